This design comes from an exercise in tuning for a short achievable clock period and few clock cycles on the open sky130 flow, not from production work.
Where RTL was checked, it was by simulation tests only, not by an equivalence proof against the original.
Runs are listed by start time; runs that overlapped did not see each other's results, and the first one shown may already differ from the original design.
The series may have gaps, and a smaller design here may also do less where the tests do not look.
The RTL of runs 5 to 9, 12, 13, 21 and 22 was laid out without a check of its function.
Power is estimated from default activity; no workload was simulated.

<file path="design/flow/run.sh">
#!/bin/bash
# synth_recipe.tcl (not shown) runs the flow's synth.tcl, then flattens the netlist and writes it again
# the make line also repeats each setting of config.mk as NAME=value (left out here)
make -C /OpenROAD-flow-scripts/flow DESIGN_CONFIG=/design/flow/config.mk WORK_HOME=/design/flow/orfs CLKGATE_MAP_FILE= SYNTH_SCRIPT=/design/flow/synth_recipe.tcl finish
</file>
<file path="design/flow/config.mk">
export PLATFORM = sky130hd
export DESIGN_NAME = TopLevel
export DESIGN_NICKNAME = TopLevel
export VERILOG_FILES = /design/flow/design.v
export SDC_FILE = /design/flow/constraint.sdc
export NUM_CORES = 4
export LEC_CHECK = 0
export CAP_MARGIN = 20
export CORE_MARGIN = 2
export CORE_UTILIZATION = 40
export SLEW_MARGIN = 20
</file>
<file path="design/flow/constraint.sdc">
create_clock -name core_clock -period 4.2 [get_ports {Clk}]
set_input_delay 0.8400 -clock core_clock [delete_from_list [all_inputs] [get_ports {Clk}]]
set_output_delay 0.8400 -clock core_clock [all_outputs]
set_load 0.01 [all_outputs]
</file>
<file path="design/flow/design.v">
package definitions;
localparam logic [2:0] _CMP     = 3'b000;
localparam logic [2:0] _BRANCH  = 3'b001;
localparam logic [2:0] _LOAD    = 3'b010;
localparam logic [2:0] _STORE   = 3'b011;
localparam logic [2:0] _XOR     = 3'b100;
localparam logic [2:0] _ADD     = 3'b101;
localparam logic [2:0] _SUB     = 3'b110;
localparam logic [2:0] _LSHIFT  = 3'b111;
endpackage
import definitions::*;
module ALU (
  input [7:0] InA, InB,
  input [2:0] Opcode,
  input RDX,
  input Shift,
  output logic [7:0] Out,
  output logic GE_FlagSet
);
  wire [7:0] LFSR_Out;
  LFSR_Acc lfsr_acc(InA, InB, LFSR_Out);
  wire [7:0] Sub = InA - InB;
  always_comb begin
    Out = 0;       
    GE_FlagSet = 0;
    case(Opcode)
      _CMP : begin
            GE_FlagSet = (Sub[7] == 0) ? 1 : 0;
            Out = InB + 1;  
        end
      _BRANCH: Out = Shift ? LFSR_Out : 0;
      _XOR : Out = InA ^ InB;
      _ADD : Out = InA + InB;
      _SUB : Out = InA - InB;
      _LSHIFT : Out = RDX ? ^(InB) : InA << InB;
    endcase
    if (Shift)
        Out = LFSR_Out;
  end
endmodule
module LFSR_Acc(
  input [6:0] Pattern,
  input [6:0] LFSR,
  output [7:0] Result
);
assign Result = {1'b0, LFSR[5:0], ^(Pattern&LFSR)};
endmodule
import definitions::*;
module Ctrl (
  input [8:0] Instruction,	    
  input IsLoadingReg,
  output logic 
    Immediate,
    RegSet,
    BranchEn,
    ConditionBranch,
    Halt,
    Shift,  
    RDX,
    MemToReg,
    RegWriteEn,
    MemWriteEn,
    Inc
);
wire [2:0] Opcode = Instruction[8:6];
assign Immediate = (Opcode == _LSHIFT) & ~(Instruction[5:3] == 3'b110);
assign RegSet = (Opcode == _LSHIFT) & (Instruction[5:3] == 3'b111) & !IsLoadingReg;
assign ConditionBranch = Instruction[5];
wire BranchOpSpecial;
assign BranchOpSpecial = ~|(Instruction[3:0]);
assign BranchEn = (Opcode == _BRANCH) & !BranchOpSpecial & !IsLoadingReg;
assign Halt = (Opcode == _BRANCH) & ConditionBranch & BranchOpSpecial & !IsLoadingReg;
assign Shift = (Opcode == _BRANCH) & !ConditionBranch & BranchOpSpecial &!IsLoadingReg;
assign RDX = (Opcode == _LSHIFT) & (Instruction[5:3] == 3'b110);
assign Inc = (Opcode == _CMP) & (Instruction[5:3] == 3'b111);
assign MemToReg = (Opcode == _LOAD) & !IsLoadingReg;
assign RegWriteEn = ((Opcode == _LOAD) | (Opcode == _XOR) | 
                    (Opcode == _ADD) | (Opcode == _SUB) | 
                    (Opcode == _LSHIFT) | Inc | Shift) & !IsLoadingReg;
assign MemWriteEn = (Opcode == _STORE) & !IsLoadingReg;
endmodule
module InstFetch(
    input              Reset,			    
                        Start,			    
                        Clk,			    
                        BranchEn,
                        ConditionBranch,
                        GE_Flag,         
    input        [4:0] BranchOffset,
    output logic [9:0] ProgCtr            
);
wire [9:0] ExtendedOffset = 10'(signed'(BranchOffset));
wire BranchTaken = BranchEn & (!ConditionBranch | GE_Flag);
always_ff @(posedge Clk)	            
	if(Reset)
	    ProgCtr <= 0;				        
	else if(Start)					    
	    ProgCtr <= ProgCtr;
    else if (BranchTaken)
        ProgCtr <= ProgCtr + ExtendedOffset;
    else
	    ProgCtr <= ProgCtr+'b1; 	        
endmodule
module RegFile #(parameter W=8, D=4)(
    input Clk,
          Reset,
          Start,
          RegSet,
          WriteEn,
          Shift,
          GE_FlagSet,
    input [D-1:0] RaddrA,
                  RaddrB,
                  Waddr,
    input [W-1:0] DataIn,
    output IsLoadingReg,
            GE_Flag,
    output [W-1:0] DataOutA,
    output [W-1:0] DataOutB
);
logic [W-1:0] Registers[2**D];
logic IsLoading, GE_FlagReg;
logic [D-1:0] LoadingReg;
wire [D-1:0] Waddr_final;
assign IsLoadingReg = IsLoading;
assign DataOutA = Shift ? Registers[6] : Registers[RaddrA];
assign DataOutB = Shift ? Registers[7] :Registers[RaddrB];
assign GE_Flag = GE_FlagReg;
assign Waddr_final = Shift ? 'b111 : IsLoading ? LoadingReg : Waddr;
always_ff @ (posedge Clk) begin
    if(RegSet & !Reset & !Start) begin
        IsLoading <= 1'b1;
        LoadingReg <= RaddrB;
    end
    if((IsLoading | WriteEn) & !Reset & !Start) begin
        if(Waddr_final == 'b111)
            Registers[Waddr_final][6:0] <= DataIn[6:0];
        else 
            Registers[Waddr_final]<= DataIn;
    end
    if(IsLoading | Reset) begin
        IsLoading <= 1'b0;
        GE_FlagReg <= 1'b0;
    end 
    if(Reset) begin
        for(int i=0;i<2**D;i++)
            Registers[i] <= 0;
    end
    if(GE_FlagSet) 
        GE_FlagReg <= 1'b1;
    else 
        GE_FlagReg <= 1'b0;
end
endmodule
module TopLevel(
	input Reset,    
          Clk,	    
	output logic Ack,	    
	output [9:0] InstAddr,
	input  [8:0] InstData,
	output [7:0] DataAddr,
	output [7:0] DataWrite,
	output       DataWriteEn,
	input  [7:0] DataRead
);
wire Start = 1'b0;
wire [9:0] PgmCtr, PCTarg;
wire [8:0] Instruction;
wire [7:0] ReadA, ReadB;     
wire [7:0] InA, InB, 	     
           InConstant,       
           ALU_out;          
wire [7:0] RegWriteValue,    
           MemWriteValue,    
           MemReadValue;     
wire [2:0] Waddr;
wire Immediate,
     RegSet,
     IsLoadingReg,
     Halt,
     Shift,
     RDX,
     MemToReg,
     MemWriteEn,
     RegWriteEn,
     Inc,
     BranchEn,
     ConditionBranch,
     GE_Flag,
     GE_FlagSet;
logic[15:0] CycleCt;
assign Ack = !Reset & Halt;
assign InstAddr = PgmCtr;
assign Instruction = InstData;
InstFetch IF (
    .Reset           (Reset),
    .Start           (Start),
    .Clk             (Clk),
    .BranchEn        (BranchEn),
    .ConditionBranch (ConditionBranch),
    .GE_Flag         (GE_Flag),              
    .BranchOffset    (Instruction[4:0]),
    .ProgCtr         (PgmCtr)
);					  
Ctrl Ctrl (
    .Instruction  (Instruction),
    .IsLoadingReg (IsLoadingReg),
    .Immediate    (Immediate),
    .RegSet       (RegSet),
    .BranchEn     (BranchEn),
    .ConditionBranch (ConditionBranch),
    .Halt		  (Halt),
    .Shift        (Shift),
    .RDX          (RDX),
    .MemToReg     (MemToReg),
    .RegWriteEn   (RegWriteEn),
    .MemWriteEn   (MemWriteEn),
    .Inc          (Inc)
);
assign Waddr = (RDX | RegSet | Inc) ? Instruction[2:0] : Instruction[5:3];
assign RegWriteValue = IsLoadingReg ? Instruction : 
                       MemToReg ? MemReadValue : ALU_out;
RegFile #(.W(8),.D(3)) RF (	 
    .Clk,
    .Reset        (Reset),
    .RegSet       (RegSet),
    .Start        (Start),
    .Shift        (Shift),
    .GE_FlagSet   (GE_FlagSet),
    .WriteEn      (RegWriteEn), 
    .RaddrA       (Instruction[5:3]),
    .RaddrB       (Instruction[2:0]), 
    .Waddr        (Waddr),
    .DataIn       (RegWriteValue), 
    .GE_Flag      (GE_Flag),
    .IsLoadingReg (IsLoadingReg),
    .DataOutA     (ReadA), 
    .DataOutB     (ReadB)
);
assign InA = ReadA;
assign InConstant = {5'b0, Instruction[2:0]};
assign InB = Immediate ? InConstant : ReadB;
ALU ALU  (
    .InA        (InA),
    .InB        (InB), 
    .Opcode     (Instruction[8:6]),
    .RDX        (RDX),
    .Shift      (Shift),
    .Out        (ALU_out),
    .GE_FlagSet (GE_FlagSet)
);
assign MemWriteValue = ReadA;
assign DataAddr    = InB;
assign DataWrite   = MemWriteValue;
assign DataWriteEn = MemWriteEn;
assign MemReadValue = DataRead;
always_ff @(posedge Clk)
  if (Reset == 1)	    
  	CycleCt <= 0;
  else if(Ack == 0)    
  	CycleCt <= CycleCt+16'b1;
endmodule
</file>
==> results of run 1 <==
## layer usage
| metal | vias up | share of wire [%] | wire (microns) |
|---|---|---|---|
| li1 | 3028 | - | - |
| met1 | 3240 | 41 | 9750 |
| met2 | 322 | 49 | 11500 |
| met3 | 55 | 6.9 | 1630 |
| met4 | 0 | 3.2 | 757 |
| met5 | - | 0 | 0 |
## final cells by class
type                            instances  area (sq um)
Clock inverter                          4          22.5
Sequential cell                        79          1610
Multi-Input combinational cell        548          4830
Fill cell                            1342          6200
Clock buffer                           12           246
Inverter                               27           104
Tap cell                              211           264
Timing Repair Buffer                  232          1980
## flip-flops by register name (all words and copies together), names as in the netlist
name / flops
RF.GE_FlagReg: 1
RF.LoadingReg: 3
RF.IsLoading: 1
RF.Registers: 64
IF.ProgCtr: 10
## synthesized netlist by cell type (5+ instances only)
cell       n
buf_4      9
o21ai_1   21
nand3_1   36
xor2_1     9
o211ai_1   6
o31ai_1    6
nand2_1   54
nor2b_1   12
clkbuf_1  21
mux2i_1   24
nand2b_1   7
inv_1     22
or3_1     11
buf_2      8
mux4_2    32
nor3_1    14
o21ai_2    6
o21ai_0   30
dfxtp_1   76
buf_1      5
and3_1    15
nor2_1    47
a21oi_1   49
a21o_1     7
xnor2_1   12
ha_1      32
a31oi_1   22
buf_6      5
a211oi_1   8
## final timing paths
check             slack, ns                  to               start  depth (start not counted)
setup / recovery       0.10  RF.Registers[1][3]         InstData[3]                         17
hold / removal         0.47  RF.Registers[5][0]  RF.Registers[5][0]                          2
setup reg to reg       0.27  RF.Registers[1][3]        RF.IsLoading                         17
hold reg to reg        0.47  RF.Registers[5][0]  RF.Registers[5][0]                          2
## power breakdown
part           internal [mW]  switching, mW
clock                  0.414          0.321
sequential             0.771         0.0133
combinational          0.297          0.325
total                   1.48          0.659
## through the flow
| stage | TNS, ns | worst slack, ns | cells | utilization, % |
|---|---|---|---|---|
| 2_1_floorplan | 0 | 0.000101 | 702 | - |
| 3_3_place_gp | -34.13 | -0.938 | 1064 | 52.3 |
| 4_1_cts | 0 | 0.00521 | 1095 | 56.4 |
| 6_report | 0 | 0.105 | 1113 | 59.4 |
| 5_1_grt | -0.0149 | -0.0149 | 1113 | 59.4 |
| 3_5_place_dp | -41.10 | -0.922 | 1064 | 52.3 |
## worst min-delay path, cell delays in order (launching register included)
cell     delay (ns)
dfxtp_1        0.32
nand2_1        0.05
mux2i_1        0.06
## cells by family after synthesis
logic type | count (synthesis) | share of synthesized area (%)
and+or+nand+nor | 227 | 18.9
AOI/OAI and AO/OA | 202 | 22.0
DFF | 79 | 25.7
buffers and inverters | 75 | 5.79
muxes | 62 | 17.0
adders and majority gates | 35 | 7.35
xor gates and xnor gates | 22 | 3.29
## repair_timing
item	CTS	global route
gates resized for setup	57	76
endpoints found under the setup margin	68	50
buffers inserted	16	18
pin swaps	23	44
==> summary.txt, run 1 <==
- Status: complete, no violations
- Slew @ Worst Pin: 0.844 ns
- Critical Path Sink Type: flop
- Post-synth EDFFs: 3
- Top FF cell, synth: dfxtp_1
- Die height: ~130 microns
- Number of antenna violations at the first check in global routing: 0
- Synth warn: 6
- Max_slew headroom: between 40 and 50%
- Fin crit period: a little over 4 ns
- GR met2 Demand/Resource: between 40% and 50%
- Number of global-route vias before repair: approximately 6500
- Top cells by area, synth: dfxtp_1 (24%), mux4_2 (12%), ha_1 (6.4%), a21oi_1 (3.9%), mux2i_1 (3.8%)
- Crit path launch type: primary input
- Async SR Flop Fraction: 0%
- Via-to-Cell Ratio: between 5 and 6
- Mapped cell area: 6270 sq um
- Clk root buf: clkbuf_16
- CTS tree: yes
- FF+latch count, synth: 79
- Static leakage power: 3.64 nW
- Antenna diodes: 0
- Total grt overflow: 0
- H-Tree Depth: 3
- Initial core utilization: about two fifths
- Register area share after synthesis: between 20% and 30%
- CP top delay family: buffers and inverters
- CORE AREA: 15300 sq um
- Clock Tree Buf Depth: 2
- Min-Delay Path Class: reg2reg
- Most common cell on crit path: buf_4
- CTS clk-pin slew, worst paths: roughly 0.06 ns
- Row cnt: 45
- Max Clk Rate: 244 MHz
- DR iter-0 viols: between 600 and 700
- Ports: between 40 and 50
- Dpl hpwl: 17.6 mm
- Share of layout cells above drive strength 1: about two fifths
- Pin count of the biggest net entering global routing: 36
- Area fraction of the dominant cell type after synthesis: between 20 and 25%
- Critical path class: in2reg
- Num CTS Buffers: 9
- Max Cap Violations: 0
- Clock Skews: 0.00775 ns
- PwrDens: ~240 nW/um^2
- DRC: 0
- Crit path max fanout: 8
- Detailed Routing Iterations Pass 1: 7
- IO Port Bufs: 46
- Drt wl/cell: between 20 and 25 microns
- Routed Wire Length: between 20 and 25 mm
- Leading cell type in the layout, fill and taps excluded: buf_4
- Antenna Nets Post-Route: 0
- Dpl cell area: approximately 8000 sq um
- Critical-path cell list: clkdlybuf4s15_1, buf_6, buf_4, mux4_2, o21ai_0, a21oi_2, buf_4, ha_1, o21ai_2, buf_4, buf_4, a311o_1, a21oi_2, a2111oi_1, or3_1, buf_12, mux2i_4
- Synthesized instance count: ~700
- Maximum VDD drop: around 0.22 mV
- Slowest-stage cell, CP: mux4_2
- Critical path buffer and inverter count: 7
- Hold_buf cts: 0
- Commonest non-fill, non-tap cells in the layout: buf_4 (166), dfxtp_1 (76), nand2_1 (54)
- GR peak layer: met2
- Slew Limit Fails: 0
- # setup viols final: 0
- Tcrit/Tclk final: approximately 98%
- All-Layer GR Usage: between 20% and 30%
- Fin Hold WS: 0.473 ns
- Die area: 16700 sq um
- Die X: 129 microns
- Routability Congestion: about 0.96
- Total power: between 2 and 2.5 mW
- Layout area overhead: 44.5%
- Syn nets: between 700 and 800
- Worst-Skew Late Latency: ~0.35 ns
- Mean Syn Cell Area: around 8.9 sq um
- Synth area leader: dfxtp_1
- GR Util met1: between 30% and 40%
- Vias post-DR: around 6600
- Layout Nets: ~950
- Netlist cell types: 85
- First-pass GRT wire length: roughly 36 mm
- Critical Path RT: ~4.5 ns
- Post-route cell area: roughly 9000 sq um
- Num Clock Sinks: between 70 and 80
- Critical path's largest stage delay: approximately 0.53 ns
- Met3 Resource Use GR: about 3.4%
- Final Hold Vio Count: 0
- Critical Path AT: roughly 4.4 ns
Testbench counts, summed over its fixed seeds: cycles 71,309.
==> run 2: changes to the inputs <==
==> design/flow/design.v (replaced) <==
package definitions;
localparam logic [2:0] _CMP     = 3'b000;
localparam logic [2:0] _BRANCH  = 3'b001;
localparam logic [2:0] _LOAD    = 3'b010;
localparam logic [2:0] _STORE   = 3'b011;
localparam logic [2:0] _XOR     = 3'b100;
localparam logic [2:0] _ADD     = 3'b101;
localparam logic [2:0] _SUB     = 3'b110;
localparam logic [2:0] _LSHIFT  = 3'b111;
endpackage
import definitions::*;
module TopLevel(
	input Reset,    
          Clk,	    
	output logic Ack,	    
	output [9:0] InstAddr,
	input  [8:0] InstData,
	output [7:0] DataAddr,
	output [7:0] DataWrite,
	output       DataWriteEn,
	input  [7:0] DataRead
);
logic [9:0] pc;
logic [7:0] rf [0:7];       
logic       isVal;          
logic       halted;
logic [7:0] valDest;        
logic [7:0] opA, opB, imm;
logic [7:0] shOH;           
logic       xAdd, xSub, xXor, xLsl, xRdx, xInc, xLd, xImm, xShift, xCmp, xSt;
logic [7:0] xWe;            
logic       xDest7;
wire [7:0] sumAB  = opA + opB;
wire [7:0] diffAB = opA - opB;
wire [7:0] incB   = opB + 8'd1;
logic [7:0] lsl;
always_comb begin
  lsl = 8'd0;
  for (int j = 0; j < 8; j++)
    for (int k = 0; k <= j; k++)
      lsl[j] = lsl[j] | (shOH[k] & opA[j-k]);
end
wire [7:0] lfsr = {1'b0, rf[7][5:0], ^(rf[6][6:0] & rf[7][6:0])};
wire [7:0] resRaw = ({8{xAdd}}   & sumAB)
                  | ({8{xSub}}   & diffAB)
                  | ({8{xXor}}   & (opA ^ opB))
                  | ({8{xLsl}}   & lsl)
                  | ({8{xRdx}}   & {7'b0, ^opB})
                  | ({8{xInc}}   & incB)
                  | ({8{xLd}}    & DataRead)
                  | ({8{xImm}}   & imm)
                  | ({8{xShift}} & lfsr);
wire [7:0] res = {resRaw[7] & ~xDest7, resRaw[6:0]};
wire       fEx = xCmp & ~diffAB[7];
always_ff @(posedge Clk)
  for (int i = 0; i < 8; i++)
    if (Reset)       rf[i] <= 8'd0;
    else if (xWe[i]) rf[i] <= res;
wire [8:0] w  = InstData;
wire [2:0] op = w[8:6];
wire [2:0] fa = w[5:3];
wire [2:0] fb = w[2:0];
wire       run = ~halted;
wire isBrGrp  = ~isVal & (op == _BRANCH);
wire isBr     = isBrGrp & (w[3:0] != 4'd0);
wire isHalt   = isBrGrp & (w[3:0] == 4'd0) & w[5];
wire isShift  = isBrGrp & (w[3:0] == 4'd0) & ~w[5];
wire taken    = isBr & (~w[5] | fEx);
wire isMov1   = ~isVal & (w[8:3] == 6'b111111);
wire isRdx    = ~isVal & (w[8:3] == 6'b111110);
wire isLslA   = ~isVal & (op == _LSHIFT) & (fa[2:1] != 2'b11);
wire isInc    = ~isVal & (op == _CMP) & (fa == 3'b111);
wire isLd     = ~isVal & (op == _LOAD);
wire isSt     = ~isVal & (op == _STORE);
wire isXor    = ~isVal & (op == _XOR);
wire isAdd    = ~isVal & (op == _ADD);
wire isSub    = ~isVal & (op == _SUB);
wire isCmpF   = (op == _CMP);        
wire [7:0] aOH = 8'd1 << fa;
wire [7:0] bOH = 8'd1 << fb;
wire [7:0] weD = isVal ? valDest
               : ({8{isLd | isXor | isAdd | isSub | isLslA}} & aOH)
               | ({8{isMov1 | isRdx | isInc}} & bOH)
               | {isShift, 7'b0};
wire [9:0] pcInc = pc + 10'd1;
wire [9:0] pcBr  = pc + {{5{w[4]}}, w[4:0]};
wire [7:0] rdA = xWe[fa] ? res : rf[fa];
wire [7:0] rdB = xWe[fb] ? res : rf[fb];
always_ff @(posedge Clk) begin
  if (Reset) begin
    pc      <= 10'd0;
    isVal   <= 1'b0;
    halted  <= 1'b0;
    valDest <= 8'd0;
    {xAdd, xSub, xXor, xLsl, xRdx, xInc, xLd, xImm, xShift, xCmp, xSt} <= '0;
    xWe     <= 8'd0;
    xDest7  <= 1'b0;
  end else begin
    pc      <= taken ? pcBr : pcInc;
    isVal   <= run & isMov1;
    halted  <= halted | isHalt;
    valDest <= bOH;
    xAdd    <= run & isAdd;
    xSub    <= run & isSub;
    xXor    <= run & isXor;
    xLsl    <= run & (isLslA | isMov1);
    xRdx    <= run & isRdx;
    xInc    <= run & isInc;
    xLd     <= run & isLd;
    xImm    <= run & isVal;
    xShift  <= run & isShift;
    xCmp    <= run & isCmpF;
    xSt     <= run & isSt;
    xWe     <= {8{run}} & weD;
    xDest7  <= weD[7];
  end
  opA  <= rdA;
  opB  <= rdB;
  imm  <= w[7:0];
  shOH <= bOH;
end
assign InstAddr    = pc;
assign DataAddr    = opB;
assign DataWrite   = opA;
assign DataWriteEn = xSt;
assign Ack         = halted;
endmodule
==> summary.txt, run 2 <==
- Dpl hpwl: roughly 16 mm
- Vias post-DR: 6648
- # setup viols final: 0
- Layout area overhead: 17.6%
- Maximum VDD drop: between 0.2 and 0.3 mV
- Die X: 139 microns
- Routed Wire Length: 23.0 mm
- Drt wl/cell: about 21 microns
- Total power: 3.39 mW
- CTS tree: yes
- Detailed Routing Iterations Pass 1: 5
- Slew @ Worst Pin: around 0.9 ns
- RSZ-0062 raised after global routing: no
- Largest regs: rf: 64 flops, pc: 10 flops
- Final Hold Vio Count: 0
- Clk root buf: clkbuf_16
- Number of global-route vias before repair: approximately 6300
- Post-synth EDFFs: 0
- DR iter-0 viols: 617
- Synth top cells by count: dfxtp_1 (136), nor2_1 (107), a211oi_1 (58), nand2_1 (56), clkbuf_1 (42)
- Area fraction of the dominant cell type after synthesis: between 30% and 40%
- CORE AREA: ~18000 sq um
- Max Cap Violations: 0
- Layout Nets: between 900 and 1000
- Mean Syn Cell Area: 8.74 sq um
- All-Layer GR Usage: 24.0%
- Pin count of the biggest net entering global routing: 81
- Critical path class: reg2reg
- Top reg by flops: rf
- Critical Path RT: roughly 4.5 ns
- Async SR Flop Fraction: 0%
- Setup Fix Bufs, Post-CTS: 0
- Tcrit/Tclk final: 90.0%
- Critical Path Sink Type: flop
- CTS clk-pin slew, worst paths: 0.06 ns
- H-Tree Depth: 4
- Post-route cell area: between 8000 and 9000 sq um
- Clock Skews: 0.0101 ns
- Critical path buffer and inverter count: 2
- PwrDens: just under 400 nW/um^2
- Static leakage power: 3.11 nW
- Slew Limit Fails: 0
- First-pass GRT wire length: 36.5 mm
- Synth warn: 2
- Clock Tree Buf Depth: 2
- Row cnt: 49
- Critical-path cell list: inv_1, ha_1, a31o_1, or3_4, a21bo_2, a21boi_2, nand2_1, ha_1, inv_1, fa_1, nor2b_1, o21ai_0, nand2b_1, a2111oi_2, o21a_1, nor3_1
- Dpl cell area: 7990 sq um
- Critical Path AT: 4.04 ns
- Total grt overflow: 0
- Final core utilization: 47.8%
- DRC: 0
- Share of layout cells above drive strength 1: between 10% and 20%
- Num Clock Sinks: ~140
- Max Clk Rate: ~260 MHz
- Ports: 47
- FF-to-FF setup slack: 0.42 ns
- TNS Setup: 0 ns
- Die height: 139 microns
- Leading cell type in the layout, fill and taps excluded: dfxtp_1
- Commonest non-fill, non-tap cells in the layout: dfxtp_1 (136), nor2_1 (107), a211oi_1 (58)
- Via-to-Cell Ratio: around 6.0
- Initial core utilization: between 40% and 50%
- Synthesized instance count: 832
- Register area share after synthesis: between 30% and 40%
- Number of antenna violations at the first check in global routing: 0
- Crit path launch type: flop
- Number of flip-flops in the largest register: 64
- FF+latch count, synth: 136
- Antenna Nets Post-Route: 0
- Worst-Skew Late Latency: around 0.42 ns
- Slowest-stage cell, CP: a2111oi_2
- Die area: a little under 20000 sq um
- Num CTS Buffers: 17
- Syn nets: 875
- Min-Delay Path Class: reg2reg
- Most frequent cell after synthesis: dfxtp_1
- Crit path max fanout: 8
- CP top delay family: compound AO/OA/AOI/OAI gates
- Top cells by area, synth: dfxtp_1 (37%), a211oi_1 (6.0%), nor2_1 (5.5%), mux2i_1 (3.9%), ha_1 (3.6%)
- Synth area leader: dfxtp_1
- Top FF cell, synth: dfxtp_1
- Mapped cell area: 7270 sq um
- Routability Congestion: around 0.9
- Max_slew headroom: between 30% and 40%
- Antenna diodes: 0
- Netlist cell types: 67
- Status: complete, no violations
- Layout fillers: about 1800
- Fin crit period: 3.78 ns
- IO Port Bufs: between 40 and 50
- Critical path's largest stage delay: approximately 0.44 ns
-- run 2: cell types whose count changed after synthesis, sizes merged, moves of 11 or more --
cell	previous run	this run
a211oi	12	59
a21oi	49	23
a22oi	0	31
a31oi	24	7
and3	15	2
clkbuf	21	44
dfxtp	76	136
ha	32	21
mux4	32	11
nand3	38	17
nor2	47	108
nor2b	12	24
o21ai	57	37
-- run 2: through the flow --
stage          instances  worst slack, ns  hold WS (ns)
3_5_place_dp        1072            0.209         0.442
5_1_grt             1102           0.0510         0.479
6_report            1102            0.421         0.454
3_3_place_gp        1072            0.294         0.442
2_1_floorplan        832            0.409         0.426
4_1_cts             1102            0.207         0.456
-- run 2: final timing paths --
path / from / endpoint / depth (start not counted)
min reg2reg: valDest[6] / xWe[6] / 2
max: opB[5] / pc[6] / 16
max reg2reg: opB[5] / pc[6] / 16
min: valDest[6] / xWe[6] / 2
-- run 2: layout make-up --
cell class | count | area [sq um] | area share [%]
Tap cell | 229 | 287 | 3.35
Inverter | 27 | 101 | 1.19
Clock buffer | 21 | 450 | 5.27
Multi-Input combinational cell | 602 | 4190 | 49.0
Sequential cell | 136 | 2720 | 31.8
Timing Repair Buffer | 78 | 696 | 8.13
Clock inverter | 9 | 103 | 1.20
-- run 2: worst min-delay path, cell delays in order, from the launching register on --
cell and delay [ns]:
dfxtp_1 0.30, nand2_1 0.05, a21oi_1 0.05
-- run 2: power by group --
| part | total (mW) | switching [mW] | internal, mW |
|---|---|---|---|
| Sequential | 1.40 | 0.0621 | 1.34 |
| Clock | 1.42 | 0.546 | 0.878 |
| Combinational | 0.564 | 0.328 | 0.236 |
-- run 2: timing repair --
| item | in CTS | in global routing |
|---|---|---|
| gates resized for setup | 0 | 4 |
| hold buffers | 0 | 0 |
| endpoints found under the hold margin | 0 | 0 |
| endpoints found under the setup margin | 0 | 5 |
-- run 2: routing by layer --
layer / GRT usage [%] / share of wire [%]
met5: 0 / 0
met4: 10.2 / 2.7
met3: 3.52 / 6.3
met2: 35.7 / 44
met1: 34.7 / 47
-- run 2: cell families after synthesis --
family,count (synthesis),synth area share [%]
adders and majority gates,24,4.44
and+or+nand+nor,265,17.0
muxes,47,8.50
AOI/OAI and AO/OA,242,24.7
DFF,136,37.4
buffers and inverters,94,5.07
xor gates and xnor gates,24,2.89
Testbench counts for the RTL of run 2, summed over its fixed seeds: cycles 71,357.
==> run 3: changes to the inputs <==
--- a/design/flow/config.mk
+++ b/design/flow/config.mk
@@ -5,7 +5,9 @@
 export SDC_FILE = /design/flow/constraint.sdc
 export NUM_CORES = 4
 export LEC_CHECK = 0
+export ABC_CLOCK_PERIOD_IN_PS = 1500
 export CAP_MARGIN = 20
 export CORE_MARGIN = 2
 export CORE_UTILIZATION = 40
+export SETUP_SLACK_MARGIN = 2.6
 export SLEW_MARGIN = 20
==> summary.txt, run 3 <==
- Async SR Flop Fraction: 0%
- PwrDens: approximately 360 nW/um^2
- Met3 Resource Use GR: roughly 5.2%
- Maximum VDD drop: roughly 0.27 mV
- Slew @ Worst Pin: 0.868 ns
- Layout area overhead: 46.3%
- GR met2 Demand/Resource: 44.1%
- Layout Nets: around 980
- Netlist cell types: 67
- Mapped cell area: ~7300 sq um
- Pin count of the biggest net entering global routing: between 80 and 90
- Clk root buf: clkbuf_16
- Row cnt: between 40 and 50
- Number of flip-flops in the largest register: 64
- Fin worst setup slack: 0.884 ns
- Post-synth EDFFs: 0
- Routed Wire Length: roughly 28 mm
- Sw frac: between 20% and 30%
- Initial core utilization: approximately two fifths
- Register area share after synthesis: 37.4%
- Synthesized instance count: around 830
- Num CTS Buffers: 17
- Synth warn: 2
- Drt wl/cell: roughly 24 microns
- Crit path max fanout: 5
- Slew Limit Fails: 0
- Vias post-DR: 7338
- Critical Path RT: approximately 4.5 ns
- Max Clk Rate: around 300 MHz
- Die area: 19300 sq um
- CORE AREA: about 18000 sq um
- Routability Congestion: around 0.9
- Clock Skews: roughly 0.011 ns
- FF+latch count, synth: 136
- H-Tree Depth: 4
- TNS Setup: 0 ns
- Dpl cell area: around 8200 sq um
- Min-Delay Path Class: reg2reg
- Die X: roughly 140 microns
- Number of global-route vias before repair: approximately 7100
- Area fraction of the dominant cell type after synthesis: 37.4%
- Top FF cell, synth: dfxtp_1
- Leading cell type in the layout, fill and taps excluded: dfxtp_1
- DR iter-0 viols: about 770
- Final Hold Vio Count: 0
- Syn nets: between 800 and 900
- Num Clock Sinks: 136
- Top reg by flops: rf
- Top cells by area, synth: dfxtp_1 (37%), a211oi_1 (6.0%), nor2_1 (5.5%), mux2i_1 (3.9%), ha_1 (3.6%)
- CTS tree: yes
- Share of layout cells above drive strength 1: roughly 35%
- Max Cap Violations: 0
- Commonest non-fill, non-tap cells in the layout: dfxtp_1 (111), nor2_1 (103), a211oi_1 (55), buf_6 (55), nand2_1 (51)
- Antenna diodes: 0
- Power Internal: approximately 2.7 mW
- Die height: around 140 microns
- Combinational share of power: 24.4%
- Max_slew headroom: a little over two fifths
- Detailed Routing Iterations Pass 1: 6
- DRC: 0
- Largest regs: rf: 64 flops, pc: 10 flops
- CTS clk-pin slew, worst paths: about 0.060 ns
- Clock Tree Buf Depth: 2
- GR peak layer: met2
- Antenna Nets Post-Route: 0
- Post-route cell area: around 11000 sq um
- Critical Path Sink Type: flop
- Critical path class: reg2reg
- Status: complete, no violations
- GR Util met1: a little under two fifths
- Most frequent cell after synthesis: dfxtp_1
- Tcrit/Tclk final: between 70% and 80%
- Mean Syn Cell Area: 8.74 sq um
- All-Layer GR Usage: between 20% and 30%
- IO Port Bufs: 46
- Static leakage power: ~4 nW
- Total power: approximately 3.8 mW
- Via-to-Cell Ratio: around 6.2
- Synth area leader: dfxtp_1
- Synth top cells by count: dfxtp_1 (136), nor2_1 (107), a211oi_1 (58), nand2_1 (56), clkbuf_1 (42)
- Dpl hpwl: 16.7 mm
- Switching pwr: 1.10 mW
- Number of antenna violations at the first check in global routing: 0
- Seq pwr share: a little under two fifths
- Critical Path AT: 3.66 ns
- RSZ-0062 raised after global routing: yes
- First-pass GRT wire length: between 40 and 50 mm
- Ports: 47
- Hold_buf cts: 0
- Crit path launch type: flop
- Worst-Skew Late Latency: between 0.4 and 0.5 ns
- Fin crit period: approximately 3.3 ns
- Pre-CTS WS: about 0.40 ns
- Placed insts: about 1100
- # setup viols final: 0
- Fin cells: roughly 1200
- Clock power frac: around two fifths
- Total grt overflow: 0
-- run 3: cell counts after synthesis --
No cell type changed its count.
-- run 3: cells by family after synthesis --
group | Yosys count | share of synthesized area (%)
XOR/XNOR | 24 | 2.89
adder cells (fa/ha/maj) | 24 | 4.44
flip-flops | 136 | 37.4
buffers and inverters | 94 | 5.07
AO/OA/AOI/OAI | 242 | 24.7
multiplexers | 47 | 8.50
AND/OR/NAND/NOR | 265 | 17.0
-- run 3: routing by layer --
metal | vias up | part of all wire (%)
met3 | 82 | 8.4
li1 | 3282 | -
met2 | 422 | 46
met4 | 0 | 3.9
met5 | - | 0
met1 | 3552 | 42
-- run 3: what timing repair did --
item | CTS | global route
cloned | 9 | 2
buffers inserted | 72 | 13
endpoints found under the setup margin | 151 | 133
resized for setup | 317 | 61
pin swaps | 48 | 31
-- run 3: worst paths after layout --
kind | startpoint | to | slack [ns] | depth (start not counted)
worst max register to register | opB[1] | pc[5] | 0.88 | 18
worst min-delay path | valDest[6] | xWe[6] | 0.48 | 2
worst max-delay path | opB[1] | pc[5] | 0.88 | 18
worst min register to register | valDest[6] | xWe[6] | 0.48 | 2
-- run 3: through the flow --
stage / hold slack (ns) / util, %
CTS: 0.462 / 57.3
global route: 0.494 / 59.4
detailed placement: 0.451 / 45.6
floorplan: 0.431 / -
global placement: 0.448 / 45.6
finish: 0.483 / 59.4
-- run 3: power groups by stage --
| stage | clock [mW] | sequential, mW | combinational [mW] |
|---|---|---|---|
| after floorplan | 0 | 1.42 | 0.406 |
| after global placement | 0 | 1.45 | 0.552 |
| after detailed placement | 0 | 1.45 | 0.557 |
| after CTS | 1.49 | 1.41 | 0.847 |
| after global routing | 1.55 | 1.42 | 0.978 |
| final | 1.48 | 1.41 | 0.931 |
-- run 3: critical path, cell delays in order, from the launching register on --
cell	delay [ns]
dfxtp_4	0.38
inv_4	0.05
ha_4	0.23
nand3b_1	0.21
a21oi_4	0.11
or3_4	0.38
a21bo_4	0.24
a21boi_4	0.15
buf_6	0.12
nand2_4	0.06
inv_4	0.06
ha_4	0.19
a21o_1	0.19
a21oi_4	0.17
o21bai_4	0.11
buf_4	0.16
a211oi_2	0.18
nor3_1	0.08
nor3_1	0.16
-- run 3: area by class of cell --
cell class,count,area (sq um)
sequential,136,2800
fill,1462,7260
multi-input combinational,604,5030
clock inverter,8,95.1
tap,229,287
timing repair buffer,155,1820
inverter,27,125
clock buffer,24,482
==> run 4: changes to the inputs <==
==> design/flow/config.mk (replaced) <==
export PLATFORM = sky130hd
export DESIGN_NAME = TopLevel
export DESIGN_NICKNAME = TopLevel
export VERILOG_FILES = /design/flow/design.v
export SDC_FILE = /design/flow/constraint.sdc
export NUM_CORES = 4
export LEC_CHECK = 0
export ABC_CLOCK_PERIOD_IN_PS = 2000
export CAP_MARGIN = 20
export CORE_MARGIN = 2
export CORE_UTILIZATION = 40
export SETUP_SLACK_MARGIN = 2.2
export SLEW_MARGIN = 20
==> summary.txt, run 4 <==
- Number of antenna violations at the first check in global routing: 0
- TNS Setup: 0 ns
- Die X: roughly 140 microns
- Mapped cell area: about 7300 sq um
- Max_slew headroom: 37.8%
- Leading cell type in the layout, fill and taps excluded: dfxtp_1
- Largest family of logic cells by synthesized area: compound AO/OA/AOI/OAI gates
- Commonest non-fill, non-tap cells in the layout: dfxtp_1 (112), nor2_1 (102), buf_4 (61)
- Final Hold Vio Count: 0
- Vias post-DR: roughly 7300
- WL met3: between 2 and 2.5 mm
- Met2 routed WL: between 10 and 15 mm
- Antenna diodes: 0
- Worst-Skew Late Latency: ~0.43 ns
- DRC: 0
- FF+latch count, synth: ~140
- Clock Tree Buf Depth: 2
- Synth area leader: dfxtp_1
- Crit path max fanout: 7
- Status: complete, no violations
- Max Cap Violations: 0
- Critical Path AT: about 3.6 ns
- Critical path class: reg2reg
- Number of flip-flops in the largest register: 64
- Via-to-Cell Ratio: 6.13
- Multiplexer share of the synthesized area: 8.50%
- Netlist cell types: between 60 and 70
- Top sig layer: met4
- Pre-CTS WS: ~0.32 ns
- Number of global-route vias before repair: ~7000
- Critical Path RT: 4.48 ns
- Top FF cell, synth: dfxtp_1
- Post-route cell area: around 11000 sq um
- Area fraction of the dominant cell type after synthesis: between 30% and 40%
- First-pass GRT wire length: 40.8 mm
- Syn nets: 875
- Adder-cell area share of the yosys netlist: 4.44%
- Critical Path Sink Type: flop
- Min-Delay Path Class: reg2reg
- PwrDens: about 370 nW/um^2
- Hold_buf cts: 0
- H-Tree Depth: 4
- Critical path buffer and inverter count: 3
- Top cells by area, synth: dfxtp_1 (37%), a211oi_1 (6.0%), nor2_1 (5.5%), mux2i_1 (3.9%), ha_1 (3.6%)
- Dpl hpwl: ~16 mm
- Routability Congestion: just over 0.9
- Register area share after synthesis: 37.4%
- IO Port Bufs: 46
- Static leakage power: between 4 and 5 nW
- Share of layout cells above drive strength 1: 35.2%
- Register area: between 2000 and 3000 sq um
- Die area: 19300 sq um
- Critical path's largest stage delay: around 0.37 ns
- Routed Wire Length: between 20 and 30 mm
- CTS tree: yes
- RSZ-0062 raised after global routing: yes
- Most frequent cell after synthesis: dfxtp_1
- Row cnt: between 40 and 50
- Simple-gate share of the synthesized area: around 17%
- # setup viols final: 0
- Layout area overhead: 46.9%
- Layout Nets: ~1000
- CTS clk-pin slew, worst paths: ~0.06 ns
- Maximum VDD drop: ~0.27 mV
- DR iter-0 viols: 791
- Dpl cell area: slightly above 8000 sq um
- Top reg by flops: rf
- Fin worst setup slack: between 0.8 and 0.9 ns
- Clock Skews: 0.00897 ns
- Layout fillers: about 1500
- Slowest-stage cell, CP: dfxtp_4
- Largest regs: rf: 64 flops, pc: 10 flops
- Total grt overflow: 0
- Detailed Routing Iterations Pass 1: 6
- Num Clock Sinks: between 100 and 150
- Clk root buf: clkbuf_16
- WL met1: 12.1 mm
- Crit path launch type: flop
- Initial core utilization: 40.6%
- Slew Limit Fails: 0
- Die height: about 140 microns
- Synth top cells by count: dfxtp_1 (136), nor2_1 (107), a211oi_1 (58), nand2_1 (56), clkbuf_1 (42)
- XOR/XNOR Fraction of Synth Area: roughly 2.9%
- Tcrit/Tclk final: about four fifths
- Drt wl/cell: 23.2 microns
- Post-synthesis compound-gate area fraction: between 20% and 30%
- Synth warn: 2
- CORE AREA: 17900 sq um
- Synthesized instance count: 832
- All-Layer GR Usage: between 20% and 30%
- Mean Syn Cell Area: just under 9 sq um
- Fin crit period: 3.33 ns
- Ports: 47
- Footprint of the multi-input gates: roughly 5000 sq um
- Post-synth EDFFs: 0
- Pin count of the biggest net entering global routing: slightly above 80
- Num CTS Buffers: 17
- Max Clk Rate: about 300 MHz
- Critical-path cell list: ha_4, a21o_1, a31o_1, buf_4, o21ai_2, a21bo_4, a21boi_4, buf_6, nand2_4, ha_4, inv_2, fa_2, nor2b_2, o21ai_2, nand2b_4, nand3_2, nor3_2, o21a_1, nor3_1
- Async SR Flop Fraction: 0%
- Fin Hold WS: ~0.45 ns
- Slew @ Worst Pin: ~0.93 ns
- Antenna Nets Post-Route: 0
- CP top delay family: compound AO/OA/AOI/OAI gates
## run 4: cell counts after synthesis
Identical to the previous run, type by type.
## run 4: final timing paths
kind / start / slack, ns / depth (start not counted) / endpoint
setup / recovery: opA[4] / 0.87 / 19 / pc[6]
hold / removal: valDest[6] / 0.45 / 2 / xWe[6]
setup reg to reg: opA[4] / 0.87 / 19 / pc[6]
hold reg to reg: valDest[6] / 0.45 / 2 / xWe[6]
## run 4: kinds of logic (layout without fill, tap and decap cells)
| group | count (synthesis) | after routing |
|---|---|---|
| xor+xnor | 24 | 24 |
| flops | 136 | 136 |
| simple gates | 265 | 265 |
| buf+inv | 94 | 225 |
| compound gates | 242 | 243 |
| mux | 47 | 47 |
| fa+ha+maj | 24 | 24 |
## run 4: per-stage QoR
stage / util, % / cells / power, mW
floorplan: - / 832 / 1.82
global placement: 45.5 / 1061 / 2.00
detailed placement: 45.5 / 1061 / 2.00
CTS: 56.8 / 1161 / 3.88
global route: 59.7 / 1193 / 4.12
finish: 59.7 / 1193 / 3.99
## run 4: timing repair
action                                  4_1_cts  5_1_grt
pin swaps                                    47       32
resized for setup                           229       74
cloned                                        9        2
setup buffers                                59       30
endpoints found under the setup margin      136      112
## run 4: worst reg2reg max path, stage by stage (launching register included)
cell	delay, ns
dfxtp_4	0.37
ha_4	0.24
a21o_1	0.19
a31o_1	0.25
buf_4	0.14
o21ai_2	0.21
a21bo_4	0.18
a21boi_4	0.06
buf_6	0.14
nand2_4	0.06
ha_4	0.12
inv_2	0.04
fa_2	0.36
nor2b_2	0.16
o21ai_2	0.09
nand2b_4	0.15
nand3_2	0.10
nor3_2	0.14
o21a_1	0.15
nor3_1	0.04
## run 4: cell type report
class	instances	share of cell area, %
Inverter	27	1.03
Clock buffer	21	4.31
Multi-Input combinational cell	603	47.0
Sequential cell	136	26.1
Timing Repair Buffer	166	17.3
Clock inverter	11	1.60
Tap cell	229	2.68
## run 4: per-layer routing
metal	vias up	track usage (%)
met2	406	41.9
met4	0	10.8
li1	3309	-
met1	3532	38.3
met3	67	4.94
met5	-	0
## run 4: where the power goes
group / leakage (nW) / total, mW / internal (mW) / switching [mW]
sequential: 1.12 / 1.41 / 1.34 / 0.0678
clock: 0.300 / 1.61 / 1.03 / 0.585
combinational: 2.61 / 0.965 / 0.482 / 0.483
==> run 5: changes to the inputs <==
--- a/design/flow/design.v
+++ b/design/flow/design.v
@@ -20,6 +20,29 @@
 	output       DataWriteEn,
 	input  [7:0] DataRead
 );
+function automatic logic [8:0] padd8(input logic [7:0] a, input logic [7:0] b, input logic cin);
+  logic [7:0] g, p, gg, pp, gn, pn;
+  logic [8:0] c;
+  g = a & b;
+  p = a ^ b;
+  gg = g; pp = p;
+  for (int d = 1; d < 8; d = d * 2) begin
+    gn = gg; pn = pp;
+    for (int i = d; i < 8; i++) begin
+      gn[i] = gg[i] | (pp[i] & gg[i-d]);
+      pn[i] = pp[i] & pp[i-d];
+    end
+    gg = gn; pp = pn;
+  end
+  c[0] = cin;
+  for (int i = 0; i < 8; i++) c[i+1] = gg[i] | (pp[i] & cin);
+  padd8 = {c[8], p ^ c[7:0]};
+endfunction
+function automatic logic [9:0] pinc10(input logic [9:0] a);
+  logic [9:0] r;
+  for (int i = 0; i < 10; i++) r[i] = a[i] ^ (&(a | ~((10'd1 << i) - 10'd1)));
+  pinc10 = r;
+endfunction
 logic [9:0] pc;
 logic [7:0] rf [0:7];       
 logic       isVal;          
@@ -30,9 +53,12 @@
 logic       xAdd, xSub, xXor, xLsl, xRdx, xInc, xLd, xImm, xShift, xCmp, xSt;
 logic [7:0] xWe;            
 logic       xDest7;
-wire [7:0] sumAB  = opA + opB;
-wire [7:0] diffAB = opA - opB;
-wire [7:0] incB   = opB + 8'd1;
+wire [8:0] sumC   = padd8(opA, opB, 1'b0);
+wire [8:0] diffC  = padd8(opA, ~opB, 1'b1);
+wire [8:0] incC   = padd8(opB, 8'd0, 1'b1);
+wire [7:0] sumAB  = sumC[7:0];
+wire [7:0] diffAB = diffC[7:0];
+wire [7:0] incB   = incC[7:0];
 logic [7:0] lsl;
 always_comb begin
   lsl = 8'd0;
@@ -82,8 +108,12 @@
                : ({8{isLd | isXor | isAdd | isSub | isLslA}} & aOH)
                | ({8{isMov1 | isRdx | isInc}} & bOH)
                | {isShift, 7'b0};
-wire [9:0] pcInc = pc + 10'd1;
-wire [9:0] pcBr  = pc + {{5{w[4]}}, w[4:0]};
+wire [9:0] pcInc = pinc10(pc);
+wire [8:0] loSum = padd8({3'b0, pc[4:0]}, {3'b0, w[4:0]}, 1'b0);
+wire [4:0] hiP   = pinc10({5'b0, pc[9:5]});
+wire [4:0] hiM   = ~pinc10({5'b0, ~pc[9:5]});
+wire [4:0] hiBr  = (loSum[5] ^ w[4]) ? (w[4] ? hiM : hiP) : pc[9:5];
+wire [9:0] pcBr  = {hiBr, loSum[4:0]};
 wire [7:0] rdA = xWe[fa] ? res : rf[fa];
 wire [7:0] rdB = xWe[fb] ? res : rf[fb];
 always_ff @(posedge Clk) begin
==> design/flow/config.mk (replaced) <==
export PLATFORM = sky130hd
export DESIGN_NAME = TopLevel
export DESIGN_NICKNAME = TopLevel
export VERILOG_FILES = /design/flow/design.v
export SDC_FILE = /design/flow/constraint.sdc
export NUM_CORES = 4
export LEC_CHECK = 0
export ABC_CLOCK_PERIOD_IN_PS = 1500
export CAP_MARGIN = 20
export CORE_MARGIN = 2
export CORE_UTILIZATION = 40
export SETUP_SLACK_MARGIN = 2.6
export SLEW_MARGIN = 20
==> summary.txt, run 5 <==
- Static leakage power: approximately 4 nW
- Register area share after synthesis: approximately 36%
- Status: complete, no violations
- Mapped cell area: 7470 sq um
- Clk root buf: clkbuf_16
- H-Tree Depth: 4
- Detailed Routing Iterations Pass 1: 6
- Critical Path Sink Type: flop
- Ports: 47
- Min-Delay Path Class: reg2reg
- Leading cell type in the layout, fill and taps excluded: dfxtp_1
- Max Clk Rate: roughly 410 MHz
- Post-synth EDFFs: 0
- Pin count of the biggest net entering global routing: 39
- Netlist cell types: roughly 70
- Share of layout cells above drive strength 1: slightly above 40%
- Crit path max fanout: 5
- Crit path from: opB[3]
- Commonest non-fill, non-tap cells in the layout: dfxtp_1 (109), nor2_1 (107), buf_4 (64)
- First-pass GRT wire length: slightly above 40 mm
- Syn nets: between 800 and 900
- Vias post-DR: between 7000 and 8000
- Top cells by area, synth: dfxtp_1 (36%), a211oi_1 (6.2%), nor2_1 (5.9%), ha_1 (5.2%), mux4_2 (4.8%)
- Die height: roughly 140 microns
- Most frequent cell after synthesis: dfxtp_1
- PwrDens: 342 nW/um^2
- CORE AREA: between 15000 and 20000 sq um
- Mean Syn Cell Area: just under 9 sq um
- Routed Wire Length: roughly 27 mm
- Number of antenna violations at the first check in global routing: 0
- Synth top cells by count: dfxtp_1 (136), nor2_1 (118), a211oi_1 (62), nand2_1 (46), clkbuf_1 (45)
- Max Cap Violations: 0
- Async SR Flop Fraction: 0%
- Routability Congestion: ~0.84
- Die area: approximately 20000 sq um
- Layout area overhead: 46.1%
- Layout Nets: a little over 1000
- Tcrit/Tclk final: 58.5%
- Largest regs: rf: 64 flops, pc: 10 flops
- Clock Skews: 0.0128 ns
- Max_slew headroom: 35.5%
- Synthesized instance count: around 840
- Antenna Nets Post-Route: 0
- Antenna diodes: 0
- Worst Hold Launch: pc[0]
- Synth area leader: dfxtp_1
- Adder-cell area share of the yosys netlist: 5.72%
- Top reg by flops: rf
- Slew Limit Fails: 0
- RSZ-0062 raised after global routing: yes
- Total power: between 3 and 4 mW
- Multiplexer share of the synthesized area: roughly a tenth
- Maximum VDD drop: 0.325 mV
- Top FF cell, synth: dfxtp_1
- Total grt overflow: 0
- TNS Setup: 0 ns
- Pre-CTS WS: 0.728 ns
- Fin Hold WS: just under 0.5 ns
- Num CTS Buffers: 17
- Slew @ Worst Pin: approximately 0.97 ns
- Fin crit period: ~2.5 ns
- Dpl hpwl: around 16 mm
- Number of flip-flops in the largest register: between 60 and 70
- Synth warn: 2
- IO Port Bufs: between 40 and 50
- Initial core utilization: 41.2%
- Clock Tree Buf Depth: 2
- XOR/XNOR Fraction of Synth Area: under 10%
- Die X: roughly 140 microns
- CTS clk-pin slew, worst paths: around 0.06 ns
- # setup viols final: 0
- Crit path launch type: flop
- DRC: 0
- FF+latch count, synth: between 100 and 150
- Via-to-Cell Ratio: roughly 6.1
- Reg-to-reg startpoint: opB[3]
- CTS tree: yes
- Area fraction of the dominant cell type after synthesis: a little over a third
- All-Layer GR Usage: 26.3%
- Drt wl/cell: about 22 microns
- Row cnt: 49
- Num Clock Sinks: ~140
- Largest family of logic cells by synthesized area: compound AO/OA/AOI/OAI gates
- Critical Path AT: between 2 and 3 ns
- Fin worst setup slack: about 1.7 ns
- Simple-gate share of the synthesized area: roughly 16%
- Final Hold Vio Count: 0
- Post-synthesis compound-gate area fraction: 22.8%
- DR iter-0 viols: between 700 and 800
- Critical Path RT: 4.57 ns
- Number of global-route vias before repair: about 7000
- Worst-Skew Late Latency: 0.43 ns
- Critical path class: reg2reg
run 5: cell types whose count changed after synthesis, moves of 6 or more:
cell | before | now
nor2b_1 | 24 | 5
a22oi_1 | 31 | 25
nor2_1 | 107 | 118
a21oi_1 | 23 | 40
and3_1 | 2 | 9
o21ai_0 | 37 | 31
ha_1 | 21 | 31
o211ai_1 | 12 | 4
inv_1 | 27 | 38
a22o_1 | 8 | 1
nand2_1 | 56 | 46
run 5: kinds of logic after synthesis:
kind of cell	Yosys count
adders and majority gates	33
DFF	136
buffers and inverters	106
xor gates and xnor gates	27
muxes	51
and+or+nand+nor	253
AOI/OAI and AO/OA	238
run 5: report_power, final:
part	internal [mW]	switching, mW	leakage, nW
registers	1.34	0.0762	1.12
logic	0.474	0.482	2.71
clock network	0.759	0.606	0.263
total	2.57	1.16	4.10
run 5: worst max-delay path, stage by stage (launching register included):
cell,delay (ns)
dfxtp_4,0.37
inv_2,0.05
ha_4,0.28
o21ai_2,0.06
a221o_2,0.41
buf_6,0.15
o21ai_2,0.12
mux2_4,0.33
a41oi_4,0.16
buf_6,0.16
buf_16,0.13
mux2i_1,0.07
nor2_1,0.10
run 5: layer usage:
layer	part of all wire (%)	up-vias	global-route usage, %
met5	0	-	0
met4	3.0	0	10.2
met3	7.7	58	4.45
met2	47	351	41.9
met1	43	3594	35.7
li1	-	3360	-
run 5: layout make-up:
| type | instances | area (sq um) |
|---|---|---|
| Fill cell | 1487 | 7230 |
| Multi-Input combinational cell | 605 | 5300 |
| Sequential cell | 136 | 2810 |
| Timing Repair Buffer | 162 | 1810 |
| Clock buffer | 19 | 433 |
| Tap cell | 229 | 287 |
| Inverter | 40 | 185 |
| Clock inverter | 13 | 95.1 |
run 5: through the flow:
step	util [%]	cell area, sq um	cells
2_1_floorplan	-	8080	844
3_3_place_gp	46.6	8450	1065
3_5_place_dp	46.6	8450	1065
4_1_cts	57.6	10400	1187
5_1_grt	60.2	10900	1204
6_report	60.2	10900	1204
run 5: worst paths after layout:
path | end | slack, ns | cells after the start
setup / recovery | rf[0][7] | 1.74 | 12
hold / removal | pc[0] | 0.48 | 1
setup reg to reg | rf[0][7] | 1.74 | 12
hold reg to reg | pc[0] | 0.48 | 1
run 5: repair_timing:
| action | CTS | global route |
|---|---|---|
| resized for setup | 326 | 78 |
| pin swaps | 54 | 43 |
| setup endpoints to repair | 153 | 131 |
| buffers inserted | 82 | 15 |
| cloned | 8 | 2 |
| hold buffers | 0 | 0 |
==> run 6: changes to the inputs <==
==> design/flow/config.mk (replaced) <==
export PLATFORM = sky130hd
export DESIGN_NAME = TopLevel
export DESIGN_NICKNAME = TopLevel
export VERILOG_FILES = /design/flow/design.v
export SDC_FILE = /design/flow/constraint.sdc
export NUM_CORES = 4
export LEC_CHECK = 0
export ABC_CLOCK_PERIOD_IN_PS = 1000
export CAP_MARGIN = 20
export CORE_MARGIN = 2
export CORE_UTILIZATION = 40
export SETUP_SLACK_MARGIN = 3.0
export SLEW_MARGIN = 20
==> summary.txt, run 6 <==
- Number of global-route vias before repair: ~7700
- Layout area overhead: 56.6%
- Critical Path RT: roughly 4.5 ns
- Num CTS Buffers: 17
- Clock Tree Buf Depth: 2
- Vias post-DR: approximately 7900
- H-Tree Depth: 4
- Crit path launch type: flop
- Worst-Skew Late Latency: between 0.4 and 0.5 ns
- Area fraction of the dominant cell type after synthesis: 36.4%
- Critical Path AT: 2.78 ns
- IO Port Bufs: 46
- CTS clk-pin slew, worst paths: 0.06 ns
- All-Layer GR Usage: between 20% and 30%
- TNS Setup: 0 ns
- Fin worst setup slack: 1.72 ns
- Pin count of the biggest net entering global routing: 54
- Clock Skews: between 0.008 and 0.009 ns
- Final Hold Vio Count: 0
- Register area share after synthesis: 36.4%
- Max Clk Rate: approximately 400 MHz
- Mean Syn Cell Area: 8.86 sq um
- Hold Path Cell Cnt: 2
- RSZ-0062 raised after global routing: yes
- Footprint of the multi-input gates: around 5600 sq um
- Static leakage power: between 4 and 5 nW
- Leading cell type in the layout, fill and taps excluded: dfxtp_1
- Worst Reg-to-Reg Cells: 11
- Antenna diodes: 0
- Total grt overflow: 0
- Detailed Routing Iterations Pass 1: 6
- Slew Limit Fails: 0
- Die height: around 140 microns
- FF+latch count, synth: ~140
- Synthesized instance count: approximately 840
- Hold_buf cts: 0
- Crit path max fanout: 8
- Mapped cell area: between 7000 and 8000 sq um
- DR iter-0 viols: 974
- CORE AREA: 18100 sq um
- Register area: about 2800 sq um
- Ports: 47
- Status: complete, no violations
- Synth top cells by count: dfxtp_1 (136), nor2_1 (118), a211oi_1 (62), nand2_1 (46), clkbuf_1 (45)
- Via-to-Cell Ratio: about 6.4
- Number of antenna violations at the first check in global routing: 0
- Maximum VDD drop: ~0.34 mV
- Share of layout cells above drive strength 1: between 40 and 50%
- # setup viols final: 0
- Number of flip-flops in the largest register: 64
- Largest regs: rf: 64 flops, pc: 10 flops
- Min-Delay Path Class: reg2reg
- Synth area leader: dfxtp_1
- Post-synth EDFFs: 0
- Pre-CTS WS: 0.715 ns
- Critical path class: reg2reg
- First-pass GRT wire length: 44.4 mm
- PwrDens: between 300 and 400 nW/um^2
- Top reg by flops: rf
- Routed Wire Length: roughly 30 mm
- Top cells by area, synth: dfxtp_1 (36%), a211oi_1 (6.2%), nor2_1 (5.9%), ha_1 (5.2%), mux4_2 (4.8%)
- Fin crit period: around 2.5 ns
- Layout Nets: ~1000
- Tcrit/Tclk final: between 50% and 60%
- Row cnt: 49
- Initial core utilization: 41.2%
- Commonest non-fill, non-tap cells in the layout: dfxtp_1 (104), nor2_1 (99), buf_4 (80)
- Syn nets: 896
- Die X: roughly 140 microns
- CTS tree: yes
- Synth warn: 2
- Critical Path Sink Type: flop
- Netlist cell types: approximately 70
- Dpl hpwl: 17.2 mm
- Most frequent cell after synthesis: dfxtp_1
- Die area: 19800 sq um
- Async SR Flop Fraction: 0%
- Max Cap Violations: 0
- Antenna Nets Post-Route: 0
- Slew @ Worst Pin: 0.807 ns
- Layout fillers: between 1000 and 1500
- Top FF cell, synth: dfxtp_1
- Max_slew headroom: 46.1%
- Clk root buf: clkbuf_16
- DRC: 0
- Drt wl/cell: 24.6 microns
- Num Clock Sinks: between 100 and 150
- Routability Congestion: just under 0.9
[run 6: cell counts after synthesis]
Identical to the previous run, type by type.
[run 6: per-stage QoR]
step / total power [mW] / utilization [%] / hold slack (ns) / cells / cell area (sq um)
floorplan: 1.92 / - / 0.438 / 844 / 8370
global placement: 2.05 / 47.4 / 0.446 / 1067 / 8610
detailed placement: 2.07 / 47.4 / 0.455 / 1067 / 8610
CTS: 3.85 / 61.0 / 0.482 / 1206 / 11100
global route: 4.12 / 64.5 / 0.508 / 1237 / 11700
finish: 4.02 / 64.5 / 0.468 / 1237 / 11700
[run 6: cell families (layout without fill, tap and decap cells)]
group	after synthesis	count (layout)	synth area share, %
adders and majority gates	33	33	5.72
xor gates and xnor gates	27	27	3.16
DFF	136	136	36.4
AOI/OAI and AO/OA	238	239	22.8
muxes	51	51	9.57
and+or+nand+nor	253	255	15.9
buffers and inverters	106	267	6.43
[run 6: critical path, cell delays in order, from the launching register on]
cell and delay [ns]:
dfxtp_4 0.38, inv_2 0.05, ha_4 0.28, o21ai_4 0.07, a221o_2 0.43, buf_6 0.16
or2_4 0.23, a21oi_2 0.14, buf_6 0.17, and2_4 0.20, o31a_2 0.15, o311ai_1 0.09
[run 6: metal layers]
metal,wire length (microns),up-vias,global-route usage (%)
li1,-,3428,-
met1,12200,3874,37.6
met2,14400,475,47.1
met3,2500,105,5.06
met4,1320,0,14.6
met5,0,-,0
[run 6: report_power, final]
group | internal, mW | leakage [nW] | switching [mW] | total (mW)
logic | 0.541 | 3.03 | 0.555 | 1.10
registers | 1.34 | 1.13 | 0.0706 | 1.41
clock network | 0.904 | 0.302 | 0.608 | 1.51
total | 2.78 | 4.45 | 1.23 | 4.02
[run 6: path summary, 6_finish.rpt]
| check | slack, ns | startpoint | end |
|---|---|---|---|
| max | 1.72 | opB[1] | pc[6] |
| min | 0.47 | valDest[0] | xWe[0] |
| max reg2reg | 1.72 | opB[1] | pc[6] |
| min reg2reg | 0.47 | valDest[0] | xWe[0] |
[run 6: area by class of cell]
type / count / area share [%]
clock inverter: 12 / 0.898
tap: 229 / 2.45
timing repair buffer: 195 / 19.2
multi-input combinational: 605 / 47.5
inverter: 40 / 1.76
sequential: 136 / 24.0
clock buffer: 20 / 4.18
[run 6: what timing repair did]
item,CTS,global route
gates resized for setup,343,86
pin swaps,45,58
endpoints found under the setup margin,161,143
gates cloned,10,2
buffers inserted,97,29
==> run 7: changes to the inputs <==
--- a/design/flow/design.v
+++ b/design/flow/design.v
@@ -52,7 +52,7 @@
 logic [7:0] shOH;           
 logic       xAdd, xSub, xXor, xLsl, xRdx, xInc, xLd, xImm, xShift, xCmp, xSt;
 logic [7:0] xWe;            
-logic       xDest7;
+logic [7:0] daReg, dwReg;   
 wire [8:0] sumC   = padd8(opA, opB, 1'b0);
 wire [8:0] diffC  = padd8(opA, ~opB, 1'b1);
 wire [8:0] incC   = padd8(opB, 8'd0, 1'b1);
@@ -76,12 +76,12 @@
                   | ({8{xLd}}    & DataRead)
                   | ({8{xImm}}   & imm)
                   | ({8{xShift}} & lfsr);
-wire [7:0] res = {resRaw[7] & ~xDest7, resRaw[6:0]};
+wire [7:0] res = resRaw;    
 wire       fEx = xCmp & ~diffAB[7];
 always_ff @(posedge Clk)
   for (int i = 0; i < 8; i++)
     if (Reset)       rf[i] <= 8'd0;
-    else if (xWe[i]) rf[i] <= res;
+    else if (xWe[i]) rf[i] <= (i == 7) ? {1'b0, res[6:0]} : res;
 wire [8:0] w  = InstData;
 wire [2:0] op = w[8:6];
 wire [2:0] fa = w[5:3];
@@ -114,8 +114,14 @@
 wire [4:0] hiM   = ~pinc10({5'b0, ~pc[9:5]});
 wire [4:0] hiBr  = (loSum[5] ^ w[4]) ? (w[4] ? hiM : hiP) : pc[9:5];
 wire [9:0] pcBr  = {hiBr, loSum[4:0]};
-wire [7:0] rdA = xWe[fa] ? res : rf[fa];
-wire [7:0] rdB = xWe[fb] ? res : rf[fb];
+wire fwdA  = xWe[fa];
+wire fwdB  = xWe[fb];
+wire fwdA7 = xWe[fa] & (fa != 3'd7);
+wire fwdB7 = xWe[fb] & (fb != 3'd7);
+wire [7:0] rfA = rf[fa];
+wire [7:0] rfB = rf[fb];
+wire [7:0] rdA = {fwdA7 ? res[7] : rfA[7], fwdA ? res[6:0] : rfA[6:0]};
+wire [7:0] rdB = {fwdB7 ? res[7] : rfB[7], fwdB ? res[6:0] : rfB[6:0]};
 always_ff @(posedge Clk) begin
   if (Reset) begin
     pc      <= 10'd0;
@@ -124,7 +130,6 @@
     valDest <= 8'd0;
     {xAdd, xSub, xXor, xLsl, xRdx, xInc, xLd, xImm, xShift, xCmp, xSt} <= '0;
     xWe     <= 8'd0;
-    xDest7  <= 1'b0;
   end else begin
     pc      <= taken ? pcBr : pcInc;
     isVal   <= run & isMov1;
@@ -142,16 +147,17 @@
     xCmp    <= run & isCmpF;
     xSt     <= run & isSt;
     xWe     <= {8{run}} & weD;
-    xDest7  <= weD[7];
   end
+  if (isLd | isSt) daReg <= rdB;
+  if (isSt)         dwReg <= rdA;
   opA  <= rdA;
   opB  <= rdB;
   imm  <= w[7:0];
   shOH <= bOH;
 end
 assign InstAddr    = pc;
-assign DataAddr    = opB;
-assign DataWrite   = opA;
+assign DataAddr    = daReg;
+assign DataWrite   = dwReg;
 assign DataWriteEn = xSt;
 assign Ack         = halted;
 endmodule
==> design/flow/config.mk (replaced) <==
export PLATFORM = sky130hd
export DESIGN_NAME = TopLevel
export DESIGN_NICKNAME = TopLevel
export VERILOG_FILES = /design/flow/design.v
export SDC_FILE = /design/flow/constraint.sdc
export NUM_CORES = 4
export LEC_CHECK = 0
export ABC_CLOCK_PERIOD_IN_PS = 1500
export CAP_MARGIN = 20
export CORE_MARGIN = 2
export CORE_UTILIZATION = 40
export SETUP_SLACK_MARGIN = 2.6
export SLEW_MARGIN = 20
==> summary.txt, run 7 <==
- Drt wl/cell: 22.0 microns
- Status: complete, no violations
- GR peak layer: met2
- Crit path max fanout: 7
- Leading cell type in the layout, fill and taps excluded: nor2_1
- Die area: roughly 21000 sq um
- Commonest non-fill, non-tap cells in the layout: nor2_1 (109), dfxtp_1 (102), buf_4 (55)
- Tcrit/Tclk final: 58.9%
- Crit path launch type: flop
- Via-to-Cell Ratio: between 5 and 6
- Static leakage power: roughly 3.9 nW
- Die height: 144 microns
- Slew @ Worst Pin: 0.577 ns
- Synthesized instance count: between 800 and 900
- H-Tree Depth: 4
- Max Clk Rate: 404 MHz
- Initial core utilization: between 40 and 50%
- Share of layout cells above drive strength 1: between 30 and 40%
- Slowest-stage cell, CP: dfxtp_4
- Critical Path AT: roughly 2.8 ns
- Met3 Resource Use GR: 4.83%
- Ports: 47
- FF+latch count, synth: 150
- IO Port Bufs: 46
- Top reg by flops: rf
- Slew Limit Fails: 0
- All-Layer GR Usage: 25.4%
- Layout area overhead: 39.3%
- Area fraction of the dominant cell type after synthesis: about 34%
- Clock Skews: around 0.011 ns
- Async SR Flop Fraction: 0%
- Total grt overflow: 0
- Critical Path Sink Type: flop
- DR iter-0 viols: 758
- # setup viols final: 0
- GR met2 Demand/Resource: 41.0%
- Vias post-DR: approximately 7300
- Final Hold Vio Count: 0
- Layout fillers: between 1500 and 2000
- Synth warn: 2
- Num Clock Sinks: 150
- RSZ-0062 raised after global routing: yes
- Critical-path cell list: buf_6, buf_6, inv_2, ha_4, o211a_4, or2_4, a21o_1, a221oi_2, a21oi_2, nor2_4, buf_6, a211oi_1
- Antenna Nets Post-Route: 0
- Synth area leader: dfxtp_1
- GR Util met1: between 30% and 40%
- Post-synth EDFFs: 16
- TNS Setup: 0 ns
- Routed Wire Length: 27.0 mm
- Worst-Skew Late Latency: between 0.4 and 0.5 ns
- Pin count of the biggest net entering global routing: 43
- Detailed Routing Iterations Pass 1: 7
- Dpl hpwl: between 15 and 20 mm
- CORE AREA: a little under 20000 sq um
- Number of antenna violations at the first check in global routing: 0
- Synth top cells by count: dfxtp_1 (134), nor2_1 (116), a211oi_1 (63), clkbuf_1 (45), nand2_1 (40)
- Routability Congestion: 0.919
- Total power: around 3.9 mW
- Layout Nets: ~1000
- Max Cap Violations: 0
- Most frequent cell after synthesis: dfxtp_1
- Fin crit period: between 2 and 2.5 ns
- Critical path class: reg2reg
- Maximum VDD drop: between 0.2 and 0.3 mV
- First-pass GRT wire length: between 30 and 40 mm
- Mean Syn Cell Area: 9.17 sq um
- Num CTS Buffers: 17
- Mapped cell area: 7860 sq um
- Clk root buf: clkbuf_16
- Most common cell on crit path: buf_6
- CTS clk-pin slew, worst paths: 0.06 ns
- Number of flip-flops in the largest register: 63
- CTS tree: yes
- Die X: around 140 microns
- Number of global-route vias before repair: about 7000
- Row cnt: 51
- Top cells by area, synth: dfxtp_1 (34%), edfxtp_1 (6.1%), a211oi_1 (6.0%), nor2_1 (5.5%), ha_1 (4.9%)
- Clock Tree Buf Depth: 2
- Netlist cell types: 75
- DRC: 0
- Register area share after synthesis: around two fifths
- Min-Delay Path Class: reg2reg
- Critical path's largest stage delay: about 0.37 ns
- Largest regs: rf: 63 flops, pc: 10 flops
- Max_slew headroom: 61.5%
- Antenna diodes: 0
- Critical Path RT: about 4.5 ns
- Syn nets: a little over 900
- PwrDens: about 360 nW/um^2
- Top FF cell, synth: dfxtp_1
-- run 7: final timing paths --
path / from / endpoint / slack (ns) / depth (start not counted)
min: valDest[7] / xWe[7] / 0.46 / 2
max: opB[0] / rf[5][4] / 1.72 / 12
max reg2reg: opB[0] / rf[5][4] / 1.72 / 12
min reg2reg: valDest[7] / xWe[7] / 0.46 / 2
-- run 7: metrics by stage --
step / util, % / hold slack [ns] / setup slack (ns) / std cells / instance area, sq um
floorplan: - / 0.431 / 1.85 / 857 / 8420
global placement: 45.4 / 0.436 / 0.782 / 1113 / 8810
detailed placement: 45.4 / 0.445 / 0.722 / 1113 / 8810
CTS: 53.2 / 0.461 / 1.67 / 1199 / 10300
global route: 56.4 / 0.465 / 1.63 / 1228 / 10900
finish: 56.4 / 0.458 / 1.72 / 1228 / 10900
-- run 7: per-layer routing --
layer	vias up	share of wire (%)
met5	-	0
met4	0	3.4
met2	338	47
met3	66	7.1
met1	3535	43
li1	3385	-
-- run 7: logic make-up after synthesis --
| family | Yosys count | synth area share (%) |
|---|---|---|
| and+or+nand+nor | 245 | 14.5 |
| adders and majority gates | 33 | 5.44 |
| xor gates and xnor gates | 30 | 3.34 |
| buffers and inverters | 106 | 5.70 |
| muxes | 38 | 6.58 |
| DFF | 150 | 40.2 |
| AOI/OAI and AO/OA | 255 | 24.2 |
-- run 7: repair_timing --
item / CTS / global route
setup buffers: 49 / 25
hold buffers: 0 / 0
gates resized for setup: 298 / 78
pin swaps: 37 / 46
endpoints found under the setup margin: 185 / 147
cloned: 5 / 4
-- run 7: critical path: cells and delay by family, from the launching register on --
family,cells,cell delay [ns]
and+or+nand+nor,2,0.47
adders and majority gates,1,0.16
buffers and inverters,4,0.43
DFF,1,0.37
AOI/OAI and AO/OA,5,0.89
-- run 7: area by class of cell --
type                    count  area (sq um)  area share (%)
multi-input cells         603          5130            46.9
flip-flops and latches    150          3240            29.6
repair buffers            143          1530            14.0
clock buffers              18           439            4.01
well taps                 265           332            3.03
inverters                  35           153            1.39
clock inverters            14           113            1.03
-- run 7: report_power, final --
group	switching (mW)	internal (mW)
Sequential	0.0849	1.51
Combinational	0.451	0.412
Clock	0.653	0.785
Total	1.19	2.70
==> run 8: changes to the inputs <==
==> design/flow/config.mk (replaced) <==
export PLATFORM = sky130hd
export DESIGN_NAME = TopLevel
export DESIGN_NICKNAME = TopLevel
export VERILOG_FILES = /design/flow/design.v
export SDC_FILE = /design/flow/constraint.sdc
export NUM_CORES = 4
export LEC_CHECK = 0
export ABC_CLOCK_PERIOD_IN_PS = 2000
export CAP_MARGIN = 20
export CORE_MARGIN = 2
export CORE_UTILIZATION = 40
export SETUP_SLACK_MARGIN = 2.3
export SLEW_MARGIN = 20
export TNS_END_PERCENT = 100
==> summary.txt, run 8 <==
- Commonest non-fill, non-tap cells in the layout: nor2_1 (108), dfxtp_1 (104), a211oi_2 (60)
- Register area share after synthesis: between 40 and 50%
- Post-synth EDFFs: 16
- Sw frac: approximately 28%
- Layout area overhead: 39.6%
- Crit path launch type: flop
- CORE AREA: 19400 sq um
- Clock Tree Buf Depth: 2
- Critical Path AT: around 2.8 ns
- Pin count of the biggest net entering global routing: 94
- Num CTS Buffers: 17
- TNS Setup: 0 ns
- Clock Skews: between 0.007 and 0.008 ns
- Power Internal: around 2.9 mW
- Initial core utilization: roughly two fifths
- Via-to-Cell Ratio: around 6.0
- Netlist cell types: between 70 and 80
- FF+latch count, synth: 150
- CTS tree: yes
- Worst-Skew Late Latency: between 0.4 and 0.5 ns
- Hold Path Cell Cnt: 2
- Synthesized instance count: roughly 860
- DR iter-0 viols: between 700 and 800
- FF-to-FF setup slack: between 1.5 and 2 ns
- All-Layer GR Usage: around 25%
- Critical Path Sink Type: flop
- Top reg by flops: rf
- Fin crit period: ~2.5 ns
- First-pass GRT wire length: about 40 mm
- Layout fillers: approximately 1700
- Register area: approximately 3200 sq um
- Vias post-DR: between 7000 and 8000
- Routed Wire Length: approximately 27 mm
- Number of global-route vias before repair: between 6000 and 7000
- Adder-cell area share of the yosys netlist: 5.44%
- Total power: roughly 4.1 mW
- Dpl hpwl: 16.9 mm
- Ports: 47
- Simple-gate share of the synthesized area: 14.5%
- Layout Nets: around 1000
- Final core utilization: 56.6%
- RSZ-0062 raised after global routing: yes
- Post-synthesis compound-gate area fraction: 24.2%
- Row cnt: between 50 and 60
- CTS clk-pin slew, worst paths: 0.06 ns
- Total grt overflow: 0
- Combinational share of power: 22.4%
- Footprint of the multi-input gates: between 5000 and 6000 sq um
- Area fraction of the dominant cell type after synthesis: about a third
- Most frequent cell after synthesis: dfxtp_1
- Top FF cell, synth: dfxtp_1
- Maximum VDD drop: ~0.28 mV
- Die area: just over 20000 sq um
- Drt wl/cell: ~22 microns
- Clk root buf: clkbuf_16
- Crit path max fanout: 6
- Multiplexer share of the synthesized area: 6.58%
- Seq pwr share: about two fifths
- Mapped cell area: approximately 8000 sq um
- # setup viols final: 0
- Max_slew headroom: 45.7%
- Antenna Nets Post-Route: 0
- Clock power frac: roughly two fifths
- Slew @ Worst Pin: around 0.8 ns
- DRC: 0
- PwrDens: about 370 nW/um^2
- Number of antenna violations at the first check in global routing: 0
- Leading cell type in the layout, fill and taps excluded: nor2_1
- Switching pwr: between 1 and 1.5 mW
- Static leakage power: between 3 and 4 nW
- Mean Syn Cell Area: between 9 and 10 sq um
- Synth area leader: dfxtp_1
- Die height: approximately 140 microns
- Worst Reg-to-Reg Cells: 11
- Synth top cells by count: dfxtp_1 (134), nor2_1 (116), a211oi_1 (63), clkbuf_1 (45), nand2_1 (40)
- Async SR Flop Fraction: 0%
- Largest family of logic cells by synthesized area: compound AO/OA/AOI/OAI gates
- Syn nets: between 900 and 1000
- Detailed Routing Iterations Pass 1: 8
- Number of flip-flops in the largest register: between 60 and 70
- Status: complete, no violations
- Min-Delay Path Class: reg2reg
- Slew Limit Fails: 0
- Antenna diodes: 0
- Largest regs: rf: 63 flops, pc: 10 flops
- Routability Congestion: slightly above 0.9
- Max Clk Rate: approximately 410 MHz
- Die X: about 140 microns
- Hold_buf cts: 0
- IO Port Bufs: 46
- Top cells by area, synth: dfxtp_1 (34%), edfxtp_1 (6.1%), a211oi_1 (6.0%), nor2_1 (5.5%), ha_1 (4.9%)
- Num Clock Sinks: 150
- Tcrit/Tclk final: 58.4%
- Max Cap Violations: 0
- Final Hold Vio Count: 0
- Share of layout cells above drive strength 1: ~40%
- Synth warn: 2
- Critical Path RT: 4.56 ns
- XOR/XNOR Fraction of Synth Area: under 10%
- Critical path class: reg2reg
- H-Tree Depth: 4
[run 8: changes by cell type in the layout (fill, tap and decap cells not counted), moves of 4 or more]
cell,previous run,this run
buf_2,18,5
clkdlybuf4s15_1,0,6
inv_1,25,21
inv_6,6,1
buf_6,36,24
a211oi_2,41,60
clkbuf_2,0,17
clkdlybuf4s15_2,0,6
buf_8,6,2
a211oi_1,30,10
[run 8: stage by stage]
| step | hold WS [ns] | cell area, sq um | setup WS, ns | std cells |
|---|---|---|---|---|
| CTS | 0.476 | 10400 | 1.65 | 1193 |
| global route | 0.497 | 11000 | 1.67 | 1219 |
| finish | 0.481 | 11000 | 1.75 | 1219 |
| global placement | 0.439 | 8680 | 0.762 | 1110 |
| detailed placement | 0.462 | 8680 | 0.720 | 1110 |
| floorplan | 0.431 | 8230 | 1.85 | 857 |
[run 8: power by group through the flow]
stage | combinational (mW) | sequential (mW) | clock, mW
after floorplan | 0.444 | 1.58 | 0
after global placement | 0.577 | 1.62 | 0
after detailed placement | 0.579 | 1.62 | 0
after CTS | 0.793 | 1.59 | 1.59
after global routing | 0.973 | 1.59 | 1.66
final | 0.916 | 1.59 | 1.58
[run 8: path summary, 6_finish.rpt]
path	start	endpoint
max reg2reg	opB[0]	pc[6]
max	opB[0]	pc[6]
min	valDest[6]	xWe[6]
min reg2reg	valDest[6]	xWe[6]
[run 8: cells by family (layout without fill, tap and decap cells)]
group | count (synthesis) | count (layout)
xor gates and xnor gates | 30 | 30
AOI/OAI and AO/OA | 255 | 255
DFF | 150 | 150
buffers and inverters | 106 | 203
and+or+nand+nor | 245 | 245
muxes | 38 | 38
adders and majority gates | 33 | 33
[run 8: timing repair]
| action | in CTS | in global routing |
|---|---|---|
| endpoints found under the setup margin | 184 | 135 |
| setup buffers | 51 | 25 |
| resized for setup | 232 | 124 |
| gates cloned | 2 | 1 |
| pin swaps | 35 | 67 |
[run 8: cell type report]
class / count / share of cell area, %
flip-flops and latches: 150 / 29.5
clock buffers: 23 / 4.46
repair buffers: 138 / 12.4
multi-input cells: 601 / 48.0
clock inverters: 7 / 1.08
inverters: 35 / 1.46
well taps: 265 / 3.02
[run 8: worst max-delay path: stages (launching register included)]
cell	delay (ns)
dfxtp_4	0.38
buf_4	0.15
inv_2	0.06
ha_4	0.16
o211a_4	0.27
o21ai_4	0.19
a31oi_4	0.13
o21ai_4	0.23
a21oi_4	0.13
buf_6	0.15
or4b_1	0.46
nand4_1	0.08
[run 8: routing by layer]
metal  wire length (microns)  vias to the layer above  share of wire, %  GRT usage [%]
li1                        -                     3348                 -              -
met1                   11100                     3545                42           34.2
met2                   13000                      333                48           41.0
met3                    1860                       65               7.0           4.44
met4                     793                        0               3.0           9.91
met5                       0                        -                 0              0
==> run 9: changes to the inputs <==
--- a/design/flow/design.v
+++ b/design/flow/design.v
@@ -43,6 +43,20 @@
   for (int i = 0; i < 10; i++) r[i] = a[i] ^ (&(a | ~((10'd1 << i) - 10'd1)));
   pinc10 = r;
 endfunction
+function automatic logic ge7(input logic [6:0] a, input logic [6:0] b);
+  logic [7:0] gt, eq, gt2, eq2;
+  for (int i = 0; i < 7; i++) begin
+    gt[i] = a[i] & ~b[i];
+    eq[i] = ~(a[i] ^ b[i]);
+  end
+  gt[7] = 1'b0; eq[7] = 1'b1;
+  for (int d = 1; d < 8; d = d * 2)
+    for (int i = 0; i < 8; i += 2 * d) begin
+      gt[i + 2*d - 1] = gt[i + 2*d - 1] | (eq[i + 2*d - 1] & gt[i + d - 1]);
+      eq[i + 2*d - 1] = eq[i + 2*d - 1] & eq[i + d - 1];
+    end
+  ge7 = gt[7] | eq[7];
+endfunction
 logic [9:0] pc;
 logic [7:0] rf [0:7];       
 logic       isVal;          
@@ -53,12 +67,21 @@
 logic       xAdd, xSub, xXor, xLsl, xRdx, xInc, xLd, xImm, xShift, xCmp, xSt;
 logic [7:0] xWe;            
 logic [7:0] daReg, dwReg;   
-wire [8:0] sumC   = padd8(opA, opB, 1'b0);
-wire [8:0] diffC  = padd8(opA, ~opB, 1'b1);
-wire [8:0] incC   = padd8(opB, 8'd0, 1'b1);
-wire [7:0] sumAB  = sumC[7:0];
-wire [7:0] diffAB = diffC[7:0];
-wire [7:0] incB   = incC[7:0];
+logic [7:0] resReg;
+logic [7:0] rWe;
+logic [7:0] curRf [0:7];
+always_comb
+  for (int i = 0; i < 8; i++) begin
+    curRf[i] = rWe[i] ? resReg : rf[i];
+    if (i == 7) curRf[i][7] = 1'b0;
+  end
+always_ff @(posedge Clk)
+  for (int i = 0; i < 8; i++)
+    if (Reset) rf[i] <= 8'd0;
+    else       rf[i] <= curRf[i];
+wire [7:0] sumAB  = padd8(opA, opB, 1'b0);
+wire [7:0] diffAB = padd8(opA, ~opB, 1'b1);
+wire [7:0] incB   = padd8(opB, 8'd0, 1'b1);
 logic [7:0] lsl;
 always_comb begin
   lsl = 8'd0;
@@ -66,22 +89,18 @@
     for (int k = 0; k <= j; k++)
       lsl[j] = lsl[j] | (shOH[k] & opA[j-k]);
 end
-wire [7:0] lfsr = {1'b0, rf[7][5:0], ^(rf[6][6:0] & rf[7][6:0])};
-wire [7:0] resRaw = ({8{xAdd}}   & sumAB)
-                  | ({8{xSub}}   & diffAB)
-                  | ({8{xXor}}   & (opA ^ opB))
-                  | ({8{xLsl}}   & lsl)
-                  | ({8{xRdx}}   & {7'b0, ^opB})
-                  | ({8{xInc}}   & incB)
-                  | ({8{xLd}}    & DataRead)
-                  | ({8{xImm}}   & imm)
-                  | ({8{xShift}} & lfsr);
-wire [7:0] res = resRaw;    
-wire       fEx = xCmp & ~diffAB[7];
-always_ff @(posedge Clk)
-  for (int i = 0; i < 8; i++)
-    if (Reset)       rf[i] <= 8'd0;
-    else if (xWe[i]) rf[i] <= (i == 7) ? {1'b0, res[6:0]} : res;
+wire [7:0] lfsr = {1'b0, curRf[7][5:0], ^(curRf[6][6:0] & curRf[7][6:0])};
+wire [7:0] misc = ({8{xXor}}   & (opA ^ opB))
+                | ({8{xLsl}}   & lsl)
+                | ({8{xRdx}}   & {7'b0, ^opB})
+                | ({8{xLd}}    & DataRead)
+                | ({8{xImm}}   & imm)
+                | ({8{xShift}} & lfsr);
+wire [7:0] res  = ({8{xAdd}} & sumAB)
+                | ({8{xSub}} & diffAB)
+                | ({8{xInc}} & incB)
+                | misc;
+wire       fEx  = xCmp & (opA[7] ^ opB[7] ^ ge7(opA[6:0], opB[6:0]));
 wire [8:0] w  = InstData;
 wire [2:0] op = w[8:6];
 wire [2:0] fa = w[5:3];
@@ -91,7 +110,6 @@
 wire isBr     = isBrGrp & (w[3:0] != 4'd0);
 wire isHalt   = isBrGrp & (w[3:0] == 4'd0) & w[5];
 wire isShift  = isBrGrp & (w[3:0] == 4'd0) & ~w[5];
-wire taken    = isBr & (~w[5] | fEx);
 wire isMov1   = ~isVal & (w[8:3] == 6'b111111);
 wire isRdx    = ~isVal & (w[8:3] == 6'b111110);
 wire isLslA   = ~isVal & (op == _LSHIFT) & (fa[2:1] != 2'b11);
@@ -114,12 +132,15 @@
 wire [4:0] hiM   = ~pinc10({5'b0, ~pc[9:5]});
 wire [4:0] hiBr  = (loSum[5] ^ w[4]) ? (w[4] ? hiM : hiP) : pc[9:5];
 wire [9:0] pcBr  = {hiBr, loSum[4:0]};
+wire [9:0] nextF0 = (isBr & ~w[5]) ? pcBr : pcInc;
+wire [9:0] nextF1 = isBr ? pcBr : pcInc;
+wire [9:0] pcNext = fEx ? nextF1 : nextF0;
 wire fwdA  = xWe[fa];
 wire fwdB  = xWe[fb];
 wire fwdA7 = xWe[fa] & (fa != 3'd7);
 wire fwdB7 = xWe[fb] & (fb != 3'd7);
-wire [7:0] rfA = rf[fa];
-wire [7:0] rfB = rf[fb];
+wire [7:0] rfA = curRf[fa];
+wire [7:0] rfB = curRf[fb];
 wire [7:0] rdA = {fwdA7 ? res[7] : rfA[7], fwdA ? res[6:0] : rfA[6:0]};
 wire [7:0] rdB = {fwdB7 ? res[7] : rfB[7], fwdB ? res[6:0] : rfB[6:0]};
 always_ff @(posedge Clk) begin
@@ -130,8 +151,9 @@
     valDest <= 8'd0;
     {xAdd, xSub, xXor, xLsl, xRdx, xInc, xLd, xImm, xShift, xCmp, xSt} <= '0;
     xWe     <= 8'd0;
+    rWe     <= 8'd0;
   end else begin
-    pc      <= taken ? pcBr : pcInc;
+    pc      <= pcNext;
     isVal   <= run & isMov1;
     halted  <= halted | isHalt;
     valDest <= bOH;
@@ -147,13 +169,15 @@
     xCmp    <= run & isCmpF;
     xSt     <= run & isSt;
     xWe     <= {8{run}} & weD;
+    rWe     <= xWe;
   end
   if (isLd | isSt) daReg <= rdB;
   if (isSt)         dwReg <= rdA;
-  opA  <= rdA;
-  opB  <= rdB;
-  imm  <= w[7:0];
-  shOH <= bOH;
+  opA    <= rdA;
+  opB    <= rdB;
+  imm    <= w[7:0];
+  shOH   <= bOH;
+  resReg <= res;
 end
 assign InstAddr    = pc;
 assign DataAddr    = daReg;
==> summary.txt, run 9 <==
- Status: complete, no violations
- Pin count of the biggest net entering global routing: between 60 and 70
- RSZ-0062 raised after global routing: yes
- DR iter-0 viols: 641
- Area fraction of the dominant cell type after synthesis: about a third
- Number of flip-flops in the largest register: 63
- CTS tree: yes
- First-pass GRT wire length: roughly 42 mm
- Footprint of the multi-input gates: around 5400 sq um
- PwrDens: ~360 nW/um^2
- All-Layer GR Usage: about 24%
- Number of antenna violations at the first check in global routing: 0
- Die X: 151 microns
- Total grt overflow: 0
- IO Port Bufs: 46
- Post-route cell area: around 11000 sq um
- Max Cap Violations: 0
- Mean Syn Cell Area: approximately 9 sq um
- Row cnt: 53
- Antenna Nets Post-Route: 0
- Synth area leader: dfxtp_1
- Largest regs: rf: 63 flops, pc: 10 flops
- Hold_buf cts: 0
- Async SR Flop Fraction: 0%
- Total power: between 4 and 5 mW
- Synth warn: 3
- Detailed Routing Iterations Pass 1: 5
- Antenna diodes: 0
- Number of global-route vias before repair: ~7100
- Dpl hpwl: roughly 19 mm
- Most frequent cell after synthesis: dfxtp_1
- Commonest non-fill, non-tap cells in the layout: nor2_1 (119), dfxtp_1 (115), buf_4 (77)
- Maximum VDD drop: roughly 0.23 mV
- DRC: 0
- Layout fillers: 1834
- Fin crit period: around 2.5 ns
- Synth top cells by count: dfxtp_1 (150), nor2_1 (124), mux2i_1 (83), clkbuf_1 (48), nand2_1 (45)
- Slew Limit Fails: 0
- Initial core utilization: about two fifths
- Syn nets: just under 1000
- Routability Congestion: between 0.9 and 1
- Register area: 3580 sq um
- Static leakage power: about 4.4 nW
- Slew @ Worst Pin: ~0.8 ns
- Max_slew headroom: ~45%
- Final Hold Vio Count: 0
- Clock Tree Buf Depth: 2
- FF+latch count, synth: between 150 and 200
- Num Clock Sinks: around 170
- Critical path class: reg2reg
- Max Clk Rate: 407 MHz
- Mapped cell area: between 8000 and 9000 sq um
- Top cells by area, synth: dfxtp_1 (35%), mux2i_1 (9.6%), edfxtp_1 (5.6%), nor2_1 (5.4%), ha_1 (4.5%)
- Top FF cell, synth: dfxtp_1
- H-Tree Depth: 4
- Routed Wire Length: between 20 and 30 mm
- Worst-Skew Late Latency: 0.44 ns
- Tcrit/Tclk final: approximately three fifths
- Layout area overhead: 31.9%
- CTS clk-pin slew, worst paths: approximately 0.070 ns
- Die height: about 150 microns
- Crit path max fanout: 6
- Top reg by flops: rf
- Fin Hold WS: around 0.45 ns
- Ports: 47
- Vias post-DR: a little under 8000
- Synthesized instance count: roughly 940
- Num CTS Buffers: 17
- Critical Path AT: about 2.8 ns
- Die area: 22800 sq um
- Share of layout cells above drive strength 1: between 30% and 40%
- Via-to-Cell Ratio: about 5.8
- Critical Path RT: between 4 and 5 ns
- Placed insts: ~1200
- Clk root buf: clkbuf_16
- Layout Nets: 1089
- # setup viols final: 0
- Clock Skews: about 0.013 ns
- Crit path launch type: flop
- Critical Path Sink Type: flop
- CORE AREA: between 20000 and 25000 sq um
- TNS Setup: 0 ns
- Post-synth EDFFs: 16
- Min-Delay Path Class: reg2reg
- Leading cell type in the layout, fill and taps excluded: nor2_1
- Drt wl/cell: 21.0 microns
- Dpl cell area: 9370 sq um
- Netlist cell types: 75
- Register area share after synthesis: between 40% and 50%
- Fin cells: approximately 1300
run 9: cells by family after synthesis:
logic type / count (synthesis) / share of synthesized area (%)
adder cells (fa/ha/maj): 33 / 4.95
AO/OA/AOI/OAI: 218 / 18.0
buffers and inverters: 113 / 5.29
flip-flops: 166 / 40.3
multiplexers: 101 / 12.6
XOR/XNOR: 25 / 2.85
AND/OR/NAND/NOR: 287 / 16.0
run 9: path summary, 6_finish.rpt:
kind / start / endpoint / slack [ns] / cells past startpoint
worst max-delay path: opB[6] / pc[9] / 1.74 / 11
worst min-delay path: valDest[0] / xWe[0] / 0.45 / 2
worst max register to register: opB[6] / pc[9] / 1.74 / 11
worst min register to register: valDest[0] / xWe[0] / 0.45 / 2
run 9: layout make-up:
cell class / count / area share, %
multi-input combinational: 665 / 47.4
tap: 275 / 3.02
clock buffer: 17 / 3.73
inverter: 41 / 1.50
sequential: 166 / 31.4
timing repair buffer: 146 / 11.5
clock inverter: 15 / 1.41
run 9: worst max-delay path, stage by stage, from the launching register on:
cell and delay (ns):
dfxtp_4 0.35, inv_2 0.04, ha_4 0.26, buf_4 0.14, buf_6 0.10, a21o_1 0.15
a31o_4 0.25, nor4_4 0.24, nor3_4 0.08, buf_12 0.14, or4_4 0.51, o211ai_1 0.10
run 9: power breakdown:
part           internal [mW]  leakage, nW  total [mW]  switching [mW]
registers               1.65         1.39        1.75          0.0992
clock network          0.843        0.284        1.56           0.718
logic                  0.372         2.74       0.782           0.410
run 9: what timing repair did:
| action | CTS | global route |
|---|---|---|
| setup buffers | 52 | 34 |
| pin swaps | 38 | 34 |
| endpoints found under the setup margin | 123 | 79 |
| gates resized for setup | 272 | 91 |
| gates cloned | 2 | 1 |
run 9: per-layer routing:
metal	track usage [%]	part of all wire (%)	vias up
li1	-	-	3618
met1	33.8	45	3718
met4	10.7	3.6	0
met5	0	0	-
met3	3.83	6.1	60
met2	37.5	45	313
run 9: stage by stage:
step	worst slack, ns	util, %
floorplan	1.71	-
global placement	0.727	44.3
detailed placement	0.670	44.3
CTS	1.74	51.8
global route	1.66	53.9
finish	1.74	53.9
==> run 10: changes to the inputs <==
--- a/design/flow/design.v
+++ b/design/flow/design.v
@@ -66,7 +66,6 @@
 logic [7:0] shOH;           
 logic       xAdd, xSub, xXor, xLsl, xRdx, xInc, xLd, xImm, xShift, xCmp, xSt;
 logic [7:0] xWe;            
-logic [7:0] daReg, dwReg;   
 logic [7:0] resReg;
 logic [7:0] rWe;
 logic [7:0] curRf [0:7];
@@ -171,8 +170,6 @@
     xWe     <= {8{run}} & weD;
     rWe     <= xWe;
   end
-  if (isLd | isSt) daReg <= rdB;
-  if (isSt)         dwReg <= rdA;
   opA    <= rdA;
   opB    <= rdB;
   imm    <= w[7:0];
@@ -180,8 +177,8 @@
   resReg <= res;
 end
 assign InstAddr    = pc;
-assign DataAddr    = daReg;
-assign DataWrite   = dwReg;
+assign DataAddr    = opB;
+assign DataWrite   = opA;
 assign DataWriteEn = xSt;
 assign Ack         = halted;
 endmodule
==> summary.txt, run 10 <==
- CTS tree: yes
- Top cells by area, synth: dfxtp_1 (36%), mux2i_1 (9.1%), nor2_1 (5.9%), ha_1 (4.7%), nand2_1 (2.6%)
- Syn nets: 1000
- Slew @ Worst Pin: 0.663 ns
- Slew Limit Fails: 0
- Drt wl/cell: about 21 microns
- Routed Wire Length: about 29 mm
- Fin crit period: around 2.3 ns
- CTS clk-pin slew, worst paths: 0.06 ns
- Min-Delay Path Class: reg2reg
- Most frequent cell after synthesis: dfxtp_1
- Top reg by flops: rf
- Synthesized instance count: roughly 950
- Share of layout cells above drive strength 1: between 30% and 40%
- Num Clock Sinks: 150
- Crit path max fanout: 8
- Hold_buf cts: 0
- RSZ-0062 raised after global routing: yes
- H-Tree Depth: 4
- Register area share after synthesis: around 36%
- Pin count of the biggest net entering global routing: 99
- Post-synth EDFFs: 0
- First-pass GRT wire length: roughly 45 mm
- Commonest non-fill, non-tap cells in the layout: nor2_1 (123), dfxtp_1 (113), buf_4 (78)
- Max Cap Violations: 0
- Hold Path Cell Cnt: 1
- Status: complete, no violations
- Total power: ~3.9 mW
- Die area: between 20000 and 25000 sq um
- Critical path class: reg2reg
- Number of global-route vias before repair: between 7000 and 8000
- DRC: 0
- Max Clk Rate: between 400 and 500 MHz
- Largest regs: rf: 63 flops, pc: 10 flops
- All-Layer GR Usage: a little over a quarter
- Synth warn: 3
- Worst-Skew Late Latency: around 0.43 ns
- TNS Setup: 0 ns
- Number of flip-flops in the largest register: 63
- # setup viols final: 0
- Netlist cell types: 81
- Max_slew headroom: between 50% and 60%
- Async SR Flop Fraction: 0%
- Final Hold Vio Count: 0
- Antenna diodes: 0
- Antenna Nets Post-Route: 0
- Synth top cells by count: dfxtp_1 (150), nor2_1 (130), mux2i_1 (76), nand2_1 (58), inv_1 (42)
- Worst Reg-to-Reg Cells: 9
- Vias post-DR: slightly below 8000
- Total grt overflow: 0
- DR iter-0 viols: approximately 750
- Die X: about 150 microns
- Static leakage power: 4.42 nW
- Synth area leader: dfxtp_1
- Maximum VDD drop: 0.302 mV
- PwrDens: between 300 and 400 nW/um^2
- IO Port Bufs: 46
- Top FF cell, synth: dfxtp_1
- Initial core utilization: around 41%
- Number of antenna violations at the first check in global routing: 0
- Layout area overhead: 35.4%
- Critical Path Sink Type: flop
- Leading cell type in the layout, fill and taps excluded: nor2_1
- Placed insts: approximately 1200
- Mean Syn Cell Area: 8.78 sq um
- Critical Path RT: 4.55 ns
- Area fraction of the dominant cell type after synthesis: around 36%
- Clk root buf: clkbuf_16
- Ports: between 40 and 50
- Routability Congestion: 0.898
- Critical Path AT: 2.67 ns
- Detailed Routing Iterations Pass 1: 5
- Crit path launch type: flop
- Via-to-Cell Ratio: slightly below 6
- Tcrit/Tclk final: about 55%
- Clock Skews: approximately 0.0064 ns
- Dpl hpwl: 18.6 mm
- Die height: ~150 microns
- Mapped cell area: roughly 8300 sq um
- Num CTS Buffers: 17
- Fin cells: around 1300
- Clock Tree Buf Depth: 2
- FF+latch count, synth: 150
- Row cnt: 52
- CORE AREA: ~20000 sq um
- Layout Nets: between 1000 and 1500
[run 10: changes by cell type after synthesis, sizes merged, moves of 7 or more]
cell    before  now
edfxtp      16    0
nand2       46   58
buf         23   34
clkbuf      49   38
a22oi       21   11
a221oi       8   15
[run 10: path summary, 6_finish.rpt]
check / startpoint / to / slack [ns]
setup / recovery: opB[4] / pc[5] / 1.88
setup reg to reg: opB[4] / pc[5] / 1.88
hold / removal: xWe[4] / rWe[4] / 0.49
hold reg to reg: xWe[4] / rWe[4] / 0.49
[run 10: critical path, cell delays in order (launching register included)]
cell	delay, ns
dfxtp_4	0.38
inv_2	0.05
ha_4	0.23
a21o_4	0.22
a31o_4	0.27
nor4_4	0.34
nor3_4	0.08
buf_6	0.15
or4_4	0.41
o211ai_1	0.10
[run 10: timing repair]
action,4_1_cts,5_1_grt
endpoints found under the hold margin,0,0
gates resized for setup,292,61
setup endpoints to repair,91,53
setup buffers,74,21
cloned,4,0
pin swaps,59,43
[run 10: area by class of cell]
cell class,count,area (sq um)
inverters,43,181
flip-flops and latches,150,3110
multi-input cells,683,5510
well taps,270,338
clock inverters,15,119
clock buffers,17,425
repair buffers,163,1590
fillers,1823,9090
[run 10: layer usage]
layer | track usage [%] | vias up | share of wire, %
li1 | - | 3670 | -
met1 | 36.0 | 3809 | 44
met2 | 40.8 | 372 | 45
met3 | 4.23 | 82 | 6.9
met4 | 12.1 | 0 | 4.1
met5 | 0 | - | 0
[run 10: cell families after synthesis]
family | Yosys count | share of synthesized area [%]
buffers and inverters | 115 | 5.83
AOI/OAI and AO/OA | 217 | 18.9
adders and majority gates | 33 | 5.14
DFF | 150 | 36.1
and+or+nand+nor | 307 | 17.5
muxes | 100 | 13.5
xor gates and xnor gates | 26 | 3.06
[run 10: power breakdown]
group | switching [mW] | internal (mW) | total (mW)
Clock | 0.656 | 0.765 | 1.42
Sequential | 0.106 | 1.47 | 1.58
Combinational | 0.431 | 0.423 | 0.854
[run 10: stage by stage]
stage	utilization, %	worst slack [ns]	cell area (sq um)	hold slack (ns)
3_3_place_gp	44.7	0.841	9110	0.464
2_1_floorplan	-	1.77	8570	0.433
3_5_place_dp	44.7	0.844	9110	0.462
5_1_grt	55.4	1.83	11300	0.497
4_1_cts	53.9	1.93	11000	0.478
6_report	55.4	1.88	11300	0.487
Testbench counts for the RTL of run 10, summed over its fixed seeds: cycles 71,357.
==> run 11: changes to the inputs <==
==> design/flow/flow/run.sh (new file) <==
#!/bin/bash
# Standard layout, run through standard.sh; output logged here.
bash standard.sh > standard.log 2>&1
==> design/flow/standard.sh (new file) <==
#!/bin/bash
# synth_recipe.tcl (not shown) runs the flow's synth.tcl, then flattens the netlist and writes it again
# the make line also repeats each setting of config.mk as NAME=value (left out here)
make -C /OpenROAD-flow-scripts/flow DESIGN_CONFIG=/design/flow/config.mk WORK_HOME=/design/flow/orfs CLKGATE_MAP_FILE= SYNTH_SCRIPT=/design/flow/synth_recipe.tcl "${@:-finish}"
removed: design/flow/run.sh
==> summary.txt, run 11 <==
- Status: complete, no violations
- Number of antenna violations at the first check in global routing: 0
- Synth area leader: dfxtp_1
- Critical-path cell list: inv_2, ha_4, a21o_4, a31o_4, nor4_4, nor3_4, buf_6, or4_4, o211ai_1
- Post-synth EDFFs: 0
- Slew @ Worst Pin: approximately 0.66 ns
- Ports: 47
- Number of global-route vias before repair: 7650
- Static leakage power: around 4.4 nW
- Total grt overflow: 0
- Share of layout cells above drive strength 1: between 30% and 40%
- IO Port Bufs: 46
- Clk root buf: clkbuf_16
- Row cnt: 52
- Critical path's largest stage delay: 0.41 ns
- Die X: around 150 microns
- Antenna Nets Post-Route: 0
- Top reg by flops: rf
- Leading cell type in the layout, fill and taps excluded: nor2_1
- First-pass GRT wire length: between 40 and 50 mm
- Mapped cell area: 8330 sq um
- Largest regs: rf: 63 flops, pc: 10 flops
- Pre-CTS WS: 0.844 ns
- Clock Tree Buf Depth: 2
- DRC: 0
- Routability Congestion: ~0.9
- All-Layer GR Usage: 26.3%
- PwrDens: ~340 nW/um^2
- Fin crit period: about 2.3 ns
- Fin cells: 1341
- Critical Path RT: 4.55 ns
- Num CTS Buffers: 17
- TNS Setup: 0 ns
- Routed Wire Length: approximately 29 mm
- Max Clk Rate: between 400 and 500 MHz
- Antenna diodes: 0
- Fin worst setup slack: around 1.9 ns
- # setup viols final: 0
- Synth warn: 3
- Slowest-stage cell, CP: or4_4
- Max_slew headroom: roughly 56%
- Syn nets: 1000
- Crit path launch type: flop
- DR iter-0 viols: between 700 and 800
- RSZ-0062 raised after global routing: yes
- Layout Nets: between 1000 and 1500
- Maximum VDD drop: 0.302 mV
- Dpl hpwl: approximately 19 mm
- Synth top cells by count: dfxtp_1 (150), nor2_1 (130), mux2i_1 (76), nand2_1 (58), inv_1 (42)
- Area fraction of the dominant cell type after synthesis: 36.1%
- Async SR Flop Fraction: 0%
- H-Tree Depth: 4
- Top FF cell, synth: dfxtp_1
- CTS clk-pin slew, worst paths: 0.06 ns
- Critical Path Sink Type: flop
- CP top delay family: simple AND/OR/NAND/NOR gates
- Detailed Routing Iterations Pass 1: 5
- Slew Limit Fails: 0
- Initial core utilization: slightly above 40%
- Critical Path AT: 2.67 ns
- Netlist cell types: between 80 and 90
- Most frequent cell after synthesis: dfxtp_1
- Vias post-DR: a little under 8000
- Top cells by area, synth: dfxtp_1 (36%), mux2i_1 (9.1%), nor2_1 (5.9%), ha_1 (4.7%), nand2_1 (2.6%)
- Number of flip-flops in the largest register: 63
- Placed insts: between 1000 and 1500
- Via-to-Cell Ratio: ~5.9
- Final Hold Vio Count: 0
- Layout area overhead: 35.4%
- Die area: approximately 22000 sq um
- Pin count of the biggest net entering global routing: between 90 and 100
- Synthesized instance count: approximately 950
- Die height: between 100 and 150 microns
- Min-Delay Path Class: reg2reg
- Tcrit/Tclk final: a little under three fifths
- Clock Skews: around 0.0064 ns
- FF+latch count, synth: 150
- Final core utilization: between 50% and 60%
- Max Cap Violations: 0
- Commonest non-fill, non-tap cells in the layout: nor2_1 (123), dfxtp_1 (113), buf_4 (78)
- CORE AREA: roughly 20000 sq um
- Critical path class: reg2reg
- CTS tree: yes
- Worst-Skew Late Latency: 0.43 ns
- Crit path max fanout: 8
- Num Clock Sinks: 150
- Critical path buffer and inverter count: 2
- Register area share after synthesis: a little over a third
- Mean Syn Cell Area: 8.78 sq um
- Hold_buf cts: 0
- Drt wl/cell: between 20 and 25 microns
[run 11: cell counts after synthesis]
No cell type changed its count.
[run 11: logic make-up after synthesis]
group                      share of synthesized area, %
AOI/OAI and AO/OA                                  18.9
xor gates and xnor gates                           3.06
adders and majority gates                          5.14
buffers and inverters                              5.83
DFF                                                36.1
muxes                                              13.5
and+or+nand+nor                                    17.5
[run 11: metrics by stage]
stage	power, mW	area, sq um	hold WS [ns]
2_1_floorplan	1.99	8570	0.433
6_report	3.85	11300	0.487
5_1_grt	3.98	11300	0.497
3_5_place_dp	2.19	9110	0.462
3_3_place_gp	2.20	9110	0.464
4_1_cts	3.78	11000	0.478
[run 11: repair_timing]
action / CTS / global route
endpoints found under the hold margin: 0 / 0
gates resized for setup: 292 / 61
endpoints found under the setup margin: 91 / 53
pin swaps: 59 / 43
setup buffers: 74 / 21
gates cloned: 4 / 0
[run 11: final cells by class]
| cell class | count | area, sq um |
|---|---|---|
| clock inverter | 15 | 119 |
| fill | 1823 | 9090 |
| timing repair buffer | 163 | 1590 |
| inverter | 43 | 181 |
| tap | 270 | 338 |
| sequential | 150 | 3110 |
| clock buffer | 17 | 425 |
| multi-input combinational | 683 | 5510 |
[run 11: worst paths after layout]
path	end	startpoint	cells past startpoint	slack, ns
setup / recovery	pc[5]	opB[4]	9	1.88
hold / removal	rWe[4]	xWe[4]	1	0.49
hold reg to reg	rWe[4]	xWe[4]	1	0.49
setup reg to reg	pc[5]	opB[4]	9	1.88
[run 11: where the power goes]
part	switching, mW	total, mW	leakage, nW	internal (mW)
sequential	0.106	1.58	1.24	1.47
combinational	0.431	0.854	2.93	0.423
clock	0.656	1.42	0.254	0.765
total	1.19	3.85	4.42	2.66
[run 11: worst register-to-register path: stages (launching register included)]
cell,delay [ns]
dfxtp_4,0.38
inv_2,0.05
ha_4,0.23
a21o_4,0.22
a31o_4,0.27
nor4_4,0.34
nor3_4,0.08
buf_6,0.15
or4_4,0.41
o211ai_1,0.10
[run 11: routing by layer]
layer / vias to the layer above / routed length, microns / track usage, %
met5: - / 0 / 0
met2: 372 / 12800 / 40.8
met3: 82 / 1990 / 4.23
met1: 3809 / 12800 / 36.0
li1: 3670 / - / -
met4: 0 / 1180 / 12.1
==> run 12: changes to the inputs <==
--- a/design/flow/design.v
+++ b/design/flow/design.v
@@ -65,6 +65,7 @@
 logic [7:0] opA, opB, imm;
 logic [7:0] shOH;           
 logic       xAdd, xSub, xXor, xLsl, xRdx, xInc, xLd, xImm, xShift, xCmp, xSt;
+logic       xFc;            
 logic [7:0] xWe;            
 logic [7:0] resReg;
 logic [7:0] rWe;
@@ -99,16 +100,23 @@
                 | ({8{xSub}} & diffAB)
                 | ({8{xInc}} & incB)
                 | misc;
-wire       fEx  = xCmp & (opA[7] ^ opB[7] ^ ge7(opA[6:0], opB[6:0]));
+wire       fEx  = (xCmp & (opA[7] ^ opB[7] ^ ge7(opA[6:0], opB[6:0]))) | xFc;
 wire [8:0] w  = InstData;
 wire [2:0] op = w[8:6];
 wire [2:0] fa = w[5:3];
 wire [2:0] fb = w[2:0];
 wire       run = ~halted;
+logic       pendBge, predReg, foldedReg;
+logic [9:0] altPc;
+logic [4:0] pendIx;
+wire        squash = pendBge & (fEx ^ predReg);
+wire        go     = run & ~squash;
+wire        fUse   = fEx & ~foldedReg;
 wire isBrGrp  = ~isVal & (op == _BRANCH);
 wire isBr     = isBrGrp & (w[3:0] != 4'd0);
 wire isHalt   = isBrGrp & (w[3:0] == 4'd0) & w[5];
 wire isShift  = isBrGrp & (w[3:0] == 4'd0) & ~w[5];
+wire taken    = isBr & (~w[5] | fUse);
 wire isMov1   = ~isVal & (w[8:3] == 6'b111111);
 wire isRdx    = ~isVal & (w[8:3] == 6'b111110);
 wire isLslA   = ~isVal & (op == _LSHIFT) & (fa[2:1] != 2'b11);
@@ -119,21 +127,55 @@
 wire isAdd    = ~isVal & (op == _ADD);
 wire isSub    = ~isVal & (op == _SUB);
 wire isCmpF   = (op == _CMP);        
+wire pNormal  = isVal | ~((op == _BRANCH) | (w[8:3] == 6'b111111));
+localparam int NT = 32;
+logic       tValid [NT];
+logic       tCtx   [NT];      
+logic [4:0] tTag   [NT];
+logic       tIsB   [NT];      
+logic       tIsBge [NT];      
+logic       tFus   [NT];      
+logic       tFval  [NT];      
+logic [7:0] tV     [NT];      
+logic [9:0] tT     [NT];      
+logic [1:0] tCtr   [NT];      
+wire [4:0] ix    = pc[4:0];
+wire       hit   = tValid[ix] & (tTag[ix] == pc[9:5]);
+wire       seqHit = hit & ~tCtx[ix];
+wire       tgtHit = hit &  tCtx[ix];
+wire [9:0] eT    = tT[ix];
+wire       pred  = tCtr[ix][1];
+wire foldB   = seqHit & pNormal & tIsB[ix];
+wire foldBge = seqHit & pNormal & tIsBge[ix];
+wire fuse    = seqHit & isMov1 & tFus[ix];
+wire tgtFold = tgtHit & tIsB[ix];           
+wire [9:0] pcInc  = pinc10(pc);
+wire [9:0] pcInc2 = {pinc10({1'b0, pc[9:1]}) , pc[0]};
+wire [8:0] loSum = padd8({3'b0, pc[4:0]}, {3'b0, w[4:0]}, 1'b0);
+wire [4:0] hiP   = pinc10({5'b0, pc[9:5]});
+wire [4:0] hiM   = ~pinc10({5'b0, ~pc[9:5]});
+wire [4:0] hiBr  = (loSum[5] ^ w[4]) ? (w[4] ? hiM : hiP) : pc[9:5];
+wire [9:0] pcBr  = {hiBr, loSum[4:0]};
+wire [9:0] pcTk  = tgtFold ? eT : pcBr;
+wire [9:0] pcNt  = (foldB | (foldBge & pred)) ? eT
+                 : ((foldBge & ~pred) | fuse) ? pcInc2 : pcInc;
+wire [9:0] pcNext = squash ? altPc : (taken ? pcTk : pcNt);
+logic       seqReg, tkReg;
+logic [9:0] prevPc;
+wire        wIsBPat   = (op == _BRANCH) & (w[3:0] != 4'd0) & ~w[5];
+wire        wIsBgePat = (op == _BRANCH) & (w[3:0] != 4'd0) &  w[5];
+wire        wFus      = (op != _CMP) | (fa == fb);
+wire        wFval     = (op == _CMP);
+wire [4:0]  lx        = prevPc[4:0];
+wire        lSame     = tValid[lx] & (tTag[lx] == prevPc[9:5]) & (tCtx[lx] == tkReg);
+wire        learn     = ~lSame & ((seqReg & (wIsBPat | wIsBgePat | (isVal & wFus)))
+                                | (tkReg & wIsBPat));
 wire [7:0] aOH = 8'd1 << fa;
 wire [7:0] bOH = 8'd1 << fb;
 wire [7:0] weD = isVal ? valDest
                : ({8{isLd | isXor | isAdd | isSub | isLslA}} & aOH)
                | ({8{isMov1 | isRdx | isInc}} & bOH)
                | {isShift, 7'b0};
-wire [9:0] pcInc = pinc10(pc);
-wire [8:0] loSum = padd8({3'b0, pc[4:0]}, {3'b0, w[4:0]}, 1'b0);
-wire [4:0] hiP   = pinc10({5'b0, pc[9:5]});
-wire [4:0] hiM   = ~pinc10({5'b0, ~pc[9:5]});
-wire [4:0] hiBr  = (loSum[5] ^ w[4]) ? (w[4] ? hiM : hiP) : pc[9:5];
-wire [9:0] pcBr  = {hiBr, loSum[4:0]};
-wire [9:0] nextF0 = (isBr & ~w[5]) ? pcBr : pcInc;
-wire [9:0] nextF1 = isBr ? pcBr : pcInc;
-wire [9:0] pcNext = fEx ? nextF1 : nextF0;
 wire fwdA  = xWe[fa];
 wire fwdB  = xWe[fb];
 wire fwdA7 = xWe[fa] & (fa != 3'd7);
@@ -144,37 +186,70 @@
 wire [7:0] rdB = {fwdB7 ? res[7] : rfB[7], fwdB ? res[6:0] : rfB[6:0]};
 always_ff @(posedge Clk) begin
   if (Reset) begin
-    pc      <= 10'd0;
-    isVal   <= 1'b0;
-    halted  <= 1'b0;
-    valDest <= 8'd0;
-    {xAdd, xSub, xXor, xLsl, xRdx, xInc, xLd, xImm, xShift, xCmp, xSt} <= '0;
-    xWe     <= 8'd0;
-    rWe     <= 8'd0;
+    pc        <= 10'd0;
+    isVal     <= 1'b0;
+    halted    <= 1'b0;
+    valDest   <= 8'd0;
+    {xAdd, xSub, xXor, xLsl, xRdx, xInc, xLd, xImm, xShift, xCmp, xSt, xFc} <= '0;
+    xWe       <= 8'd0;
+    rWe       <= 8'd0;
+    pendBge   <= 1'b0;
+    foldedReg <= 1'b0;
+    seqReg    <= 1'b0;
+    tkReg     <= 1'b0;
   end else begin
-    pc      <= pcNext;
-    isVal   <= run & isMov1;
-    halted  <= halted | isHalt;
-    valDest <= bOH;
-    xAdd    <= run & isAdd;
-    xSub    <= run & isSub;
-    xXor    <= run & isXor;
-    xLsl    <= run & (isLslA | isMov1);
-    xRdx    <= run & isRdx;
-    xInc    <= run & isInc;
-    xLd     <= run & isLd;
-    xImm    <= run & isVal;
-    xShift  <= run & isShift;
-    xCmp    <= run & isCmpF;
-    xSt     <= run & isSt;
-    xWe     <= {8{run}} & weD;
-    rWe     <= xWe;
-  end
+    pc        <= pcNext;
+    isVal     <= go & isMov1 & ~fuse;
+    halted    <= halted | (go & isHalt);
+    valDest   <= bOH;
+    xAdd      <= go & isAdd;
+    xSub      <= go & isSub;
+    xXor      <= go & isXor;
+    xLsl      <= go & (isLslA | (isMov1 & ~fuse));
+    xRdx      <= go & isRdx;
+    xInc      <= go & isInc;
+    xLd       <= go & isLd;
+    xImm      <= go & (isVal | fuse);
+    xShift    <= go & isShift;
+    xCmp      <= go & isCmpF;
+    xSt       <= go & isSt;
+    xFc       <= go & fuse & tFval[ix];
+    xWe       <= {8{go}} & weD;
+    rWe       <= xWe;
+    pendBge   <= go & ~taken & foldBge;
+    foldedReg <= go & (taken ? tgtFold : (foldB | foldBge));
+    seqReg    <= go & ~taken & ~foldB & ~foldBge & ~fuse;
+    tkReg     <= go & taken & ~tgtFold;
+  end
+  predReg <= pred;
+  altPc   <= pred ? pcInc2 : eT;
+  pendIx  <= ix;
+  prevPc  <= pc;
   opA    <= rdA;
   opB    <= rdB;
-  imm    <= w[7:0];
+  imm    <= fuse ? tV[ix] : w[7:0];
   shOH   <= bOH;
   resReg <= res;
+end
+always_ff @(posedge Clk) begin
+  for (int i = 0; i < NT; i++) begin
+    if (Reset) tValid[i] <= 1'b0;
+    else if (learn && lx == i) begin
+      tValid[i] <= 1'b1;
+      tCtx[i]   <= tkReg;
+      tTag[i]   <= prevPc[9:5];
+      tIsB[i]   <= wIsBPat;
+      tIsBge[i] <= wIsBgePat;
+      tFus[i]   <= wFus;
+      tFval[i]  <= wFval;
+      tV[i]     <= w[7:0];
+      tT[i]     <= pcBr;
+      tCtr[i]   <= w[4] ? 2'd2 : 2'd1;    
+    end else if (pendBge && pendIx == i) begin
+      if (fEx) tCtr[i] <= (tCtr[i] == 2'd3) ? 2'd3 : tCtr[i] + 2'd1;
+      else     tCtr[i] <= (tCtr[i] == 2'd0) ? 2'd0 : tCtr[i] - 2'd1;
+    end
+  end
 end
 assign InstAddr    = pc;
 assign DataAddr    = opB;
==> design/flow/run.sh (new file) <==
#!/bin/bash
# synth_recipe.tcl (not shown) runs the flow's synth.tcl, then flattens the netlist and writes it again
# the make line also repeats each setting of config.mk as NAME=value (left out here)
make -C /OpenROAD-flow-scripts/flow DESIGN_CONFIG=/design/flow/config.mk WORK_HOME=/design/flow/orfs CLKGATE_MAP_FILE= SYNTH_SCRIPT=/design/flow/synth_recipe.tcl finish
removed: design/flow/flow/run.sh
removed: design/flow/standard.sh
==> summary.txt, run 12 <==
- Async SR Flop Fraction: 0%
- Synth area leader: edfxtp_1
- Hold_buf cts: 0
- # setup viols final: 0
- PwrDens: 398 nW/um^2
- Dpl hpwl: 142 mm
- Total grt overflow: 0
- Routability Congestion: around 1.1
- Final Hold Vio Count: 0
- Pin count of the biggest net entering global routing: about 80
- IO Port Bufs: 46
- Power Internal: between 20 and 25 mW
- Die area: 127000 sq um
- Top FF cell, synth: edfxtp_1
- First-pass GRT wire length: approximately 300 mm
- CTS clk-pin slew, worst paths: 0.06 ns
- Number of flip-flops in the largest register: 320
- Commonest non-fill, non-tap cells in the layout: edfxtp_1 (960), buf_4 (405), a22oi_1 (200)
- All-Layer GR Usage: 33.5%
- Clock power frac: 39.5%
- Critical Path RT: approximately 4.6 ns
- Status: complete, no violations
- Top cells by area, synth: edfxtp_1 (58%), dfxtp_1 (8.4%), a22oi_1 (3.2%), mux2i_1 (3.2%), nor2_1 (2.3%)
- CTS tree: yes
- Leading cell type in the layout, fill and taps excluded: edfxtp_1
- Combinational share of power: between 10% and 20%
- Register area: between 30000 and 40000 sq um
- Netlist cell types: 85
- Fin Hold WS: 0.471 ns
- RSZ-0062 raised after global routing: yes
- Critical Path Sink Type: flop
- CORE AREA: approximately 120000 sq um
- Slew @ Worst Pin: between 0.8 and 0.9 ns
- Fin crit period: 4.04 ns
- Layout Nets: 4410
- Slowest-stage cell, CP: dfxtp_4
- Clock Skews: roughly 0.035 ns
- Register area share after synthesis: 66.7%
- Routed Wire Length: roughly 230 mm
- Num Clock Sinks: between 1000 and 1500
- Slew Limit Fails: 0
- Switching pwr: around 6.9 mW
- Mean Syn Cell Area: about 14 sq um
- DRC: 0
- TNS Setup: 0 ns
- Initial core utilization: 40.1%
- Antenna Nets Post-Route: 0
- Ports: 47
- Footprint of the multi-input gates: between 15000 and 20000 sq um
- Synthesized instance count: 3644
- Max Cap Violations: 0
- Row cnt: approximately 130
- Crit path launch type: flop
- Clk root buf: clkbuf_16
- Critical path class: reg2reg
- Tcrit/Tclk final: ~96%
- Share of layout cells above drive strength 1: between 30% and 40%
- Number of global-route vias before repair: about 37000
- Static leakage power: between 20 and 25 nW
- Detailed Routing Iterations Pass 1: 9
- Number of antenna violations at the first check in global routing: 10
- Layout fillers: between 9000 and 10000
- Max_slew headroom: 43.4%
- Most frequent cell after synthesis: edfxtp_1
- Critical-path cell list: buf_6, nand3b_1, buf_4, nor2_4, a22o_1, nor3_1, a31oi_1, xor2_2, a2111oi_4, buf_4, a41oi_4, nand2b_4, buf_6, buf_16, buf_12, buf_12, buf_4, nor2_4, buf_12
- Largest regs: tT: 320 flops, tV: 256 flops, tTag: 160 flops
- Synth warn: 13
- Via-to-Cell Ratio: ~6.6
- Min-Delay Path Class: reg2reg
- Syn nets: 3703
- Seq pwr share: roughly 47%
- Num CTS Buffers: 119
- Mapped cell area: 49500 sq um
- Worst-Skew Late Latency: 0.75 ns
- Layout area overhead: 37.6%
- Max Clk Rate: about 250 MHz
- Maximum VDD drop: approximately 0.39 mV
- FF+latch count, synth: roughly 1200
- Critical path's largest stage delay: 0.42 ns
- Crit path max fanout: 17
- Area fraction of the dominant cell type after synthesis: 58.2%
- Sw frac: between 20% and 30%
- Top reg by flops: tT
- Die height: 356 microns
- Final core utilization: a little under three fifths
- Critical path buffer and inverter count: 9
- Synth top cells by count: edfxtp_1 (960), nor2_1 (300), a22oi_1 (211), dfxtp_1 (208), clkbuf_1 (182)
- H-Tree Depth: 3
- Critical Path AT: about 4.5 ns
- Post-synth EDFFs: 960
- CP top delay family: buffers and inverters
- DR iter-0 viols: ~7200
- Clock Tree Buf Depth: 3
- Drt wl/cell: 37.7 microns
- Die X: between 300 and 400 microns
- Vias post-DR: between 40000 and 50000
run 12: what timing repair did:
item / CTS / global route
gates resized for setup: 254 / 782
pin swaps: 112 / 137
gates cloned: 25 / 47
buffers inserted: 130 / 146
setup endpoints to repair: 1611 / 1581
run 12: worst reg2reg max path, cell delays in order (launching register included):
cell and delay, ns:
dfxtp_4 0.42, buf_6 0.14, nand3b_1 0.17, buf_4 0.23, nor2_4 0.18, a22o_1 0.19
nor3_1 0.05, a31oi_1 0.28, xor2_2 0.36, a2111oi_4 0.08, buf_4 0.17, a41oi_4 0.25
nand2b_4 0.09, buf_6 0.15, buf_16 0.13, buf_12 0.13, buf_12 0.12, buf_4 0.15
nor2_4 0.15, buf_12 0.22
run 12: worst paths after layout:
kind / startpoint / end / slack (ns) / cells past startpoint
setup reg to reg: prevPc[3] / tT[29][8] / 0.16 / 19
hold reg to reg: xWe[3] / rWe[3] / 0.47 / 1
setup / recovery: prevPc[3] / tT[29][8] / 0.16 / 19
hold / removal: xWe[3] / rWe[3] / 0.47 / 1
run 12: power groups by stage:
stage	Sequential, mW	Clock, mW	Combinational, mW
3_3_place_gp	13.1	0	2.47
6_report	12.8	10.7	3.56
5_1_grt	12.8	11.2	3.64
4_1_cts	12.8	10.7	2.74
3_5_place_dp	13.1	0	2.47
2_1_floorplan	13.0	0	1.30
run 12: per-stage QoR:
step	instances	power, mW	cell area, sq um	setup WS [ns]
final	6100	27.1	68100	0.164
after global routing	6095	27.6	68100	0.144
after CTS	5901	26.3	62800	0.348
after detailed placement	5519	15.5	56100	-0.391
after global placement	5519	15.6	56100	-0.398
after floorplan	3644	14.3	50400	0.457
run 12: cells by family after synthesis:
| kind of cell | Yosys count | synth area share (%) |
|---|---|---|
| flip-flops | 1168 | 66.7 |
| AO/OA/AOI/OAI | 880 | 13.4 |
| AND/OR/NAND/NOR | 875 | 8.82 |
| buffers and inverters | 341 | 2.85 |
| multiplexers | 233 | 5.13 |
| adder cells (fa/ha/maj) | 104 | 2.34 |
| XOR/XNOR | 43 | 0.761 |
run 12: final cells by class:
type,count,share of cell area (%)
inverter,95,0.551
timing repair buffer,828,14.9
multi-input combinational,2138,27.1
antenna,6,0.0220
clock inverter,64,0.856
tap,1637,3.01
clock buffer,163,4.90
timing repair inverter,1,0.0110
sequential,1168,48.6
run 12: per-layer routing:
layer	vias up	part of all wire (%)	global-route usage, %
met5	-	0.048	0
met4	10	7.2	16.4
met3	852	14	9.57
met2	3389	43	50.2
met1	20229	36	44.6
li1	15938	-	-
==> run 13: changes to the inputs <==
--- a/design/flow/design.v
+++ b/design/flow/design.v
@@ -66,6 +66,7 @@
 logic [7:0] shOH;           
 logic       xAdd, xSub, xXor, xLsl, xRdx, xInc, xLd, xImm, xShift, xCmp, xSt;
 logic       xFc;            
+logic       kill;           
 logic [7:0] xWe;            
 logic [7:0] resReg;
 logic [7:0] rWe;
@@ -107,16 +108,19 @@
 wire [2:0] fb = w[2:0];
 wire       run = ~halted;
 logic       pendBge, predReg, foldedReg;
-logic [9:0] altPc;
-logic [4:0] pendIx;
-wire        squash = pendBge & (fEx ^ predReg);
-wire        go     = run & ~squash;
-wire        fUse   = fEx & ~foldedReg;
+logic [9:0] altF, killPc;
+wire        go   = run & ~kill;
+wire        fUse = fEx & ~foldedReg;
+wire        misF = pendBge & ~kill & (fEx ^ predReg);
 wire isBrGrp  = ~isVal & (op == _BRANCH);
 wire isBr     = isBrGrp & (w[3:0] != 4'd0);
 wire isHalt   = isBrGrp & (w[3:0] == 4'd0) & w[5];
 wire isShift  = isBrGrp & (w[3:0] == 4'd0) & ~w[5];
-wire taken    = isBr & (~w[5] | fUse);
+wire isBgeU   = isBr & w[5];
+wire predU    = w[4];
+wire taken    = isBr & (~w[5] | predU);
+wire misU     = go & ~misF & isBgeU & (fUse ^ predU);
+wire mis      = misF | misU;
 wire isMov1   = ~isVal & (w[8:3] == 6'b111111);
 wire isRdx    = ~isVal & (w[8:3] == 6'b111110);
 wire isLslA   = ~isVal & (op == _LSHIFT) & (fa[2:1] != 2'b11);
@@ -128,10 +132,10 @@
 wire isSub    = ~isVal & (op == _SUB);
 wire isCmpF   = (op == _CMP);        
 wire pNormal  = isVal | ~((op == _BRANCH) | (w[8:3] == 6'b111111));
-localparam int NT = 32;
+localparam int NT = 8;
 logic       tValid [NT];
 logic       tCtx   [NT];      
-logic [4:0] tTag   [NT];
+logic [9:0] tTag   [NT];      
 logic       tIsB   [NT];      
 logic       tIsBge [NT];      
 logic       tFus   [NT];      
@@ -139,47 +143,78 @@
 logic [7:0] tV     [NT];      
 logic [9:0] tT     [NT];      
 logic [1:0] tCtr   [NT];      
-wire [4:0] ix    = pc[4:0];
-wire       hit   = tValid[ix] & (tTag[ix] == pc[9:5]);
-wire       seqHit = hit & ~tCtx[ix];
-wire       tgtHit = hit &  tCtx[ix];
-wire [9:0] eT    = tT[ix];
-wire       pred  = tCtr[ix][1];
-wire foldB   = seqHit & pNormal & tIsB[ix];
-wire foldBge = seqHit & pNormal & tIsBge[ix];
-wire fuse    = seqHit & isMov1 & tFus[ix];
-wire tgtFold = tgtHit & tIsB[ix];           
+logic [2:0] tNext;            
+logic [NT-1:0] hitV;
+always_comb
+  for (int i = 0; i < NT; i++) hitV[i] = tValid[i] & (tTag[i] == pc);
+logic       lCtx, lIsB, lIsBge, lFus, lFval, lPred;
+logic [7:0] lV;
+logic [9:0] lT;
+always_comb begin
+  {lCtx, lIsB, lIsBge, lFus, lFval, lPred} = '0;
+  lV = '0; lT = '0;
+  for (int i = 0; i < NT; i++) begin
+    lCtx   |= hitV[i] & tCtx[i];
+    lIsB   |= hitV[i] & tIsB[i];
+    lIsBge |= hitV[i] & tIsBge[i];
+    lFus   |= hitV[i] & tFus[i];
+    lFval  |= hitV[i] & tFval[i];
+    lPred  |= hitV[i] & tCtr[i][1];
+    lV     |= {8{hitV[i]}} & tV[i];
+    lT     |= {10{hitV[i]}} & tT[i];
+  end
+end
+logic          fiHit, fiCtx, fiIsB, fiIsBge, fiFus, fiFval, fiPred;
+logic [7:0]    fiV;
+logic [9:0]    fiT;
+logic [NT-1:0] fiHitV, pendHitV, ctrV;
+logic          ctrUpd, ctrUp;
+logic          seqReg, tkReg, seq1Reg, prevNormal, prevMov1;
+logic [9:0]    prevPc, prevPrevPc;
+wire seqE    = fiHit & seqReg & ~fiCtx;
+wire tgtE    = fiHit & seqReg &  fiCtx;
+wire foldB   = seqE & pNormal & fiIsB;
+wire foldBge = seqE & pNormal & fiIsBge;
+wire fuse    = seqE & isMov1 & fiFus;
+wire tgtFold = tgtE & fiIsB;           
 wire [9:0] pcInc  = pinc10(pc);
-wire [9:0] pcInc2 = {pinc10({1'b0, pc[9:1]}) , pc[0]};
+wire [9:0] pcInc2 = {pinc10({1'b0, pc[9:1]}), pc[0]};
 wire [8:0] loSum = padd8({3'b0, pc[4:0]}, {3'b0, w[4:0]}, 1'b0);
 wire [4:0] hiP   = pinc10({5'b0, pc[9:5]});
 wire [4:0] hiM   = ~pinc10({5'b0, ~pc[9:5]});
 wire [4:0] hiBr  = (loSum[5] ^ w[4]) ? (w[4] ? hiM : hiP) : pc[9:5];
 wire [9:0] pcBr  = {hiBr, loSum[4:0]};
-wire [9:0] pcTk  = tgtFold ? eT : pcBr;
-wire [9:0] pcNt  = (foldB | (foldBge & pred)) ? eT
-                 : ((foldBge & ~pred) | fuse) ? pcInc2 : pcInc;
-wire [9:0] pcNext = squash ? altPc : (taken ? pcTk : pcNt);
-logic       seqReg, tkReg;
-logic [9:0] prevPc;
+wire [9:0] pcTk  = tgtFold ? fiT : pcBr;
+wire [9:0] pcNt  = (foldB | (foldBge & fiPred)) ? fiT
+                 : ((foldBge & ~fiPred) | fuse) ? pcInc2 : pcInc;
+wire [9:0] pcNext = kill ? killPc : (taken ? pcTk : pcNt);
+wire [9:0] altU   = predU ? pcInc : pcTk;
 wire        wIsBPat   = (op == _BRANCH) & (w[3:0] != 4'd0) & ~w[5];
 wire        wIsBgePat = (op == _BRANCH) & (w[3:0] != 4'd0) &  w[5];
 wire        wFus      = (op != _CMP) | (fa == fb);
 wire        wFval     = (op == _CMP);
-wire [4:0]  lx        = prevPc[4:0];
-wire        lSame     = tValid[lx] & (tTag[lx] == prevPc[9:5]) & (tCtx[lx] == tkReg);
-wire        learn     = ~lSame & ((seqReg & (wIsBPat | wIsBgePat | (isVal & wFus)))
-                                | (tkReg & wIsBPat));
+logic       lHit;
+always_comb begin
+  lHit = 1'b0;
+  for (int i = 0; i < NT; i++) lHit |= tValid[i] & (tTag[i] == prevPrevPc);
+end
+logic       lrn, lrnCtx, lrnIsB, lrnIsBge, lrnFus, lrnFval, lrnCtr1;
+logic [9:0] lrnTag, lrnT;
+logic [7:0] lrnV;
+wire        learn = seq1Reg & ~lHit & ~(lrn & (lrnTag == prevPrevPc)) & ((seqReg & prevNormal & (wIsBPat | wIsBgePat))
+                                     | (seqReg & prevMov1 & isVal & wFus)
+                                     | (tkReg & wIsBPat));
 wire [7:0] aOH = 8'd1 << fa;
 wire [7:0] bOH = 8'd1 << fb;
 wire [7:0] weD = isVal ? valDest
                : ({8{isLd | isXor | isAdd | isSub | isLslA}} & aOH)
                | ({8{isMov1 | isRdx | isInc}} & bOH)
                | {isShift, 7'b0};
-wire fwdA  = xWe[fa];
-wire fwdB  = xWe[fb];
-wire fwdA7 = xWe[fa] & (fa != 3'd7);
-wire fwdB7 = xWe[fb] & (fb != 3'd7);
+wire [7:0] xWeK = xWe & {8{~kill}};
+wire fwdA  = xWeK[fa];
+wire fwdB  = xWeK[fb];
+wire fwdA7 = xWeK[fa] & (fa != 3'd7);
+wire fwdB7 = xWeK[fb] & (fb != 3'd7);
 wire [7:0] rfA = curRf[fa];
 wire [7:0] rfB = curRf[fb];
 wire [7:0] rdA = {fwdA7 ? res[7] : rfA[7], fwdA ? res[6:0] : rfA[6:0]};
@@ -193,14 +228,19 @@
     {xAdd, xSub, xXor, xLsl, xRdx, xInc, xLd, xImm, xShift, xCmp, xSt, xFc} <= '0;
     xWe       <= 8'd0;
     rWe       <= 8'd0;
+    kill      <= 1'b0;
     pendBge   <= 1'b0;
     foldedReg <= 1'b0;
     seqReg    <= 1'b0;
     tkReg     <= 1'b0;
+    seq1Reg   <= 1'b0;
+    fiHit     <= 1'b0;
+    tNext     <= 3'd0;
+    lrn       <= 1'b0;
   end else begin
     pc        <= pcNext;
     isVal     <= go & isMov1 & ~fuse;
-    halted    <= halted | (go & isHalt);
+    halted    <= halted | (go & ~mis & isHalt);
     valDest   <= bOH;
     xAdd      <= go & isAdd;
     xSub      <= go & isSub;
@@ -212,41 +252,66 @@
     xImm      <= go & (isVal | fuse);
     xShift    <= go & isShift;
     xCmp      <= go & isCmpF;
-    xSt       <= go & isSt;
-    xFc       <= go & fuse & tFval[ix];
+    xSt       <= go & ~mis & isSt;
+    xFc       <= go & fuse & fiFval;
     xWe       <= {8{go}} & weD;
-    rWe       <= xWe;
-    pendBge   <= go & ~taken & foldBge;
+    rWe       <= xWeK;
+    kill      <= mis;
+    pendBge   <= go & foldBge;
     foldedReg <= go & (taken ? tgtFold : (foldB | foldBge));
     seqReg    <= go & ~taken & ~foldB & ~foldBge & ~fuse;
     tkReg     <= go & taken & ~tgtFold;
-  end
-  predReg <= pred;
-  altPc   <= pred ? pcInc2 : eT;
-  pendIx  <= ix;
-  prevPc  <= pc;
+    seq1Reg   <= seqReg;
+    fiHit     <= |hitV;
+    tNext     <= lrn ? tNext + 3'd1 : tNext;
+    lrn       <= learn;
+  end
+  lrnCtx     <= tkReg;
+  lrnTag     <= prevPrevPc;
+  lrnIsB     <= wIsBPat;
+  lrnIsBge   <= wIsBgePat;
+  lrnFus     <= wFus;
+  lrnFval    <= wFval;
+  lrnV       <= w[7:0];
+  lrnT       <= pcBr;
+  lrnCtr1    <= w[4];
+  predReg    <= fiPred;
+  if (foldBge) altF <= fiPred ? pcInc2 : fiT;
+  killPc     <= misF ? altF : altU;
+  ctrUpd     <= pendBge & ~kill;
+  ctrUp      <= fEx;
+  ctrV       <= pendHitV;
+  pendHitV   <= fiHitV;
+  {fiCtx, fiIsB, fiIsBge, fiFus, fiFval, fiPred} <= {lCtx, lIsB, lIsBge, lFus, lFval, lPred};
+  fiV        <= lV;
+  fiT        <= lT;
+  fiHitV     <= hitV;
+  prevPc     <= pc;
+  prevPrevPc <= prevPc;
+  prevNormal <= pNormal;
+  prevMov1   <= isMov1;
   opA    <= rdA;
   opB    <= rdB;
-  imm    <= fuse ? tV[ix] : w[7:0];
+  imm    <= fuse ? fiV : w[7:0];
   shOH   <= bOH;
   resReg <= res;
 end
 always_ff @(posedge Clk) begin
   for (int i = 0; i < NT; i++) begin
     if (Reset) tValid[i] <= 1'b0;
-    else if (learn && lx == i) begin
+    else if (lrn && tNext == i) begin
       tValid[i] <= 1'b1;
-      tCtx[i]   <= tkReg;
-      tTag[i]   <= prevPc[9:5];
-      tIsB[i]   <= wIsBPat;
-      tIsBge[i] <= wIsBgePat;
-      tFus[i]   <= wFus;
-      tFval[i]  <= wFval;
-      tV[i]     <= w[7:0];
-      tT[i]     <= pcBr;
-      tCtr[i]   <= w[4] ? 2'd2 : 2'd1;    
-    end else if (pendBge && pendIx == i) begin
-      if (fEx) tCtr[i] <= (tCtr[i] == 2'd3) ? 2'd3 : tCtr[i] + 2'd1;
+      tCtx[i]   <= lrnCtx;
+      tTag[i]   <= lrnTag;
+      tIsB[i]   <= lrnIsB;
+      tIsBge[i] <= lrnIsBge;
+      tFus[i]   <= lrnFus;
+      tFval[i]  <= lrnFval;
+      tV[i]     <= lrnV;
+      tT[i]     <= lrnT;
+      tCtr[i]   <= lrnCtr1 ? 2'd2 : 2'd1;    
+    end else if (ctrUpd && ctrV[i]) begin
+      if (ctrUp) tCtr[i] <= (tCtr[i] == 2'd3) ? 2'd3 : tCtr[i] + 2'd1;
       else     tCtr[i] <= (tCtr[i] == 2'd0) ? 2'd0 : tCtr[i] - 2'd1;
     end
   end
==> summary.txt, run 13 <==
- Crit path from: opB[0]
- DR iter-0 viols: 2084
- Synth top cells by count: edfxtp_1 (290), dfxtp_1 (286), xnor2_1 (160), nor2_1 (156), nand2_1 (107)
- Die area: 63300 sq um
- Total power: approximately 13 mW
- Number of global-route vias before repair: about 17000
- Routability Congestion: 0.915
- H-Tree Depth: 2
- All-Layer GR Usage: a little under a quarter
- Slew @ Worst Pin: 0.942 ns
- # setup viols final: 0
- Final core utilization: 52.6%
- Synth warn: 13
- Total grt overflow: 0
- Clock Skews: 0.0321 ns
- Share of layout cells above drive strength 1: a little under a third
- Clk root buf: clkbuf_16
- Dpl cell area: 26200 sq um
- Most frequent cell after synthesis: edfxtp_1
- Status: complete, no violations
- Initial core utilization: 40.5%
- Via-to-Cell Ratio: roughly 5.8
- CORE AREA: between 60000 and 70000 sq um
- Pin count of the biggest net entering global routing: 63
- TNS Setup: 0 ns
- Top FF cell, synth: edfxtp_1
- Max_slew headroom: a little under two fifths
- RSZ-0062 raised after global routing: yes
- Synth area leader: edfxtp_1
- Min-Delay Path Class: reg2reg
- Post-synth EDFFs: 290
- Synthesized instance count: ~2100
- Fin Hold WS: about 0.32 ns
- PwrDens: roughly 400 nW/um^2
- Simple-gate share of the synthesized area: 9.81%
- XOR/XNOR Fraction of Synth Area: 7.79%
- Hold_buf cts: 0
- Reg-to-reg startpoint: opB[0]
- FF+latch count, synth: ~580
- Worst-Skew Late Latency: around 0.64 ns
- Largest family of logic cells by synthesized area: compound AO/OA/AOI/OAI gates
- Num Clock Sinks: 576
- Leading cell type in the layout, fill and taps excluded: edfxtp_1
- Die X: 252 microns
- Register area share after synthesis: slightly below 60%
- Dpl hpwl: ~44 mm
- Netlist cell types: between 80 and 90
- Die height: between 200 and 300 microns
- Maximum VDD drop: 0.334 mV
- Top cells by area, synth: edfxtp_1 (36%), dfxtp_1 (23%), xnor2_1 (5.7%), mux2i_1 (3.6%), nor2_1 (2.4%)
- Critical Path RT: 4.77 ns
- DRC: 0
- Mean Syn Cell Area: roughly 12 sq um
- Vias post-DR: 18192
- Max Cap Violations: 0
- Worst Hold Launch: pendHitV[6]
- Fin crit period: between 2 and 2.5 ns
- Critical path class: reg2reg
- Mapped cell area: between 20000 and 25000 sq um
- Async SR Flop Fraction: 0%
- Static leakage power: around 11 nW
- Final Hold Vio Count: 0
- IO Port Bufs: 46
- Crit path launch type: flop
- Drt wl/cell: 25.6 microns
- Num CTS Buffers: 58
- Row cnt: 90
- Routed Wire Length: 79.7 mm
- Clock Tree Buf Depth: 3
- Max Clk Rate: 406 MHz
- CTS tree: yes
- Critical Path AT: about 3 ns
- Antenna Nets Post-Route: 0
- Adder-cell area share of the yosys netlist: 2.78%
- Detailed Routing Iterations Pass 1: 7
- Syn nets: about 2100
- Ports: 47
- Critical Path Sink Type: flop
- Multiplexer share of the synthesized area: around 6.0%
- Number of antenna violations at the first check in global routing: 0
- Layout Nets: 2344
- Tcrit/Tclk final: 58.6%
- Post-synthesis compound-gate area fraction: between 10% and 20%
- Layout area overhead: 29.8%
- Post-route cell area: 31800 sq um
- Commonest non-fill, non-tap cells in the layout: edfxtp_1 (290), dfxtp_1 (238), xnor2_1 (144)
- Area fraction of the dominant cell type after synthesis: a little over a third
- Slew Limit Fails: 0
- First-pass GRT wire length: around 110 mm
- Largest regs: tT: 80 flops, tTag: 80 flops, tV: 64 flops
- Crit path max fanout: 3
- CTS clk-pin slew, worst paths: about 0.060 ns
==> run 13: worst paths after layout <==
path	to	slack, ns	depth (start not counted)
worst min register to register	ctrV[6]	0.32	0
worst min-delay path	ctrV[6]	0.32	0
worst max register to register	xSt	1.74	11
worst max-delay path	xSt	1.74	11
==> run 13: routing by layer <==
layer / GRT usage, % / wire [microns]
met5: 0 / 0
met4: 8.50 / 3380
met3: 3.69 / 6260
met2: 38.9 / 37300
met1: 32.5 / 32800
==> run 13: kinds of logic after synthesis <==
family | after synthesis
buf+inv | 191
fa+ha+maj | 56
mux | 131
simple gates | 486
flops | 576
xor+xnor | 218
compound gates | 400
==> run 13: layout make-up <==
class / instances / area [sq um]
diodes: 1 / 2.50
inverters: 61 / 235
well taps: 782 / 978
repair buffers: 291 / 3300
clock inverters: 26 / 229
clock buffers: 82 / 1680
flip-flops and latches: 576 / 14600
fillers: 5056 / 28600
multi-input cells: 1295 / 10800
==> run 13: report_power, final <==
group,switching (mW),total [mW],internal (mW)
clock network,2.23,5.10,2.87
logic,0.690,1.37,0.682
registers,0.227,6.27,6.04
total,3.15,12.7,9.59
==> run 13: what timing repair did <==
item	4_1_cts	5_1_grt
hold endpoints to repair	0	0
gates cloned	12	3
buffers inserted	136	53
endpoints found under the setup margin	426	307
pin swaps	94	90
gates resized for setup	435	162
==> run 13: per-stage QoR <==
stage	setup slack, ns	instances
3_5_place_dp	0.680	2801
3_3_place_gp	0.731	2800
4_1_cts	1.76	3057
6_report	1.74	3114
5_1_grt	1.65	3113
2_1_floorplan	1.68	2058
==> run 13: critical path: stages (launching register included) <==
cell and delay, ns:
dfxtp_4 0.40, inv_4 0.05, ha_4 0.26, o211ai_1 0.09, buf_4 0.15, a21oi_4 0.19, o2111ai_4 0.19, buf_6 0.16
a2111oi_4 0.30, a311o_1 0.20, mux2i_1 0.23, and3_1 0.18
==> run 14: changes to the inputs <==
--- a/design/flow/design.v
+++ b/design/flow/design.v
@@ -108,7 +108,8 @@
 wire [2:0] fb = w[2:0];
 wire       run = ~halted;
 logic       pendBge, predReg, foldedReg;
-logic [9:0] altF, killPc;
+logic [9:0] altF, altFk, altUk;
+logic       killF;
 wire        go   = run & ~kill;
 wire        fUse = fEx & ~foldedReg;
 wire        misF = pendBge & ~kill & (fEx ^ predReg);
@@ -140,7 +141,6 @@
 logic       tIsBge [NT];      
 logic       tFus   [NT];      
 logic       tFval  [NT];      
-logic [7:0] tV     [NT];      
 logic [9:0] tT     [NT];      
 logic [1:0] tCtr   [NT];      
 logic [2:0] tNext;            
@@ -148,11 +148,10 @@
 always_comb
   for (int i = 0; i < NT; i++) hitV[i] = tValid[i] & (tTag[i] == pc);
 logic       lCtx, lIsB, lIsBge, lFus, lFval, lPred;
-logic [7:0] lV;
 logic [9:0] lT;
 always_comb begin
   {lCtx, lIsB, lIsBge, lFus, lFval, lPred} = '0;
-  lV = '0; lT = '0;
+  lT = '0;
   for (int i = 0; i < NT; i++) begin
     lCtx   |= hitV[i] & tCtx[i];
     lIsB   |= hitV[i] & tIsB[i];
@@ -160,12 +159,10 @@
     lFus   |= hitV[i] & tFus[i];
     lFval  |= hitV[i] & tFval[i];
     lPred  |= hitV[i] & tCtr[i][1];
-    lV     |= {8{hitV[i]}} & tV[i];
     lT     |= {10{hitV[i]}} & tT[i];
   end
 end
 logic          fiHit, fiCtx, fiIsB, fiIsBge, fiFus, fiFval, fiPred;
-logic [7:0]    fiV;
 logic [9:0]    fiT;
 logic [NT-1:0] fiHitV, pendHitV, ctrV;
 logic          ctrUpd, ctrUp;
@@ -187,7 +184,7 @@
 wire [9:0] pcTk  = tgtFold ? fiT : pcBr;
 wire [9:0] pcNt  = (foldB | (foldBge & fiPred)) ? fiT
                  : ((foldBge & ~fiPred) | fuse) ? pcInc2 : pcInc;
-wire [9:0] pcNext = kill ? killPc : (taken ? pcTk : pcNt);
+wire [9:0] pcNext = kill ? (killF ? altFk : altUk) : (taken ? pcTk : pcNt);
 wire [9:0] altU   = predU ? pcInc : pcTk;
 wire        wIsBPat   = (op == _BRANCH) & (w[3:0] != 4'd0) & ~w[5];
 wire        wIsBgePat = (op == _BRANCH) & (w[3:0] != 4'd0) &  w[5];
@@ -200,10 +197,9 @@
 end
 logic       lrn, lrnCtx, lrnIsB, lrnIsBge, lrnFus, lrnFval, lrnCtr1;
 logic [9:0] lrnTag, lrnT;
-logic [7:0] lrnV;
-wire        learn = seq1Reg & ~lHit & ~(lrn & (lrnTag == prevPrevPc)) & ((seqReg & prevNormal & (wIsBPat | wIsBgePat))
-                                     | (seqReg & prevMov1 & isVal & wFus)
-                                     | (tkReg & wIsBPat));
+wire        asVal = seqReg & prevMov1 & isVal & wFus;
+wire        asBr  = (seqReg & prevNormal & (wIsBPat | wIsBgePat)) | (tkReg & wIsBPat);
+wire        learn = seq1Reg & ~lHit & ~(lrn & (lrnTag == prevPrevPc)) & (asVal | asBr);
 wire [7:0] aOH = 8'd1 << fa;
 wire [7:0] bOH = 8'd1 << fb;
 wire [7:0] weD = isVal ? valDest
@@ -229,6 +225,7 @@
     xWe       <= 8'd0;
     rWe       <= 8'd0;
     kill      <= 1'b0;
+    killF     <= 1'b0;
     pendBge   <= 1'b0;
     foldedReg <= 1'b0;
     seqReg    <= 1'b0;
@@ -257,6 +254,7 @@
     xWe       <= {8{go}} & weD;
     rWe       <= xWeK;
     kill      <= mis;
+    killF     <= misF;
     pendBge   <= go & foldBge;
     foldedReg <= go & (taken ? tgtFold : (foldB | foldBge));
     seqReg    <= go & ~taken & ~foldB & ~foldBge & ~fuse;
@@ -268,22 +266,21 @@
   end
   lrnCtx     <= tkReg;
   lrnTag     <= prevPrevPc;
-  lrnIsB     <= wIsBPat;
-  lrnIsBge   <= wIsBgePat;
-  lrnFus     <= wFus;
+  lrnIsB     <= asBr & wIsBPat;
+  lrnIsBge   <= asBr & wIsBgePat;
+  lrnFus     <= asVal;
   lrnFval    <= wFval;
-  lrnV       <= w[7:0];
-  lrnT       <= pcBr;
+  lrnT       <= asVal ? {2'b0, w[7:0]} : pcBr;
   lrnCtr1    <= w[4];
   predReg    <= fiPred;
   if (foldBge) altF <= fiPred ? pcInc2 : fiT;
-  killPc     <= misF ? altF : altU;
+  altFk      <= altF;
+  altUk      <= altU;
   ctrUpd     <= pendBge & ~kill;
   ctrUp      <= fEx;
   ctrV       <= pendHitV;
   pendHitV   <= fiHitV;
   {fiCtx, fiIsB, fiIsBge, fiFus, fiFval, fiPred} <= {lCtx, lIsB, lIsBge, lFus, lFval, lPred};
-  fiV        <= lV;
   fiT        <= lT;
   fiHitV     <= hitV;
   prevPc     <= pc;
@@ -292,7 +289,7 @@
   prevMov1   <= isMov1;
   opA    <= rdA;
   opB    <= rdB;
-  imm    <= fuse ? fiV : w[7:0];
+  imm    <= fuse ? fiT[7:0] : w[7:0];
   shOH   <= bOH;
   resReg <= res;
 end
@@ -307,7 +304,6 @@
       tIsBge[i] <= lrnIsBge;
       tFus[i]   <= lrnFus;
       tFval[i]  <= lrnFval;
-      tV[i]     <= lrnV;
       tT[i]     <= lrnT;
       tCtr[i]   <= lrnCtr1 ? 2'd2 : 2'd1;    
     end else if (ctrUpd && ctrV[i]) begin
==> summary.txt, run 14 <==
- Maximum VDD drop: ~0.35 mV
- Number of global-route vias before repair: 16960
- Hold_buf cts: 0
- Critical Path Sink Type: flop
- CTS clk-pin slew, worst paths: about 0.060 ns
- Critical path's largest stage delay: 0.37 ns
- Ports: 47
- Slowest-stage cell, CP: dfxtp_4
- IO Port Bufs: 46
- Detailed Routing Iterations Pass 1: 7
- Share of layout cells above drive strength 1: 31.4%
- Met3 Resource Use GR: 3.23%
- CP top delay family: compound AO/OA/AOI/OAI gates
- Top FF cell, synth: dfxtp_1
- Worst hold endpoint: ctrV[5]
- Register area share after synthesis: a little over half
- All-Layer GR Usage: around 25%
- Worst-Skew Late Latency: 0.64 ns
- First-pass GRT wire length: around 110 mm
- Die area: about 59000 sq um
- Worst Hold Launch: pendHitV[5]
- Tcrit/Tclk final: a little under three fifths
- Final Hold Vio Count: 0
- Antenna Nets Post-Route: 0
- Via-to-Cell Ratio: approximately 5.7
- WP depth: 8
- Max_slew headroom: 41.3%
- Dpl hpwl: roughly 45 mm
- Commonest non-fill, non-tap cells in the layout: dfxtp_1 (229), edfxtp_1 (226), buf_4 (158)
- DRC: 0
- Initial core utilization: around two fifths
- Worst reg2reg endpoint: xSt
- GR peak layer: met2
- FF-to-FF setup slack: 1.85 ns
- Max Clk Rate: 425 MHz
- Synth warn: 12
- Hold Path Cell Cnt: 0
- RSZ-0062 raised after global routing: yes
- Async SR Flop Fraction: 0%
- Worst Reg-to-Reg Cells: 8
- Fin crit period: about 2.4 ns
- Mean Syn Cell Area: around 11 sq um
- Routability Congestion: ~0.9
- Syn nets: just over 2000
- Synthesized instance count: 2010
- Reg-to-reg startpoint: opB[2]
- Clk root buf: clkbuf_16
- Mapped cell area: 22800 sq um
- Status: complete, no violations
- Area fraction of the dominant cell type after synthesis: 29.8%
- Crit path launch type: flop
- Total grt overflow: 0
- CTS tree: yes
- Post-route cell area: between 20000 and 30000 sq um
- Die X: 243 microns
- Slew Limit Fails: 0
- GR Util met1: roughly a third
- Synth top cells by count: dfxtp_1 (282), edfxtp_1 (226), nor2_1 (160), xnor2_1 (145), nand2_1 (104)
- Number of antenna violations at the first check in global routing: 2
- CORE AREA: between 50000 and 60000 sq um
- Static leakage power: 11.0 nW
- Most frequent cell after synthesis: dfxtp_1
- Critical path buffer and inverter count: 1
- Max Cap Violations: 0
- Pin count of the biggest net entering global routing: about 50
- Layout area overhead: 31.6%
- GR met2 Demand/Resource: around 40%
- Post-synth EDFFs: 226
- Top cells by area, synth: edfxtp_1 (30%), dfxtp_1 (25%), xnor2_1 (5.6%), mux2i_1 (4.1%), nor2_1 (2.6%)
- Dpl cell area: roughly 24000 sq um
- Clock Skews: around 0.045 ns
- Die height: between 200 and 250 microns
- Largest regs: tT: 80 flops, tTag: 80 flops, rf: 63 flops
- Layout Nets: about 2300
- Placed insts: between 2000 and 3000
- Row cnt: 87
- Synth area leader: edfxtp_1
- TNS Setup: 0 ns
- Crit path max fanout: 5
- # setup viols final: 0
- Vias post-DR: 17499
- H-Tree Depth: 2
- DR iter-0 viols: 1831
- Slew @ Worst Pin: about 0.88 ns
- Clock Tree Buf Depth: 3
- PwrDens: roughly 400 nW/um^2
- FF+latch count, synth: around 510
- Critical path class: reg2reg
- Critical-path cell list: inv_2, ha_4, or3_4, o221a_4, a311o_1, a31oi_1, mux2_4, and3_4
- Fin cells: roughly 3000
- Netlist cell types: 95
- Num Clock Sinks: 508
- Drt wl/cell: roughly 25 microns
- Leading cell type in the layout, fill and taps excluded: dfxtp_1
- Min-Delay Path Class: reg2reg
- Routed Wire Length: ~76 mm
- Critical Path RT: approximately 4.7 ns
- Critical Path AT: ~2.9 ns
- Num CTS Buffers: between 50 and 60
==> run 14: changes by cell type in the layout (fill, tap and decap cells not counted), sizes merged, moves of 14 or more <==
cell,previous run,this run
a22oi,65,51
edfxtp,290,226
xnor2,160,145
mux2,32,48
==> run 14: kinds of logic after synthesis <==
kind of cell,Yosys count,share of synthesized area [%]
muxes,150,7.30
buffers and inverters,200,3.71
AOI/OAI and AO/OA,388,12.2
and+or+nand+nor,499,11.0
xor gates and xnor gates,209,8.22
DFF,508,54.6
adders and majority gates,56,2.99
==> run 14: worst max-delay path by stage <==
stage | from | end | slack [ns]
2_1_floorplan | InstData[1] | pc[8] | 1.73
3_3_place_gp | InstData[6] | pc[8] | 0.58
3_5_place_dp | InstData[6] | pc[7] | 0.61
4_1_cts | opB[2] | xSt | 1.81
5_1_grt | pc[0] | altUk[5] | 1.80
6_report | opB[2] | xSt | 1.85
==> run 14: layout make-up <==
| cell class | count | area, sq um |
|---|---|---|
| clock inverter | 20 | 196 |
| fill | 4850 | 26400 |
| timing repair buffer | 306 | 3470 |
| antenna | 1 | 2.50 |
| inverter | 67 | 264 |
| tap | 756 | 946 |
| clock buffer | 80 | 1530 |
| sequential | 508 | 12600 |
| multi-input combinational | 1310 | 11000 |
==> run 14: metrics by stage <==
stage / worst slack (ns) / power, mW / hold slack (ns) / util, %
floorplan: 1.73 / 6.28 / 0.310 / -
detailed placement: 0.607 / 6.63 / 0.312 / 43.2
global placement: 0.580 / 6.61 / 0.310 / 43.2
CTS: 1.81 / 11.5 / 0.326 / 51.1
finish: 1.85 / 11.7 / 0.325 / 53.2
global route: 1.80 / 12.0 / 0.328 / 53.2
==> run 14: power breakdown <==
group          switching, mW  internal [mW]
combinational          0.735          0.728
clock                   1.99           2.66
sequential             0.236           5.31
total                   2.96           8.69
==> run 14: worst register-to-register path: cells and delay by family, from the launching register on <==
kind,cells,cell delay [ns]
AO/OA/AOI/OAI,3,0.80
AND/OR/NAND/NOR,2,0.54
adder cells (fa/ha/maj),1,0.16
buffers and inverters,1,0.05
multiplexers,1,0.34
flip-flops,1,0.37
==> run 14: timing repair <==
| action | CTS | global route |
|---|---|---|
| buffers inserted | 147 | 57 |
| resized for setup | 496 | 100 |
| gates cloned | 14 | 8 |
| endpoints found under the setup margin | 361 | 221 |
| pin swaps | 101 | 76 |
==> run 14: layer usage <==
layer	up-vias	routed length (microns)
met4	0	3280
met2	760	36400
met1	8718	31600
li1	7852	-
met3	169	4860
met5	-	0
Testbench counts for the RTL of run 14, summed over its fixed seeds: cycles 65,439.
==> run 15: changes to the inputs <==
--- a/design/flow/design.v
+++ b/design/flow/design.v
@@ -21,22 +21,22 @@
 	input  [7:0] DataRead
 );
 function automatic logic [8:0] padd8(input logic [7:0] a, input logic [7:0] b, input logic cin);
-  logic [7:0] g, p, gg, pp, gn, pn;
+  logic [7:0] g, t, gg, tt, gn, tn;
   logic [8:0] c;
   g = a & b;
-  p = a ^ b;
-  gg = g; pp = p;
+  t = a | b;            
+  gg = g; tt = t;
   for (int d = 1; d < 8; d = d * 2) begin
-    gn = gg; pn = pp;
+    gn = gg; tn = tt;
     for (int i = d; i < 8; i++) begin
-      gn[i] = gg[i] | (pp[i] & gg[i-d]);
-      pn[i] = pp[i] & pp[i-d];
+      gn[i] = gg[i] | (tt[i] & gg[i-d]);
+      tn[i] = tt[i] & tt[i-d];
     end
-    gg = gn; pp = pn;
+    gg = gn; tt = tn;
   end
   c[0] = cin;
-  for (int i = 0; i < 8; i++) c[i+1] = gg[i] | (pp[i] & cin);
-  padd8 = {c[8], p ^ c[7:0]};
+  for (int i = 0; i < 8; i++) c[i+1] = gg[i] | (tt[i] & cin);
+  padd8 = {c[8], (a ^ b) ^ c[7:0]};
 endfunction
 function automatic logic [9:0] pinc10(input logic [9:0] a);
   logic [9:0] r;
@@ -44,18 +44,18 @@
   pinc10 = r;
 endfunction
 function automatic logic ge7(input logic [6:0] a, input logic [6:0] b);
-  logic [7:0] gt, eq, gt2, eq2;
+  logic [7:0] g, t;
   for (int i = 0; i < 7; i++) begin
-    gt[i] = a[i] & ~b[i];
-    eq[i] = ~(a[i] ^ b[i]);
+    g[i] = a[i] & ~b[i];
+    t[i] = a[i] | ~b[i];
   end
-  gt[7] = 1'b0; eq[7] = 1'b1;
+  g[7] = 1'b0; t[7] = 1'b1;
   for (int d = 1; d < 8; d = d * 2)
     for (int i = 0; i < 8; i += 2 * d) begin
-      gt[i + 2*d - 1] = gt[i + 2*d - 1] | (eq[i + 2*d - 1] & gt[i + d - 1]);
-      eq[i + 2*d - 1] = eq[i + 2*d - 1] & eq[i + d - 1];
+      g[i + 2*d - 1] = g[i + 2*d - 1] | (t[i + 2*d - 1] & g[i + d - 1]);
+      t[i + 2*d - 1] = t[i + 2*d - 1] & t[i + d - 1];
     end
-  ge7 = gt[7] | eq[7];
+  ge7 = g[7] | t[7];
 endfunction
 logic [9:0] pc;
 logic [7:0] rf [0:7];       
@@ -249,7 +249,7 @@
     xImm      <= go & (isVal | fuse);
     xShift    <= go & isShift;
     xCmp      <= go & isCmpF;
-    xSt       <= go & ~mis & isSt;
+    xSt       <= go & isSt;
     xFc       <= go & fuse & fiFval;
     xWe       <= {8{go}} & weD;
     rWe       <= xWeK;
@@ -315,6 +315,6 @@
 assign InstAddr    = pc;
 assign DataAddr    = opB;
 assign DataWrite   = opA;
-assign DataWriteEn = xSt;
+assign DataWriteEn = xSt & ~kill;    
 assign Ack         = halted;
 endmodule
==> summary.txt, run 15 <==
- Num Clock Sinks: about 510
- DRC: 0
- DR iter-0 viols: about 2000
- Register area: 12600 sq um
- Number of antenna violations at the first check in global routing: 3
- CTS clk-pin slew, worst paths: 0.06 ns
- CTS tree: yes
- Critical path class: reg2reg
- Synth area leader: edfxtp_1
- Hold_buf cts: 0
- Critical-path cell list: buf_12, ha_4, nand2b_4, a2111o_1, nand3_2, nand4_1, buf_4, nand3_4, mux2i_4, a21oi_2
- Top FF cell, synth: dfxtp_1
- Top cells by area, synth: edfxtp_1 (30%), dfxtp_1 (25%), xnor2_1 (5.7%), mux2i_1 (4.2%), ha_1 (3.1%)
- Clk root buf: clkbuf_16
- IO Port Bufs: 46
- Mapped cell area: 22800 sq um
- Worst-Skew Late Latency: around 0.63 ns
- Fin crit period: 2.30 ns
- Critical path's largest stage delay: ~0.41 ns
- Synthesized instance count: between 2000 and 2500
- Status: complete, no violations
- Crit path launch type: flop
- Layout fillers: 4826
- Share of layout cells above drive strength 1: between 30 and 40%
- Placed insts: 2754
- FF+latch count, synth: slightly above 500
- Max Cap Violations: 0
- Switching pwr: roughly 3 mW
- Synth top cells by count: dfxtp_1 (282), edfxtp_1 (226), nor2_1 (174), xnor2_1 (148), nand2_1 (109)
- Tcrit/Tclk final: 54.7%
- Leading cell type in the layout, fill and taps excluded: dfxtp_1
- Clock power frac: about two fifths
- Largest regs: tT: 80 flops, tTag: 80 flops, rf: 63 flops
- Num CTS Buffers: 53
- Pin count of the biggest net entering global routing: 65
- Critical Path AT: between 2 and 3 ns
- Sw frac: approximately 25%
- Post-synth EDFFs: between 200 and 250
- Number of global-route vias before repair: ~17000
- Row cnt: 87
- Vias post-DR: 17901
- Synth warn: 12
- Final Hold Vio Count: 0
- Clock Tree Buf Depth: 3
- Max_slew headroom: 31.3%
- Slew Limit Fails: 0
- Die X: 243 microns
- Critical Path Sink Type: flop
- Total grt overflow: 0
- Slowest-stage cell, CP: a2111o_1
- Die area: ~59000 sq um
- Most frequent cell after synthesis: dfxtp_1
- Commonest non-fill, non-tap cells in the layout: dfxtp_1 (239), edfxtp_1 (226), nor2_1 (153)
- RSZ-0062 raised after global routing: yes
- Detailed Routing Iterations Pass 1: 8
- Layout area overhead: 33.3%
- # setup viols final: 0
- Area fraction of the dominant cell type after synthesis: 29.8%
- Routed Wire Length: 76.5 mm
- Static leakage power: approximately 11 nW
- Slew @ Worst Pin: just over 1 ns
- Dpl hpwl: between 40 and 50 mm
- Min-Delay Path Class: reg2reg
- CORE AREA: around 56000 sq um
- Mean Syn Cell Area: 11.2 sq um
- Async SR Flop Fraction: 0%
- Footprint of the multi-input gates: around 11000 sq um
- Netlist cell types: 85
- All-Layer GR Usage: between 20% and 30%
- Fin Hold WS: approximately 0.32 ns
- Antenna Nets Post-Route: 0
- Register area share after synthesis: between 50% and 60%
- Ports: 47
- Critical Path RT: 4.66 ns
- Power Internal: 8.97 mW
- H-Tree Depth: 2
- First-pass GRT wire length: around 110 mm
- Clock Skews: 0.0485 ns
- Initial core utilization: approximately two fifths
- Drt wl/cell: around 25 microns
- Die height: approximately 240 microns
- TNS Setup: 0 ns
- Layout Nets: around 2400
- Fin cells: a little over 3000
- Routability Congestion: 0.906
- Maximum VDD drop: 0.429 mV
- Seq pwr share: a little under half
- Combinational share of power: between 10% and 20%
- Crit path max fanout: 4
- Antenna diodes: 0
- Max Clk Rate: approximately 440 MHz
- Via-to-Cell Ratio: just under 6
- Syn nets: between 2000 and 2500
- PwrDens: around 390 nW/um^2
==> run 15: cell types whose count changed after synthesis, moves of 9 or more <==
cell and change:
and2_1 -10, mux2_2 -12, o21ai_0 -12, nor2b_1 +11
xor2_1 +9, ha_1 +16, nor2_1 +14
==> run 15: cell families after synthesis <==
kind of cell | Yosys count | synth area share [%]
XOR/XNOR | 218 | 8.38
flip-flops | 508 | 54.6
buffers and inverters | 201 | 3.64
AO/OA/AOI/OAI | 385 | 12.2
AND/OR/NAND/NOR | 505 | 10.9
adder cells (fa/ha/maj) | 73 | 3.91
multiplexers | 137 | 6.40
==> run 15: per-stage QoR <==
stage	worst slack (ns)	instance area (sq um)	total power, mW	util, %
after detailed placement	0.668	24400	6.63	43.3
after CTS	1.91	29300	11.9	52.0
after global placement	0.705	24400	6.62	43.3
final	1.90	30300	12.0	53.8
after floorplan	1.45	23400	6.26	-
after global routing	1.80	30300	12.3	53.8
==> run 15: power by group through the flow <==
stage               logic (mW)  clock network (mW)  registers, mW
finish                    1.45                4.96           5.54
global route              1.54                5.23           5.55
CTS                       1.30                5.03           5.53
detailed placement       0.940                   0           5.69
global placement         0.935                   0           5.68
floorplan                0.738                   0           5.52
==> run 15: final cells by class <==
type / instances / area share (%)
clock buffers: 68 / 4.90
repair buffers: 327 / 12.4
inverters: 73 / 0.998
clock inverters: 30 / 1.19
flip-flops and latches: 508 / 41.4
well taps: 756 / 3.12
multi-input cells: 1328 / 36.1
==> run 15: routing by layer <==
metal,vias up,global-route usage (%),share of wire (%)
met3,184,4.66,8.2
met2,905,40.8,46
met1,8893,33.2,42
met5,-,0,0.035
li1,7915,-,-
met4,4,9.33,3.8
==> run 15: critical path, delay by kind of cell, from the launching register on <==
kind / cells / cell delay [ns]
AND/OR/NAND/NOR: 4 / 0.53
buffers and inverters: 2 / 0.35
multiplexers: 1 / 0.27
adder cells (fa/ha/maj): 1 / 0.14
AO/OA/AOI/OAI: 2 / 0.49
flip-flops: 1 / 0.35
==> run 15: worst paths after layout <==
kind	start	to	slack, ns	cells past startpoint
setup / recovery	opA[0]	kill	1.90	10
hold / removal	prevPc[1]	prevPrevPc[1]	0.32	0
setup reg to reg	opA[0]	kill	1.90	10
hold reg to reg	prevPc[1]	prevPrevPc[1]	0.32	0
==> run 15: repair_timing <==
item,4_1_cts,5_1_grt
setup buffers,167,51
resized for setup,434,141
cloned,20,0
endpoints found under the setup margin,363,201
pin swaps,109,81
Testbench counts for the RTL of run 15, summed over its fixed seeds: cycles 65,439.
==> run 16: changes to the inputs <==
--- a/design/flow/design.v
+++ b/design/flow/design.v
@@ -133,10 +133,12 @@
 wire isSub    = ~isVal & (op == _SUB);
 wire isCmpF   = (op == _CMP);        
 wire pNormal  = isVal | ~((op == _BRANCH) | (w[8:3] == 6'b111111));
+wire [9:0] pcInc  = pinc10(pc);
 localparam int NT = 8;
 logic       tValid [NT];
 logic       tCtx   [NT];      
 logic [9:0] tTag   [NT];      
+logic [9:0] tTagM  [NT];      
 logic       tIsB   [NT];      
 logic       tIsBge [NT];      
 logic       tFus   [NT];      
@@ -144,29 +146,33 @@
 logic [9:0] tT     [NT];      
 logic [1:0] tCtr   [NT];      
 logic [2:0] tNext;            
-logic [NT-1:0] hitV;
+logic [NT-1:0] hitV0, hitV1, hitV;
 always_comb
-  for (int i = 0; i < NT; i++) hitV[i] = tValid[i] & (tTag[i] == pc);
-logic       lCtx, lIsB, lIsBge, lFus, lFval, lPred;
-logic [9:0] lT;
+  for (int i = 0; i < NT; i++) begin
+    hitV0[i] = tValid[i] & (tTag[i] == pc);
+    hitV1[i] = tValid[i] & (tTagM[i] == pc);
+  end
+logic [5:0] lF0, lF1;    
+logic [9:0] lT0, lT1;
 always_comb begin
-  {lCtx, lIsB, lIsBge, lFus, lFval, lPred} = '0;
-  lT = '0;
+  lF0 = '0; lF1 = '0; lT0 = '0; lT1 = '0;
   for (int i = 0; i < NT; i++) begin
-    lCtx   |= hitV[i] & tCtx[i];
-    lIsB   |= hitV[i] & tIsB[i];
-    lIsBge |= hitV[i] & tIsBge[i];
-    lFus   |= hitV[i] & tFus[i];
-    lFval  |= hitV[i] & tFval[i];
-    lPred  |= hitV[i] & tCtr[i][1];
-    lT     |= {10{hitV[i]}} & tT[i];
+    lF0 |= {6{hitV0[i]}} & {tCtx[i], tIsB[i], tIsBge[i], tFus[i], tFval[i], tCtr[i][1]};
+    lF1 |= {6{hitV1[i]}} & {tCtx[i], tIsB[i], tIsBge[i], tFus[i], tFval[i], tCtr[i][1]};
+    lT0 |= {10{hitV0[i]}} & tT[i];
+    lT1 |= {10{hitV1[i]}} & tT[i];
   end
 end
+assign hitV = fuse ? hitV1 : hitV0;
+wire [5:0] lF = fuse ? lF1 : lF0;
+wire [9:0] lT = fuse ? lT1 : lT0;
 logic          fiHit, fiCtx, fiIsB, fiIsBge, fiFus, fiFval, fiPred;
 logic [9:0]    fiT;
 logic [NT-1:0] fiHitV, pendHitV, ctrV;
 logic          ctrUpd, ctrUp;
-logic          seqReg, tkReg, seq1Reg, prevNormal, prevMov1;
+logic          seqReg, tkReg, seq1Reg, prevNormal, prevMov1, tkFold, chainR;
+logic [9:0]    chainT;
+logic [NT-1:0] chainV;
 logic [9:0]    prevPc, prevPrevPc;
 wire seqE    = fiHit & seqReg & ~fiCtx;
 wire tgtE    = fiHit & seqReg &  fiCtx;
@@ -174,7 +180,6 @@
 wire foldBge = seqE & pNormal & fiIsBge;
 wire fuse    = seqE & isMov1 & fiFus;
 wire tgtFold = tgtE & fiIsB;           
-wire [9:0] pcInc  = pinc10(pc);
 wire [9:0] pcInc2 = {pinc10({1'b0, pc[9:1]}), pc[0]};
 wire [8:0] loSum = padd8({3'b0, pc[4:0]}, {3'b0, w[4:0]}, 1'b0);
 wire [4:0] hiP   = pinc10({5'b0, pc[9:5]});
@@ -196,9 +201,10 @@
   for (int i = 0; i < NT; i++) lHit |= tValid[i] & (tTag[i] == prevPrevPc);
 end
 logic       lrn, lrnCtx, lrnIsB, lrnIsBge, lrnFus, lrnFval, lrnCtr1;
-logic [9:0] lrnTag, lrnT;
+logic [9:0] lrnTag, lrnTagM, lrnT;
 wire        asVal = seqReg & prevMov1 & isVal & wFus;
 wire        asBr  = (seqReg & prevNormal & (wIsBPat | wIsBgePat)) | (tkReg & wIsBPat);
+wire        chain = tkFold & go & isBr & ~w[5];
 wire        learn = seq1Reg & ~lHit & ~(lrn & (lrnTag == prevPrevPc)) & (asVal | asBr);
 wire [7:0] aOH = 8'd1 << fa;
 wire [7:0] bOH = 8'd1 << fb;
@@ -231,6 +237,8 @@
     seqReg    <= 1'b0;
     tkReg     <= 1'b0;
     seq1Reg   <= 1'b0;
+    tkFold    <= 1'b0;
+    chainR    <= 1'b0;
     fiHit     <= 1'b0;
     tNext     <= 3'd0;
     lrn       <= 1'b0;
@@ -257,15 +265,18 @@
     killF     <= misF;
     pendBge   <= go & foldBge;
     foldedReg <= go & (taken ? tgtFold : (foldB | foldBge));
-    seqReg    <= go & ~taken & ~foldB & ~foldBge & ~fuse;
+    seqReg    <= go & ~taken & ~foldB & ~foldBge;
+    tkFold    <= go & (foldB | (foldBge & fiPred));
+    chainR    <= chain;
     tkReg     <= go & taken & ~tgtFold;
-    seq1Reg   <= seqReg;
+    seq1Reg   <= fuse | seqReg;
     fiHit     <= |hitV;
     tNext     <= lrn ? tNext + 3'd1 : tNext;
     lrn       <= learn;
   end
   lrnCtx     <= tkReg;
   lrnTag     <= prevPrevPc;
+  lrnTagM    <= ~pinc10(~prevPrevPc);
   lrnIsB     <= asBr & wIsBPat;
   lrnIsBge   <= asBr & wIsBgePat;
   lrnFus     <= asVal;
@@ -279,14 +290,16 @@
   ctrUpd     <= pendBge & ~kill;
   ctrUp      <= fEx;
   ctrV       <= pendHitV;
+  chainV     <= pendHitV;
+  chainT     <= pcBr;
   pendHitV   <= fiHitV;
-  {fiCtx, fiIsB, fiIsBge, fiFus, fiFval, fiPred} <= {lCtx, lIsB, lIsBge, lFus, lFval, lPred};
+  {fiCtx, fiIsB, fiIsBge, fiFus, fiFval, fiPred} <= lF;
   fiT        <= lT;
   fiHitV     <= hitV;
-  prevPc     <= pc;
-  prevPrevPc <= prevPc;
-  prevNormal <= pNormal;
-  prevMov1   <= isMov1;
+  prevPc     <= fuse ? pcInc : pc;
+  prevPrevPc <= fuse ? pc : prevPc;
+  prevNormal <= fuse | pNormal;        
+  prevMov1   <= isMov1 & ~fuse;
   opA    <= rdA;
   opB    <= rdB;
   imm    <= fuse ? fiT[7:0] : w[7:0];
@@ -300,12 +313,15 @@
       tValid[i] <= 1'b1;
       tCtx[i]   <= lrnCtx;
       tTag[i]   <= lrnTag;
+      tTagM[i]  <= lrnTagM;
       tIsB[i]   <= lrnIsB;
       tIsBge[i] <= lrnIsBge;
       tFus[i]   <= lrnFus;
       tFval[i]  <= lrnFval;
       tT[i]     <= lrnT;
       tCtr[i]   <= lrnCtr1 ? 2'd2 : 2'd1;    
+    end else if (chainR && chainV[i]) begin
+      tT[i]     <= chainT;
     end else if (ctrUpd && ctrV[i]) begin
       if (ctrUp) tCtr[i] <= (tCtr[i] == 2'd3) ? 2'd3 : tCtr[i] + 2'd1;
       else     tCtr[i] <= (tCtr[i] == 2'd0) ? 2'd0 : tCtr[i] - 2'd1;
==> summary.txt, run 16 <==
- FF-to-FF setup slack: around 1.7 ns
- Post-route cell area: between 40000 and 50000 sq um
- Critical-path cell list: buf_4, inv_4, ha_4, nand2b_4, a2111oi_4, buf_4, o31ai_2, a21oi_1, mux2i_1, a311o_1, mux2_4
- Die X: roughly 270 microns
- Critical Path AT: approximately 3 ns
- Mean Syn Cell Area: around 11 sq um
- Antenna Nets Post-Route: 0
- Fin Hold WS: 0.317 ns
- Top FF cell, synth: edfxtp_1
- RSZ-0062 raised after global routing: yes
- Max_slew headroom: 42.9%
- CP top delay family: compound AO/OA/AOI/OAI gates
- Crit path max fanout: 4
- Fin crit period: ~2.5 ns
- Worst-Skew Late Latency: between 0.6 and 0.7 ns
- Dpl hpwl: 61.7 mm
- Num Clock Sinks: approximately 600
- Slew Limit Fails: 0
- Slowest-stage cell, CP: dfxtp_4
- Max Cap Violations: 0
- Die area: ~74000 sq um
- Mapped cell area: approximately 29000 sq um
- Dpl cell area: about 31000 sq um
- FF+latch count, synth: 610
- Clk root buf: clkbuf_16
- CORE AREA: 71400 sq um
- IO Port Bufs: 46
- Async SR Flop Fraction: 0%
- Leading cell type in the layout, fill and taps excluded: edfxtp_1
- Number of antenna violations at the first check in global routing: 1
- Critical path class: reg2reg
- DR iter-0 viols: between 3000 and 4000
- Multiplexer share of the synthesized area: between 8 and 9%
- Netlist cell types: 79
- Ports: 47
- Pre-CTS WS: about 0.46 ns
- Critical path buffer and inverter count: 3
- DRC: 0
- Fin worst setup slack: 1.69 ns
- Most common cell on crit path: buf_4
- Commonest non-fill, non-tap cells in the layout: edfxtp_1 (306), dfxtp_1 (250), buf_4 (250)
- All-Layer GR Usage: between 20 and 30%
- Critical path's largest stage delay: between 0.3 and 0.4 ns
- Area fraction of the dominant cell type after synthesis: 31.9%
- Adder-cell area share of the yosys netlist: roughly 2.8%
- Static leakage power: about 15 nW
- First-pass GRT wire length: between 150 and 200 mm
- Layout fillers: between 5000 and 6000
- Status: complete, no violations
- Hold_buf cts: 0
- Drt wl/cell: about 28 microns
- Synth warn: 13
- Number of global-route vias before repair: roughly 23000
- Layout area overhead: 39.8%
- Register area share after synthesis: between 50 and 60%
- Slew @ Worst Pin: 0.851 ns
- Detailed Routing Iterations Pass 1: 10
- Total grt overflow: 0
- Synth area leader: edfxtp_1
- H-Tree Depth: 3
- Critical Path RT: between 4 and 5 ns
- Largest family of logic cells by synthesized area: compound AO/OA/AOI/OAI gates
- Largest regs: tT: 80 flops, tTagM: 80 flops, tTag: 80 flops
- Final core utilization: a little under three fifths
- Critical Path Sink Type: flop
- Syn nets: ~2700
- TNS Setup: 0 ns
- Num CTS Buffers: 68
- Tcrit/Tclk final: between 50 and 60%
- XOR/XNOR Fraction of Synth Area: a little under a tenth
- Crit path launch type: flop
- Initial core utilization: about two fifths
- PwrDens: approximately 370 nW/um^2
- Pin count of the biggest net entering global routing: 60
- Clock Tree Buf Depth: 3
- Share of layout cells above drive strength 1: between 30% and 40%
- Die height: ~270 microns
- Via-to-Cell Ratio: between 6 and 7
- CTS clk-pin slew, worst paths: ~0.060 ns
- Final Hold Vio Count: 0
- Routability Congestion: between 0.9 and 1
- Layout Nets: 3090
- Routed Wire Length: 111 mm
- Simple-gate share of the synthesized area: 10.4%
- CTS tree: yes
- Post-synth EDFFs: between 300 and 400
- Max Clk Rate: approximately 400 MHz
- Vias post-DR: 24351
- Min-Delay Path Class: reg2reg
- # setup viols final: 0
- Row cnt: 98
- Maximum VDD drop: approximately 0.27 mV
- Clock Skews: around 0.035 ns
- Top cells by area, synth: edfxtp_1 (32%), dfxtp_1 (21%), xnor2_1 (8.3%), mux2_2 (4.6%), mux2i_1 (3.5%)
- Synthesized instance count: 2578
- Post-synthesis compound-gate area fraction: between 10% and 20%
- Synth top cells by count: edfxtp_1 (306), dfxtp_1 (304), xnor2_1 (272), nand2_1 (196), nor2_1 (192)
- Most frequent cell after synthesis: edfxtp_1
run 16: changes by cell type after synthesis, sizes merged, moves of 16 or more:
cell	change
xnor2	+124
clkbuf	+28
nand2	+86
o21ai	+21
nor2	+18
edfxtp	+80
a21oi	+37
dfxtp	+22
a211oi	+16
a222oi	+18
mux2	+78
xor2	-33
run 16: what timing repair did:
item	in CTS	in global routing
pin swaps	144	158
setup buffers	258	127
endpoints found under the setup margin	533	300
cloned	18	8
resized for setup	578	261
run 16: through the flow:
| step | std cells | power (mW) |
|---|---|---|
| 2_1_floorplan | 2578 | 7.78 |
| 3_3_place_gp | 3478 | 8.24 |
| 4_1_cts | 3876 | 14.7 |
| 5_1_grt | 4011 | 15.3 |
| 6_report | 4012 | 15.0 |
| 3_5_place_dp | 3478 | 8.27 |
run 16: cell type report:
| type | count | area, sq um | share of cell area, % |
|---|---|---|---|
| sequential | 610 | 15500 | 38.4 |
| multi-input combinational | 1731 | 14900 | 37.0 |
| timing repair buffer | 522 | 6140 | 15.2 |
| clock buffer | 104 | 2070 | 5.15 |
| tap | 950 | 1190 | 2.95 |
| inverter | 75 | 322 | 0.799 |
| clock inverter | 18 | 180 | 0.447 |
| timing repair inverter | 1 | 5.00 | 0.0124 |
| antenna | 1 | 2.50 | 0.00621 |
run 16: logic make-up after synthesis:
| logic type | count (synthesis) |
|---|---|
| buffers and inverters | 243 |
| AND/OR/NAND/NOR | 631 |
| flip-flops | 610 |
| AO/OA/AOI/OAI | 496 |
| XOR/XNOR | 310 |
| multiplexers | 224 |
| adder cells (fa/ha/maj) | 64 |
run 16: routing by layer:
layer	GRT usage (%)	routed length [microns]	vias to the layer above	share of wire, %
met3	5.85	10500	483	9.4
met1	34.7	41500	11978	37
met5	0	13	-	0.012
met2	45.5	51600	1583	46
li1	-	-	10305	-
met4	17.1	7720	2	6.9
run 16: path summary, 6_finish.rpt:
check / from / endpoint / depth (start not counted)
hold reg to reg: pendHitV[7] / ctrV[7] / 0
setup / recovery: opB[0] / opB[6] / 11
hold / removal: pendHitV[7] / ctrV[7] / 0
setup reg to reg: opB[0] / opB[6] / 11
run 16: power by group:
group          internal, mW  switching [mW]
Clock                  3.59            2.47
Combinational          1.06           0.975
Sequential             6.48           0.382
Testbench counts for the RTL of run 16, summed over its fixed seeds: cycles 62,196.
==> run 17: changes to the inputs <==
--- a/design/flow/design.v
+++ b/design/flow/design.v
@@ -60,7 +60,7 @@
 logic [9:0] pc;
 logic [7:0] rf [0:7];       
 logic       isVal;          
-logic       halted;
+logic       halted, haltP;
 logic [7:0] valDest;        
 logic [7:0] opA, opB, imm;
 logic [7:0] shOH;           
@@ -142,6 +142,7 @@
 logic       tIsB   [NT];      
 logic       tIsBge [NT];      
 logic       tFus   [NT];      
+logic       tFcmp  [NT];      
 logic       tFval  [NT];      
 logic [9:0] tT     [NT];      
 logic [1:0] tCtr   [NT];      
@@ -152,21 +153,21 @@
     hitV0[i] = tValid[i] & (tTag[i] == pc);
     hitV1[i] = tValid[i] & (tTagM[i] == pc);
   end
-logic [5:0] lF0, lF1;    
+logic [6:0] lF0, lF1;    
 logic [9:0] lT0, lT1;
 always_comb begin
   lF0 = '0; lF1 = '0; lT0 = '0; lT1 = '0;
   for (int i = 0; i < NT; i++) begin
-    lF0 |= {6{hitV0[i]}} & {tCtx[i], tIsB[i], tIsBge[i], tFus[i], tFval[i], tCtr[i][1]};
-    lF1 |= {6{hitV1[i]}} & {tCtx[i], tIsB[i], tIsBge[i], tFus[i], tFval[i], tCtr[i][1]};
+    lF0 |= {7{hitV0[i]}} & {tCtx[i], tIsB[i], tIsBge[i], tFus[i], tFval[i], tCtr[i][1], tFcmp[i]};
+    lF1 |= {7{hitV1[i]}} & {tCtx[i], tIsB[i], tIsBge[i], tFus[i], tFval[i], tCtr[i][1], tFcmp[i]};
     lT0 |= {10{hitV0[i]}} & tT[i];
     lT1 |= {10{hitV1[i]}} & tT[i];
   end
 end
 assign hitV = fuse ? hitV1 : hitV0;
-wire [5:0] lF = fuse ? lF1 : lF0;
+wire [6:0] lF = fuse ? lF1 : lF0;
 wire [9:0] lT = fuse ? lT1 : lT0;
-logic          fiHit, fiCtx, fiIsB, fiIsBge, fiFus, fiFval, fiPred;
+logic          fiHit, fiCtx, fiIsB, fiIsBge, fiFus, fiFval, fiPred, fiFcmp;
 logic [9:0]    fiT;
 logic [NT-1:0] fiHitV, pendHitV, ctrV;
 logic          ctrUpd, ctrUp;
@@ -178,7 +179,8 @@
 wire tgtE    = fiHit & seqReg &  fiCtx;
 wire foldB   = seqE & pNormal & fiIsB;
 wire foldBge = seqE & pNormal & fiIsBge;
-wire fuse    = seqE & isMov1 & fiFus;
+wire fuseCmp = seqE & isMov1 & fiFus & fiFcmp & (fiT[5:3] != fb) & (fiT[2:0] != fb);
+wire fuse    = (seqE & isMov1 & fiFus & ~fiFcmp) | fuseCmp;
 wire tgtFold = tgtE & fiIsB;           
 wire [9:0] pcInc2 = {pinc10({1'b0, pc[9:1]}), pc[0]};
 wire [8:0] loSum = padd8({3'b0, pc[4:0]}, {3'b0, w[4:0]}, 1'b0);
@@ -193,16 +195,16 @@
 wire [9:0] altU   = predU ? pcInc : pcTk;
 wire        wIsBPat   = (op == _BRANCH) & (w[3:0] != 4'd0) & ~w[5];
 wire        wIsBgePat = (op == _BRANCH) & (w[3:0] != 4'd0) &  w[5];
-wire        wFus      = (op != _CMP) | (fa == fb);
+wire        wFcmp     = (op == _CMP) & (fa != fb);
 wire        wFval     = (op == _CMP);
 logic       lHit;
 always_comb begin
   lHit = 1'b0;
   for (int i = 0; i < NT; i++) lHit |= tValid[i] & (tTag[i] == prevPrevPc);
 end
-logic       lrn, lrnCtx, lrnIsB, lrnIsBge, lrnFus, lrnFval, lrnCtr1;
+logic       lrn, lrnCtx, lrnIsB, lrnIsBge, lrnFus, lrnFval, lrnCtr1, lrnFcmp;
 logic [9:0] lrnTag, lrnTagM, lrnT;
-wire        asVal = seqReg & prevMov1 & isVal & wFus;
+wire        asVal = seqReg & prevMov1 & isVal;
 wire        asBr  = (seqReg & prevNormal & (wIsBPat | wIsBgePat)) | (tkReg & wIsBPat);
 wire        chain = tkFold & go & isBr & ~w[5];
 wire        learn = seq1Reg & ~lHit & ~(lrn & (lrnTag == prevPrevPc)) & (asVal | asBr);
@@ -213,19 +215,28 @@
                | ({8{isMov1 | isRdx | isInc}} & bOH)
                | {isShift, 7'b0};
 wire [7:0] xWeK = xWe & {8{~kill}};
-wire fwdA  = xWeK[fa];
-wire fwdB  = xWeK[fb];
-wire fwdA7 = xWeK[fa] & (fa != 3'd7);
-wire fwdB7 = xWeK[fb] & (fb != 3'd7);
-wire [7:0] rfA = curRf[fa];
-wire [7:0] rfB = curRf[fb];
-wire [7:0] rdA = {fwdA7 ? res[7] : rfA[7], fwdA ? res[6:0] : rfA[6:0]};
-wire [7:0] rdB = {fwdB7 ? res[7] : rfB[7], fwdB ? res[6:0] : rfB[6:0]};
+function automatic logic [7:0] rdReg(input logic [2:0] r, input logic [7:0] k,
+                                     input logic [7:0] x, input logic [63:0] cur);
+  logic f, f7;
+  logic [7:0] c;
+  f  = k[r];
+  f7 = k[r] & (r != 3'd7);
+  c  = cur[r*8 +: 8];
+  rdReg = {f7 ? x[7] : c[7], f ? x[6:0] : c[6:0]};
+endfunction
+wire [63:0] curRfP = {curRf[7], curRf[6], curRf[5], curRf[4], curRf[3], curRf[2], curRf[1], curRf[0]};
+wire [7:0] rdAw = rdReg(fa, xWeK, res, curRfP);
+wire [7:0] rdBw = rdReg(fb, xWeK, res, curRfP);
+wire [7:0] rdAv = rdReg(fiT[5:3], xWeK, res, curRfP);
+wire [7:0] rdBv = rdReg(fiT[2:0], xWeK, res, curRfP);
+wire [7:0] rdA = fuseCmp ? rdAv : rdAw;
+wire [7:0] rdB = fuseCmp ? rdBv : rdBw;
 always_ff @(posedge Clk) begin
   if (Reset) begin
     pc        <= 10'd0;
     isVal     <= 1'b0;
     halted    <= 1'b0;
+    haltP     <= 1'b0;
     valDest   <= 8'd0;
     {xAdd, xSub, xXor, xLsl, xRdx, xInc, xLd, xImm, xShift, xCmp, xSt, xFc} <= '0;
     xWe       <= 8'd0;
@@ -245,7 +256,8 @@
   end else begin
     pc        <= pcNext;
     isVal     <= go & isMov1 & ~fuse;
-    halted    <= halted | (go & ~mis & isHalt);
+    haltP     <= go & isHalt;
+    halted    <= halted | (haltP & ~kill);
     valDest   <= bOH;
     xAdd      <= go & isAdd;
     xSub      <= go & isSub;
@@ -256,9 +268,9 @@
     xLd       <= go & isLd;
     xImm      <= go & (isVal | fuse);
     xShift    <= go & isShift;
-    xCmp      <= go & isCmpF;
+    xCmp      <= go & (isCmpF | fuseCmp);
     xSt       <= go & isSt;
-    xFc       <= go & fuse & fiFval;
+    xFc       <= go & fuse & ~fuseCmp & fiFval;
     xWe       <= {8{go}} & weD;
     rWe       <= xWeK;
     kill      <= mis;
@@ -281,6 +293,7 @@
   lrnIsBge   <= asBr & wIsBgePat;
   lrnFus     <= asVal;
   lrnFval    <= wFval;
+  lrnFcmp    <= wFcmp;
   lrnT       <= asVal ? {2'b0, w[7:0]} : pcBr;
   lrnCtr1    <= w[4];
   predReg    <= fiPred;
@@ -293,7 +306,7 @@
   chainV     <= pendHitV;
   chainT     <= pcBr;
   pendHitV   <= fiHitV;
-  {fiCtx, fiIsB, fiIsBge, fiFus, fiFval, fiPred} <= lF;
+  {fiCtx, fiIsB, fiIsBge, fiFus, fiFval, fiPred, fiFcmp} <= lF;
   fiT        <= lT;
   fiHitV     <= hitV;
   prevPc     <= fuse ? pcInc : pc;
@@ -318,6 +331,7 @@
       tIsBge[i] <= lrnIsBge;
       tFus[i]   <= lrnFus;
       tFval[i]  <= lrnFval;
+      tFcmp[i]  <= lrnFcmp;
       tT[i]     <= lrnT;
       tCtr[i]   <= lrnCtr1 ? 2'd2 : 2'd1;    
     end else if (chainR && chainV[i]) begin
@@ -332,5 +346,5 @@
 assign DataAddr    = opB;
 assign DataWrite   = opA;
 assign DataWriteEn = xSt & ~kill;    
-assign Ack         = halted;
+assign Ack         = haltP & ~kill;
 endmodule
==> summary.txt, run 17 <==
- Number of antenna violations at the first check in global routing: 4
- Critical Path RT: between 4 and 5 ns
- Slew Limit Fails: 0
- Async SR Flop Fraction: 0%
- Status: complete, no violations
- Die X: roughly 280 microns
- Slew @ Worst Pin: ~0.79 ns
- DRC: 0
- Slowest-stage cell, CP: dfxtp_4
- Top cells by area, synth: edfxtp_1 (31%), dfxtp_1 (20%), xnor2_1 (7.6%), mux4_2 (4.6%), mux2_2 (4.3%)
- Syn nets: ~2800
- Row cnt: 101
- Crit path launch type: flop
- Final Hold Vio Count: 0
- Synth area leader: edfxtp_1
- Routability Congestion: ~0.9
- DR iter-0 viols: between 3000 and 4000
- First-pass GRT wire length: about 170 mm
- Synth top cells by count: edfxtp_1 (314), dfxtp_1 (307), xnor2_1 (268), nand2_1 (190), nor2_1 (162)
- Vias post-DR: ~26000
- Critical path class: reg2reg
- CORE AREA: between 70000 and 80000 sq um
- Register area: roughly 16000 sq um
- H-Tree Depth: 3
- Critical Path AT: between 3 and 4 ns
- Antenna Nets Post-Route: 0
- TNS Setup: 0 ns
- Max Cap Violations: 0
- Clock Tree Buf Depth: 3
- Leading cell type in the layout, fill and taps excluded: edfxtp_1
- Post-synth EDFFs: around 310
- Antenna diodes: 0
- Critical-path cell list: buf_12, ha_4, or2_4, o211a_4, buf_6, o21ai_4, and2_4, a21oi_4, mux2_4, mux2_4
- CTS clk-pin slew, worst paths: around 0.060 ns
- Synth warn: 14
- Largest regs: tT: 80 flops, tTagM: 80 flops, tTag: 80 flops
- Die area: 79400 sq um
- Register area share after synthesis: roughly half
- Synthesized instance count: ~2700
- Drt wl/cell: approximately 29 microns
- Simple-gate share of the synthesized area: a little under an eighth
- FF+latch count, synth: just over 600
- Commonest non-fill, non-tap cells in the layout: edfxtp_1 (314), buf_4 (297), dfxtp_1 (248)
- Critical path's largest stage delay: 0.36 ns
- Via-to-Cell Ratio: between 6 and 7
- Die height: approximately 280 microns
- CTS tree: yes
- Worst-Skew Late Latency: about 0.64 ns
- Share of layout cells above drive strength 1: a little over two fifths
- Dpl cell area: approximately 33000 sq um
- # setup viols final: 0
- Critical Path Sink Type: flop
- Fin crit period: roughly 2.5 ns
- Dpl hpwl: 66.2 mm
- Multiplexer share of the synthesized area: roughly an eighth
- Mean Syn Cell Area: between 10 and 15 sq um
- Initial core utilization: roughly 41%
- XOR/XNOR Fraction of Synth Area: under 10%
- All-Layer GR Usage: approximately 29%
- Netlist cell types: 99
- Footprint of the multi-input gates: 17000 sq um
- RSZ-0062 raised after global routing: yes
- Mapped cell area: between 30000 and 40000 sq um
- Pin count of the biggest net entering global routing: 52
- Ports: between 40 and 50
- PwrDens: 348 nW/um^2
- Total grt overflow: 0
- Max Clk Rate: approximately 400 MHz
- Most common cell on crit path: mux2_4
- Layout Nets: ~3300
- Crit path max fanout: 6
- Detailed Routing Iterations Pass 1: 9
- IO Port Bufs: between 40 and 50
- Num CTS Buffers: between 60 and 70
- Largest family of logic cells by synthesized area: multiplexers
- Number of global-route vias before repair: between 20000 and 30000
- Layout area overhead: 41.0%
- Clk root buf: clkbuf_16
- Area fraction of the dominant cell type after synthesis: between 30% and 40%
- Static leakage power: 15.8 nW
- Adder-cell area share of the yosys netlist: under 10%
- Post-route cell area: between 40000 and 50000 sq um
- Routed Wire Length: between 100 and 150 mm
- Num Clock Sinks: between 600 and 700
- Max_slew headroom: a little under half
- Min-Delay Path Class: reg2reg
- Top FF cell, synth: edfxtp_1
- Layout fillers: 5798
- Tcrit/Tclk final: 59.4%
- Most frequent cell after synthesis: edfxtp_1
- Clock Skews: ~0.03 ns
- Post-synthesis compound-gate area fraction: 11.3%
- Maximum VDD drop: 0.279 mV
run 17: cell types whose count changed after synthesis, sizes merged, moves of 10 or more:
cell / delta
a211oi: -21
a21oi: -12
nor3: +31
mux4: +57
nor2b: +13
nand4: +19
clkbuf: -23
a41oi: +10
nor2: -27
buf: +33
mux2i: -15
a22oi: +61
a222oi: -22
run 17: timing repair:
| item | CTS | global route |
|---|---|---|
| pin swaps | 194 | 178 |
| setup buffers | 342 | 95 |
| gates resized for setup | 746 | 251 |
| hold buffers | 0 | 0 |
| gates cloned | 24 | 6 |
| setup endpoints to repair | 526 | 254 |
run 17: cell type report:
type,count,share of cell area (%)
Clock buffer,106,4.68
Clock inverter,20,0.454
Inverter,74,0.718
Multi-Input combinational cell,1830,39.0
Sequential cell,621,36.2
Tap cell,1030,2.96
Timing Repair Buffer,592,16.0
run 17: path summary, 6_finish.rpt:
check                           startpoint     endpoint  slack [ns]  cells past startpoint
worst max-delay path                 pc[2]      lrnT[6]        1.70                     10
worst min-delay path             fiHitV[4]  pendHitV[4]        0.33                      0
worst max register to register       pc[2]      lrnT[6]        1.70                     10
worst min register to register   fiHitV[4]  pendHitV[4]        0.33                      0
run 17: where the power goes:
group          switching, mW  internal, mW
Combinational           1.02          1.10
Clock                   2.56          3.54
Sequential             0.368          6.59
run 17: critical path, delay by kind of cell, from the launching register on:
family	cells	cell delay, ns
mux	2	0.56
flops	1	0.36
simple gates	2	0.48
fa+ha+maj	1	0.16
buf+inv	2	0.27
compound gates	3	0.57
run 17: per-stage QoR:
stage	worst slack, ns	hold WS [ns]	cells	power (mW)	utilization, %
6_report	1.70	0.326	4273	15.2	57.2
3_3_place_gp	0.672	0.310	3680	8.34	43.3
5_1_grt	1.68	0.331	4273	15.6	57.2
4_1_cts	1.77	0.327	4172	14.9	54.5
3_5_place_dp	0.674	0.315	3680	8.36	43.3
2_1_floorplan	1.28	0.310	2698	7.86	-
run 17: cells by family after synthesis:
| family | Yosys count |
|---|---|
| DFF | 621 |
| buffers and inverters | 252 |
| adders and majority gates | 64 |
| and+or+nand+nor | 692 |
| AOI/OAI and AO/OA | 491 |
| muxes | 266 |
| xor gates and xnor gates | 312 |
run 17: layer usage:
layer	share of wire (%)	GRT usage (%)	wire (microns)
met5	0.034	0	41
met4	6.9	16.8	8380
met3	11	6.30	13100
met2	46	46.8	55800
met1	37	36.8	44700
Testbench counts for the RTL of run 17, summed over its fixed seeds: cycles 61,019.
==> run 18: changes to the inputs <==
--- a/design/flow/config.mk
+++ b/design/flow/config.mk
@@ -8,7 +8,8 @@
 export ABC_CLOCK_PERIOD_IN_PS = 2000
 export CAP_MARGIN = 20
 export CORE_MARGIN = 2
-export CORE_UTILIZATION = 40
+export CORE_UTILIZATION = 60
+export PLACE_DENSITY = 0.75
 export SETUP_SLACK_MARGIN = 2.3
 export SLEW_MARGIN = 20
 export TNS_END_PERCENT = 100
==> summary.txt, run 18 <==
- Die area: between 50000 and 60000 sq um
- Synth top cells by count: edfxtp_1 (314), dfxtp_1 (307), xnor2_1 (268), nand2_1 (190), nor2_1 (162)
- Crit path max fanout: 5
- Slowest-stage cell, CP: dfxtp_4
- Max_slew headroom: around 48%
- Critical Path Sink Type: flop
- Max Cap Violations: 0
- Hold_buf cts: 0
- Max Clk Rate: between 300 and 400 MHz
- Routed Wire Length: 124 mm
- Status: complete, no violations
- Worst-Skew Late Latency: 0.61 ns
- Layout Nets: 3172
- Number of antenna violations at the first check in global routing: 6
- FF+latch count, synth: approximately 620
- Register area share after synthesis: about half
- Layout fillers: roughly 2600
- CORE AREA: about 50000 sq um
- Fin worst setup slack: approximately 1.6 ns
- Most common cell on crit path: buf_12
- Final core utilization: around four fifths
- Num CTS Buffers: 66
- H-Tree Depth: 3
- Fin crit period: between 2 and 3 ns
- # setup viols final: 0
- Crit path launch type: flop
- Leading cell type in the layout, fill and taps excluded: edfxtp_1
- Initial core utilization: 60.4%
- Pin count of the biggest net entering global routing: 61
- First-pass GRT wire length: roughly 170 mm
- Register area: 15800 sq um
- Clk root buf: clkbuf_16
- Critical path's largest stage delay: about 0.38 ns
- DR iter-0 viols: approximately 5300
- DRC: 0
- Static leakage power: roughly 15 nW
- Die X: 231 microns
- Syn nets: around 2800
- CTS clk-pin slew, worst paths: roughly 0.060 ns
- Commonest non-fill, non-tap cells in the layout: edfxtp_1 (314), buf_4 (246), dfxtp_1 (244)
- Synthesized instance count: ~2700
- Share of layout cells above drive strength 1: about 40%
- TNS Setup: 0 ns
- Slew @ Worst Pin: 0.775 ns
- Critical Path RT: approximately 4.7 ns
- Dpl hpwl: between 60 and 70 mm
- Total grt overflow: 0
- Final Hold Vio Count: 0
- Detailed Routing Iterations Pass 1: 11
- Num Clock Sinks: between 600 and 700
- Post-synth EDFFs: 314
- Netlist cell types: 99
- Die height: approximately 230 microns
- Largest regs: tT: 80 flops, tTagM: 80 flops, tTag: 80 flops
- Maximum VDD drop: about 0.37 mV
- Mapped cell area: 30900 sq um
- All-Layer GR Usage: between 40% and 50%
- RSZ-0062 raised after global routing: yes
- Min-Delay Path Class: reg2reg
- Number of global-route vias before repair: between 20000 and 30000
- Area fraction of the dominant cell type after synthesis: between 30% and 40%
- Mean Syn Cell Area: between 10 and 15 sq um
- Ports: 47
- Async SR Flop Fraction: 0%
- Vias post-DR: 27387
- Clock Tree Buf Depth: 3
- IO Port Bufs: 46
- Top cells by area, synth: edfxtp_1 (31%), dfxtp_1 (20%), xnor2_1 (7.6%), mux4_2 (4.6%), mux2_2 (4.3%)
- CTS tree: yes
- Row cnt: 83
- Fin Hold WS: 0.329 ns
- PwrDens: approximately 360 nW/um^2
- Synth warn: 14
- Most frequent cell after synthesis: edfxtp_1
- Routability Congestion: ~0.94
- Layout area overhead: 34.7%
- Critical path class: reg2reg
- Critical-path cell list: buf_6, buf_12, buf_12, xnor2_2, nand4_1, nor3_4, buf_6, buf_12, buf_16, a22oi_1, nand2_2, nor3_4, a41oi_2
- Clock Skews: roughly 0.033 ns
- Synth area leader: edfxtp_1
- Top FF cell, synth: edfxtp_1
- Tcrit/Tclk final: approximately three fifths
- Via-to-Cell Ratio: between 7 and 8
- Drt wl/cell: ~32 microns
- Footprint of the multi-input gates: 16900 sq um
- Slew Limit Fails: 0
- Critical Path AT: between 3 and 4 ns
- Antenna Nets Post-Route: 0
- Pre-CTS WS: ~0.67 ns
[run 18: cell counts after synthesis]
No cell type changed its count.
[run 18: cells by family (layout without fill, tap and decap cells)]
logic type                 count (synthesis)  after routing  synth area share, %
buffers and inverters                    252            689                 3.74
other                                      0              1                    0
AOI/OAI and AO/OA                        491            491                 11.3
DFF                                      621            621                 50.4
adders and majority gates                 64             64                 2.63
xor gates and xnor gates                 312            312                 8.85
and+or+nand+nor                          692            696                 11.4
muxes                                    266            266                 11.6
[run 18: where the power goes]
group	total (mW)	internal [mW]	switching [mW]
logic	2.03	1.01	1.02
registers	6.99	6.59	0.392
clock network	5.92	3.36	2.55
[run 18: cell type report]
cell class,count,share of cell area [%]
Timing Repair Buffer,499,13.5
Clock buffer,94,4.49
Antenna cell,1,0.00601
Inverter,74,0.845
Sequential cell,621,37.9
Tap cell,680,2.04
Multi-Input combinational cell,1829,40.6
Clock inverter,22,0.583
[run 18: stage by stage]
step / total power [mW] / cell area (sq um) / std cells
global placement: 8.31 / 32700 / 3339
global route: 15.2 / 41600 / 3820
detailed placement: 8.35 / 32700 / 3339
floorplan: 7.86 / 31900 / 2698
finish: 14.9 / 41600 / 3820
CTS: 14.5 / 39700 / 3726
[run 18: path summary, 6_finish.rpt]
check,from,endpoint,slack [ns],cells after the start
max,pc[1],fiPred,1.65,13
min,pendHitV[6],ctrV[6],0.33,0
max reg2reg,pc[1],fiPred,1.65,13
min reg2reg,pendHitV[6],ctrV[6],0.33,0
[run 18: critical path, delay by kind of cell (launching register included)]
family / cells / cell delay [ns]
buf+inv: 6 / 0.84
simple gates: 4 / 0.73
flops: 1 / 0.38
compound gates: 2 / 0.31
xor+xnor: 1 / 0.13
[run 18: timing repair]
item | 4_1_cts | 5_1_grt
cloned | 20 | 3
buffers inserted | 251 | 90
resized for setup | 705 | 231
setup endpoints to repair | 538 | 361
pin swaps | 179 | 145
[run 18: metal layers]
layer  part of all wire (%)  wire length (microns)  vias up  global-route usage [%]
li1                       -                      -    10797                       -
met1                     35                  42800    13046                    57.5
met2                     43                  52800     2810                    61.8
met3                     16                  20000      730                    12.1
met4                    6.8                   8390        4                    21.1
met5                  0.014                     17        -                       0
==> run 19: changes to the inputs <==
==> design/flow/design.v: back to that of run 15 <==
--- a/design/flow/config.mk
+++ b/design/flow/config.mk
@@ -8,8 +8,7 @@
 export ABC_CLOCK_PERIOD_IN_PS = 2000
 export CAP_MARGIN = 20
 export CORE_MARGIN = 2
-export CORE_UTILIZATION = 60
-export PLACE_DENSITY = 0.75
-export SETUP_SLACK_MARGIN = 2.3
+export CORE_UTILIZATION = 40
+export SETUP_SLACK_MARGIN = 2.0
 export SLEW_MARGIN = 20
 export TNS_END_PERCENT = 100
==> summary.txt, run 19 <==
- Max Clk Rate: approximately 420 MHz
- Mean Syn Cell Area: roughly 11 sq um
- Detailed Routing Iterations Pass 1: 5
- Max Cap Violations: 0
- Static leakage power: 10.4 nW
- Critical Path AT: 2.89 ns
- FF-to-FF setup slack: between 1.5 and 2 ns
- Drt wl/cell: about 25 microns
- Die X: 243 microns
- Leading cell type in the layout, fill and taps excluded: dfxtp_1
- Fin Hold WS: around 0.32 ns
- Synth warn: 12
- Number of global-route vias before repair: about 16000
- Num CTS Buffers: a little over 50
- Layout area overhead: 24.4%
- Row cnt: 87
- Ports: 47
- First-pass GRT wire length: 108 mm
- PwrDens: ~400 nW/um^2
- Top cells by area, synth: edfxtp_1 (30%), dfxtp_1 (25%), xnor2_1 (5.7%), mux2i_1 (4.2%), ha_1 (3.1%)
- Area fraction of the dominant cell type after synthesis: a little under 30%
- Synth area leader: edfxtp_1
- Clock Skews: between 0.06 and 0.07 ns
- Syn nets: between 2000 and 2500
- Status: complete, no violations
- Most frequent cell after synthesis: dfxtp_1
- Mapped cell area: ~23000 sq um
- Worst reg2reg endpoint: pc[9]
- Min-Delay Path Class: reg2reg
- # setup viols final: 0
- IO Port Bufs: 46
- Commonest non-fill, non-tap cells in the layout: dfxtp_1 (242), edfxtp_1 (226), nor2_1 (161)
- Worst-Skew Late Latency: roughly 0.63 ns
- Initial core utilization: between 40% and 50%
- Pin count of the biggest net entering global routing: 64
- Slew @ Worst Pin: 0.961 ns
- Via-to-Cell Ratio: 5.71
- Register area share after synthesis: between 50% and 60%
- Clock Tree Buf Depth: 3
- Dpl hpwl: between 40 and 50 mm
- CORE AREA: roughly 56000 sq um
- Critical Path RT: between 4 and 5 ns
- CTS tree: yes
- Total grt overflow: 0
- Worst Hold Launch: prevPc[2]
- Routed Wire Length: 73.7 mm
- FF+latch count, synth: about 510
- DR iter-0 viols: 1536
- Hold Path Cell Cnt: 0
- Maximum VDD drop: approximately 0.30 mV
- Crit path launch type: flop
- Async SR Flop Fraction: 0%
- Synth top cells by count: dfxtp_1 (282), edfxtp_1 (226), nor2_1 (174), xnor2_1 (148), nand2_1 (109)
- Netlist cell types: 85
- Largest regs: tT: 80 flops, tTag: 80 flops, rf: 63 flops
- Slew Limit Fails: 0
- All-Layer GR Usage: 24.2%
- Critical path class: reg2reg
- Post-synth EDFFs: ~230
- Die height: between 200 and 250 microns
- Share of layout cells above drive strength 1: between 20% and 30%
- Antenna Nets Post-Route: 0
- DRC: 0
- Top FF cell, synth: dfxtp_1
- Worst Reg-to-Reg Cells: 12
- Reg-to-reg startpoint: pc[1]
- H-Tree Depth: 2
- Routability Congestion: just under 1
- TNS Setup: 0 ns
- Synthesized instance count: just over 2000
- RSZ-0062 raised after global routing: yes
- Worst hold endpoint: prevPrevPc[2]
- Final Hold Vio Count: 0
- Max_slew headroom: between 30% and 40%
- Number of antenna violations at the first check in global routing: 1
- Num Clock Sinks: slightly above 500
- Critical Path Sink Type: flop
- Tcrit/Tclk final: between 50% and 60%
- Layout Nets: 2279
- Hold_buf cts: 0
- Crit path max fanout: 6
- Fin crit period: 2.36 ns
- Vias post-DR: roughly 17000
- CTS clk-pin slew, worst paths: ~0.070 ns
- Die area: about 59000 sq um
- Clk root buf: clkbuf_16
-- run 19: cell types whose count changed in the layout (fill, tap and decap cells not counted), moves of 41 or more --
cell      change
buf_4       -108
edfxtp_1     -88
buf_6        -87
mux2_2       -80
xnor2_1      -80
mux4_2       -60
nand2_1      -56
buf_12       -48
a22oi_1      -41
-- run 19: worst max-delay path by stage --
stage           startpoint      to  slack [ns]
3_3_place_gp   InstData[1]   pc[7]        0.50
4_1_cts             opA[1]  opA[4]        1.85
6_report             pc[1]   pc[9]        1.84
5_1_grt              pc[1]   pc[9]        1.77
2_1_floorplan  InstData[4]   pc[6]        1.45
3_5_place_dp   InstData[1]   pc[7]        0.53
-- run 19: critical path, stage by stage, from the launching register on --
cell,delay [ns]
dfxtp_2,0.33
buf_12,0.13
buf_8,0.12
inv_4,0.05
ha_4,0.12
nor2b_4,0.03
o21a_1,0.19
a211o_4,0.40
buf_6,0.15
mux2i_4,0.18
xnor2_2,0.23
o221ai_2,0.12
o22ai_1,0.21
-- run 19: layout make-up --
class | instances | area [sq um]
Fill cell | 5016 | 28100
Timing Repair Buffer | 250 | 2410
Sequential cell | 508 | 12600
Multi-Input combinational cell | 1318 | 10400
Inverter | 73 | 297
Clock inverter | 25 | 243
Antenna cell | 1 | 2.50
Tap cell | 756 | 946
Clock buffer | 71 | 1460
-- run 19: through the flow --
stage          power [mW]  utilization, %  cells  setup slack, ns  instance area, sq um
3_3_place_gp         6.62            42.9   2765            0.503                 24200
5_1_grt              11.8            50.2   3001             1.77                 28300
4_1_cts              11.4            48.5   2951             1.85                 27300
2_1_floorplan        6.21               -   2027             1.45                 23000
6_report             11.5            50.3   3002             1.84                 28300
3_5_place_dp         6.63            42.9   2765            0.532                 24200
-- run 19: layer usage --
metal	track usage [%]	vias up	share of wire (%)
li1	-	7714	-
met4	8.82	2	3.8
met5	0	-	0.020
met1	34.8	8426	44
met2	36.8	841	44
met3	3.69	159	7.9
-- run 19: what timing repair did --
action                     in CTS  in global routing
gates resized for setup       249                135
buffers inserted               89                 48
gates cloned                    1                  2
pin swaps                      45                 83
setup endpoints to repair     182                118
-- run 19: logic make-up (layout without fill, tap and decap cells) --
kind of cell | after synthesis | in the layout | share of synthesized area [%]
xor+xnor | 218 | 218 | 8.38
mux | 137 | 137 | 6.40
flops | 508 | 508 | 54.6
fa+ha+maj | 73 | 73 | 3.91
other cells | 0 | 1 | 0
compound gates | 385 | 385 | 12.2
buf+inv | 201 | 419 | 3.64
simple gates | 505 | 505 | 10.9
-- run 19: power by group --
part / internal (mW) / total [mW] / switching, mW
clock network: 2.63 / 4.60 / 1.97
logic: 0.615 / 1.34 / 0.726
registers: 5.31 / 5.54 / 0.233
Testbench counts for the RTL of run 19, summed over its fixed seeds: cycles 65,439.
==> run 20: changes to the inputs <==
==> design/flow/design.v: back to that of run 17 <==
==> summary.txt, run 20 <==
- Fin worst setup slack: around 1.8 ns
- Area fraction of the dominant cell type after synthesis: between 30% and 40%
- Max_slew headroom: between 30% and 40%
- Antenna Nets Post-Route: 0
- Number of antenna violations at the first check in global routing: 0
- Commonest non-fill, non-tap cells in the layout: edfxtp_1 (314), dfxtp_1 (257), xnor2_1 (245)
- Fin crit period: roughly 2.4 ns
- Critical path class: reg2reg
- Vias post-DR: approximately 24000
- Clk root buf: clkbuf_16
- Mean Syn Cell Area: around 11 sq um
- Routed Wire Length: 110 mm
- Synthesized instance count: 2698
- Static leakage power: 13.8 nW
- Worst-Skew Late Latency: 0.62 ns
- Synth area leader: edfxtp_1
- Slew @ Worst Pin: roughly 0.93 ns
- Total grt overflow: 0
- DRC: 0
- Clock Tree Buf Depth: 3
- Leading cell type in the layout, fill and taps excluded: edfxtp_1
- Min-Delay Path Class: reg2reg
- Pre-CTS WS: approximately 0.58 ns
- Maximum VDD drop: between 0.3 and 0.4 mV
- Most frequent cell after synthesis: edfxtp_1
- Critical-path cell list: buf_12, clkinv_8, ha_4, nor2b_4, o311ai_4, a211oi_4, o21bai_1, xnor2_2, a21oi_1, o31ai_1
- Layout fillers: around 6500
- Pin count of the biggest net entering global routing: 73
- Register area share after synthesis: between 50% and 60%
- TNS Setup: 0 ns
- Antenna diodes: 0
- All-Layer GR Usage: 26.6%
- PwrDens: between 300 and 400 nW/um^2
- RSZ-0062 raised after global routing: yes
- Syn nets: 2779
- First-pass GRT wire length: ~160 mm
- Fin cells: approximately 4000
- CTS tree: yes
- Number of global-route vias before repair: approximately 24000
- Via-to-Cell Ratio: around 6
- Die height: about 280 microns
- FF+latch count, synth: roughly 620
- Fin Hold WS: 0.323 ns
- Async SR Flop Fraction: 0%
- Slowest-stage cell, CP: dfxtp_4
- Drt wl/cell: 27.3 microns
- DR iter-0 viols: between 2000 and 3000
- Top FF cell, synth: edfxtp_1
- Netlist cell types: 99
- Top cells by area, synth: edfxtp_1 (31%), dfxtp_1 (20%), xnor2_1 (7.6%), mux4_2 (4.6%), mux2_2 (4.3%)
- Critical Path AT: 2.90 ns
- Ports: 47
- Share of layout cells above drive strength 1: a little under a third
- Layout Nets: 3025
- Detailed Routing Iterations Pass 1: 6
- Num CTS Buffers: 69
- Post-route cell area: between 30000 and 40000 sq um
- Total power: between 10 and 15 mW
- Die area: 79400 sq um
- Hold_buf cts: 0
- Die X: around 280 microns
- Row cnt: a little over 100
- CORE AREA: ~76000 sq um
- Critical Path Sink Type: flop
- Max Clk Rate: about 420 MHz
- Max Cap Violations: 0
- Placed insts: about 3700
- Dpl cell area: about 33000 sq um
- Status: complete, no violations
- Final Hold Vio Count: 0
- IO Port Bufs: 46
- Dpl hpwl: 66.9 mm
- Crit path max fanout: 4
- Layout area overhead: 27.2%
- CTS clk-pin slew, worst paths: 0.06 ns
- Critical Path RT: roughly 4.7 ns
- Synth warn: 14
- H-Tree Depth: 3
- Largest regs: tT: 80 flops, tTagM: 80 flops, tTag: 80 flops
- Synth top cells by count: edfxtp_1 (314), dfxtp_1 (307), xnor2_1 (268), nand2_1 (190), nor2_1 (162)
- Mapped cell area: 30900 sq um
- Post-synth EDFFs: approximately 310
- Critical path's largest stage delay: approximately 0.42 ns
- Routability Congestion: 0.925
- Crit path launch type: flop
- Tcrit/Tclk final: about 57%
- Num Clock Sinks: roughly 620
- Final core utilization: about half
- Clock Skews: 0.0263 ns
- Initial core utilization: approximately two fifths
- # setup viols final: 0
- Slew Limit Fails: 0
run 20: power by group:
part           switching (mW)  total (mW)  internal (mW)
Combinational           0.828        1.64          0.814
Sequential              0.380        6.98           6.60
Clock                    2.46        5.85           3.39
run 20: what timing repair did:
action	in CTS	in global routing
pin swaps	82	126
endpoints found under the setup margin	397	173
resized for setup	414	202
endpoints found under the hold margin	0	0
setup buffers	130	72
cloned	10	6
run 20: area by class of cell:
cell class	instances	area [sq um]	area share (%)
multi-input cells	1827	15900	40.5
well taps	1030	1290	3.28
flip-flops and latches	621	15700	40.1
inverters	74	323	0.822
repair buffers	351	3870	9.87
clock inverters	20	151	0.386
clock buffers	101	1980	5.04
run 20: kinds of logic (layout without fill, tap and decap cells):
group | count (synthesis) | in the layout | share of synthesized area (%)
buffers and inverters | 252 | 546 | 3.74
flip-flops | 621 | 621 | 50.4
AND/OR/NAND/NOR | 692 | 694 | 11.4
adder cells (fa/ha/maj) | 64 | 64 | 2.63
multiplexers | 266 | 266 | 11.6
XOR/XNOR | 312 | 312 | 8.85
AO/OA/AOI/OAI | 491 | 491 | 11.3
run 20: worst paths after layout:
path	startpoint	endpoint	slack (ns)	cells past startpoint
hold / removal	pendHitV[5]	ctrV[5]	0.32	0
hold reg to reg	pendHitV[5]	ctrV[5]	0.32	0
setup / recovery	opB[0]	opB[7]	1.80	10
setup reg to reg	opB[0]	opB[7]	1.80	10
run 20: critical path, delay by kind of cell, from the launching register on:
kind	cells	cell delay, ns
buffers and inverters	2	0.18
AO/OA/AOI/OAI	5	1.14
adder cells (fa/ha/maj)	1	0.16
XOR/XNOR	1	0.23
AND/OR/NAND/NOR	1	0.16
flip-flops	1	0.42
run 20: metal layers:
metal,wire length [microns],part of all wire (%),track usage (%),vias up
li1,-,-,-,10487
met1,41800,38,33.3,12060
met2,51400,47,43.7,1393
met3,10000,9.1,5.57,348
met4,6480,5.9,13.1,0
met5,0,0,0,-
Testbench counts for the RTL of run 20, summed over its fixed seeds: cycles 61,019.
==> run 21: changes to the inputs <==
--- a/design/flow/design.v
+++ b/design/flow/design.v
@@ -110,9 +110,11 @@
 logic       pendBge, predReg, foldedReg;
 logic [9:0] altF, altFk, altUk;
 logic       killF;
-wire        go   = run & ~kill;
+logic       eValidR, eFR;
+wire        misE = pendBge & ~kill & eValidR & (eFR ^ predReg);
+wire        go   = run & ~kill & ~misE;
 wire        fUse = fEx & ~foldedReg;
-wire        misF = pendBge & ~kill & (fEx ^ predReg);
+wire        misF = pendBge & ~kill & ~eValidR & (fEx ^ predReg);
 wire isBrGrp  = ~isVal & (op == _BRANCH);
 wire isBr     = isBrGrp & (w[3:0] != 4'd0);
 wire isHalt   = isBrGrp & (w[3:0] == 4'd0) & w[5];
@@ -130,7 +132,8 @@
 wire isSt     = ~isVal & (op == _STORE);
 wire isXor    = ~isVal & (op == _XOR);
 wire isAdd    = ~isVal & (op == _ADD);
-wire isSub    = ~isVal & (op == _SUB);
+wire isSub    = ~isVal & (op == _SUB) & (fa != fb);
+wire isZero   = ~isVal & (op == _SUB) & (fa == fb);    
 wire isCmpF   = (op == _CMP);        
 wire pNormal  = isVal | ~((op == _BRANCH) | (w[8:3] == 6'b111111));
 wire [9:0] pcInc  = pinc10(pc);
@@ -191,7 +194,7 @@
 wire [9:0] pcTk  = tgtFold ? fiT : pcBr;
 wire [9:0] pcNt  = (foldB | (foldBge & fiPred)) ? fiT
                  : ((foldBge & ~fiPred) | fuse) ? pcInc2 : pcInc;
-wire [9:0] pcNext = kill ? (killF ? altFk : altUk) : (taken ? pcTk : pcNt);
+wire [9:0] pcNext = kill ? (killF ? altFk : altUk) : misE ? altF : (taken ? pcTk : pcNt);
 wire [9:0] altU   = predU ? pcInc : pcTk;
 wire        wIsBPat   = (op == _BRANCH) & (w[3:0] != 4'd0) & ~w[5];
 wire        wIsBgePat = (op == _BRANCH) & (w[3:0] != 4'd0) &  w[5];
@@ -211,7 +214,7 @@
 wire [7:0] aOH = 8'd1 << fa;
 wire [7:0] bOH = 8'd1 << fb;
 wire [7:0] weD = isVal ? valDest
-               : ({8{isLd | isXor | isAdd | isSub | isLslA}} & aOH)
+               : ({8{isLd | isXor | isAdd | isSub | isZero | isLslA}} & aOH)
                | ({8{isMov1 | isRdx | isInc}} & bOH)
                | {isShift, 7'b0};
 wire [7:0] xWeK = xWe & {8{~kill}};
@@ -231,6 +234,14 @@
 wire [7:0] rdBv = rdReg(fiT[2:0], xWeK, res, curRfP);
 wire [7:0] rdA = fuseCmp ? rdAv : rdAw;
 wire [7:0] rdB = fuseCmp ? rdBv : rdBw;
+wire       xImmK  = xImm & ~kill;
+wire       efA    = fuseCmp ? xWeK[fiT[5:3]] : xWeK[fa];
+wire       efB    = fuseCmp ? xWeK[fiT[2:0]] : xWeK[fb];
+wire [7:0] eA     = fuseCmp ? rdReg(fiT[5:3], xWeK, imm, curRfP) : rdReg(fa, xWeK, imm, curRfP);
+wire [7:0] eB     = fuseCmp ? rdReg(fiT[2:0], xWeK, imm, curRfP) : rdReg(fb, xWeK, imm, curRfP);
+wire       setsC  = isCmpF | fuseCmp;
+wire       eValid = ~setsC | ((~efA | xImmK) & (~efB | xImmK));
+wire       eF     = setsC ? (eA[7] ^ eB[7] ^ ge7(eA[6:0], eB[6:0])) : (fuse & fiFval);
 always_ff @(posedge Clk) begin
   if (Reset) begin
     pc        <= 10'd0;
@@ -266,7 +277,7 @@
     xRdx      <= go & isRdx;
     xInc      <= go & isInc;
     xLd       <= go & isLd;
-    xImm      <= go & (isVal | fuse);
+    xImm      <= go & (isVal | fuse | isZero);
     xShift    <= go & isShift;
     xCmp      <= go & (isCmpF | fuseCmp);
     xSt       <= go & isSt;
@@ -302,6 +313,8 @@
   altUk      <= altU;
   ctrUpd     <= pendBge & ~kill;
   ctrUp      <= fEx;
+  eValidR    <= eValid;
+  eFR        <= eF;
   ctrV       <= pendHitV;
   chainV     <= pendHitV;
   chainT     <= pcBr;
@@ -315,7 +328,7 @@
   prevMov1   <= isMov1 & ~fuse;
   opA    <= rdA;
   opB    <= rdB;
-  imm    <= fuse ? fiT[7:0] : w[7:0];
+  imm    <= fuse ? fiT[7:0] : isZero ? 8'd0 : w[7:0];
   shOH   <= bOH;
   resReg <= res;
 end
==> summary.txt, run 21 <==
- Antenna Nets Post-Route: 0
- Most frequent cell after synthesis: edfxtp_1
- Critical-path cell list: buf_6, mux2_2, mux4_2, o21ai_0, nor2_1, a22oi_1, o31ai_1, a21o_1, xnor2_1, mux2i_1
- PwrDens: 373 nW/um^2
- Number of antenna violations at the first check in global routing: 4
- Largest regs: tT: 80 flops, tTagM: 80 flops, tTag: 80 flops
- Top FF cell, synth: edfxtp_1
- Max Clk Rate: ~320 MHz
- Worst Reg-to-Reg Cells: 10
- Area fraction of the dominant cell type after synthesis: 29.2%
- Clk root buf: clkbuf_16
- Critical Path Sink Type: flop
- Slew Limit Fails: 0
- Slew @ Worst Pin: approximately 0.98 ns
- Post-synth EDFFs: 314
- Static leakage power: between 15 and 20 nW
- Leading cell type in the layout, fill and taps excluded: edfxtp_1
- Crit path max fanout: 16
- Vias post-DR: around 28000
- Fin crit period: between 3 and 4 ns
- Synth warn: 14
- Via-to-Cell Ratio: between 6 and 7
- Final Hold Vio Count: 0
- Dpl cell area: around 35000 sq um
- Critical path buffer and inverter count: 1
- First-pass GRT wire length: around 190 mm
- Mean Syn Cell Area: approximately 10 sq um
- Layout Nets: ~3600
- Detailed Routing Iterations Pass 1: 7
- TNS Setup: 0 ns
- Die height: around 290 microns
- Initial core utilization: approximately two fifths
- CP top delay family: multiplexers
- Syn nets: 3196
- WP depth: 10
- Die area: 83000 sq um
- Max Cap Violations: 0
- CTS clk-pin slew, worst paths: approximately 0.070 ns
- Critical path class: reg2reg
- Layout area overhead: 33.4%
- Worst reg2reg endpoint: eFR
- Clock Skews: between 0.02 and 0.03 ns
- Number of global-route vias before repair: roughly 28000
- Critical Path AT: 3.59 ns
- Total grt overflow: 0
- Max_slew headroom: roughly 34%
- CP endpoint: eFR
- Status: complete, no violations
- Die X: between 200 and 300 microns
- Async SR Flop Fraction: 0%
- FF-to-FF setup slack: about 1.1 ns
- Top cells by area, synth: edfxtp_1 (29%), dfxtp_1 (19%), xnor2_1 (7.2%), mux2_2 (4.6%), mux2i_1 (3.2%)
- Critical Path RT: 4.71 ns
- Routed Wire Length: about 130 mm
- Worst-Skew Late Latency: 0.65 ns
- Pre-CTS WS: 0.154 ns
- Critical path's largest stage delay: approximately 0.5 ns
- Drt wl/cell: around 28 microns
- Fin worst setup slack: 1.12 ns
- Row cnt: between 100 and 150
- Num CTS Buffers: 70
- Dpl hpwl: about 84 mm
- Slowest-stage cell, CP: o21ai_0
- RSZ-0062 raised after global routing: yes
- Num Clock Sinks: ~620
- Maximum VDD drop: between 0.3 and 0.4 mV
- Synth area leader: edfxtp_1
- Fin Hold WS: between 0.3 and 0.4 ns
- FF+latch count, synth: between 600 and 700
- Post-route cell area: 43100 sq um
- Clock Tree Buf Depth: 3
- CTS tree: yes
- Commonest non-fill, non-tap cells in the layout: edfxtp_1 (314), buf_4 (298), dfxtp_1 (259)
- Netlist cell types: 80
- Share of layout cells above drive strength 1: between 30% and 40%
- Crit path from: rWe[3]
- Hold_buf cts: 0
- DRC: 0
- Reg-to-reg startpoint: rWe[3]
- Pin count of the biggest net entering global routing: 38
- CORE AREA: 80200 sq um
- H-Tree Depth: 3
- Tcrit/Tclk final: 73.4%
- Min-Delay Path Class: reg2reg
- Synthesized instance count: ~3100
- Crit path launch type: flop
- # setup viols final: 0
- DR iter-0 viols: approximately 3300
- Ports: 47
- IO Port Bufs: 46
- All-Layer GR Usage: slightly above 30%
- Routability Congestion: between 0.9 and 1
- Register area share after synthesis: between 40 and 50%
- Synth top cells by count: edfxtp_1 (314), dfxtp_1 (309), xnor2_1 (265), nor2_1 (248), nand2_1 (184)
- Mapped cell area: ~32000 sq um
==> run 21: power breakdown <==
group	switching (mW)	total (mW)	internal [mW]
logic	1.32	2.57	1.25
registers	0.457	7.11	6.65
clock network	2.72	6.39	3.67
total	4.50	16.1	11.6
==> run 21: worst min-delay path by stage <==
| stage | from | endpoint | cells after the start | slack (ns) |
|---|---|---|---|---|
| final | fiHitV[2] | pendHitV[2] | 0 | 0.32 |
| after global routing | fiHitV[2] | pendHitV[2] | 0 | 0.33 |
| after CTS | fiHitV[2] | pendHitV[2] | 0 | 0.32 |
| after detailed placement | pendHitV[0] | ctrV[0] | 0 | 0.31 |
| after global placement | pendHitV[0] | ctrV[0] | 0 | 0.31 |
| after floorplan | pendHitV[0] | ctrV[0] | 0 | 0.31 |
==> run 21: through the flow <==
step / std cells / utilization [%] / total power, mW
finish: 4602 / 53.7 / 16.1
global route: 4602 / 53.7 / 16.5
CTS: 4527 / 51.8 / 15.9
detailed placement: 4174 / 43.9 / 9.06
global placement: 4174 / 43.9 / 9.03
floorplan: 3115 / - / 8.23
==> run 21: logic make-up after synthesis <==
family	synth area share, %
simple gates	12.5
flops	48.4
xor+xnor	8.63
mux	8.74
fa+ha+maj	2.51
compound gates	15.4
buf+inv	3.86
==> run 21: cell type report <==
class	instances	area, sq um
clock buffers	95	1960
diodes	1	2.50
fillers	6891	37100
multi-input cells	2170	17600
inverters	91	405
clock inverters	35	445
flip-flops and latches	623	15800
repair buffers	527	5600
well taps	1060	1330
==> run 21: repair_timing <==
action                                 CTS  global route
endpoints found under the hold margin    0             0
setup endpoints to repair              323           153
setup buffers                          213            71
resized for setup                      526           211
pin swaps                              118           113
cloned                                  10             3
==> run 21: layer usage <==
metal | up-vias | part of all wire, % | track usage [%]
li1 | 12287 | - | -
met1 | 14022 | 39 | 38.6
met2 | 1593 | 47 | 50.1
met3 | 410 | 8.2 | 4.37
met4 | 2 | 6.0 | 15.9
met5 | - | 0.010 | 0
==> run 22: changes to the inputs <==
--- a/design/flow/design.v
+++ b/design/flow/design.v
@@ -57,6 +57,15 @@
     end
   ge7 = g[7] | t[7];
 endfunction
+function automatic logic [9:0] brTarget(input logic [9:0] p, input logic [4:0] o);
+  logic [8:0] lo;
+  logic [4:0] hiP, hiM, hi;
+  lo  = padd8({3'b0, p[4:0]}, {3'b0, o}, 1'b0);
+  hiP = pinc10({5'b0, p[9:5]});
+  hiM = ~pinc10({5'b0, ~p[9:5]});
+  hi  = (lo[5] ^ o[4]) ? (o[4] ? hiM : hiP) : p[9:5];
+  brTarget = {hi, lo[4:0]};
+endfunction
 logic [9:0] pc;
 logic [7:0] rf [0:7];       
 logic       isVal;          
@@ -108,13 +117,15 @@
 wire [2:0] fb = w[2:0];
 wire       run = ~halted;
 logic       pendBge, predReg, foldedReg;
-logic [9:0] altF, altFk, altUk;
+logic [9:0] altF, altFk;
+logic       uPred, uTgtFold;
+logic [9:0] uPc, uFiT;
+logic [4:0] uO;
+wire  [9:0] altUk = uPred ? pinc10(uPc) : (uTgtFold ? uFiT : brTarget(uPc, uO));
 logic       killF;
-logic       eValidR, eFR;
-wire        misE = pendBge & ~kill & eValidR & (eFR ^ predReg);
-wire        go   = run & ~kill & ~misE;
+wire        go   = run & ~kill;
 wire        fUse = fEx & ~foldedReg;
-wire        misF = pendBge & ~kill & ~eValidR & (fEx ^ predReg);
+wire        misF = pendBge & ~kill & (fEx ^ predReg);
 wire isBrGrp  = ~isVal & (op == _BRANCH);
 wire isBr     = isBrGrp & (w[3:0] != 4'd0);
 wire isHalt   = isBrGrp & (w[3:0] == 4'd0) & w[5];
@@ -132,8 +143,7 @@
 wire isSt     = ~isVal & (op == _STORE);
 wire isXor    = ~isVal & (op == _XOR);
 wire isAdd    = ~isVal & (op == _ADD);
-wire isSub    = ~isVal & (op == _SUB) & (fa != fb);
-wire isZero   = ~isVal & (op == _SUB) & (fa == fb);    
+wire isSub    = ~isVal & (op == _SUB);
 wire isCmpF   = (op == _CMP);        
 wire pNormal  = isVal | ~((op == _BRANCH) | (w[8:3] == 6'b111111));
 wire [9:0] pcInc  = pinc10(pc);
@@ -175,7 +185,9 @@
 logic [NT-1:0] fiHitV, pendHitV, ctrV;
 logic          ctrUpd, ctrUp;
 logic          seqReg, tkReg, seq1Reg, prevNormal, prevMov1, tkFold, chainR;
-logic [9:0]    chainT;
+logic [9:0]    chainPc;
+logic [4:0]    chainO;
+wire  [9:0]    chainT = brTarget(chainPc, chainO);
 logic [NT-1:0] chainV;
 logic [9:0]    prevPc, prevPrevPc;
 wire seqE    = fiHit & seqReg & ~fiCtx;
@@ -194,8 +206,7 @@
 wire [9:0] pcTk  = tgtFold ? fiT : pcBr;
 wire [9:0] pcNt  = (foldB | (foldBge & fiPred)) ? fiT
                  : ((foldBge & ~fiPred) | fuse) ? pcInc2 : pcInc;
-wire [9:0] pcNext = kill ? (killF ? altFk : altUk) : misE ? altF : (taken ? pcTk : pcNt);
-wire [9:0] altU   = predU ? pcInc : pcTk;
+wire [9:0] pcNext = kill ? (killF ? altFk : altUk) : (taken ? pcTk : pcNt);
 wire        wIsBPat   = (op == _BRANCH) & (w[3:0] != 4'd0) & ~w[5];
 wire        wIsBgePat = (op == _BRANCH) & (w[3:0] != 4'd0) &  w[5];
 wire        wFcmp     = (op == _CMP) & (fa != fb);
@@ -206,7 +217,10 @@
   for (int i = 0; i < NT; i++) lHit |= tValid[i] & (tTag[i] == prevPrevPc);
 end
 logic       lrn, lrnCtx, lrnIsB, lrnIsBge, lrnFus, lrnFval, lrnCtr1, lrnFcmp;
-logic [9:0] lrnTag, lrnTagM, lrnT;
+logic [9:0] lrnTag, lrnTagM, lrnPc;
+logic [7:0] lrnW;
+logic       lrnAsVal;
+wire  [9:0] lrnT = lrnAsVal ? {2'b0, lrnW} : brTarget(lrnPc, lrnW[4:0]);
 wire        asVal = seqReg & prevMov1 & isVal;
 wire        asBr  = (seqReg & prevNormal & (wIsBPat | wIsBgePat)) | (tkReg & wIsBPat);
 wire        chain = tkFold & go & isBr & ~w[5];
@@ -214,7 +228,7 @@
 wire [7:0] aOH = 8'd1 << fa;
 wire [7:0] bOH = 8'd1 << fb;
 wire [7:0] weD = isVal ? valDest
-               : ({8{isLd | isXor | isAdd | isSub | isZero | isLslA}} & aOH)
+               : ({8{isLd | isXor | isAdd | isSub | isLslA}} & aOH)
                | ({8{isMov1 | isRdx | isInc}} & bOH)
                | {isShift, 7'b0};
 wire [7:0] xWeK = xWe & {8{~kill}};
@@ -234,14 +248,6 @@
 wire [7:0] rdBv = rdReg(fiT[2:0], xWeK, res, curRfP);
 wire [7:0] rdA = fuseCmp ? rdAv : rdAw;
 wire [7:0] rdB = fuseCmp ? rdBv : rdBw;
-wire       xImmK  = xImm & ~kill;
-wire       efA    = fuseCmp ? xWeK[fiT[5:3]] : xWeK[fa];
-wire       efB    = fuseCmp ? xWeK[fiT[2:0]] : xWeK[fb];
-wire [7:0] eA     = fuseCmp ? rdReg(fiT[5:3], xWeK, imm, curRfP) : rdReg(fa, xWeK, imm, curRfP);
-wire [7:0] eB     = fuseCmp ? rdReg(fiT[2:0], xWeK, imm, curRfP) : rdReg(fb, xWeK, imm, curRfP);
-wire       setsC  = isCmpF | fuseCmp;
-wire       eValid = ~setsC | ((~efA | xImmK) & (~efB | xImmK));
-wire       eF     = setsC ? (eA[7] ^ eB[7] ^ ge7(eA[6:0], eB[6:0])) : (fuse & fiFval);
 always_ff @(posedge Clk) begin
   if (Reset) begin
     pc        <= 10'd0;
@@ -277,7 +283,7 @@
     xRdx      <= go & isRdx;
     xInc      <= go & isInc;
     xLd       <= go & isLd;
-    xImm      <= go & (isVal | fuse | isZero);
+    xImm      <= go & (isVal | fuse);
     xShift    <= go & isShift;
     xCmp      <= go & (isCmpF | fuseCmp);
     xSt       <= go & isSt;
@@ -305,19 +311,24 @@
   lrnFus     <= asVal;
   lrnFval    <= wFval;
   lrnFcmp    <= wFcmp;
-  lrnT       <= asVal ? {2'b0, w[7:0]} : pcBr;
+  lrnAsVal   <= asVal;
+  lrnW       <= w[7:0];
+  lrnPc      <= pc;
   lrnCtr1    <= w[4];
   predReg    <= fiPred;
   if (foldBge) altF <= fiPred ? pcInc2 : fiT;
   altFk      <= altF;
-  altUk      <= altU;
+  uPred      <= predU;
+  uTgtFold   <= tgtFold;
+  uPc        <= pc;
+  uFiT       <= fiT;
+  uO         <= w[4:0];
   ctrUpd     <= pendBge & ~kill;
   ctrUp      <= fEx;
-  eValidR    <= eValid;
-  eFR        <= eF;
   ctrV       <= pendHitV;
   chainV     <= pendHitV;
-  chainT     <= pcBr;
+  chainPc    <= pc;
+  chainO     <= w[4:0];
   pendHitV   <= fiHitV;
   {fiCtx, fiIsB, fiIsBge, fiFus, fiFval, fiPred, fiFcmp} <= lF;
   fiT        <= lT;
@@ -328,7 +339,7 @@
   prevMov1   <= isMov1 & ~fuse;
   opA    <= rdA;
   opB    <= rdB;
-  imm    <= fuse ? fiT[7:0] : isZero ? 8'd0 : w[7:0];
+  imm    <= fuse ? fiT[7:0] : w[7:0];
   shOH   <= bOH;
   resReg <= res;
 end
==> summary.txt, run 22 <==
- Die X: roughly 280 microns
- Dpl hpwl: about 65 mm
- Critical path's largest stage delay: 0.55 ns
- Critical Path Sink Type: flop
- Post-synth EDFFs: 314
- Top FF cell, synth: edfxtp_1
- Mean Syn Cell Area: 11.0 sq um
- Critical Path AT: ~3.2 ns
- Crit path max fanout: 4
- Critical-path cell list: clkdlybuf4s15_1, or4b_4, or4_4, or3_4, mux2i_4, nor3_2, o221a_1, a211o_1
- CTS tree: yes
- Synth warn: 14
- Simple-gate share of the synthesized area: a little under an eighth
- PwrDens: 375 nW/um^2
- IO Port Bufs: 46
- Min-Delay Path Class: reg2reg
- Slew Limit Fails: 0
- Ports: 47
- Dpl cell area: around 32000 sq um
- Fin crit period: approximately 2.7 ns
- Register area: ~16000 sq um
- Leading cell type in the layout, fill and taps excluded: edfxtp_1
- Area fraction of the dominant cell type after synthesis: just over 30%
- CORE AREA: 74700 sq um
- Static leakage power: 13.7 nW
- Placed insts: 3654
- Worst-Skew Late Latency: 0.61 ns
- Post-synthesis compound-gate area fraction: 11.9%
- Detailed Routing Iterations Pass 1: 7
- Vias post-DR: between 20000 and 25000
- Layout fillers: approximately 6300
- Number of antenna violations at the first check in global routing: 1
- Synth area leader: edfxtp_1
- Slowest-stage cell, CP: or4_4
- Pin count of the biggest net entering global routing: 72
- Row cnt: 100
- Clock Skews: ~0.023 ns
- RSZ-0062 raised after global routing: yes
- Register area share after synthesis: approximately 50%
- Layout area overhead: 27.3%
- TNS Setup: 0 ns
- Clock Tree Buf Depth: 3
- Num CTS Buffers: slightly below 70
- Commonest non-fill, non-tap cells in the layout: edfxtp_1 (314), xnor2_1 (261), dfxtp_1 (248)
- Critical Path RT: 4.70 ns
- Fin cells: 3999
- CTS clk-pin slew, worst paths: about 0.06 ns
- Max_slew headroom: between 20% and 30%
- H-Tree Depth: 3
- DRC: 0
- Syn nets: 2844
- Layout Nets: approximately 3100
- Synthesized instance count: 2745
- Routability Congestion: 0.904
- Max Clk Rate: 372 MHz
- Tcrit/Tclk final: 63.9%
- Most frequent cell after synthesis: edfxtp_1
- Largest regs: tT: 80 flops, tTagM: 80 flops, tTag: 80 flops
- Status: complete, no violations
- # setup viols final: 0
- Critical path buffer and inverter count: 1
- Synth top cells by count: edfxtp_1 (314), dfxtp_1 (305), xnor2_1 (285), nand2_1 (228), nor2_1 (211)
- Max Cap Violations: 0
- Antenna Nets Post-Route: 0
- Largest family of logic cells by synthesized area: compound AO/OA/AOI/OAI gates
- First-pass GRT wire length: between 150 and 200 mm
- Adder-cell area share of the yosys netlist: 3.45%
- Footprint of the multi-input gates: 15200 sq um
- Via-to-Cell Ratio: around 6.1
- Netlist cell types: between 70 and 80
- FF+latch count, synth: ~620
- Antenna diodes: 0
- Critical path class: in2reg
- Total grt overflow: 0
- Crit path launch type: primary input
- Routed Wire Length: 107 mm
- Top cells by area, synth: edfxtp_1 (31%), dfxtp_1 (20%), xnor2_1 (8.2%), mux4_2 (5.0%), ha_1 (3.2%)
- DR iter-0 viols: roughly 3100
- Multiplexer share of the synthesized area: a little under a tenth
- Share of layout cells above drive strength 1: between 20% and 30%
- Total power: between 10 and 15 mW
- Post-route cell area: 38500 sq um
- Die height: 279 microns
- Mapped cell area: just over 30000 sq um
- Final Hold Vio Count: 0
- All-Layer GR Usage: a little over a quarter
- XOR/XNOR Fraction of Synth Area: 9.35%
- Async SR Flop Fraction: 0%
- Drt wl/cell: about 27 microns
- Slew @ Worst Pin: approximately 1.1 ns
- Die area: a little under 80000 sq um
- Maximum VDD drop: between 0.3 and 0.4 mV
- Final core utilization: 51.6%
- CP top delay family: simple AND/OR/NAND/NOR gates
- Num Clock Sinks: about 620
- Initial core utilization: 40.5%
- Clk root buf: clkbuf_16
- Number of global-route vias before repair: between 20000 and 25000
-- run 22: what timing repair did --
item / 4_1_cts / 5_1_grt
setup endpoints to repair: 403 / 367
gates cloned: 14 / 1
hold buffers: 0 / 0
gates resized for setup: 416 / 177
setup buffers: 165 / 41
hold endpoints to repair: 0 / 0
pin swaps: 80 / 83
-- run 22: kinds of logic (layout without fill, tap and decap cells) --
kind of cell,count (synthesis),in the layout
DFF,619,619
muxes,182,182
AOI/OAI and AO/OA,525,525
xor gates and xnor gates,323,323
and+or+nand+nor,745,746
buffers and inverters,269,553
adders and majority gates,82,82
-- run 22: per-layer routing --
metal	global-route usage, %	share of wire [%]	vias to the layer above
li1	-	-	10525
met3	5.36	11	267
met2	42.0	46	1510
met1	36.7	40	11967
met5	0	0.012	-
met4	9.58	3.4	2
-- run 22: path summary, 6_finish.rpt --
check	from	cells past startpoint	end	slack [ns]
hold / removal	fiHitV[5]	0	pendHitV[5]	0.33
setup / recovery	InstData[6]	8	pc[9]	1.51
hold reg to reg	fiHitV[5]	0	pendHitV[5]	0.33
setup reg to reg	isVal	8	pc[9]	1.52
-- run 22: per-stage QoR --
step           setup WS [ns]  hold WS, ns
2_1_floorplan          0.956        0.310
3_3_place_gp           0.472        0.314
3_5_place_dp           0.436        0.313
4_1_cts                 1.59        0.328
5_1_grt                 1.48        0.325
6_report                1.51        0.327
-- run 22: cell type report --
class	count	area share, %
flip-flops and latches	619	40.7
inverters	85	0.854
well taps	969	3.15
repair buffers	344	9.85
clock inverters	28	0.611
multi-input cells	1858	39.5
clock buffers	96	5.29
-- run 22: power breakdown --
| group | leakage, nW | switching [mW] | internal (mW) | total (mW) |
|---|---|---|---|---|
| clock network | 1.13 | 2.52 | 3.58 | 6.10 |
| logic | 7.22 | 0.809 | 0.712 | 1.52 |
| registers | 5.40 | 0.277 | 6.54 | 6.81 |
| total | 13.7 | 3.60 | 10.8 | 14.4 |
==> run 23: changes to the inputs <==
==> design/flow/design.v: back to that of run 17 <==
--- a/design/flow/config.mk
+++ b/design/flow/config.mk
@@ -9,6 +9,7 @@
 export CAP_MARGIN = 20
 export CORE_MARGIN = 2
 export CORE_UTILIZATION = 40
+export PLACE_DENSITY = 0.8
 export SETUP_SLACK_MARGIN = 2.0
 export SLEW_MARGIN = 20
 export TNS_END_PERCENT = 100
==> summary.txt, run 23 <==
- Row cnt: ~100
- Max_slew headroom: between 20% and 30%
- Static leakage power: 13.8 nW
- CTS clk-pin slew, worst paths: about 0.07 ns
- CORE AREA: ~76000 sq um
- RSZ-0062 raised after global routing: yes
- Register area: 15700 sq um
- Synth warn: 14
- Die height: about 280 microns
- Worst Reg-to-Reg Cells: 8
- Critical Path AT: between 2 and 3 ns
- Final Hold Vio Count: 0
- PwrDens: approximately 370 nW/um^2
- Total power: between 10 and 15 mW
- Post-synth EDFFs: ~310
- Leading cell type in the layout, fill and taps excluded: edfxtp_1
- Layout Nets: 3041
- Synth area leader: edfxtp_1
- Async SR Flop Fraction: 0%
- TNS Setup: 0 ns
- Initial core utilization: between 40% and 50%
- Via-to-Cell Ratio: 6.40
- Synthesized instance count: approximately 2700
- H-Tree Depth: 2
- Routed Wire Length: 110 mm
- Die area: a little under 80000 sq um
- Netlist cell types: a little under 100
- Mapped cell area: around 31000 sq um
- Fin crit period: 2.45 ns
- Clock Tree Buf Depth: 3
- IO Port Bufs: 46
- Slew Limit Fails: 0
- Slew @ Worst Pin: approximately 1.1 ns
- Dpl hpwl: between 60 and 70 mm
- Routability Congestion: a little under 1
- Status: complete, no violations
- FF-to-FF setup slack: approximately 1.8 ns
- Register area share after synthesis: just over 50%
- Mean Syn Cell Area: approximately 11 sq um
- Maximum VDD drop: around 0.35 mV
- Drt wl/cell: around 27 microns
- Critical path class: reg2reg
- Min-Delay Path Class: reg2reg
- Pin count of the biggest net entering global routing: between 60 and 70
- Commonest non-fill, non-tap cells in the layout: edfxtp_1 (314), dfxtp_1 (254), xnor2_1 (239)
- Largest regs: tT: 80 flops, tTagM: 80 flops, tTag: 80 flops
- Footprint of the multi-input gates: about 16000 sq um
- Worst reg2reg endpoint: opB[2]
- # setup viols final: 0
- Num CTS Buffers: 60
- Number of antenna violations at the first check in global routing: 5
- Total grt overflow: 0
- DR iter-0 viols: between 4000 and 5000
- Crit path max fanout: 5
- Ports: 47
- Critical Path Sink Type: flop
- Synth top cells by count: edfxtp_1 (314), dfxtp_1 (307), xnor2_1 (268), nand2_1 (190), nor2_1 (162)
- Num Clock Sinks: slightly above 600
- Clock Skews: 0.102 ns
- Syn nets: 2779
- Worst-Skew Late Latency: roughly 0.7 ns
- FF+latch count, synth: between 600 and 700
- Max Clk Rate: ~410 MHz
- Max Cap Violations: 0
- Tcrit/Tclk final: 58.3%
- Layout area overhead: 26.3%
- DRC: 0
- Worst Hold Launch: pendHitV[6]
- Hold Path Cell Cnt: 0
- Antenna diodes: 0
- CTS tree: yes
- Clk root buf: clkbuf_16
- Top FF cell, synth: edfxtp_1
- Layout fillers: just under 6000
- Crit path from: opB[2]
- Vias post-DR: ~26000
- Antenna Nets Post-Route: 0
- All-Layer GR Usage: about 25%
- First-pass GRT wire length: 150 mm
- Share of layout cells above drive strength 1: roughly a third
- Die X: 282 microns
- Reg-to-reg startpoint: opB[2]
- Final core utilization: 51.2%
- Worst hold endpoint: ctrV[6]
- Area fraction of the dominant cell type after synthesis: 30.5%
- Crit path launch type: flop
- Detailed Routing Iterations Pass 1: 19
- Number of global-route vias before repair: approximately 24000
- Top cells by area, synth: edfxtp_1 (31%), dfxtp_1 (20%), xnor2_1 (7.6%), mux4_2 (4.6%), mux2_2 (4.3%)
- Most frequent cell after synthesis: edfxtp_1
- Hold_buf cts: 0
- Fin Hold WS: between 0.3 and 0.4 ns
- Critical Path RT: between 4 and 5 ns
==> run 23: what timing repair did <==
item / in CTS / in global routing
cloned: 4 / 13
pin swaps: 65 / 101
resized for setup: 366 / 261
endpoints found under the setup margin: 299 / 201
setup buffers: 149 / 85
==> run 23: metrics by stage <==
step	setup WS, ns	std cells	instance area (sq um)
finish	1.75	4040	39000
detailed placement	0.785	3677	32700
global placement	0.797	3677	32700
floorplan	1.28	2698	31400
CTS	1.81	3942	37100
global route	1.71	4040	39000
==> run 23: worst max path at each step <==
stage | end | slack, ns | cells past startpoint
finish | opB[2] | 1.75 | 8
floorplan | pc[9] | 1.28 | 13
detailed placement | altUk[7] | 0.79 | 11
global route | resReg[6] | 1.71 | 10
CTS | opA[6] | 1.81 | 9
global placement | altUk[7] | 0.80 | 11
==> run 23: layout make-up <==
cell class | count | share of cell area [%]
Multi-Input combinational cell | 1828 | 40.8
Sequential cell | 621 | 40.3
Timing Repair Buffer | 375 | 9.49
Clock buffer | 81 | 4.31
Tap cell | 1030 | 3.30
Clock inverter | 31 | 1.04
Inverter | 74 | 0.786
==> run 23: layer usage <==
metal | global-route usage, % | part of all wire (%)
met1 | 31.2 | 35
met2 | 38.8 | 44
met3 | 6.37 | 14
met4 | 14.9 | 7.2
met5 | 0.488 | 0.018
==> run 23: logic make-up (layout without fill, tap and decap cells) <==
family / after synthesis / after routing / synth area share, %
flops: 621 / 621 / 50.4
compound gates: 491 / 491 / 11.3
fa+ha+maj: 64 / 64 / 2.63
simple gates: 692 / 695 / 11.4
buf+inv: 252 / 561 / 3.74
mux: 266 / 266 / 11.6
xor+xnor: 312 / 312 / 8.85
==> run 23: power by group <==
group | leakage (nW) | switching, mW | internal [mW] | total (mW)
Clock | 1.04 | 2.54 | 3.22 | 5.75
Sequential | 5.39 | 0.388 | 6.60 | 6.98
Combinational | 7.34 | 0.892 | 0.820 | 1.71
==> run 23: critical path, stage by stage, from the launching register on <==
cell	delay (ns)
dfxtp_4	0.41
inv_1	0.10
ha_4	0.28
a222oi_1	0.49
o21ai_1	0.17
a2111oi_2	0.31
buf_4	0.19
inv_2	0.05
a221o_1	0.32
Testbench counts for the RTL of run 23, summed over its fixed seeds: cycles 61,019.
==> run 24: changes to the inputs <==
--- a/design/flow/config.mk
+++ b/design/flow/config.mk
@@ -9,7 +9,7 @@
 export CAP_MARGIN = 20
 export CORE_MARGIN = 2
 export CORE_UTILIZATION = 40
-export PLACE_DENSITY = 0.8
+export GPL_ROUTABILITY_DRIVEN = 0
 export SETUP_SLACK_MARGIN = 2.0
 export SLEW_MARGIN = 20
 export TNS_END_PERCENT = 100
==> summary.txt, run 24 <==
- Status: complete, no violations
- Max_slew headroom: between 30% and 40%
- # setup viols final: 0
- Critical path class: reg2reg
- Clk root buf: clkbuf_16
- Critical Path Sink Type: flop
- CTS clk-pin slew, worst paths: around 0.060 ns
- Top cells by area, synth: edfxtp_1 (31%), dfxtp_1 (20%), xnor2_1 (7.6%), mux4_2 (4.6%), mux2_2 (4.3%)
- Tcrit/Tclk final: a little under three fifths
- Leading cell type in the layout, fill and taps excluded: edfxtp_1
- Top FF cell, synth: edfxtp_1
- Synth warn: 14
- Number of global-route vias before repair: about 24000
- Via-to-Cell Ratio: between 6 and 7
- Maximum VDD drop: between 0.2 and 0.3 mV
- DRC: 0
- Row cnt: 101
- Final Hold Vio Count: 0
- Routed Wire Length: 112 mm
- DR iter-0 viols: approximately 2700
- Slowest-stage cell, CP: dfxtp_4
- Mean Syn Cell Area: roughly 11 sq um
- Clock Tree Buf Depth: 3
- Num Clock Sinks: ~620
- CP top delay family: compound AO/OA/AOI/OAI gates
- Ports: 47
- Dpl hpwl: roughly 67 mm
- Slew Limit Fails: 0
- CTS tree: yes
- PwrDens: 370 nW/um^2
- Die area: 79400 sq um
- Critical-path cell list: buf_12, ha_4, or2_4, o211a_4, o21ai_4, and2_4, a21oi_2, mux2_4, mux2_4
- Post-synth EDFFs: about 310
- Layout fillers: approximately 6300
- FF+latch count, synth: around 620
- Async SR Flop Fraction: 0%
- Crit path launch type: flop
- Synth top cells by count: edfxtp_1 (314), dfxtp_1 (307), xnor2_1 (268), nand2_1 (190), nor2_1 (162)
- Slew @ Worst Pin: 1.02 ns
- Largest regs: tT: 80 flops, tTagM: 80 flops, tTag: 80 flops
- Detailed Routing Iterations Pass 1: 6
- Fin crit period: between 2 and 2.5 ns
- RSZ-0062 raised after global routing: yes
- Pin count of the biggest net entering global routing: between 70 and 80
- Critical Path RT: 4.70 ns
- Most common cell on crit path: mux2_4
- Vias post-DR: between 20000 and 25000
- Initial core utilization: approximately two fifths
- Critical path buffer and inverter count: 1
- Share of layout cells above drive strength 1: between 30 and 40%
- FF-to-FF setup slack: roughly 1.8 ns
- Most frequent cell after synthesis: edfxtp_1
- Critical path's largest stage delay: ~0.36 ns
- First-pass GRT wire length: approximately 160 mm
- Crit path max fanout: 6
- Area fraction of the dominant cell type after synthesis: a little under a third
- H-Tree Depth: 3
- Layout area overhead: 29.1%
- All-Layer GR Usage: a little over a quarter
- Critical Path AT: around 2.9 ns
- Die height: roughly 280 microns
- Layout Nets: approximately 3000
- Syn nets: 2779
- Max Clk Rate: approximately 420 MHz
- Drt wl/cell: 27.5 microns
- Min-Delay Path Class: reg2reg
- Max Cap Violations: 0
- Antenna Nets Post-Route: 0
- CORE AREA: 76200 sq um
- Mapped cell area: just over 30000 sq um
- TNS Setup: 0 ns
- Register area share after synthesis: between 50% and 60%
- Die X: roughly 280 microns
- Netlist cell types: slightly below 100
- IO Port Bufs: 46
- Static leakage power: roughly 14 nW
- Synth area leader: edfxtp_1
- Worst-Skew Late Latency: a little over 0.6 ns
- Total grt overflow: 0
- Num CTS Buffers: slightly below 70
- Clock Skews: about 0.026 ns
- Number of antenna violations at the first check in global routing: 0
- Final core utilization: between 50% and 60%
- Hold_buf cts: 0
- Commonest non-fill, non-tap cells in the layout: edfxtp_1 (314), dfxtp_1 (257), xnor2_1 (225)
- Synthesized instance count: ~2700
==> run 24: cells by family after synthesis <==
logic type | count (synthesis) | share of synthesized area [%]
buf+inv | 252 | 3.74
fa+ha+maj | 64 | 2.63
xor+xnor | 312 | 8.85
flops | 621 | 50.4
mux | 266 | 11.6
simple gates | 692 | 11.4
compound gates | 491 | 11.3
==> run 24: layer usage <==
metal / vias up / part of all wire, % / wire, microns / GRT usage (%)
li1: 10586 / - / - / -
met1: 12248 / 38 / 43100 / 34.6
met2: 1501 / 47 / 52200 / 44.3
met3: 417 / 8.8 / 9930 / 4.81
met4: 0 / 6.2 / 6930 / 13.9
met5: - / 0 / 0 / 0
==> run 24: final timing paths <==
| check | start | to | cells past startpoint |
|---|---|---|---|
| worst max register to register | pc[1] | lrnT[6] | 9 |
| worst max-delay path | pc[1] | lrnT[6] | 9 |
| worst min register to register | pendHitV[0] | ctrV[0] | 0 |
| worst min-delay path | pendHitV[0] | ctrV[0] | 0 |
==> run 24: area by class of cell <==
cell class / count / area [sq um] / share of cell area, %
antenna: 1 / 2.50 / 0.00627
clock buffer: 99 / 2000 / 5.03
clock inverter: 26 / 241 / 0.605
inverter: 74 / 298 / 0.747
multi-input combinational: 1826 / 16000 / 40.2
sequential: 621 / 15700 / 39.4
tap: 1030 / 1290 / 3.23
timing repair buffer: 395 / 4290 / 10.8
==> run 24: what timing repair did <==
| action | in CTS | in global routing |
|---|---|---|
| gates resized for setup | 420 | 216 |
| cloned | 15 | 8 |
| endpoints found under the setup margin | 401 | 126 |
| pin swaps | 85 | 117 |
| setup buffers | 149 | 89 |
==> run 24: report_power, final <==
part | switching [mW] | internal (mW)
Combinational | 0.858 | 0.837
Sequential | 0.377 | 6.60
Clock | 2.54 | 3.53
==> run 24: stage by stage <==
step                hold slack (ns)  cell area, sq um  setup WS, ns  cells  power (mW)
global route                  0.330             39900          1.78   4071        15.1
CTS                           0.328             37900          1.77   3974        14.6
finish                        0.322             39900          1.81   4072        14.7
global placement              0.312             32800         0.596   3685        8.30
detailed placement            0.314             32800         0.533   3685        8.33
floorplan                     0.310             31400          1.28   2698        7.83

re-timing with driven ports:
The results above use ideal ports. As a check the final layouts listed here were re-extracted and re-timed, cells and wires unchanged.
Step 1: set_driving_cell puts a clkbuf_16 on Clk and a buf_2 on each other input, an assumption about the parent block.
Step 2 adds t to the input delays and takes it off the output delays; t is the mean of the earliest and latest rising clock arrival at the registers after step 1. Input paths then give back, and output paths get back, about the clock's delay inside the block.
Slacks: no drivers / after step 1 / after step 2; pairs: no drivers / after step 1.
run	shift t [ns]	setup WS [ns]	worst setup path at the end	clock arrival spread, ns	cell pins on the clock port's net
run 1	0.389	0.105 / 0.122 / -0.267	input to register	0.008 / 0.007	1
run 2	0.457	0.421 / 0.421 / 0.257	input to register	0.010 / 0.010	1
run 3	0.464	0.884 / 0.884 / 0.786	input to register	0.011 / 0.011	1
run 4	0.471	0.868 / 0.868 / 0.635	input to register	0.009 / 0.009	1
run 5	0.465	1.743 / 1.743 / 1.342	input to register	0.014 / 0.014	1
run 6	0.475	1.724 / 1.724 / 1.318	input to register	0.008 / 0.008	1
run 7	0.474	1.724 / 1.724 / 1.492	input to register	0.011 / 0.011	1
run 8	0.469	1.749 / 1.749 / 1.457	input to register	0.007 / 0.008	1
run 9	0.476	1.745 / 1.745 / 1.327	input to register	0.015 / 0.015	1
run 10	0.477	1.882 / 1.882 / 1.454	input to register	0.007 / 0.007	1
run 11	0.477	1.882 / 1.882 / 1.454	input to register	0.007 / 0.007	1
run 12	0.817	0.164 / 0.164 / -0.126	input to register	0.035 / 0.035	1
run 13	0.688	1.740 / 1.740 / 1.277	input to register	0.037 / 0.037	1
run 14	0.673	1.845 / 1.830 / 1.199	input to register	0.048 / 0.048	1
run 15	0.661	1.903 / 1.888 / 1.275	input to register	0.052 / 0.052	1
run 16	0.668	1.691 / 1.691 / 1.114	input to register	0.035 / 0.036	1
run 17	0.689	1.703 / 1.703 / 1.157	input to register	0.030 / 0.030	1
run 18	0.663	1.646 / 1.646 / 1.032	input to register	0.045 / 0.045	1
run 19	0.657	1.837 / 1.837 / 1.231	input to register	0.063 / 0.063	1
run 20	0.674	1.803 / 1.800 / 1.209	input to register	0.028 / 0.028	1
run 21	0.698	1.117 / 1.117 / 0.523	input to register	0.032 / 0.031	1
run 22	0.661	1.515 / 1.516 / 0.879	input to register	0.025 / 0.025	1
run 23	0.712	1.753 / 1.753 / 1.121	input to register	0.109 / 0.108	1
run 24	0.680	1.807 / 1.807 / 1.236	input to register	0.031 / 0.031	1
With both steps, setup timing fails in run 1 and run 12, where it was met with ideal ports. For run 14, which loses most, drivers alone change the setup slack by -0.015 ns; drivers and shift together by -0.646 ns.
